Context: an optimization exercise on an open-source flow, tuned for small area. The choices shown serve that exercise and are no tape-out recipe. Function was checked by simulation only, so behaviour that the tests miss may differ from the original. Order is by start time. A run may have started before the one above it ended, and the first run may already hold edits. The series may have gaps, and a smaller design here may also do less where the tests do not look. Power figures rest on the tool's default switching activity, not on a simulated workload.

$ cat flow/config.mk
export PLATFORM = sky130hd
export DESIGN_NAME = top
export DESIGN_NICKNAME = top
export VERILOG_FILES = /design/flow/design.v
export SDC_FILE = /design/flow/constraint.sdc
export NUM_CORES = 4
export LEC_CHECK = 0
export CAP_MARGIN = 20
export CORE_MARGIN = 2
export CORE_UTILIZATION = 30
export PLACE_DENSITY = 0.5
export SLEW_MARGIN = 20
$ cat flow/constraint.sdc
create_clock -name core_clock -period 25.0 [get_ports {clk}]
set_input_delay 5.0000 -clock core_clock [delete_from_list [all_inputs] [get_ports {clk}]]
set_output_delay 5.0000 -clock core_clock [all_outputs]
set_load 0.01 [all_outputs]
$ cat flow/design.v
module PC(
  input                                 clk,
  input                                 rst,
  input         [32-1:0]        PC_in_pred,
  input		[32-1:0]	mepc,
  input					flag_mret,
  input                                 jump_sel,
  input                                 taken_sel,
  input                                 Istall,
  input                                 Dstall,
  input					wfi_stall,
  input					interrupt,
  input					mret,
  output logic  [32-1:0]        PC_address,
  output logic                          Icache_en
);
  logic [32-1:0]		PC_address_tmp;
  logic		 			flag_stall;
  assign flag_stall = Istall || Dstall || wfi_stall;
  assign PC_address = (flag_mret)? mepc : PC_address_tmp;
  always_ff@(posedge clk)begin
    if(rst)begin
      PC_address_tmp <= 32'h0fff_fffc;
      Icache_en <= 1'b0;
    end
    else if(!flag_stall)begin
   	  if(interrupt)begin
		PC_address_tmp <= 32'h1000_0000;   
		Icache_en <= 1'b1;
	  end
	  else begin
        PC_address_tmp <= PC_in_pred;
        Icache_en <= 1'b1;
	  end
    end
    else
        Icache_en <= 1'b0;
  end
endmodule
module PC_adder(
  input         [32-1:0]        PC_address,
  input         [32-1:0]        PC_added_EXE,
  input         [32-1:0]        imm_EXE,
  output logic  [32-1:0]        PC_added,
  output logic  [32-1:0]        PC_jump
);
  always_comb begin
    PC_added   = PC_address + 32'd4;
    PC_jump = PC_added_EXE + imm_EXE - 32'd8;
  end
endmodule
module controller(
  input         [32-1:0]    instruction,
  input								interrupt,
  output logic  [2:0]               MEM_ctr,   
  output logic  [2:0]               WB_ctr,   
  output logic                      RF_read,
  output logic                      csr_read,
  output logic                      csr_write,
  output logic                      imm_select,
  output logic                      alu_en,
  output logic                      utype_sel,
  output logic                      asipc_sel,
  output logic [1:0]                csr_imm_sel,
  output logic                      csr_result_sel,
  output logic 						wfi_stall,
  output logic						flag_mret
);
  logic     [6:0]                   opcode;
  logic     [2:0]                   funct3;
  assign opcode = instruction[6:0];
  assign funct3 = instruction[14:12];
  always_comb begin
    MEM_ctr         = 3'b0;
    WB_ctr          = 3'b0;
    RF_read         = 1'b0;
    csr_read        = 1'b0;
    csr_write       = 1'b0;
    imm_select      = 1'b0;
    alu_en          = 1'b1;
    utype_sel       = 1'b0;
    asipc_sel       = 1'b0;
    csr_imm_sel     = 2'b0;
    csr_result_sel  = 1'b0;
    wfi_stall       = 1'b0;
    flag_mret       = 1'b0;
    case(opcode)
      'b0110011:begin
        MEM_ctr         = 3'b000;
        WB_ctr          = 3'b011;
        RF_read         = 1'b1;
        csr_read        = 1'b0;
        csr_write       = 1'b0;
        imm_select      = 1'b0;
        alu_en          = 1'b1;
        utype_sel       = 1'b0;
        asipc_sel       = 1'b0;
        csr_imm_sel     = 2'b0;
        csr_result_sel  = 1'b0;
		wfi_stall	    = 1'b0;
		flag_mret	    = 1'b0;
      end
      'b0010011:begin
        if(instruction[31:20] == 12'b0)begin   
          MEM_ctr         = 3'b000;
          WB_ctr          = 3'b011;
          RF_read      	  = 1'b1;
          csr_read        = 1'b0;
          csr_write       = 1'b0;
          imm_select      = 1'b1;
          alu_en          = 1'b1;
          utype_sel       = 1'b0;
          asipc_sel       = 1'b0;
          csr_imm_sel     = 2'b0;
          csr_result_sel  = 1'b0;
		  wfi_stall	      = 1'b0;
		  flag_mret	      = 1'b0;
        end
        else begin   
          MEM_ctr         = 3'b000;
          WB_ctr          = 3'b011;
          RF_read         = 1'b1;
          csr_read        = 1'b0;
          csr_write       = 1'b0;
          imm_select      = 1'b1;
          alu_en          = 1'b1;
          utype_sel       = 1'b0;
          asipc_sel       = 1'b0;
          csr_imm_sel     = 2'b0;
          csr_result_sel  = 1'b0;
		  wfi_stall	      = 1'b0;
		  flag_mret	      = 1'b0;
        end
      end
      7'b0000011:begin   
        MEM_ctr         = 3'b001;
        WB_ctr          = 3'b010;
        RF_read         = 1'b1;
        csr_read        = 1'b0;
        csr_write       = 1'b0;
        imm_select      = 1'b1;
        alu_en          = 1'b1;
        utype_sel       = 1'b0;
        asipc_sel       = 1'b0;
        csr_imm_sel     = 2'b0;
        csr_result_sel  = 1'b0;
	    wfi_stall	    = 1'b0;
		flag_mret	    = 1'b0;
      end
      'b0100011:begin
        MEM_ctr         = 3'b011;
        WB_ctr          = 3'b000;
        RF_read         = 1'b1;
        csr_read        = 1'b0;
        csr_write       = 1'b0;
        imm_select      = 1'b1;
        alu_en          = 1'b1;
        utype_sel       = 1'b0;
        asipc_sel       = 1'b0;
        csr_imm_sel     = 2'b0;
        csr_result_sel  = 1'b0;
		wfi_stall	    = 1'b0;
		flag_mret	    = 1'b0;
      end
      'b1100011:begin
        MEM_ctr         = 3'b100;
        WB_ctr          = 3'b001;
        RF_read         = 1'b1;
        csr_read        = 1'b0;
        csr_write       = 1'b0;
        imm_select      = 1'b0;
        alu_en          = 1'b1;
        utype_sel       = 1'b0;
        asipc_sel       = 1'b0;
        csr_imm_sel     = 2'b0;
        csr_result_sel  = 1'b0;
		wfi_stall	    = 1'b0;
		flag_mret	    = 1'b0;
      end
      'b0110111:begin
        MEM_ctr         = 3'b000;
        WB_ctr          = 3'b011;
        RF_read         = 1'b1;
        csr_read        = 1'b0;
        csr_write       = 1'b0;
        imm_select      = 1'b1;
        alu_en          = 1'b1;
        utype_sel       = 1'b1;
        asipc_sel       = 1'b0;
        csr_imm_sel     = 2'b0;
        csr_result_sel  = 1'b0;
		wfi_stall	    = 1'b0;
		flag_mret	    = 1'b0;
      end
      'b1101111:begin
        MEM_ctr         = 3'b100;
        WB_ctr          = 3'b111;
        RF_read         = 1'b1;
        csr_read        = 1'b0;
        csr_write       = 1'b0;
        imm_select      = 1'b1;
        alu_en          = 1'b1;
        utype_sel       = 1'b0;
        asipc_sel       = 1'b0;
        csr_imm_sel     = 2'b0;
        csr_result_sel  = 1'b0;
		wfi_stall	    = 1'b0;
		flag_mret	    = 1'b0;
      end
      'b1100111:begin
        MEM_ctr         = 3'b100;
        WB_ctr          = 3'b111;
        RF_read         = 1'b1;
        csr_read        = 1'b0;
        csr_write       = 1'b0;
        imm_select      = 1'b1;
        alu_en          = 1'b1;
        utype_sel       = 1'b0;
        asipc_sel       = 1'b0;
        csr_imm_sel     = 2'b0;
        csr_result_sel  = 1'b0;
		wfi_stall	    = 1'b0;
		flag_mret	    = 1'b0;
      end
      'b0010111:begin
        MEM_ctr         = 3'b000;
        WB_ctr          = 3'b011;
        RF_read         = 1'b1;
        csr_read        = 1'b0;
        csr_write       = 1'b0;
        imm_select      = 1'b1;
        alu_en          = 1'b1;
        utype_sel       = 1'b0;
        asipc_sel       = 1'b1;
        csr_imm_sel     = 2'b0;
        csr_result_sel  = 1'b0;
		wfi_stall	    = 1'b0;
		flag_mret	    = 1'b0;
      end
      'b1110011:begin
	    if(funct3 == 3'b000)begin   
		  case(instruction[24:20])
		  5'b00010:begin   
			MEM_ctr         = 3'b0;
        	WB_ctr          = 3'b0;
        	RF_read         = 1'b0;
        	csr_read        = 1'b1;
        	csr_write       = 1'b0;				
        	imm_select      = 1'b0;		 
        	alu_en          = 1'b0;		 
        	utype_sel       = 1'b0;		 
        	asipc_sel       = 1'b0;		 
        	csr_imm_sel     = 2'b0;		 
        	csr_result_sel  = 1'b0;
        	wfi_stall		= 1'b0;
		    flag_mret	    = 1'b1;
		  end  
		  5'b00101:begin   
		     MEM_ctr         = 3'b0;
		     WB_ctr          = 3'b0;
		     RF_read         = 1'b0;
		     csr_read        = 1'b0;
		     csr_write       = 1'b1;				
		     imm_select      = 1'b0;		 
		     alu_en          = 1'b0;		 
		     utype_sel       = 1'b0;		 
		     asipc_sel       = 1'b0;		 
		     csr_imm_sel     = 2'b10;		 
		     csr_result_sel  = 1'b0;
			 wfi_stall		 = (interrupt)? 1'b0 : 1'b1;
		     flag_mret	     = 1'b0;
		  end 
		  endcase
		end
		else if(((funct3 == 3'b001) || (funct3 == 3'b101)) && instruction[11:7] == 5'b0)begin   
          MEM_ctr         = 3'b0;
          WB_ctr          = 3'b001;
          RF_read         = 1'b1;
          csr_read        = 1'b0;
          csr_write       = 1'b1;
          imm_select      = 1'b0;
          alu_en          = 1'b1;
          utype_sel       = 1'b0;
          asipc_sel       = 1'b0;
          csr_imm_sel     = 2'b0;
          csr_result_sel  = 1'b0;
		  wfi_stall	      = 1'b0;
		  flag_mret	      = 1'b0;
        end
        else if(instruction[19:15] == 5'b0)begin   
          MEM_ctr         = 3'b0;
          WB_ctr          = 3'b011;
          RF_read         = 1'b0;
          csr_read        = 1'b1;
          csr_write       = 1'b0;
          imm_select      = 1'b0;
          alu_en          = 1'b1;
          utype_sel       = 1'b0;
          asipc_sel       = 1'b0;
          csr_imm_sel     = 2'b0;
          csr_result_sel  = 1'b1;
		  wfi_stall	      = 1'b0;
		  flag_mret	      = 1'b0;
        end		
        else begin
          case(funct3)
          3'b101, 3'b110, 3'b111:begin   
            MEM_ctr         = 3'b000;
            WB_ctr          = 3'b011;
            RF_read         = 1'b1;
            csr_read        = 1'b1;
            csr_write       = 1'b1;
            imm_select      = 1'b0;
            alu_en          = 1'b1;
            utype_sel       = 1'b0;
            asipc_sel       = 1'b0;
            csr_imm_sel     = 2'b01;
            csr_result_sel  = 1'b1;
		    wfi_stall	    = 1'b0;
		    flag_mret	    = 1'b0;
          end
          default:begin
            MEM_ctr         = 3'b000;
            WB_ctr          = 3'b011;
            RF_read         = 1'b1;
            csr_read        = 1'b1;
            csr_write       = 1'b1;
            imm_select      = 1'b0;
            alu_en          = 1'b1;
            utype_sel       = 1'b0;
            asipc_sel       = 1'b0;
            csr_imm_sel     = 2'b0;
            csr_result_sel  = 1'b1;
		    wfi_stall	    = 1'b0;
		    flag_mret	    = 1'b0;
          end
          endcase
        end
      end
      default:begin
        MEM_ctr         = 3'b0;
        WB_ctr          = 3'b0;
        RF_read         = 1'b0;
        csr_read        = 1'b0;
        csr_write       = 1'b0;
        imm_select      = 1'b0;
        alu_en          = 1'b1;
        utype_sel       = 1'b0;
        asipc_sel       = 1'b0;
        csr_imm_sel     = 2'b0;
        csr_result_sel  = 1'b0;
		wfi_stall	    = 1'b0;
		flag_mret	    = 1'b0;
      end
    endcase
  end
endmodule
module RegFile(
  input                                 clk,
  input                                 rst,
  input         [4:0]                   Read_addr_1,
  input         [4:0]                   Read_addr_2,
  input         [4:0]                   write_addr,
  input         [32-1:0]        write_data,
  input                                 RF_write,
  input                                 RF_read,
  input                                 Istall,
  input                                 Dstall,
  input									wfi_stall,
  output logic  [32-1:0]        Read_data_1,
  output logic  [32-1:0]        Read_data_2
);
  logic     [31:0]                      mem[31:1];
  logic     [31:1]                      valid;
  logic                                 flag_stall;
  logic                                 we;
  assign flag_stall = Istall || Dstall || wfi_stall;
  assign we = RF_write && (!flag_stall) && (write_addr != 0);
  always_ff@(posedge clk, posedge rst)begin
    if(rst)
      valid <= 31'b0;
    else if(we)
      valid[write_addr] <= 1'b1;
  end
  always_ff@(posedge clk)begin
    if(we)
      mem[write_addr] <= write_data;
  end
  logic     [31:0]                      r1;
  logic     [31:0]                      r2;
  always_comb begin
    r1 = 32'b0;
    r2 = 32'b0;
    for(int i = 1; i < 32; i++)begin
      r1 = r1 | ({32{(Read_addr_1 == i) && valid[i]}} & mem[i]);
      r2 = r2 | ({32{(Read_addr_2 == i) && valid[i]}} & mem[i]);
    end
  end
  always_comb begin
    if(we && (Read_addr_1 == write_addr))
      Read_data_1 = write_data;
    else if(RF_read && (!flag_stall))
      Read_data_1 = r1;
    else
      Read_data_1 = 32'b0;
  end
  always_comb begin
    if(we && (Read_addr_2 == write_addr))
      Read_data_2 = write_data;
    else if(RF_read && (!flag_stall))
      Read_data_2 = r2;
    else
      Read_data_2 = 32'b0;
  end
endmodule
module CSR(
  input                                 clk,
  input                                 rst,
  input         [2:0]                   funct3,
  input         [32-1:0]        PC_address,
  input         [12-1:0]    csr_read_addr,
  input         [12-1:0]    csr_write_addr,
  input         [32-1:0]        csr_write_tmp,
  input         [32-1:0]        csr_read_data_EXE,
  input                                 csr_read,
  input                                 csr_write,
  input                                 csr_data_sel,
  input                                 Istall,
  input                                 Dstall,
  input                                 interrupt,
  output logic  [32-1:0]        csr_read_data
);
  logic     [32-1:0]            mstatus;
  logic     [32-1:0]            mie;
  logic     [32-1:0]            mtvec;
  logic     [32-1:0]            mepc;
  logic     [32-1:0]            mip;
  logic     [32-1:0]            mcycle;
  logic     [32-1:0]            minstret;
  logic     [32-1:0]            mcycleh;
  logic     [32-1:0]            minstreth;
  logic     [32-1:0]            csr_write_data;
  logic flag_stall;
  assign flag_stall = Istall || Dstall;  
  assign {mstatus[31:13], mstatus[10:8], mstatus[6:4], mstatus[2:0]} = {19'b0, 3'b0, 3'b0, 3'b0};
  assign {mie[31:12], mie[10:0]} = {20'b0, 11'b0};
  assign  mip[11]                = interrupt;   
  assign  mtvec                  = 32'h10000000;
  assign {mip[31:12], mip[10:0]} = {20'b0, 11'b0};
  always_comb begin
    if(csr_write)begin
      case(funct3)
      3'b000, 3'b001, 3'b101:   
        csr_write_data = csr_write_tmp;
      3'b010, 3'b110:   
        csr_write_data = csr_read_data_EXE | csr_write_tmp;
      3'b011, 3'b111:   
        csr_write_data = csr_read_data_EXE & (~csr_write_tmp);
      default:
        csr_write_data = 32'b0;
      endcase
    end
    else
      csr_write_data = 32'b0;
  end
  always_ff@(posedge clk, posedge rst)begin   
    if(rst)begin
      {mstatus[12:11], mstatus[7], mstatus[3]}      <= 4'b0;
      mie[11]                                       <= 1'b0;
      mepc                                          <= 32'd0;
    end
    else begin
      if(csr_write && (!flag_stall))begin
        case(csr_write_addr)   
        12'h300: {mstatus[12:11], mstatus[7], mstatus[3]} <= {csr_write_data[12:11], csr_write_data[7], csr_write_data[3]};
        12'h304: mie[11]                                  <= csr_write_data[11];
        12'h341, 12'h105: mepc                            <= csr_write_data;   
        endcase
      end
    end
  end
  always_ff@(posedge clk, posedge rst)begin   
    if(rst)begin
      mcycle        <= 32'd0;
      mcycleh       <= 32'd0;
    end
    else if(mcycle == 32'hFFFFFFFF)begin
      mcycle        <= mcycle + 1;
      mcycleh       <= mcycleh + 1;
    end
    else
      mcycle        <= mcycle + 1;
  end
  always_ff@(posedge clk, posedge rst)begin
    if(rst)begin
      minstret      <= 32'hFFFFFFFF;
      minstreth     <= 32'hFFFFFFFF;
    end
    else if(minstret == 32'hFFFFFFFF && (!flag_stall))begin
      minstret      <= minstret + 1;
      minstreth     <= minstreth + 1;
    end
    else if(!flag_stall)
      minstret      <= minstret + 1;
  end
  always_comb begin
    if(csr_read)begin
      if(csr_data_sel)   
        case(csr_read_addr)
        12'h300: csr_read_data = {19'b0, csr_write_data[12:11], 3'b0, csr_write_data[7], 3'b0, csr_write_data[3], 3'b0};
        12'h304: csr_read_data = {20'b0, csr_write_data[11], 11'b0};
        12'h305: csr_read_data = 32'h10000000;
        12'h341: csr_read_data = csr_write_data;
        12'hB00: csr_read_data = csr_write_data;
        12'hB02: csr_read_data = csr_write_data;
        12'hB80: csr_read_data = csr_write_data;
        12'hB82: csr_read_data = csr_write_data;
        default: csr_read_data = 32'b0;
        endcase
      else begin
        case(csr_read_addr)
        12'h300: 		  csr_read_data = mstatus;
        12'h304: 		  csr_read_data = mie;
        12'h305: 		  csr_read_data = mtvec;
        12'h341, 12'h302: csr_read_data = mepc;
        12'hB00: 		  csr_read_data = mcycle;
        12'hB02: 		  csr_read_data = minstret;
        12'hB80: 		  csr_read_data = mcycleh;
        12'hB82: 		  csr_read_data = minstreth;
        default: 		  csr_read_data = 32'b0;
        endcase
      end
    end
    else
      csr_read_data = 32'b0;
  end
endmodule
module ALU(
  input         [32-1:0]        src1,
  input         [32-1:0]        src2,
  input         [6:0]                   opcode_EXE,
  input         [6:0]                   funct7,
  input         [2:0]                   funct3_EXE,
  input                                 branch,
  input                                 enable,
  output logic  [32-1:0]        alu_result,
  output logic                          jump_sel
);
  logic     [63:0]            temp;
  logic                                 alu_zero;
  assign jump_sel = branch & alu_zero;
  assign temp = (funct7 == 7'b0100000)? {{(32){src1[31]}}, src1} >> src2[4:0] : 64'b0;
  always_comb begin
    alu_result = 32'b0;
    alu_zero = 1'b0;
    if(enable)begin
      case(opcode_EXE)
        'b0110011, 'b0010011:
          case(funct3_EXE)
            'b000:begin
              if(funct7 == 7'b0100000)begin   
                alu_result = src1 - src2;
                alu_zero = 1'b0;
              end
              else begin
                alu_result = src1 + src2;   
                alu_zero = 1'b0;
              end
            end
            'b010:begin
              if(src1[31] > src2[31])begin
                alu_result = 32'b1;
                alu_zero = 1'b0;
              end
              else if(src1[31] < src2[31])begin
                alu_result = 32'b0;
                alu_zero = 1'b0;
              end
              else begin
                alu_result = (src1[30:0] < src2[30:0])? 32'b1 : 32'b0;
                alu_zero = 1'b0;
              end
            end
            'b100:begin
              alu_result = src1 ^ src2;
              alu_zero = 1'b0;
            end
            'b001:begin
              alu_result = src1 << src2[4:0];
              alu_zero = 1'b0;
            end
            'b101:begin
              if(funct7 == 7'b010_0000)begin   
                alu_result = temp[31:0];
                alu_zero = 1'b0;
              end
              else begin   
                alu_result = src1 >> src2[4:0];
                alu_zero = 1'b0;
              end
            end
            'b110:begin
              alu_result = src1 | src2;
              alu_zero = 1'b0;
            end
            'b111:begin
              alu_result = src1 & src2;
              alu_zero = 1'b0;
            end
            'b011:begin
              alu_result = (src1 < src2);
              alu_zero = 1'b0;
            end
          endcase   
          7'b0000011:begin   
            case(funct3_EXE)
              3'b010:begin   
                alu_result = src1 + src2;   
                alu_zero = 1'b0;
              end
              3'b000:begin   
                alu_result = src1 + src2;
                alu_zero = 1'b0;
              end
              3'b001:begin   
                alu_result = src1 + src2;
                alu_zero = 1'b0;
              end
              3'b100:begin   
                alu_result = src1 + src2;
                alu_zero = 1'b0;
              end
              3'b101:begin   
                alu_result = src1 + src2;
                alu_zero = 1'b0;
              end
            endcase  
          end
          'b0100011:begin
            alu_result = src1 + src2;
            alu_zero = 1'b0;
          end
          'b1100011:begin
            case(funct3_EXE)
              3'b000:begin   
                alu_result = src1 - src2;
                alu_zero = (alu_result == 0);
              end
              3'b001:begin 
                alu_result = src1 - src2;
                alu_zero = (alu_result != 0);
              end
              3'b100:begin   
                if (src1[31] < src2[31])begin
                  alu_result = 32'b0;   
                  alu_zero = 1'b0;   
                end
                else if(src1[31] > src2[31])begin
                  alu_result = 32'b0;
                  alu_zero = 1'b1;   
                end
                else begin
                  alu_result = 32'b0;   
                  alu_zero = (src1[30:0] < src2[30:0]);
                end
              end
              3'b101:begin   
                if (src1[31] < src2[31])begin
                  alu_result = 32'b0;
                  alu_zero = 1'b1;   
                end
                else if(src1[31] > src2[31])begin
                  alu_result = 32'b0;
                  alu_zero = 1'b0;   
                end
                else begin
                  alu_result = 32'b0;
                  alu_zero = ((src1[30:0] > src2[30:0]) || (src1 == src2));
                end
              end
              3'b110:begin   
                alu_result = 32'b0;
                alu_zero = (src1 < src2);
              end
              3'b111:begin   
                alu_result = 32'b0;
                alu_zero = ((src1 > src2) || (src1 == src2));
              end
              default:begin
                alu_result = 32'b0;
                alu_zero = 1'b0;
              end
            endcase
          end
          'b0110111:begin
            alu_result = src2;
            alu_zero = 1'b0;
          end
          'b1101111:begin
            alu_result = 32'b0;
            alu_zero = 1'b1;  
          end
          'b1100111:begin
            alu_result = src1 + src2;
            alu_zero = 1'b1;  
          end
          'b0010111:begin
            alu_result = src1 + src2 - 32'd4;  
            alu_zero = 1'b1;
          end
          'b1110011:begin
              alu_result = src2;   
              alu_zero = 1'b0;
          end
          default:begin
            alu_result = 32'b0;
            alu_zero = 1'b0;
          end   
        endcase
    end   
    else begin
      alu_result = 32'b0;
      alu_zero = 1'b0;
    end   
  end
endmodule
module imm_generator(
  input         [32-1:0]        imm_in,
  output logic  [32-1:0]        imm
);
  logic     [6:0]                       opcode_ID;
  assign opcode_ID = imm_in[6:0];
  always_comb begin
    case(opcode_ID)
      'b0010011, 'b0000011, 'b1100111:begin   
      if(imm_in[31] == 0)
        imm = {20'b0, imm_in[31:20]};
      else if(imm_in[31] == 1)
        imm = {20'hfffff, imm_in[31:20]};
      else
        imm = 32'b0;
      end
      'b0100011:begin
      if(imm_in[31] == 0)
        imm = {20'b0, imm_in[31:25], imm_in[11:7]};
      else if(imm_in[31] == 1)
        imm = {20'hfffff, imm_in[31:25], imm_in[11:7]};
      else
        imm = 32'b0;
      end
      'b1100011:begin
        if (imm_in[31] == 0)
          imm = {19'b0,imm_in[31], imm_in[7], imm_in[30:25], imm_in[11:8], 1'b0};
        else if (imm_in[31] == 1)
          imm = {19'h7ffff,imm_in[31], imm_in[7], imm_in[30:25], imm_in[11:8], 1'b0};
        else
          imm = 32'b0;
      end
      'b0110111, 'b0010111:
      imm = {imm_in[31:12], 12'b0};
      'b1101111:begin
        if (imm_in[31] == 0 )
          imm = {11'b0, imm_in[31], imm_in[19:12], imm_in[20], imm_in[30:21], 1'b0};
        else if(imm_in[31] == 1)
          imm = {11'h7ff, imm_in[31], imm_in[19:12], imm_in[20], imm_in[30:21], 1'b0};
        else
          imm = 32'b0;
      end
      'b1110011:
        imm = {27'b0, imm_in[19:15]};   
      default:   
        imm = 32'b0;
    endcase
  end
endmodule
module pipreg_IF_ID(
  input                                 clk,
  input                                 rst,
  input                                 address_rst,
  input         [32-1:0]        PC_added,
  input         [32-1:0]        Icache_out,
  input                                 Istall,
  input                                 Dstall,
  input									wfi_stall,
  input                                 flush,
  input                                 flush_jalr,
  output logic  [32-1:0]        PC_added_ID,
  output logic  [32-1:0]        instruction,
  output logic  [4:0]                   Read_addr_1_ID,
  output logic  [4:0]                   Read_addr_2_ID,
  output logic  [4:0]                   write_addr_ID,
  output logic  [11:0]                  csr_addr_ID,
  output logic  [32-1:0]        imm_in
);
  logic                                 flag_stall;
  logic                                 flag_flush;
  assign flag_stall  = Istall || Dstall || wfi_stall;
  assign flag_flush  = flush || flush_jalr;
  assign Read_addr_1_ID = instruction[19:15];
  assign Read_addr_2_ID = instruction[24:20];
  assign write_addr_ID  = instruction[11:7];
  assign csr_addr_ID    = instruction[31:20];
  assign imm_in         = instruction;
  always_ff@(posedge clk, posedge rst)begin
    if(rst)begin
      PC_added_ID        <= 32'b0;
      instruction        <= 32'd0;
    end
    else if(address_rst)begin
      PC_added_ID        <= 32'b0;
      instruction        <= 32'd0;
    end
    else if(!flag_stall) begin
      if(!flag_flush)begin
        PC_added_ID      <= PC_added;
        instruction      <= Icache_out;
      end
      else begin
        PC_added_ID      <= 32'b0;
        instruction      <= 32'h00000013;
      end
    end
  end
endmodule
module pipreg_ID_EXE(
    input                                   clk,
    input                                   rst,
    input           [32-1:0]        PC_added_ID,
    input           [32-1:0]        instruction,
    input           [4:0]                   Read_addr_1_ID,
    input           [4:0]                   Read_addr_2_ID,
    input           [32-1:0]        Read_data_1,
    input           [32-1:0]        Read_data_2,
    input           [4:0]                   write_addr_ID,
    input           [11:0]                  csr_addr_ID,
    input           [32-1:0]        csr_read_data,
    input           [32-1:0]        imm,
    input           [2:0]                   WB_ctr,
    input           [2:0]                   MEM_ctr,
    input                                   csr_write,
    input                                   imm_select,
    input                                   alu_en_ID,
    input                                   utype_sel,
    input                                   asipc_sel,
    input                                   csr_imm_sel,
    input                                   csr_result_sel,
    input                                   Istall,
    input                                   Dstall,
	input									wfi_stall,
    input                                   flush,
    input                                   flush_jalr,
    output logic    [32-1:0]        PC_added_EXE,
    output logic    [6:0]                   opcode_EXE,
    output logic    [2:0]                   funct3_EXE,
    output logic    [6:0]                   funct7,
    output logic    [4:0]                   Read_addr_1_EXE,
    output logic    [4:0]                   Read_addr_2_EXE,
    output logic    [32-1:0]        Read_data_1_EXE,
    output logic    [32-1:0]        Read_data_2_EXE,
    output logic    [4:0]                   write_addr_EXE,
    output logic    [12-1:0]    csr_addr_EXE,
    output logic    [32-1:0]        csr_read_data_EXE,
    output logic    [32-1:0]        imm_EXE,
    output logic    [2:0]                   WB_ctr_ID_EXE,
    output logic    [2:0]                   MEM_ctr_ID_EXE,
    output logic                            csr_write_EXE,
    output logic                            imm_select_ID_EXE,
    output logic                            alu_en_EXE,
    output logic                            utype_sel_ID_EXE,
    output logic                            asipc_sel_ID_EXE,
    output logic                            csr_imm_sel_EXE,
    output logic                            csr_result_sel_EXE
);
  logic                                     flag_stall;
  logic                                     flag_flush;
  assign flag_stall = Istall || Dstall || wfi_stall;
  assign flag_flush = flush || flush_jalr;
  assign csr_addr_EXE = {funct7, Read_addr_2_EXE};
  always_ff@(posedge clk, posedge rst)begin
    if(rst)begin
      PC_added_EXE                       <= 32'b0;
      opcode_EXE                         <= 7'd0;
      funct3_EXE                         <= 3'd0;
      funct7                             <= 7'd0;
      Read_addr_1_EXE                    <= 5'b0;
      Read_addr_2_EXE                    <= 5'b0;
      Read_data_1_EXE                    <= 32'b0;
      Read_data_2_EXE                    <= 32'b0;
      write_addr_EXE                     <= 5'b0;
      csr_read_data_EXE                  <= 32'b0;
      imm_EXE                            <= 32'b0;
      WB_ctr_ID_EXE                      <= 3'b0;
      MEM_ctr_ID_EXE                     <= 3'b0;
      csr_write_EXE                      <= 1'b0;
      {imm_select_ID_EXE, alu_en_EXE}    <= 2'b0;
      utype_sel_ID_EXE                   <= 1'b0;
      asipc_sel_ID_EXE                   <= 1'b0;
      csr_imm_sel_EXE                    <= 1'b0;
      csr_result_sel_EXE                 <= 1'b0;
    end
    else if(!flag_stall)begin
      if(!flag_flush)begin
        PC_added_EXE                     <= PC_added_ID;
        opcode_EXE                       <= instruction[6:0];
        funct3_EXE                       <= instruction[14:12];
        funct7                           <= instruction[31:25];
        Read_addr_1_EXE                  <= Read_addr_1_ID;
        Read_addr_2_EXE                  <= Read_addr_2_ID;
        Read_data_1_EXE                  <= Read_data_1;
        Read_data_2_EXE                  <= Read_data_2;
        write_addr_EXE                   <= write_addr_ID;
        csr_read_data_EXE                <= csr_read_data;
        imm_EXE                          <= imm;
        WB_ctr_ID_EXE                    <= WB_ctr;
        MEM_ctr_ID_EXE                   <= MEM_ctr;
        csr_write_EXE                    <= csr_write;
        {imm_select_ID_EXE, alu_en_EXE}  <= {imm_select, alu_en_ID};
        utype_sel_ID_EXE                 <= utype_sel;
        asipc_sel_ID_EXE                 <= asipc_sel;
        csr_imm_sel_EXE                  <= csr_imm_sel;
        csr_result_sel_EXE               <= csr_result_sel;
      end
      else begin
        PC_added_EXE                     <= 32'b0;
        opcode_EXE                       <= 7'd0;
        funct3_EXE                       <= 3'd0;
        funct7                           <= 7'd0;
        Read_addr_1_EXE                  <= 5'b0;
        Read_addr_2_EXE                  <= 5'b0;
        Read_data_1_EXE                  <= 32'b0;
        Read_data_2_EXE                  <= 32'b0;
        write_addr_EXE                   <= 5'b0;
        csr_read_data_EXE                <= 32'b0;
        imm_EXE                          <= 32'h00000013;
        WB_ctr_ID_EXE                    <= 3'b0;
        MEM_ctr_ID_EXE                   <= 3'b0;
        csr_write_EXE                    <= 1'b0;
        {imm_select_ID_EXE, alu_en_EXE}  <= 2'b0;
        utype_sel_ID_EXE                 <= 1'b0;
        asipc_sel_ID_EXE                 <= 1'b0;
        csr_imm_sel_EXE                  <= 1'b0;
        csr_result_sel_EXE               <= 1'b0;
      end
    end
  end
endmodule
module pipreg_EXE_MEM(
  input                                 clk,
  input                                 rst,
  input         [32-1:0]        PC_added_EXE,
  input         [4:0]                   Read_addr_2_EXE,
  input         [4:0]                   write_addr_EXE,
  input         [32-1:0]        alu_result,
  input         [32-1:0]        Read_data_sw_EXE,
  input         [6:0]                   opcode_EXE,
  input         [2:0]                   funct3_EXE,
  input         [2:0]                   MEM_ctr_ID_EXE,
  input         [2:0]                   WB_ctr_ID_EXE,
  input                                 Istall,
  input                                 Dstall,
  input 								wfi_stall,
  output logic  [32-1:0]        PC_added_MEM,
  output logic  [4:0]                   Read_addr_2_MEM,
  output logic  [4:0]                   write_addr_MEM,
  output logic  [32-1:0]        alu_result_MEM,
  output logic  [32-1:0]        D_address,
  output logic  [32-1:0]        Read_data_2_MEM,
  output logic  [6:0]                   opcode_MEM,
  output logic  [2:0]                   funct3_MEM,
  output logic                          Dcache_en,
  output logic                          Dcache_write,
  output logic  [2:0]                   WB_ctr_EXE_MEM
);
  logic                                 flag_stall;
  assign flag_stall = Istall || Dstall || wfi_stall;
  assign D_address = alu_result_MEM;
  always_ff@(posedge clk, posedge rst)begin
    if(rst)begin
      PC_added_MEM              <= 32'b0;
      Read_addr_2_MEM           <= 5'd0;
      write_addr_MEM            <= 5'b0;
      alu_result_MEM            <= 32'b0;
      Read_data_2_MEM           <= 32'b0;
      opcode_MEM                <= 7'd0;
      funct3_MEM                <= 3'd0;
      {Dcache_write, Dcache_en} <= 2'b0;
      WB_ctr_EXE_MEM            <= 3'b0;
    end
    else if(!flag_stall)begin
      PC_added_MEM              <= PC_added_EXE;
      Read_addr_2_MEM           <= Read_addr_2_EXE;
      write_addr_MEM            <= write_addr_EXE;
      alu_result_MEM            <= alu_result;
      Read_data_2_MEM           <= Read_data_sw_EXE;
      opcode_MEM                <= opcode_EXE;
      funct3_MEM                <= funct3_EXE;
      {Dcache_write, Dcache_en} <= MEM_ctr_ID_EXE[1:0];
      WB_ctr_EXE_MEM            <= WB_ctr_ID_EXE;
    end
    else
      Dcache_en                 <= 1'b0;
  end
endmodule
module pipreg_MEM_WB(
  input                                 clk,
  input                                 rst,
  input         [32-1:0]        PC_added_MEM,
  input         [4:0]                   write_addr_MEM,
  input         [32-1:0]        alu_result_MEM,
  input         [32-1:0]        Dcache_out_ext,
  input         [2:0]                   WB_ctr_EXE_MEM,
  input                                 Istall,
  input                                 Dstall,
  input									wfi_stall,
  output logic  [4:0]                   write_addr,
  output logic                          RF_write_WB,
  output logic  [32-1:0]        write_data
);
  logic                                 flag_stall;
  assign flag_stall = Istall || Dstall || wfi_stall;
  always_ff@(posedge clk, posedge rst)begin
    if(rst)begin
      write_addr        <= 5'b0;
      RF_write_WB       <= 1'b0;
      write_data        <= 32'b0;
    end
    else if(!flag_stall)begin
      write_addr        <= write_addr_MEM;
      RF_write_WB       <= WB_ctr_EXE_MEM[1];
      write_data        <= WB_ctr_EXE_MEM[2] ? PC_added_MEM :
                           WB_ctr_EXE_MEM[0] ? alu_result_MEM : Dcache_out_ext;
    end
  end
endmodule
module mux_imm(
  input         [32-1:0]        a,
  input         [32-1:0]        b,
  input                                 select,
  output logic  [32-1:0]        y
);
  assign y  = (!select)? a : b;
endmodule
module mux_jal(
  input         [32-1:0]        a,
  input         [32-1:0]        b,
  input                                 select,
  output logic  [32-1:0]        y
);
  assign y  = (!select)? a : b;
endmodule
module mux_lw(
  input         [32-1:0]        a,
  input         [32-1:0]        b,
  input                                 select,
  output logic  [32-1:0]        y
);
  assign y  = (!select)? a : b;
endmodule
module mux_utype(
  input         [32-1:0]        a,
  input         [32-1:0]        b,
  input                                 select,
  output logic  [32-1:0]        y
);
  assign y  = (!select)? a : b;
endmodule
module forwarding(
  input         [4:0]       write_addr_MEM,
  input         [4:0]       write_addr,
  input         [4:0]       Read_addr_1_EXE,
  input         [4:0]       Read_addr_2_EXE,
  input                     RF_write_WB,
  input                     RF_write_MEM,   
  input         [6:0]       opcode_EXE,
  input         [6:0]       opcode_MEM,
  input                     Dcache_en,
  input                     Dcache_write,
  output logic  [1:0]       rs_sel,
  output logic  [1:0]       rt_sel,
  output logic              sw_data_sel
);
  logic                     rs_hazard_EXE;
  logic                     rs_hazard_MEM;
  logic                     rs_hazard_WB;
  logic                     rt_hazard_EXE;
  logic                     rt_hazard_MEM;
  logic                     rt_hazard_WB;
  assign rs_hazard_EXE  = (opcode_MEM == 'b0000011) && (!Dcache_write) && (write_addr_MEM == Read_addr_1_EXE) && (RF_write_MEM) && (write_addr_MEM != 5'b0);
  assign rs_hazard_MEM  = (write_addr_MEM == Read_addr_1_EXE) && (RF_write_MEM) && (write_addr_MEM != 5'b0);
  assign rs_hazard_WB   = (write_addr == Read_addr_1_EXE) && (RF_write_WB) && (write_addr != 5'b0);
  assign rt_hazard_EXE  = (opcode_MEM == 'b0000011) && (!Dcache_write) && (write_addr_MEM == Read_addr_2_EXE) && (RF_write_MEM) && (write_addr_MEM != 5'b0);
  assign rt_hazard_MEM  = (write_addr_MEM == Read_addr_2_EXE) && (RF_write_MEM) && (write_addr_MEM != 5'b0);
  assign rt_hazard_WB   = (write_addr == Read_addr_2_EXE) && (RF_write_WB) && (write_addr != 5'b0);
  always_comb begin
    if(rs_hazard_EXE)
      rs_sel = 2'b11;
    else if(rs_hazard_MEM)  
      rs_sel = 2'b01;
    else if(rs_hazard_WB)  
      rs_sel = 2'b10;  
    else
      rs_sel = 2'b00;
  end
  always_comb begin
    if((opcode_EXE != 'b0010011 ) && (opcode_EXE != 'b0100011) && (opcode_EXE != 7'b0000_011) && (opcode_EXE != 'b0110111))begin  
      if(rt_hazard_EXE)
        rt_sel = 2'b11;
      else if(rt_hazard_MEM)
        rt_sel = 2'b01;
      else if(rt_hazard_WB)
        rt_sel = 2'b10;
      else
        rt_sel = 2'b00;
    end
    else if(opcode_EXE == 'b0100011)begin
      if((Dcache_en) && (!Dcache_write) && (write_addr_MEM == Read_addr_2_EXE) && (RF_write_MEM) && (write_addr_MEM != 5'b0))
        rt_sel = 2'b11;
      else
        rt_sel = 2'b00;
    end
    else
      rt_sel = 2'b00;
  end
  always_comb begin   
    if(RF_write_WB && (opcode_EXE == 'b0100011))begin
      if(write_addr == Read_addr_2_EXE)
        sw_data_sel = 1'b1;
      else
        sw_data_sel = 1'b0;
    end
    else
      sw_data_sel = 1'b0;
  end
endmodule
module forwarding_csr(
  input         [12-1:0]       csr_read_addr,
  input         [12-1:0]       csr_write_addr,
  output logic                              csr_data_sel
);
  always_comb begin
      if(csr_read_addr == csr_write_addr)
        csr_data_sel = 1'b1;
      else
        csr_data_sel = 1'b0;
  end
endmodule
module mux_rs(
  input         [32-1:0]        Read_data_1_EXE_asipc,
  input         [32-1:0]        alu_result_MEM,
  input         [32-1:0]        write_data,
  input         [32-1:0]        Dcache_out_ext,
  input         [1:0]                   rs_sel,
  output logic  [32-1:0]        src1
);
  always_comb begin
    case(rs_sel)
      2'b00: src1 = Read_data_1_EXE_asipc;
      2'b01: src1 = alu_result_MEM;
      2'b10: src1 = write_data;
      2'b11: src1 = Dcache_out_ext;
    endcase
  end
endmodule
module mux_rt(
  input         [32-1:0]        imm_out,
  input         [32-1:0]        alu_result_MEM,
  input         [32-1:0]        write_data,
  input         [32-1:0]        Dcache_out_ext,
  input         [1:0]                   rt_sel,
  output logic  [32-1:0]        src2
);
  always_comb begin
    case(rt_sel)
      2'b00: src2 = imm_out;
      2'b01: src2 = alu_result_MEM;
      2'b10: src2 = write_data;
      2'b11: src2 = Dcache_out_ext;
    endcase
  end
endmodule
module mux_csr_imm(
  input         [32-1:0]        src1,
  input         [32-1:0]        imm_EXE,
  input			[32-1:0]		PC_added_EXE,
  input         [1:0]                   csr_imm_sel_EXE,
  output logic  [32-1:0]        csr_write_tmp
);
  always_comb begin
    case(csr_imm_sel_EXE)
    2'b00: csr_write_tmp = src1;
    2'b01: csr_write_tmp = imm_EXE;
	2'b10: csr_write_tmp = PC_added_EXE;
    default: csr_write_tmp = src1;
    endcase
  end
endmodule
module mux_csr_result(
  input         [32-1:0]        alu_result_tmp,
  input         [32-1:0]        csr_read_data_EXE,
  input                                 csr_result_sel_EXE,
  output logic  [32-1:0]        alu_result
);
  always_comb begin
    case(csr_result_sel_EXE)
    1'b0: alu_result  = alu_result_tmp;
    1'b1: alu_result  = csr_read_data_EXE;
    default: alu_result = alu_result_tmp;
    endcase
  end
endmodule
module mux_sw_data(
  input         [32-1:0]        Read_data_2_EXE_u,   
  input         [32-1:0]        write_data,
  input                                 sw_data_sel,
  output logic  [32-1:0]        Read_data_sw_EXE
  );
  always_comb begin
    case(sw_data_sel)
      1'b0: Read_data_sw_EXE = Read_data_2_EXE_u;
      1'b1: Read_data_sw_EXE = write_data;
    endcase
  end
endmodule
module forwarding_2(
  input         [4:0]       write_addr,
  input         [4:0]       Read_addr_2_MEM,
  input                     Dcache_write,
  input                     RF_write_WB,
  input         [6:0]       opcode_MEM,
  output logic              D_in_sel
);
  logic                     dcache_hazard_MEM;
  assign dcache_hazard_MEM = ((opcode_MEM == 'b0100011)||(opcode_MEM == 7'b0000011)) && Dcache_write && (write_addr == Read_addr_2_MEM) && (write_addr != 5'd0) && RF_write_WB;
  always_comb begin
    if(dcache_hazard_MEM)
      D_in_sel = 1'b1;
    else
      D_in_sel = 1'b0;   
  end
endmodule
module mux_D_in(
  input         [32-1:0]        Read_data_2_MEM,
  input         [32-1:0]        write_data,   
  input                                 D_in_sel,
  output logic  [32-1:0]        Dcache_in
);
  always_comb begin
    case(D_in_sel)
      1'b0: Dcache_in = Read_data_2_MEM;
      1'b1: Dcache_in = write_data;
    endcase
  end
endmodule
module queue(
  input                                 clk,
  input                                 rst,
  input         [32-1:0]        PC_added,
  input         [6:0]                   opcode_IF,   
  input         [6:0]                   opcode_ID,
  input         [6:0]                   imm_IM_31_25,
  input         [12:0]                  imm_IM_24_12,
  input         [4:0]                   imm_IM_11_7,
  input                                 taken_sel,
  input                                 Istall,
  input                                 Dstall,
  input									wfi_stall,
  output logic  [32-1:0]        PC_imm,
  output logic  [32-1:0]        PC_imm_que
 );
  logic     [32-1:0]            imm_que;
  logic     [32-1:0]            slots;   
  logic                                 flag_stall;
  assign flag_stall = Istall || Dstall || wfi_stall;
  always_comb begin
    if(taken_sel)
      imm_que = PC_added;
    else
      imm_que = PC_added - 32'd4 + {{20{imm_IM_31_25[6]}}, imm_IM_11_7[0], imm_IM_31_25[5:0], imm_IM_11_7[4:1], 1'b0};
  end
  always_ff@(posedge clk, posedge rst)begin
    if(rst)begin
      slots <= 32'b0;
      PC_imm_que <= 32'b0;
    end
    else begin
      if(!flag_stall)
        slots <= imm_que;
      if((!flag_stall) && (opcode_ID == 'b1100011))
        PC_imm_que <= slots;
    end
  end
  always_ff@(posedge clk, posedge rst)begin
    if(rst)
      PC_imm <= 32'b0;
    else begin
      case(opcode_IF)
        'b1100011:
        PC_imm <= PC_added - 32'd4 + {{20{imm_IM_31_25[6]}}, imm_IM_11_7[0], imm_IM_31_25[5:0], imm_IM_11_7[4:1], 1'b0};
        'b1101111:
        PC_imm <= PC_added - 32'd4 + {{11{imm_IM_31_25[6]}}, imm_IM_31_25[6], imm_IM_24_12[7:0], imm_IM_24_12[8], imm_IM_31_25[5:0], imm_IM_24_12[12:9], 1'b0};
        default:
        PC_imm <= 32'd0;
      endcase
    end
end
endmodule
module predict(
  input                     clk,
  input                     rst,
  input         [6:0]       opcode_EXE,
  input                     jump_sel,
  input                     Istall,
  input                     Dstall,
  input						wfi_stall,
  output logic              taken_sel
);
  parameter                 ntaken0 = 2'b00, ntaken1 = 2'b01, taken1 = 2'b10, taken0 = 2'b11;
  logic                     flag_stall;
  logic [1:0]               cstate;
  logic [1:0]               nstate;
  assign flag_stall = Istall || Dstall || wfi_stall;
  always_ff@(posedge clk, posedge rst)begin
    if(rst)
      cstate <= ntaken0;
    else if(!flag_stall)
      cstate <= nstate;
  end
  always_comb begin
    if(jump_sel && (opcode_EXE == 'b1100011))begin
      case(cstate)
        ntaken0:begin
          if(jump_sel)
            nstate = ntaken1;
          else
            nstate = ntaken0;
        end
        ntaken1:begin
          if(jump_sel)
            nstate = taken1;
          else
            nstate = ntaken0;
        end
        taken1:begin
          if(jump_sel)
            nstate = taken0;
          else
            nstate = ntaken1;
        end
        taken0:begin
          if(jump_sel)
            nstate = taken0;
          else
            nstate = taken1;
        end
      endcase
    end
    else   
      nstate = cstate;
  end
  always_comb begin
    case(cstate)
      ntaken0, ntaken1:
      taken_sel = 1'b0;
      taken0, taken1:
      taken_sel = 1'b1;
    endcase
  end
endmodule
module mux_pred(
  input         [32-1:0]        PC_added,
  input         [32-1:0]        PC_imm_que,
  input         [32-1:0]        PC_imm,
  input         [6:0]                   opcode_EXE,
  input         [6:0]                   opcode_IF,
  input                                 taken_sel,
  input                                 jump_sel,
  input                                 Istall,
  input                                 Dstall,
  output logic  [32-1:0]        PC_in_pred,
  output logic                          flush
);
  logic                                 Btype_IF;
  logic                                 Btype_EXE;
  logic                                 flag_stall;
  assign Btype_IF   = (opcode_IF == 'b1100011);
  assign Btype_EXE  = (opcode_EXE == 'b1100011);
  assign flag_stall = Istall || Dstall;
  always_comb begin
    if((opcode_IF == 'b1101111) && (taken_sel))begin
      PC_in_pred = PC_imm;
      flush = 1'b0;
    end
    else if(!flag_stall)begin
      case({Btype_IF, Btype_EXE, taken_sel, jump_sel})
      4'b0000, 4'b0001, 4'b0010, 4'b0011, 4'b0100, 4'b1000, 4'b1001, 4'b1100, 4'b0111:begin
        PC_in_pred = PC_added;
        flush = 1'b0;
      end
     4'b0101, 4'b0110, 4'b1101, 4'b1110:begin
        PC_in_pred = PC_imm_que;
        flush = 1'b1;
      end
     4'b1010, 4'b1011, 4'b1111:begin
        PC_in_pred = PC_imm;
        flush = 1'b0;
      end
      default:begin
        PC_in_pred = PC_added;
        flush = 1'b0;
      end
      endcase
    end
    else begin
      PC_in_pred = PC_added;
      flush = 1'b0;
    end
  end
endmodule
module mux_jalr(
  input         [32-1:0]        PC_jump,
  input         [32-1:0]        alu_result,
  input         [6:0]                   opcode_EXE,
  output logic  [32-1:0]        PC_jump_jalr,
  output logic                          flush_jalr
);
  logic                                 jalr_sel;
  assign jalr_sel = (opcode_EXE == 'b1100111);
  always_comb begin
    case(jalr_sel)
      1'b0: begin
        PC_jump_jalr = PC_jump;
        flush_jalr = 1'b0;
      end
      1'b1:begin
        PC_jump_jalr = alu_result;
        flush_jalr = 1'b1;
      end
    endcase
  end
endmodule
module mux_asipc(
  input         [32-1:0]        PC_added_EXE,
  input         [32-1:0]        Read_data_1_EXE,
  input                                 asipc_sel,  
  output logic  [32-1:0]        Read_data_1_EXE_asipc
);
  always_comb begin
    case(asipc_sel)
      1'b0: Read_data_1_EXE_asipc = Read_data_1_EXE;
      1'b1: Read_data_1_EXE_asipc = PC_added_EXE;
    endcase
  end
endmodule
module load_extension(
  input         [32-1:0]        Dcache_out,
  input         [6:0]                   opcode_MEM,
  input         [2:0]                   funct3_MEM,
  output logic  [32-1:0]        Dcache_out_ext
);
  always_comb begin
    if(opcode_MEM == 'b0000011)begin
      case(funct3_MEM)
        3'b000:   
          Dcache_out_ext = {{24{Dcache_out[7]}}, Dcache_out[7:0]};
        3'b001:   
          Dcache_out_ext = {{16{Dcache_out[15]}}, Dcache_out[15:0]};
        3'b100:   
          Dcache_out_ext = {24'b0, Dcache_out[7:0]};
        3'b101:
          Dcache_out_ext = {16'b0, Dcache_out[15:0]};
        default:   
          Dcache_out_ext = Dcache_out;
      endcase
    end
    else
      Dcache_out_ext = Dcache_out;
  end
endmodule
module valid_array(
  input                         CK,
  input                         rst,
  input     [2-1:0]        A,
  input                         CS,
  input                         OE,   
  output logic                  v_bit
);
  logic                         v_idx[(1<<2)-1:0];
  always_ff@(posedge CK, posedge rst)begin
    if(rst)begin
      for(int i = 0; i < (1<<2); i++ )
        v_idx[i] <= 1'b0;
      v_bit <= 1'b0;
    end
    else if(CS)begin
      if(OE)   
        v_bit <= v_idx[A];
      else   
        v_idx[A] <= 1'b1;
    end
  end
endmodule
module tag_array(
  input                         CK,
  input         [2-1:0]    A,
  input         [26-1:0]      DI,
  input                         WEB,
  input                         OE,
  input                         CS,
  output logic  [26-1:0]      DO
);
  logic     [26-1:0]          mem[(1<<2)-1:0];
  logic     [2-1:0]        a_q;
  always_ff@(posedge CK)begin
    if(CS)begin
      a_q <= A;
      if(!WEB)
        mem[A] <= DI;
    end
  end
  assign DO = (OE)? mem[a_q] : 26'b0;
endmodule
module data_array(
  input                         CK,
  input         [2-1:0]    A,
  input         [31:0]          DI,
  input         [3:0]           WEB,
  input                         OE,
  input                         CS,
  output logic  [31:0]          DO
);
  logic     [31:0]              mem[(1<<2)-1:0];
  logic     [2-1:0]        a_q;
  always_ff@(posedge CK)begin
    if(CS)begin
      a_q <= A;
      for(int b = 0; b < 4; b++)begin
        if(!WEB[b])
          mem[A][b*8 +: 8] <= DI[b*8 +: 8];
      end
    end
  end
  assign DO = (OE)? mem[a_q] : 32'b0;
endmodule
module I_comparator(
  input     [26-1:0]      tag,
  input     [26-1:0]      I_tag,
  input                     v_bit,
  output logic              hit
);
  assign hit = ((tag==I_tag) && v_bit)? 1'b1 : 1'b0;
endmodule
module I_ctr(
  input                                 clk,
  input                                 rst,
  input         [32-1:0]        address,
  input                                 Icache_en,
  input                                 ready,
  input                                 hit,
  input                                 stall_Dcount,
  input									wfi_stall,
  output logic                          CS_tag,
  output logic                          OE_tag,
  output logic                          WEB_tag,
  output logic  [3:0]                   CS_data,
  output logic                          OE_data,
  output logic  [4-1:0]           WEB_data,
  output logic                          Istall,
  output logic                          IM_enable,
  output logic  [32-1:0]        IM_address,
  output logic                          address_rst
);
  parameter                             IDLE = 3'b000, FETCH = 3'b001, WAIT = 3'b010, COUNT = 3'b011, READ = 3'b100;
  logic     [2:0]                       cstate;
  logic     [2:0]                       nstate;
  logic     [1:0]                       counter;
  logic									flag_stall;
  logic     [63:0]                      L1I_access;
  logic     [63:0]                      L1I_miss;
  assign 	flag_stall = stall_Dcount || wfi_stall;
  always_ff@(posedge clk, posedge rst)begin
    if(rst)
      counter <= 2'b0;
    else if((cstate == IDLE)||((counter == 2'b11) && ready))
      counter <= 2'b0;
    else if((cstate == COUNT)&& ready && (!flag_stall))
      counter <= counter + 1;
  end
  always_ff@(posedge clk, posedge rst)begin
    if(rst)
      address_rst <=1'b1;
    else
      address_rst <= 1'b0;
  end
  always_ff@(posedge clk, posedge rst)begin
    if(rst)begin
      L1I_access <= 32'b0;
      L1I_miss <= 32'b0;
    end
    else if(cstate == FETCH)begin
      L1I_access <= L1I_access + 1;
      L1I_miss <= L1I_miss + 1;
    end
  end
  always_ff@(posedge clk, posedge rst)begin
    if(rst)
      cstate <= IDLE;
    else
      cstate <= nstate;
  end
  always_comb begin
    nstate = IDLE;   
    case(cstate)
    IDLE:begin
      if(Icache_en)   
        nstate = FETCH;
      else
        nstate = IDLE;
    end
    FETCH:
      nstate = WAIT;
    WAIT:begin
      if(hit)
        nstate = READ;
      else
        nstate = COUNT;
    end
    COUNT:begin
      if((counter == 2'b11) && ready)
        nstate = READ;
      else
        nstate = COUNT;
    end
    READ:
      nstate = IDLE;
    endcase
  end
  always_comb begin
    CS_tag            = 1'b0;
    OE_tag            = 1'b0;
    WEB_tag           = 1'b0;
    OE_data           = 1'b1;
    WEB_data          = 4'b1111;
    Istall            = 1'b0;
    IM_enable         = 1'b0;
    IM_address        = address;
    CS_data           = 4'b0000;
    case(cstate)
    IDLE: begin
      CS_tag            = 1'b0;
      OE_tag            = 1'b0;
      WEB_tag           = 1'b0;
      OE_data           = 1'b1;
      WEB_data          = 4'b1111;
      Istall            = (Icache_en)? 1'b1 : 1'b0;
      IM_enable         = 1'b0;
      IM_address        = address;
      case(address[3:2])
      2'b00: CS_data    = 4'b0001;
      2'b01: CS_data    = 4'b0010;
      2'b10: CS_data    = 4'b0100;
      2'b11: CS_data    = 4'b1000;
      default: CS_data  = 4'b0000;
      endcase
    end
    FETCH:begin
      CS_tag            = 1'b1;
      OE_tag            = 1'b1;
      WEB_tag           = 1'b1;
      CS_data           = 4'b0;
      OE_data           = 1'b0;
      WEB_data          = 4'b0;
      Istall            = 1'b1;
      IM_enable         = 1'b0;
      IM_address        = address;
    end
    WAIT:begin
      CS_tag            = 1'b1;
      OE_tag            = 1'b1;
      WEB_tag           = 1'b1;
      CS_data           = 4'b0;
      OE_data           = 1'b0;
      WEB_data          = 4'b0;
      Istall            = 1'b1;
      IM_enable         = 1'b0;
      IM_address        = address;
    end
    COUNT:begin
      CS_tag            = 1'b0;
      OE_tag            = 1'b0;
      WEB_tag           = 1'b0;
      CS_data           = 4'b0001 << counter;
      OE_data           = 1'b0;
      WEB_data          = 4'b0000;
      Istall            = 1'b1;
      IM_enable         = 1'b1;
      IM_address        = {address[31:4], counter, 2'b00};
    end
    READ:begin
      CS_tag            = 1'b1;
      OE_tag            = 1'b0;
      WEB_tag           = 1'b0;
      OE_data           = 1'b1 ;
      WEB_data          = 4'b1111;
      Istall            = 1'b1;
      IM_enable         = 1'b0;
      IM_address        = address;
      case(address[3:2])
      2'b00: CS_data    = 4'b0001;
      2'b01: CS_data    = 4'b0010;
      2'b10: CS_data    = 4'b0100;
      2'b11: CS_data    = 4'b1000;
      default: CS_data  = 4'b0000;
      endcase
    end
    endcase
  end
endmodule
module mux_DO(
  input         [32-1:0]        DO_0,
  input         [32-1:0]        DO_1,
  input         [32-1:0]        DO_2,
  input         [32-1:0]        DO_3,
  input         [1:0]                   DO_sel,  
  output logic  [32-1:0]        data
);
  always_comb begin
    case(DO_sel)
      2'b00: data = DO_0;
      2'b01: data = DO_1;
      2'b10: data = DO_2;
      2'b11: data = DO_3;
    default: data = 32'b0;
    endcase
  end
endmodule
module I_performance(
  input                     clk,
  input                     rst,
  input                     Icache_en,
  input                     v_bit,
  input                     hit,
  output logic  [63:0]      L1I_access,
  output logic  [63:0]      L1I_miss
);
  always_ff@(posedge clk, posedge rst)begin
    if(rst)
      L1I_access <= 64'b0;
    else if(Icache_en)
      L1I_access <= L1I_access + 1;
  end
  always_ff@(posedge clk, posedge rst)begin
    if(rst)
      L1I_miss <= 64'b0;
    else if((!hit) && v_bit)
      L1I_miss <= L1I_miss + 1;
  end
endmodule
module Icache(
  input                                 clk,
  input                                 rst,
  input         [32-1:0]        address,
  input                                 Icache_en,
  input                                 ready,
  input                                 stall_Dcount,
  input									wfi_stall,
  input         [32-1:0]        DataIn,
  output logic  [32-1:0]        DataOut,
  output logic                          IM_enable,
  output logic  [32-1:0]        IM_address,
  output logic                          Istall,
  output logic                          hit,
  output logic                          address_rst,
  output logic  [63:0]                  L1I_access,
  output logic  [63:0]                  L1I_miss
);
  logic     [32-1:0]            DO[3:0];
  logic                                 CS_tag;
  logic                                 OE_tag;
  logic                                 v_bit;
  logic                                 WEB_tag;
  logic                                 OE_data;
  logic     [26-1:0]                  tag;
  logic     [3:0]                       WEB_data;
  logic     [3:0]                       CS_data;
  valid_array v_array(
        .CK(clk),
        .rst(rst),
        .A(address[2+3:4]),
        .CS(CS_tag),
        .OE(OE_tag),
        .v_bit(v_bit)
        );
  tag_array t_array(
        .CK(clk),
        .A(address[2+3:4]),
        .DO(tag),
        .DI(address[31:2+4]),
        .WEB(WEB_tag),
        .OE(OE_tag),
        .CS(CS_tag)
        );
  data_array d_array0(
        .CK(clk),
        .A(address[2+3:4]),
        .DO(DO[0]),
        .DI(DataIn),
        .WEB(WEB_data),
        .OE(OE_data),
        .CS(CS_data[0])
        );
  data_array d_array1(
        .CK(clk),
        .A(address[2+3:4]),
        .DO(DO[1]),
        .DI(DataIn),
        .WEB(WEB_data),
        .OE(OE_data),
        .CS(CS_data[1])
        );
  data_array d_array2(
        .CK(clk),
        .A(address[2+3:4]),
        .DO(DO[2]),
        .DI(DataIn),
        .WEB(WEB_data),
        .OE(OE_data),
        .CS(CS_data[2])
        );
  data_array d_array3(
        .CK(clk),
        .A(address[2+3:4]),
        .DO(DO[3]),
        .DI(DataIn),
        .WEB(WEB_data),
        .OE(OE_data),
        .CS(CS_data[3])
        );
  mux_DO mux_DO_I(
        .DO_0(DO[0]),
        .DO_1(DO[1]),
        .DO_2(DO[2]),
        .DO_3(DO[3]),
        .DO_sel(address[3:2]),
        .data(DataOut)
        );
  I_comparator I_comp(
        .tag(tag),
        .I_tag(address[31:2+4]),  
        .v_bit(v_bit),
        .hit(hit)
        );
  I_performance I_perf(
        .clk(clk),
        .rst(rst),
        .Icache_en(Icache_en),
        .v_bit(v_bit),
        .hit(hit),
        .L1I_access(L1I_access),
        .L1I_miss(L1I_miss)
        );
  I_ctr I_ctr(
        .clk(clk),
        .rst(rst),
        .address(address),
        .Icache_en(Icache_en),
        .ready(ready),
        .hit(hit),
        .stall_Dcount(stall_Dcount),
		.wfi_stall(wfi_stall),
        .CS_tag(CS_tag),
        .OE_tag(OE_tag),
        .WEB_tag(WEB_tag),
        .CS_data(CS_data),
        .OE_data(OE_data),
        .WEB_data(WEB_data),
        .Istall(Istall),
        .IM_enable(IM_enable),
        .IM_address(IM_address),
        .address_rst(address_rst)
        );
endmodule
module D_comparator(
  input     [26-1:0]      tag,
  input     [26-1:0]      D_tag,
  input                     v_bit,
  output logic              hit
);
  assign hit = ((tag == D_tag) && v_bit)? 1'b1 : 1'b0;
endmodule
module D_ctr(
  input                                 clk,
  input                                 rst,
  input         [32-1:0]        address,
  input                                 Dcache_en,
  input                                 Dcache_write,  
  input                                 ready,
  input                                 hit,
  input         [2:0]                   funct3_MEM,
  output logic                          CS_tag,
  output logic                          OE_tag,
  output logic                          WEB_tag,
  output logic  [3:0]                   CS_data,
  output logic                          OE_data,
  output logic  [4-1:0]           WEB_data,
  output logic                          Dstall,
  output logic                          stall_Dcount,
  output logic  [32-1:0]        DM_address,
  output logic                          DM_enable,
  output logic                          DM_write,
  output logic                          D_sel
);
  parameter                             IDLE = 3'b000, FETCH = 3'b001, WAIT = 3'b010, COUNT = 3'b011, READ = 3'b100, WRITE = 3'b101, WRITE_DM = 3'b110;
  logic     [2:0]                       cstate;
  logic     [2:0]                       nstate;
  logic     [1:0]                       counter;
  logic     [63:0]                      L1D_access;
  logic     [63:0]                      L1D_miss;
  always_ff@(posedge clk, posedge rst)begin
    if(rst)
      counter <= 2'b0;
    else if(cstate == IDLE)
      counter <= 2'b0;
    else if( (cstate == COUNT) && ready )
      counter <= counter + 1;
  end
  always_ff@(posedge clk, posedge rst)begin
    if(rst)begin
      L1D_access <= 32'b0;
      L1D_miss <= 32'b0;
    end
    else if(cstate == FETCH)begin
      L1D_access <= L1D_access + 1;
      L1D_miss <= L1D_miss + 1;
    end
  end
  always_ff@(posedge clk, posedge rst)begin
    if(rst)
      cstate <= IDLE;
    else
      cstate <= nstate;
  end
  always_comb begin
    case(cstate)
    IDLE:begin
      if(Dcache_en)
        nstate = FETCH;
      else
        nstate = IDLE;
    end
    FETCH:
      nstate = WAIT;
    WAIT:begin
      if(hit && (!Dcache_write))
        nstate = READ;
      else if(hit && Dcache_write)
        nstate = WRITE;
      else   
        nstate = COUNT;
    end
    COUNT:begin
      if((counter == 2'b11) && ready && Dcache_write)
        nstate = WRITE;
      else if((counter == 2'b11) && ready && (!(Dcache_write)))
        nstate = READ;
      else
        nstate = COUNT;
    end
    READ:begin
      if(Dcache_write)
        nstate = WRITE_DM;
      else
        nstate = IDLE;
    end
    WRITE:
      nstate = READ;   
    WRITE_DM:
      if(ready)
        nstate = IDLE;
      else
        nstate = WRITE_DM;
    default: nstate = IDLE;
    endcase
  end
  always_comb begin
    CS_tag            = 1'b0;
    OE_tag            = 1'b0;
    WEB_tag           = 1'b0;
    OE_data           = 1'b1;
    WEB_data          = 4'b1111;
    Dstall            = 1'b0;
    stall_Dcount      = 1'b0;
    DM_address        = address;
    DM_enable         = 1'b0;
    DM_write          = 1'b0;
    D_sel             = 1'b0;
    CS_data           = 4'b0000;
    case(cstate)
    IDLE: begin
      CS_tag            = 1'b0;
      OE_tag            = 1'b0;
      WEB_tag           = 1'b0;
      OE_data           = 1'b1;
      WEB_data          = 4'b1111;
      Dstall            = 1'b0;
      stall_Dcount      = 1'b0;
      DM_address        = address;
      DM_enable         = 1'b0;
      DM_write          = 1'b0;
      D_sel             = 1'b0;
      case(address[3:2])
        2'b00: CS_data  = 4'b0001;
        2'b01: CS_data  = 4'b0010;
        2'b10: CS_data  = 4'b0100;
        2'b11: CS_data  = 4'b1000;
      endcase
    end
    FETCH:begin
      CS_tag            = 1'b1;
      OE_tag            = 1'b1;
      WEB_tag           = 1'b1;
      CS_data           = 1'b0;
      OE_data           = 1'b0;
      WEB_data          = 4'b0;
      Dstall            = 1'b1;
      stall_Dcount      = 1'b0;
      DM_address        = address;
      DM_enable         = 1'b0;
      DM_write          = 1'b0;
      D_sel             = 1'b0;
    end
    WAIT:begin
      CS_tag            = 1'b1;
      OE_tag            = 1'b1;
      WEB_tag           = 1'b1;
      CS_data           = 1'b0;
      OE_data           = 1'b0;
      WEB_data          = 4'b0;
      Dstall            = 1'b1;
      stall_Dcount      = 1'b0;
      DM_address        = address;
      DM_enable         = 1'b0;
      DM_write          = 1'b0;
      D_sel             = 1'b0;
    end
    COUNT:begin
      CS_tag            = 1'b0;
      OE_tag            = 1'b0;
      WEB_tag           = 1'b0;
      CS_data           = 4'b0001 << counter;
      OE_data           = 1'b0;
      WEB_data          = 4'b0000;
      Dstall            = 1'b1;
      stall_Dcount      = 1'b1;
      DM_address        = {address[31:4], counter, 2'b00};
      DM_enable         = 1'b1;
      DM_write          = 1'b0;
      D_sel             = 1'b1;   
    end
    READ:begin
      CS_tag            = 1'b1;   
      OE_tag            = 1'b0;
      WEB_tag           = 1'b0;
      OE_data           = 1'b1;
      WEB_data          = 4'b1111;
      Dstall            = 1'b1;
      stall_Dcount      = 1'b0;
      DM_address        = address;
      DM_enable         = (Dcache_write)? 1'b1 : 1'b0;
      DM_write          = (Dcache_write)? 1'b1 : 1'b0;
      D_sel             = 1'b0;
      case(address[3:2])
        2'b00: CS_data  = 4'b0001;
        2'b01: CS_data  = 4'b0010;
        2'b10: CS_data  = 4'b0100;
        2'b11: CS_data  = 4'b1000;
      endcase
    end
    WRITE:begin
      CS_tag            = 1'b1;
      OE_tag            = 1'b0;
      WEB_tag           = 1'b0;
      OE_data           = 1'b0;
      Dstall            = 1'b1;
      stall_Dcount      = 1'b1;
      DM_address        = address;
      DM_enable         = 1'b0;
      DM_write          = 1'b0;
      D_sel             = 1'b0;   
      case(address[3:2])
        2'b00: CS_data  = 4'b0001;
        2'b01: CS_data  = 4'b0010;
        2'b10: CS_data  = 4'b0100;
        2'b11: CS_data  = 4'b1000;
      endcase
      if(funct3_MEM == 3'b000)begin   
        case(address[1:0])
          2'b00: WEB_data = 4'b1110;
          2'b01: WEB_data = 4'b1101;
          2'b10: WEB_data = 4'b1011;
          2'b11: WEB_data = 4'b0111;
        endcase
      end
      else if(funct3_MEM == 3'b001)begin   
        WEB_data        = 4'b1100;
      end
      else
        WEB_data        = 4'b0000;
    end
    WRITE_DM:begin
      CS_tag            = 1'b0;
      OE_tag            = 1'b0;
      WEB_tag           = 1'b0;
      OE_data           = 1'b1;
      WEB_data          = 4'b1111;   
      Dstall            = 1'b1;
      stall_Dcount      = 1'b1;
      DM_address        = address;
      DM_enable         = 1'b1;
      DM_write          = 1'b1;
      D_sel             = 1'b0;   
      case(address[3:2])
        2'b00: CS_data  = 4'b0001;
        2'b01: CS_data  = 4'b0010;
        2'b10: CS_data  = 4'b0100;
        2'b11: CS_data  = 4'b1000;
      endcase
    end
    endcase
  end
endmodule
module mux_Din(
  input         [32-1:0]        Dcache_in,
  input         [32-1:0]        DM_out,
  input                                 D_sel,
  output logic  [32-1:0]        Dcache_in_DI
);
  always_comb begin
    case(D_sel)
      1'b0:Dcache_in_DI = Dcache_in;
      1'b1:Dcache_in_DI = DM_out;
    endcase
  end
endmodule
module D_performance(
  input                     clk,
  input                     rst,
  input                     Dcache_en,
  input                     v_bit,
  input                     hit,
  output logic  [63:0]      L1D_access,
  output logic  [63:0]      L1D_miss
);
  always_ff@(posedge clk, posedge rst)begin
    if(rst)
      L1D_access <= 64'b0;
    else if(Dcache_en)
      L1D_access <= L1D_access + 1;
  end
  always_ff@(posedge clk, posedge rst)begin
    if(rst)
      L1D_miss <= 64'b0;
    else if((!hit) && v_bit)
      L1D_miss <= L1D_miss + 1;
  end
endmodule
module Dcache(
  input                                 clk,
  input                                 rst,
  input         [32-1:0]        address,   
  input                                 Dcache_en,
  input                                 Dcache_write,
  input         [32-1:0]        Dcache_in,
  input                                 ready,
  input         [32-1:0]        DataIn,
  input         [2:0]                   funct3_MEM,
  output logic  [32-1:0]        DataOut,
  output logic  [32-1:0]        DM_address,
  output logic                          DM_enable,
  output logic                          DM_write,
  output logic                          Dstall,
  output logic                          stall_Dcount,
  output logic  [63:0]                  L1D_access,
  output logic  [63:0]                  L1D_miss
);
  logic     [32-1:0]            DO[3:0];
  logic     [32-1:0]            Dcache_in_DI;
  logic                                 CS_tag;
  logic                                 OE_tag;
  logic                                 v_bit;
  logic                                 WEB_tag;
  logic                                 OE_data;
  logic                                 hit;
  logic                                 D_sel;
  logic     [26-1:0]                  tag;
  logic     [3:0]                       WEB_data;
  logic     [3:0]                       CS_data;
  valid_array v_array(
        .CK(clk),
        .rst(rst),
        .A(address[2+3:4]),
        .CS(CS_tag),
        .OE(OE_tag),
        .v_bit(v_bit)
        );
  tag_array t_array(
        .CK(clk),
        .A(address[2+3:4]),
        .DO(tag),
        .DI(address[31:2+4]),
        .WEB(WEB_tag),
        .OE(OE_tag),
        .CS(CS_tag)
        );
  data_array d_array0(
        .CK(clk),
        .A(address[2+3:4]),
        .DO(DO[0]),
        .DI(Dcache_in_DI),  
        .WEB(WEB_data),
        .OE(OE_data),
        .CS(CS_data[0])
        );
  data_array d_array1(
        .CK(clk),
        .A(address[2+3:4]),
        .DO(DO[1]),
        .DI(Dcache_in_DI),  
        .WEB(WEB_data),
        .OE(OE_data),
		.CS(CS_data[1])
        );
  data_array d_array2(
        .CK(clk),
        .A(address[2+3:4]),
        .DO(DO[2]),
        .DI(Dcache_in_DI),  
        .WEB(WEB_data),
        .OE(OE_data),
        .CS(CS_data[2])
        );
  data_array d_array3(
        .CK(clk),
        .A(address[2+3:4]),
        .DO(DO[3]),
        .DI(Dcache_in_DI),  
        .WEB(WEB_data),
        .OE(OE_data),
        .CS(CS_data[3])
        );
  mux_DO mux_DO_D(
        .DO_0(DO[0]),
        .DO_1(DO[1]),
        .DO_2(DO[2]),
        .DO_3(DO[3]),
        .DO_sel(address[3:2]),
        .data(DataOut)
        );
  D_comparator D_comp(
        .tag(tag),
        .D_tag(address[31:2+4]),   
        .v_bit(v_bit),
        .hit(hit)
        );
  D_performance D_perf(
        .clk(clk),
        .rst(rst),
        .Dcache_en(Dcache_en),
        .v_bit(v_bit),
        .hit(hit),
        .L1D_access(L1D_access),
        .L1D_miss(L1D_miss)
  );
  D_ctr D_ctr(
        .clk(clk),
        .rst(rst),
        .address(address),
        .Dcache_en(Dcache_en),
        .Dcache_write(Dcache_write),
        .ready(ready),
        .hit(hit),
        .funct3_MEM(funct3_MEM),
        .CS_tag(CS_tag),
        .OE_tag(OE_tag),
        .WEB_tag(WEB_tag),
        .CS_data(CS_data),
        .OE_data(OE_data),
        .WEB_data(WEB_data),
        .Dstall(Dstall),
        .stall_Dcount(stall_Dcount),
        .DM_address(DM_address),
        .DM_enable(DM_enable),
        .DM_write(DM_write),
        .D_sel(D_sel)
        );
  mux_Din mux_Din(
        .Dcache_in(Dcache_in),
        .DM_out(DataIn),
        .D_sel(D_sel),
        .Dcache_in_DI(Dcache_in_DI)
        );
endmodule
module M_wra(
  input                                     clk,
  input                                     rst,
  input                                     IM_enable,
  input     [32-1:0]                IM_address,
  input                                     DM_enable,
  input     [32-1:0]                DM_address,
  input     [32-1:0]                DM_in,
  input                                     DM_write,
  input                                     HGRANT_M1,
  input                                     HGRANT_M2,
  input     [32-1:0]            HRDATA,
  input                                     HREADY,
  input     [2-1:0]            HRESP,
  output logic  [32-1:0]            IM_out,
  output logic  [32-1:0]            DM_out,
  output logic                              ready,
  output logic  [32-1:0]        HADDR_M1,
  output logic  [32-1:0]        HADDR_M2,
  output logic                              HBUSREQ_M1,
  output logic                              HBUSREQ_M2,
  output logic  [3-1:0]        HSIZE_M1,
  output logic  [3-1:0]        HSIZE_M2,
  output logic  [2-1:0]       HTRANS_M1,
  output logic  [2-1:0]       HTRANS_M2,
  output logic                              HLOCK_M1,
  output logic                              HLOCK_M2,
  output logic  [32-1:0]        HWDATA_M1,
  output logic  [32-1:0]        HWDATA_M2,
  output logic                              HWRITE_M1,
  output logic                              HWRITE_M2
);
  parameter IDLE = 3'b000, WAIT = 3'b001, ADDR = 3'b010, WRITE = 3'b011, READ = 3'b100;
  logic [2:0] cstate, nstate;
  always_ff@(posedge clk)begin
    if(rst)
      cstate <= IDLE;
    else
      cstate <= nstate;
  end
  always_comb begin
    case(cstate)
    IDLE:begin
      if(IM_enable||DM_enable)
        nstate = WAIT;
      else
        nstate = IDLE;
    end
    WAIT:begin
      if((HGRANT_M1||HGRANT_M2))
        nstate = ADDR;
      else
        nstate = WAIT;
    end
    ADDR:begin
      if(DM_write)
        nstate = WRITE;
      else if(!DM_write)
        nstate = READ;
      else
        nstate = ADDR;
    end
    WRITE:begin
      if(HREADY && (!HRESP))
        nstate = IDLE;
      else
        nstate = WRITE;
    end
    READ:begin
      if(HREADY && (!HRESP))
        nstate = IDLE;
      else
        nstate = READ;
    end
    default:
      nstate = IDLE;
    endcase
  end
  always_comb begin
    case(cstate)
    IDLE:begin
      IM_out        = HRDATA;
      DM_out        = HRDATA;
      ready         = 1'b0;
      HADDR_M1      = 32'd0;
      HADDR_M2      = IM_address;
      HBUSREQ_M1    = 1'b0;
      HBUSREQ_M2    = 1'b0;
      HSIZE_M1      = 3'd0;
      HSIZE_M2      = 3'd0;
      HTRANS_M1     = 2'd0;
      HTRANS_M2     = 2'd0;
      HLOCK_M1      = 1'b0;
      HLOCK_M2      = 1'b0;
      HWDATA_M1     = 32'd0;
      HWDATA_M2     = 32'd0;
      HWRITE_M1     = 1'd0;
      HWRITE_M2     = 1'd0;
    end
    WAIT:begin
      IM_out        = 32'd0;
      DM_out        = 32'd0;
      ready         = 1'b0;
      HADDR_M1      = 32'd0;
      HADDR_M2      = IM_address;
      HBUSREQ_M1    = DM_enable;
      HBUSREQ_M2    = IM_enable;
      HSIZE_M1      = 3'b0;
      HSIZE_M2      = 3'b0;
      HTRANS_M1     = 2'b0;
      HTRANS_M2     = 2'b0;
      HLOCK_M1      = 1'b0;
      HLOCK_M2      = 1'b0;
      HWDATA_M1     = 32'd0;
      HWDATA_M2     = 32'd0;
      HWRITE_M1     = 1'b0;
      HWRITE_M2     = 1'b0;
    end
    ADDR:begin
      IM_out        = 32'd0;
      DM_out        = 32'd0;
      ready         = 1'b0;
      HADDR_M1      = DM_address;
      HADDR_M2      = IM_address;
      HBUSREQ_M1    = 1'b0;
      HBUSREQ_M2    = 1'b0;
      HSIZE_M1      = 3'b010;
      HSIZE_M2      = 3'b010;
      HTRANS_M1     = 2'b10;
      HTRANS_M2     = 2'b10;
      HLOCK_M1      = 1'b0;
      HLOCK_M2      = 1'b0;
      HWDATA_M1     = 32'd0;
      HWDATA_M2     = 32'd0;
      HWRITE_M1     = 1'b0;
      HWRITE_M2     = 1'b0;
    end
    WRITE:begin   
      IM_out        = 32'd0;
      DM_out        = 32'd0;
      ready         = HREADY;
      HADDR_M1      = DM_address;
      HADDR_M2      = 32'b0;
      HBUSREQ_M1    = 1'b0;
      HBUSREQ_M2    = 1'b0;
      HSIZE_M1      = 3'b010;
      HSIZE_M2      = 3'b010;
      HTRANS_M1     = 2'b10;
      HTRANS_M2     = 2'b10;
      HLOCK_M1      = 1'b0;
      HLOCK_M2      = 1'b0;
      HWDATA_M1     = DM_in;   
      HWDATA_M2     = 32'd0;   
      HWRITE_M1     = 1'b1;
      HWRITE_M2     = 1'b0;
    end
    READ:begin
      IM_out        = HRDATA;
      DM_out        = HRDATA;
      ready         = HREADY;
      HADDR_M1      = DM_address;
      HADDR_M2      = IM_address;
      HBUSREQ_M1    = 1'b0;
      HBUSREQ_M2    = 1'b0;
      HSIZE_M1      = 3'b010;
      HSIZE_M2      = 3'b010;
      HTRANS_M1     = 2'b10;
      HTRANS_M2     = 2'b10;
      HLOCK_M1      = 1'b0;
      HLOCK_M2      = 1'b0;
      HWDATA_M1     = 1'b0;
      HWDATA_M2     = 1'b0;
      HWRITE_M1     = 1'b0;
      HWRITE_M2     = 1'b0;
    end
    default:begin
      IM_out        = 32'b0;
      DM_out        = 32'b0;
      ready         = 1'b0;
      HADDR_M1      = 32'b0;
      HADDR_M2      = 32'b0;
      HBUSREQ_M1    = 1'b0;
      HBUSREQ_M2    = 1'b0;
      HSIZE_M1      = 3'b0;
      HSIZE_M2      = 3'b0;
      HTRANS_M1     = 2'b0;
      HTRANS_M2     = 2'b0;
      HLOCK_M1      = 1'b0;
      HLOCK_M2      = 1'b0;
      HWDATA_M1     = 32'b0;
      HWDATA_M2     = 32'b0;
      HWRITE_M1     = 1'b0;
      HWRITE_M2     = 1'b0;
    end
    endcase
  end
endmodule
module CPU(
  input                                     clk,
  input                                     rst,
  input                                     HGRANT_M1,
  input                                     HGRANT_M2,
  input         [32-1:0]        HRDATA,
  input                                     HREADY,
  input         [2-1:0]        HRESP,
  input                                     interrupt,   
  output logic  [32-1:0]        HADDR_M1,
  output logic  [32-1:0]        HADDR_M2,
  output logic                              HBUSREQ_M1,
  output logic                              HBUSREQ_M2,
  output logic  [3-1:0]        HSIZE_M1,
  output logic  [3-1:0]        HSIZE_M2,
  output logic  [2-1:0]       HTRANS_M1,
  output logic  [2-1:0]       HTRANS_M2,
  output logic                              HLOCK_M1,
  output logic                              HLOCK_M2,
  output logic  [32-1:0]        HWDATA_M1,
  output logic  [32-1:0]        HWDATA_M2,
  output logic                              HWRITE_M1,
  output logic                              HWRITE_M2,
  output logic  [63:0]                      L1I_access,
  output logic  [63:0]                      L1I_miss,
  output logic  [63:0]                      L1D_access,
  output logic  [63:0]                      L1D_miss
);
  logic [32-1:0]                    PC_added;
  logic [32-1:0]                    PC_added_ID;
  logic [32-1:0]                    PC_added_EXE;
  logic [32-1:0]                    PC_added_MEM;
  logic [32-1:0]                    PC_added_WB;
  logic [32-1:0]                    PC_imm;
  logic [32-1:0]                    PC_in_pred;
  logic [32-1:0]                    PC_jump;
  logic [32-1:0]                    PC_jump_jalr;
  logic [32-1:0]                    PC_imm_que;
  logic [32-1:0]                    PC_address;
  logic [32-1:0]                    Icache_out;
  logic [32-1:0]                    instruction;
  logic [6:0]                               opcode_EXE;
  logic [6:0]                               opcode_MEM;
  logic [6:0]                               funct7;
  logic [2:0]                               funct3_EXE;
  logic [2:0]                               funct3_MEM;
  logic [4:0]                               Read_addr_1_ID;
  logic [4:0]                               Read_addr_2_ID;
  logic [4:0]                               write_addr_ID;
  logic [4:0]                               Read_addr_1_EXE;
  logic [4:0]                               Read_addr_2_EXE;
  logic [4:0]                               write_addr_EXE;
  logic [4:0]                               Read_addr_2_MEM;
  logic [4:0]                               write_addr_MEM;
  logic [4:0]                               write_addr;
  logic                                     RF_read;
  logic                                     RF_write_WB;
  logic [32-1:0]                    Read_data_1;
  logic [32-1:0]                    Read_data_1_EXE;
  logic [32-1:0]                    Read_data_1_EXE_asipc;
  logic [32-1:0]                    Read_data_2;
  logic [32-1:0]                    Read_data_2_EXE;
  logic [32-1:0]                    Read_data_2_EXE_u;
  logic [32-1:0]                    Read_data_sw_EXE;
  logic [32-1:0]                    Read_data_2_MEM;
  logic [32-1:0]                    write_data;
  logic [32-1:0]                    write_data_lw;
  logic                                     csr_read;
  logic                                     csr_write;
  logic                                     csr_write_EXE;
  logic [12-1:0]                csr_addr_ID;
  logic [11:0]                              csr_addr_EXE;
  logic [32-1:0]                    csr_read_data;
  logic [32-1:0]                    csr_read_data_EXE;
  logic [32-1:0]                    csr_write_tmp;
  logic                                     IM_enable;
  logic [32-1:0]                    IM_address;
  logic [32-1:0]                    IM_out;
  logic                                     ready;
  logic                                     DM_enable;
  logic [32-1:0]                    DM_address;
  logic [32-1:0]                    DM_out;
  logic                                     DM_write;
  logic                                     Icache_en;
  logic                                     hit;
  logic                                     address_rst;
  logic                                     Istall;
  logic                                     Dcache_en;
  logic [32-1:0]                    D_address;
  logic [32-1:0]                    Dcache_in;
  logic [32-1:0]                    Dcache_out;
  logic [32-1:0]                    Dcache_out_WB;
  logic [32-1:0]                    Dcache_out_ext;
  logic                                     Dcache_write;
  logic                                     Dstall;
  logic [32-1:0]                    imm;
  logic [32-1:0]                    imm_in;
  logic [32-1:0]                    imm_EXE;
  logic [32-1:0]                    imm_out;
  logic                                     alu_en_ID;
  logic                                     alu_en_EXE;
  logic [32-1:0]                    src1;
  logic [32-1:0]                    src2;
  logic [32-1:0]                    alu_result_tmp;
  logic [32-1:0]                    alu_result;
  logic [32-1:0]                    alu_result_MEM;
  logic [32-1:0]                    alu_result_WB;
  logic [2:0]                               MEM_ctr;
  logic [2:0]                               MEM_ctr_ID_EXE;
  logic [2:0]                               WB_ctr;
  logic [2:0]                               WB_ctr_ID_EXE;
  logic [2:0]                               WB_ctr_EXE_MEM;
  logic                                     flush;
  logic                                     flush_jalr;
  logic                                     stall_Dcount;
  logic										wfi_stall;
  logic [1:0]                               rs_sel;
  logic [1:0]                               rt_sel;
  logic                                     imm_select;
  logic                                     imm_select_ID_EXE;
  logic                                     lw_select;
  logic                                     jump_sel;
  logic                                     utype_sel;
  logic                                     utype_sel_ID_EXE;
  logic                                     jal_sel;
  logic                                     taken_sel;
  logic                                     D_in_sel;
  logic                                     asipc_sel;
  logic [1:0]                               csr_imm_sel;
  logic [1:0]                               csr_imm_sel_EXE;
  logic                                     csr_data_sel;
  logic                                     csr_result_sel;
  logic                                     csr_result_sel_EXE;
  logic                                     sw_data_sel;
  logic                                     asipc_sel_ID_EXE;
  logic										flag_mret;
  PC PC(
        .clk(clk),
        .rst(rst),
        .PC_in_pred(PC_in_pred),
		.mepc(csr_read_data),
        .jump_sel(jump_sel),
        .taken_sel(taken_sel),
        .Istall(Istall),
        .Dstall(Dstall),
		.wfi_stall(wfi_stall),
		.interrupt(interrupt),
		.flag_mret(flag_mret),
        .PC_address(PC_address),
        .Icache_en(Icache_en)
        );
  PC_adder PC_adder(
        .PC_address(PC_address),
        .PC_added_EXE(PC_added_EXE),
        .imm_EXE(imm_EXE),
        .PC_added(PC_added),
        .PC_jump(PC_jump)
        );
  pipreg_IF_ID pip_if_id(
        .clk(clk),
        .rst(rst),
        .address_rst(address_rst),
        .PC_added(PC_added),
        .Icache_out(Icache_out),   
        .Istall(Istall),
        .Dstall(Dstall),
		.wfi_stall(wfi_stall),
        .flush(flush),
        .flush_jalr(flush_jalr),
        .PC_added_ID(PC_added_ID),
        .instruction(instruction),
        .Read_addr_1_ID(Read_addr_1_ID),
        .Read_addr_2_ID(Read_addr_2_ID),
        .write_addr_ID(write_addr_ID),
        .csr_addr_ID(csr_addr_ID),
        .imm_in(imm_in)
       );
  pipreg_ID_EXE pip_id_exe(
        .clk(clk),
        .rst(rst),
        .PC_added_ID(PC_added_ID),
        .instruction(instruction),
        .Read_addr_1_ID(Read_addr_1_ID),
        .Read_addr_2_ID(Read_addr_2_ID),
        .Read_data_1(Read_data_1),
        .Read_data_2(Read_data_2),
        .write_addr_ID(write_addr_ID),
        .csr_addr_ID(csr_addr_ID),
        .csr_read_data(csr_read_data),
        .imm(imm),
        .MEM_ctr(MEM_ctr),
        .WB_ctr(WB_ctr),
        .csr_write(csr_write),
        .imm_select(imm_select),
        .alu_en_ID(alu_en_ID),
        .utype_sel(utype_sel),
        .asipc_sel(asipc_sel),
        .csr_imm_sel(csr_imm_sel),
        .csr_result_sel(csr_result_sel),
        .Istall(Istall),
        .Dstall(Dstall),
		.wfi_stall(wfi_stall),
        .flush(flush),
        .flush_jalr(flush_jalr),
        .PC_added_EXE(PC_added_EXE),
        .opcode_EXE(opcode_EXE),
        .funct3_EXE(funct3_EXE),
        .funct7(funct7),
        .Read_addr_1_EXE(Read_addr_1_EXE),
        .Read_addr_2_EXE(Read_addr_2_EXE),
        .Read_data_1_EXE(Read_data_1_EXE),
        .Read_data_2_EXE(Read_data_2_EXE),
        .write_addr_EXE(write_addr_EXE),
        .csr_addr_EXE(csr_addr_EXE),
        .csr_read_data_EXE(csr_read_data_EXE),
        .imm_EXE(imm_EXE),
        .MEM_ctr_ID_EXE(MEM_ctr_ID_EXE),
        .WB_ctr_ID_EXE(WB_ctr_ID_EXE),
        .csr_write_EXE(csr_write_EXE),
        .imm_select_ID_EXE(imm_select_ID_EXE),
        .alu_en_EXE(alu_en_EXE),
        .utype_sel_ID_EXE(utype_sel_ID_EXE),
        .asipc_sel_ID_EXE(asipc_sel_ID_EXE),
        .csr_imm_sel_EXE(csr_imm_sel_EXE),
        .csr_result_sel_EXE(csr_result_sel_EXE)
        );
  pipreg_EXE_MEM pip_exe_mem(
        .clk(clk),
        .rst(rst),
        .PC_added_EXE(PC_added_EXE),
        .Read_addr_2_EXE(Read_addr_2_EXE),
        .write_addr_EXE(write_addr_EXE),
        .alu_result(alu_result),
        .Read_data_sw_EXE(Read_data_sw_EXE),
        .opcode_EXE(opcode_EXE),
        .funct3_EXE(funct3_EXE),
        .MEM_ctr_ID_EXE(MEM_ctr_ID_EXE),
        .WB_ctr_ID_EXE(WB_ctr_ID_EXE),
        .Istall(Istall),
        .Dstall(Dstall),
		.wfi_stall(wfi_stall),
        .PC_added_MEM(PC_added_MEM),
        .Read_addr_2_MEM(Read_addr_2_MEM),
        .write_addr_MEM(write_addr_MEM),
        .alu_result_MEM(alu_result_MEM),
        .D_address(D_address),
        .Read_data_2_MEM(Read_data_2_MEM),
        .opcode_MEM(opcode_MEM),
        .funct3_MEM(funct3_MEM),
        .Dcache_en(Dcache_en),
        .Dcache_write(Dcache_write),
        .WB_ctr_EXE_MEM(WB_ctr_EXE_MEM)
        );
  pipreg_MEM_WB pip_mem_wb(
        .clk(clk),
        .rst(rst),
        .PC_added_MEM(PC_added_MEM),
        .write_addr_MEM(write_addr_MEM),
        .alu_result_MEM(alu_result_MEM),
        .Dcache_out_ext(Dcache_out_ext),
        .WB_ctr_EXE_MEM(WB_ctr_EXE_MEM),
        .Istall(Istall),
        .Dstall(Dstall),
		.wfi_stall(wfi_stall),
        .write_addr(write_addr),
        .RF_write_WB(RF_write_WB),
        .write_data(write_data)
        );
  mux_imm mux_imm(
        .a(Read_data_2_EXE),
        .b(imm_EXE),
        .select(imm_select_ID_EXE),
        .y(imm_out)
        );
  mux_utype mux_utype(
        .a(Read_data_2_EXE),
        .b(src2),
        .select(utype_sel_ID_EXE),
        .y(Read_data_2_EXE_u)
        );
  controller ctr(   
        .instruction(instruction),
        .interrupt(interrupt),
        .MEM_ctr(MEM_ctr),
        .WB_ctr(WB_ctr),
        .RF_read(RF_read),
        .csr_read(csr_read),
        .csr_write(csr_write),
        .imm_select(imm_select),
        .alu_en(alu_en_ID),
        .utype_sel(utype_sel),
        .asipc_sel(asipc_sel),
        .csr_imm_sel(csr_imm_sel),
        .csr_result_sel(csr_result_sel),
		.wfi_stall(wfi_stall),
		.flag_mret(flag_mret)
        );
  RegFile RF(
        .clk(clk),
        .rst(rst),
        .Read_addr_1(Read_addr_1_ID),
        .Read_addr_2(Read_addr_2_ID),
        .write_addr(write_addr),
        .write_data(write_data),
        .Read_data_1(Read_data_1),
        .Read_data_2(Read_data_2),
        .RF_write(RF_write_WB),
        .RF_read(RF_read),
        .Istall(Istall),
        .Dstall(Dstall),
		.wfi_stall(wfi_stall)
        );
  CSR CSR(   
        .clk(clk),
        .rst(rst),
        .funct3(funct3_EXE),
        .PC_address(PC_address),
        .csr_read_addr(csr_addr_ID),
        .csr_write_addr(csr_addr_EXE),
        .csr_write_tmp(csr_write_tmp),   
        .csr_read_data_EXE(csr_read_data_EXE),
        .csr_read(csr_read),
        .csr_write(csr_write_EXE),
        .csr_data_sel(csr_data_sel),
        .Istall(Istall),
        .Dstall(Dstall),
        .csr_read_data(csr_read_data),
        .interrupt(interrupt)
        );
  ALU ALU(
        .src1(src1),
        .src2(src2),
        .opcode_EXE(opcode_EXE),
        .funct7(funct7),
        .funct3_EXE(funct3_EXE),
        .branch(MEM_ctr_ID_EXE[2]),   
        .enable(alu_en_EXE),
        .alu_result(alu_result_tmp),
        .jump_sel(jump_sel)
        );
  mux_csr_result mux_csr_result(
        .alu_result_tmp(alu_result_tmp),
        .csr_read_data_EXE(csr_read_data_EXE),
        .csr_result_sel_EXE(csr_result_sel_EXE),
        .alu_result(alu_result)
        );
  imm_generator imm0(
        .imm_in(imm_in),
        .imm(imm)
        );
  load_extension load_ext(
        .Dcache_out(Dcache_out),
        .opcode_MEM(opcode_MEM),
        .funct3_MEM(funct3_MEM),
        .Dcache_out_ext(Dcache_out_ext)
        );
  forwarding fwd0(
        .write_addr_MEM(write_addr_MEM),
        .write_addr(write_addr),
        .Read_addr_1_EXE(Read_addr_1_EXE),
        .Read_addr_2_EXE(Read_addr_2_EXE),
        .RF_write_WB(RF_write_WB),
        .RF_write_MEM(WB_ctr_EXE_MEM[1]),
        .opcode_EXE(opcode_EXE),
        .opcode_MEM(opcode_MEM),
        .Dcache_en(Dcache_en),
        .Dcache_write(Dcache_write),
        .rs_sel(rs_sel),
        .rt_sel(rt_sel),
        .sw_data_sel(sw_data_sel)
        );
  forwarding_2 fwd1(
        .write_addr(write_addr),
        .Read_addr_2_MEM(Read_addr_2_MEM),
        .Dcache_write(Dcache_write),
        .RF_write_WB(RF_write_WB),
        .opcode_MEM(opcode_MEM),
        .D_in_sel(D_in_sel)
        );
  forwarding_csr fwd_csr(
        .csr_read_addr(csr_addr_ID),
        .csr_write_addr(csr_addr_EXE),
        .csr_data_sel(csr_data_sel)
        );
  mux_csr_imm mux_csr_imm(
        .src1(src1),
        .imm_EXE(imm_EXE),
		.PC_added_EXE(PC_added_EXE),
        .csr_imm_sel_EXE(csr_imm_sel_EXE),
        .csr_write_tmp(csr_write_tmp)
        );
  mux_rs mux_rs(
        .Read_data_1_EXE_asipc(Read_data_1_EXE_asipc),
        .alu_result_MEM(alu_result_MEM),
        .write_data(write_data),
        .Dcache_out_ext(Dcache_out_ext),
        .rs_sel(rs_sel),
        .src1(src1)
        );
  mux_rt mux_rt(
        .imm_out(imm_out),
        .alu_result_MEM(alu_result_MEM),
        .write_data(write_data),
        .Dcache_out_ext(Dcache_out_ext),
        .rt_sel(rt_sel),
        .src2(src2)
        );
  mux_sw_data mux_sw_data(
        .Read_data_2_EXE_u(Read_data_2_EXE_u),  
        .write_data(write_data),
        .sw_data_sel(sw_data_sel),
        .Read_data_sw_EXE(Read_data_sw_EXE)
        );
  mux_D_in mux_D_in(
        .Read_data_2_MEM(Read_data_2_MEM),
        .write_data(write_data),
        .D_in_sel(D_in_sel),
        .Dcache_in(Dcache_in)
        );
  queue queue(
        .clk(clk),
        .rst(rst),
        .PC_added(PC_added),
        .opcode_IF(Icache_out[6:0]),  
        .opcode_ID(instruction[6:0]),
        .imm_IM_31_25(Icache_out[31:25]),
        .imm_IM_24_12(Icache_out[24:12]),
        .imm_IM_11_7(Icache_out[11:7]),
        .taken_sel(taken_sel),
        .Istall(Istall),
        .Dstall(Dstall),
		.wfi_stall(wfi_stall),
        .PC_imm(PC_imm),
        .PC_imm_que(PC_imm_que)
        );
  predict pred(
        .clk(clk),
        .rst(rst),
        .opcode_EXE(opcode_EXE),
        .jump_sel(jump_sel),
        .Istall(Istall),
        .Dstall(Dstall),
		.wfi_stall(wfi_stall),
        .taken_sel(taken_sel)
        );
  mux_pred mux_pred(
        .PC_added(PC_added),
        .PC_imm_que(PC_imm_que),
        .PC_imm(PC_imm),
        .opcode_EXE(opcode_EXE),
        .opcode_IF(Icache_out[6:0]),
        .taken_sel(taken_sel),
        .jump_sel(jump_sel),
        .Istall(Istall),
        .Dstall(Dstall),
        .PC_in_pred(PC_in_pred),
        .flush(flush)
        );
  mux_jalr mux_jalr(
        .PC_jump(PC_jump),
        .alu_result(alu_result),
        .opcode_EXE(opcode_EXE),
        .PC_jump_jalr(PC_jump_jalr),
        .flush_jalr(flush_jalr)
        );
  mux_asipc mux_asipc(
        .PC_added_EXE(PC_added_EXE),
        .Read_data_1_EXE(Read_data_1_EXE),
        .asipc_sel(asipc_sel_ID_EXE),
        .Read_data_1_EXE_asipc(Read_data_1_EXE_asipc)   
        );
  Icache Icache(
        .clk(clk),
        .rst(rst),
        .address(PC_address),
        .Icache_en(Icache_en),
        .ready(ready),   
        .stall_Dcount(stall_Dcount),
		.wfi_stall(wfi_stall),
        .DataIn(IM_out),
        .IM_enable(IM_enable),
        .IM_address(IM_address),
        .DataOut(Icache_out),
        .Istall(Istall),   
        .hit(hit),
        .address_rst(address_rst),
        .L1I_access(L1I_access),
        .L1I_miss(L1I_miss)
        );
  Dcache Dcache(   
        .clk(clk),
        .rst(rst),
        .address(D_address),   
        .Dcache_en(Dcache_en),
        .Dcache_write(Dcache_write),
        .Dcache_in(Dcache_in),
        .ready(ready),
        .DataIn(DM_out),
        .funct3_MEM(funct3_MEM),
        .DM_address(DM_address),
        .DM_enable(DM_enable),
        .DataOut(Dcache_out),
        .DM_write(DM_write),
        .Dstall(Dstall),
        .stall_Dcount(stall_Dcount),   
        .L1D_access(L1D_access),
        .L1D_miss(L1D_miss)
        );
  M_wra M_wrapper0(
        .clk(clk),
        .rst(rst),
        .IM_enable(IM_enable),
        .IM_address(IM_address),
        .DM_enable(DM_enable),
        .DM_address(DM_address),
        .DM_in(Dcache_out),
        .DM_write(DM_write),
        .HGRANT_M1(HGRANT_M1),
        .HGRANT_M2(HGRANT_M2),
        .HRDATA(HRDATA),
        .HREADY(HREADY),
        .HRESP(HRESP),
        .IM_out(IM_out),
        .DM_out(DM_out),
        .ready(ready),
        .HADDR_M1(HADDR_M1),
        .HADDR_M2(HADDR_M2),
        .HBUSREQ_M1(HBUSREQ_M1),
        .HBUSREQ_M2(HBUSREQ_M2),
        .HSIZE_M1(HSIZE_M1),
        .HSIZE_M2(HSIZE_M2),
        .HTRANS_M1(HTRANS_M1),
        .HTRANS_M2(HTRANS_M2),
        .HLOCK_M1(HLOCK_M1),
        .HLOCK_M2(HLOCK_M2),
        .HWDATA_M1(HWDATA_M1),
        .HWDATA_M2(HWDATA_M2),
        .HWRITE_M1(HWRITE_M1),
        .HWRITE_M2(HWRITE_M2)
        );
endmodule
module Arbiter(
  input                                         HCLK,
  input                                         HRESETn,
  input             [2-1:0]       HTRANS,
  input                                         HREADY,
  input             [2-1:0]        HRESP,
  input                                         HBUSREQ0,  
  input                                         HBUSREQ1,
  input                                         HBUSREQ2,
  input                                         HLOCK0,
  input                                         HLOCK1,
  input                                         HLOCK2,
  output  logic                                 HGRANT0,
  output  logic                                 HGRANT1,
  output  logic                                 HGRANT2,
  output  logic     [4-1:0]      HMASTER,   
  output  logic                                 HMASTLOCK
);
  logic     [3-1:0]               ReqMaster;
  logic     [3-1:0]               NextGrantMaster;
  logic     [3-1:0]               GrantMaster;
  logic     [4-1:0]              NextMaster;
  logic                                         NextLock;
  logic                                         StillReq;
  always_comb
  begin
    ReqMaster = {HBUSREQ2, HBUSREQ1, HBUSREQ0};
    {HGRANT2, HGRANT1, HGRANT0} = GrantMaster;
    StillReq = |(ReqMaster & GrantMaster);
  end
  always_comb  
  begin
    if({HBUSREQ2, HBUSREQ1, HBUSREQ0} == 3'b000)
      NextGrantMaster = 3'b001;
    else if({HBUSREQ2, HBUSREQ1, HBUSREQ0} == 3'b110)
      NextGrantMaster = 3'b010;
    else
      NextGrantMaster = {HBUSREQ2, HBUSREQ1, HBUSREQ0};
  end
  always_ff@(posedge HCLK or negedge HRESETn)
  begin
    if (~HRESETn)
      GrantMaster <= #1 3'd0;
    else if (HREADY && (~HMASTLOCK) && (~NextLock) && (~StillReq))
      GrantMaster <= #1 NextGrantMaster;
  end
  always_comb
  begin
    case (GrantMaster)
      3'b001:   
      begin
        NextMaster = 4'b0000;
        NextLock = HLOCK0;
      end
      3'b010:   
      begin
        NextMaster = 4'b0001;
        NextLock = HLOCK1;
      end
      3'b100:   
      begin
        NextMaster = 4'b0010;
        NextLock = HLOCK2;
      end
      default:
      begin
        NextMaster = 4'b0000;
        NextLock = HLOCK0;
      end
    endcase
  end
  always_ff@(posedge HCLK or negedge HRESETn)
  begin
    if (~HRESETn)
      HMASTER <= #1 4'd0;
    else if (HREADY)
      HMASTER <= #1 NextMaster;   
  end
  always_ff@(posedge HCLK or negedge HRESETn)
  begin
    if (~HRESETn)
      HMASTLOCK <= #1 1'b0;
    else if (HREADY)
      HMASTLOCK <= #1 NextLock;
  end
endmodule
module Decoder(
  input         [32-1:0]        HADDR,
  output logic                              HSELDefault,
  output logic                              HSEL_S1,
  output logic                              HSEL_S2,
  output logic                              HSEL_S3,
  output logic                              HSEL_S4,
  output logic                              HSEL_S5
);
  always_comb
  begin
    HSELDefault = ((HADDR[31:28] != 4'b0001)&&(HADDR[31:28] != 4'b0010));
    HSEL_S1 = (HADDR[31:28] == 4'b0001);
    HSEL_S2 = (HADDR[31:28] == 4'b0010);
    HSEL_S3 = (HADDR[31:28] == 4'b0000);   
    HSEL_S4 = (HADDR[31:28] == 4'b0011);   
    HSEL_S5 = (HADDR[31:28] == 4'b0100);   
  end
endmodule
module MuxM2S(
  input                                     HCLK,
  input                                     HRESETn,
  input         [4-1:0]      HMASTER,
  input                                     HREADY,
  input         [32-1:0]        HADDR_M1,
  input         [2-1:0]       HTRANS_M1,
  input                                     HWRITE_M1,
  input         [3-1:0]        HSIZE_M1,
  input         [32-1:0]        HWDATA_M1,
  input         [32-1:0]        HADDR_M2,
  input         [2-1:0]       HTRANS_M2,
  input                                     HWRITE_M2,
  input         [3-1:0]        HSIZE_M2,
  input         [32-1:0]        HWDATA_M2,
  output logic  [32-1:0]        HADDR,
  output logic  [2-1:0]       HTRANS,
  output logic                              HWRITE,
  output logic  [3-1:0]        HSIZE,
  output logic  [32-1:0]        HWDATA
);
  logic [4-1:0] MasterPrev;
  always_ff@(posedge HCLK or negedge HRESETn)
  begin
    if (~HRESETn)
      MasterPrev <= #1 4'd0;
    else if (HREADY)
      MasterPrev <= #1 HMASTER;
  end
  always_comb   
  begin
    case(HMASTER)
      4'b0000:
        HADDR = 32'd0;   
      4'b0001:
        HADDR = HADDR_M1;
      4'b0010:
        HADDR = HADDR_M2;
      default:
        HADDR = 32'b0;
    endcase
  end
  always_comb
  begin
    case(HMASTER)
      4'b0000:
        HTRANS = 2'b0;
      4'b0001:
        HTRANS = HTRANS_M1;
      4'b0010:
        HTRANS = HTRANS_M2;
      default:
        HTRANS = 2'b0;
    endcase
  end
  always_comb   
  begin
    case(HMASTER)
      4'b0000:
        HWRITE = 1'b0;
      4'b0001:
        HWRITE = HWRITE_M1;
      4'b0010:
        HWRITE = HWRITE_M2;
      default:
        HWRITE = 1'b0;
    endcase
  end
  always_comb   
  begin
    case(MasterPrev)
      4'b0000:
        HSIZE = 3'b0;
      4'b0001:
        HSIZE = HSIZE_M1;
      4'b0010:
        HSIZE = HSIZE_M2;
      default:
        HSIZE = 3'b0;
    endcase
  end
  always_comb   
  begin
    case(HMASTER)
      4'b0000:
        HWDATA = 32'd0;
      4'b0001:
        HWDATA = HWDATA_M1;
      4'b0010:
        HWDATA = HWDATA_M2;
      default:
        HWDATA = 32'd0;
    endcase
  end
endmodule
module MuxS2M(
  input                                     HCLK,
  input                                     HRESETn,
  input                                     HSELDefault,       
  input                                     HSEL_S1,           
  input                                     HSEL_S2,           
  input                                     HSEL_S3,
  input                                     HSEL_S4,
  input                                     HSEL_S5,
  input         [32-1:0]        HRDATA_S1,
  input                                     HREADY_S1,
  input         [2-1:0]        HRESP_S1,
  input         [32-1:0]        HRDATA_S2,
  input                                     HREADY_S2,
  input         [2-1:0]        HRESP_S2,
  input         [32-1:0]        HRDATA_S3,
  input                                     HREADY_S3,
  input         [2-1:0]        HRESP_S3,
  input         [32-1:0]        HRDATA_S4,
  input                                     HREADY_S4,
  input         [2-1:0]        HRESP_S4,
  input         [32-1:0]        HRDATA_S5,
  input                                     HREADY_S5,
  input         [2-1:0]        HRESP_S5,
  input                                     HREADYDefault,
  input         [2-1:0]        HRESPDefault,
  output logic  [32-1:0]        HRDATA,
  output logic                              HREADY,
  output logic  [2-1:0]        HRESP
);
  logic     [6-1:0]            SelNext;
  logic     [6-1:0]            SelReg;
  always_comb
  begin
    SelNext = {HSEL_S5, HSEL_S4, HSEL_S3, HSEL_S2, HSEL_S1, HSELDefault};
  end
  always_ff@(posedge HCLK or negedge HRESETn)
  begin
    if (~HRESETn)
      SelReg <= #1 6'd0;
    else if (HREADY)
      SelReg <= #1 SelNext;
  end
  always_comb   
  begin
    case(SelReg)
      6'b000001:   
        HRDATA = 32'd0;
      6'b000010:
        HRDATA = HRDATA_S1;
      6'b000100:
        HRDATA = HRDATA_S2;
      6'b001000:   
        HRDATA = HRDATA_S3;
      6'b010000:   
        HRDATA = HRDATA_S4;
      6'b100000:   
        HRDATA = HRDATA_S5;
      default:
        HRDATA = 32'd0;
    endcase
  end
  always_comb   
  begin
    case(SelReg)
      6'b000001:   
        HREADY = HREADYDefault;
      6'b000010:
        HREADY = HREADY_S1;
      6'b000100:
        HREADY = HREADY_S2;
      6'b001000:
        HREADY = HREADY_S3;
      6'b010000:
        HREADY = HREADY_S4;
      6'b100000:
        HREADY = HREADY_S5;
      default:
        HREADY = 1'b1;   
    endcase
  end
  always_comb   
  begin
    case(SelReg)
      6'b000001:   
        HRESP = HRESPDefault;
      6'b000010:
        HRESP = HRESP_S1;
      6'b000100:
        HRESP = HRESP_S2;
      6'b001000:
        HRESP = HRESP_S3;
      6'b010000:
        HRESP = HRESP_S4;
      6'b100000:
        HRESP = HRESP_S5;
      default:
        HRESP = 2'b0;
    endcase
  end
endmodule
module DefaultSlave(
  input                                     HCLK,
  input                                     HRESETn,
  input         [2-1:0]       HTRANS,
  input                                     HSELDefault,
  output logic                              HREADYDefault,
  output logic  [2-1:0]        HRESPDefault
);
  enum logic [1:0] {
    IDLE, ERROR1, ERROR2
  } cstate, nstate;
  always_ff@(posedge HCLK or negedge HRESETn)
  begin
    if (~HRESETn)
      cstate <= #1 IDLE;
    else
      cstate <= #1 nstate;
  end
  always_comb
  begin
    case (cstate)
      IDLE: nstate = (HSELDefault && ((HTRANS == 2'b10)
        || (HTRANS == 2'b11)))? ERROR1: IDLE;
      ERROR1: nstate = ERROR2;
      ERROR2: nstate = IDLE;
      default: nstate = IDLE;
    endcase
  end
  always_comb
  begin
    HREADYDefault = (cstate != ERROR1);
    HRESPDefault = ((cstate == ERROR1) || (cstate == ERROR2))?
      2'b01: 2'b00;
  end
endmodule
module AHB(
  input                                 HCLK,
  input                                 HRESETn,
  input     [32-1:0]        HADDR_M1,
  input     [2-1:0]       HTRANS_M1,
  input                                 HWRITE_M1,
  input     [3-1:0]        HSIZE_M1,
  input     [32-1:0]        HWDATA_M1,
  input                                 HBUSREQ_M1,
  input                                 HLOCK_M1,
  input     [32-1:0]        HADDR_M2,
  input     [2-1:0]       HTRANS_M2,
  input                                 HWRITE_M2,
  input     [3-1:0]        HSIZE_M2,
  input     [32-1:0]        HWDATA_M2,
  input                                 HBUSREQ_M2,
  input                                 HLOCK_M2,
  input     [32-1:0]        HRDATA_S1,
  input                                 HREADY_S1,
  input     [2-1:0]        HRESP_S1,
  input     [32-1:0]        HRDATA_S2,
  input                                 HREADY_S2,
  input     [2-1:0]        HRESP_S2,
  input     [32-1:0]        HRDATA_S3,
  input                                 HREADY_S3,
  input     [2-1:0]        HRESP_S3,
  input     [32-1:0]        HRDATA_S4,
  input                                 HREADY_S4,
  input     [2-1:0]        HRESP_S4,
  input     [32-1:0]        HRDATA_S5,
  input                                 HREADY_S5,
  input     [2-1:0]        HRESP_S5,
  output    [32-1:0]        HRDATA,
  output                                HREADY,
  output    [2-1:0]        HRESP,
  output                                HGRANT_M1,
  output                                HGRANT_M2,
  output    [2-1:0]       HTRANS,
  output    [32-1:0]        HADDR,
  output                                HWRITE,
  output    [3-1:0]        HSIZE,
  output    [32-1:0]        HWDATA,
  output    [4-1:0]      HMASTER,
  output                                HMASTLOCK,
  output                                HSEL_S1,
  output                                HSEL_S2,
  output                                HSEL_S3,
  output                                HSEL_S4,
  output                                HSEL_S5
);
  logic                                 HSELDefault;
  logic                                 HREADYDefault;
  logic     [2-1:0]        HRESPDefault;
  logic                                 HGRANTdummy;
  Arbiter  uArbiter(
    .HCLK(HCLK),
    .HRESETn(HRESETn),
    .HTRANS(HTRANS),
    .HREADY(HREADY),
    .HRESP(HRESP),
    .HBUSREQ0(1'b0),
    .HBUSREQ1(HBUSREQ_M1),
    .HBUSREQ2(HBUSREQ_M2),
    .HLOCK0(1'b0),
    .HLOCK1(HLOCK_M1),
    .HLOCK2(HLOCK_M2),
    .HGRANT0(HGRANTdummy),
    .HGRANT1(HGRANT_M1),
    .HGRANT2(HGRANT_M2),
    .HMASTER(HMASTER),
    .HMASTLOCK(HMASTLOCK)
  );
  Decoder uDecoder(
    .HADDR(HADDR),
    .HSELDefault(HSELDefault),  
    .HSEL_S1(HSEL_S1),  
    .HSEL_S2(HSEL_S2),  
    .HSEL_S3(HSEL_S3),  
    .HSEL_S4(HSEL_S4),  
    .HSEL_S5(HSEL_S5)   
  );
  MuxM2S uMuxM2S(
    .HCLK(HCLK),
    .HRESETn(HRESETn),
    .HMASTER(HMASTER),
    .HREADY(HREADY),
    .HADDR_M1(HADDR_M1),
    .HTRANS_M1(HTRANS_M1),
    .HWRITE_M1(HWRITE_M1),
    .HSIZE_M1(HSIZE_M1),
    .HWDATA_M1(HWDATA_M1),
    .HADDR_M2(HADDR_M2),
    .HTRANS_M2(HTRANS_M2),
    .HWRITE_M2(HWRITE_M2),
    .HSIZE_M2(HSIZE_M2),
    .HWDATA_M2(HWDATA_M2),
    .HADDR(HADDR),
    .HTRANS(HTRANS),
    .HWRITE(HWRITE),
    .HSIZE(HSIZE),
    .HWDATA(HWDATA)
  );
  MuxS2M uMuxS2M(
    .HCLK(HCLK),
    .HRESETn(HRESETn),
    .HSELDefault(HSELDefault),  
    .HSEL_S1(HSEL_S1),
    .HSEL_S2(HSEL_S2),
    .HSEL_S3(HSEL_S3),
    .HSEL_S4(HSEL_S4),
    .HSEL_S5(HSEL_S5),
    .HRDATA_S1(HRDATA_S1),
    .HREADY_S1(HREADY_S1),
    .HRESP_S1(HRESP_S1),
    .HRDATA_S2(HRDATA_S2),
    .HREADY_S2(HREADY_S2),
    .HRESP_S2(HRESP_S2),
    .HRDATA_S3(HRDATA_S3),
    .HREADY_S3(HREADY_S3),
    .HRESP_S3(HRESP_S3),
    .HRDATA_S4(HRDATA_S4),
    .HREADY_S4(HREADY_S4),
    .HRESP_S4(HRESP_S4),
    .HRDATA_S5(HRDATA_S5),
    .HREADY_S5(HREADY_S5),
    .HRESP_S5(HRESP_S5),
    .HREADYDefault(HREADYDefault),
    .HRESPDefault(HRESPDefault),
    .HRDATA(HRDATA),
    .HREADY(HREADY),
    .HRESP(HRESP)
  );
  DefaultSlave uDefaultSlave(
    .HCLK(HCLK),
    .HRESETn(HRESETn),
    .HTRANS(HTRANS),
    .HSELDefault(HSELDefault),
    .HREADYDefault(HREADYDefault),
    .HRESPDefault(HRESPDefault)
  );
endmodule
module S1_wra(
  input                                     clk,
  input                                     rst,
  input         [32-1:0]        HADDR,
  input         [3-1:0]        HSIZE,
  input         [2-1:0]       HTRANS,
  input         [32-1:0]        HWDATA,
  input                                     HWRITE,
  input         [4-1:0]      HMASTER,
  input                                     HMASTLOCK,
  input                                     HSEL_S1,
  input         [32-1:0]            IM_out,
  output logic  [32-1:0]        HRDATA_S1,
  output logic                              HREADY_S1,
  output logic  [2-1:0]        HRESP_S1,
  output logic                              IM_enable,
  output logic  [32-1:0]            IM_address,
  output logic  [32-1:0]            IM_in,
  output logic                              IM_write
);
  logic [2:0] cstate, nstate;
  parameter IDLE = 3'b000, ADDR = 3'b001, WRITE = 3'b010, WAIT_READ = 3'b011, READ = 3'b100;
  always_ff@(posedge clk, posedge rst)begin
    if(rst)
      cstate <= IDLE;
    else
      cstate <= nstate;
  end
  always_comb begin
    case(cstate)
      IDLE:begin
        if(HSEL_S1&&(HMASTER == 4'b0010))   
          nstate = ADDR;
        else
          nstate = IDLE;
      end
      ADDR:begin
        if(HWRITE)
          nstate = WRITE;
        else
          nstate = WAIT_READ;
      end
      WRITE:
        nstate = IDLE;
      WAIT_READ:
        nstate = READ;
      READ:
        nstate = IDLE;
      default:
        nstate = IDLE;
    endcase
  end
  always_comb begin
    case(cstate)
      IDLE:begin
        HRDATA_S1   = IM_out;
        HREADY_S1   = 1'b1;
        HRESP_S1    = 2'b0;
        IM_enable   = 1'b0;
        IM_address  = HADDR;
        IM_in       = HWDATA;
        IM_write    = HWRITE;
      end
      ADDR:begin
        HRDATA_S1   = 32'b0;
        HREADY_S1   = 1'b0;
        HRESP_S1    = 1'b0;
        IM_enable   = 1'b1;
        IM_address  = HADDR;
        IM_in       = HWDATA;
        IM_write    = HWRITE;
      end
      WRITE:begin   
        HRDATA_S1   = 32'b0;
        HREADY_S1   = 1'b1;
        HRESP_S1    = 1'b0;
        IM_enable   = 1'b1;
        IM_address  = HADDR;
        IM_in       = HWDATA;
        IM_write    = HWRITE;
      end
      WAIT_READ:begin  
        HRDATA_S1   = IM_out;
        HREADY_S1   = 1'b0;
        HRESP_S1    = 1'b0;
        IM_enable   = 1'b1;
        IM_address  = HADDR;  
        IM_in       = 32'b0;
        IM_write    = HWRITE;
      end
      READ:begin
        HRDATA_S1   = IM_out;
        HREADY_S1   = 1'b1;
        HRESP_S1    = 1'b0;
        IM_enable   = 1'b1;
        IM_address  = HADDR;
        IM_in       = 32'b0;
        IM_write    = HWRITE;
      end
      default:begin
        HRDATA_S1   = 32'b0;
        HREADY_S1   = 1'b1;
        HRESP_S1    = 1'b0;
        IM_enable   = 1'b0;
        IM_address  = 32'b0;
        IM_in       = 32'b0;
        IM_write    = 1'b0;
      end
    endcase
  end
endmodule
module S2_wra(
  input                                     clk,
  input                                     rst,
  input         [2-1:0]       HTRANS,
  input         [32-1:0]        HADDR,
  input                                     HWRITE,
  input         [3-1:0]        HSIZE,
  input         [32-1:0]        HWDATA,
  input         [4-1:0]      HMASTER,
  input                                     HMASTLOCK,
  input                                     HSEL_S2,
  input         [32-1:0]            DM_out,
  output logic  [32-1:0]        HRDATA_S2,
  output logic                              HREADY_S2,
  output logic  [2-1:0]        HRESP_S2,
  output logic                              DM_enable,
  output logic  [32-1:0]            DM_address,
  output logic  [32-1:0]            DM_in,
  output logic                              DM_write
);
  logic [2:0] cstate, nstate;
  parameter IDLE = 3'b000, ADDR = 3'b001, WRITE = 3'b010, WAIT_READ = 3'b011, READ = 3'b100;
  always_ff@(posedge clk, posedge rst)begin
    if(rst)
      cstate <= IDLE;
    else
      cstate <= nstate;
  end
  always_comb begin
    case(cstate)
      IDLE:begin
        if(HSEL_S2&&(HMASTER == 4'b0001))  
          nstate = ADDR;
        else
          nstate = IDLE;
      end
      ADDR:begin
        if(HWRITE)
          nstate = WRITE;
        else
          nstate = WAIT_READ;
      end
      WRITE:
        nstate = IDLE;
      WAIT_READ:
        nstate = READ;
      READ:
        nstate = IDLE;
      default:
        nstate = IDLE;
    endcase
  end
  always_comb begin
    case(cstate)
      IDLE:begin
        HRDATA_S2   = 32'b0;
        HREADY_S2   = 1'b1;
        HRESP_S2    = 1'b0;
        DM_enable   = 1'b0;
        DM_address  = HADDR;
        DM_in       = 32'b0;
        DM_write    = 1'b0;
      end
      ADDR:begin
        HRDATA_S2   = 32'b0;
        HREADY_S2   = 1'b0;
        HRESP_S2    = 1'b0;
        DM_enable   = 1'b1;
        DM_address  = HADDR;
        DM_in       = HWDATA;
        DM_write    = HWRITE;
      end
      WRITE:begin
        HRDATA_S2   = 32'b0;
        HREADY_S2   = 1'b1;
        HRESP_S2    = 1'b0;
        DM_enable   = 1'b1;
        DM_address  = HADDR;
        DM_in       = HWDATA;
        DM_write    = HWRITE;
      end
      WAIT_READ:begin
        HRDATA_S2   = 32'b0;   
        HREADY_S2   = 1'b0;
        HRESP_S2    = 1'b0;
        DM_enable   = 1'b1;
        DM_address  = HADDR;   
        DM_in       = 32'b0;
        DM_write    = HWRITE;
      end
      READ:begin
        HRDATA_S2   = DM_out;
        HREADY_S2   = 1'b1;
        HRESP_S2    = 1'b0;
        DM_enable   = 1'b1;
        DM_address  = HADDR;
        DM_in       = 32'b0;
        DM_write    = HWRITE;
      end
      default:begin
        HRDATA_S2   = 32'b0;
        HREADY_S2   = 1'b0;
        HRESP_S2    = 1'b0;
        DM_enable   = 1'b0;
        DM_address  = 32'b0;
        DM_in       = 32'b0;
        DM_write    = 1'b0;
      end
    endcase
  end
endmodule
module top(
  input                             clk,
  input                             rst,
  input         [32-1:0]    IM_out,
  input         [32-1:0]    DM_out,
  output logic                      IM_enable,
  output logic  [32-1:0]    IM_address,
  output logic  [32-1:0]    IM_in,
  output logic                      IM_write,
  output logic                      DM_write,
  output logic                      DM_enable,
  output logic  [32-1:0]    DM_in,
  output logic  [32-1:0]    DM_address,
  output logic  [63:0]              L1I_access,
  output logic  [63:0]              L1I_miss,
  output logic  [63:0]              L1D_access,
  output logic  [63:0]              L1D_miss
);
  logic                             HGRANT_M1;
  logic                             HGRANT_M2;
  logic [32-1:0]        HADDR_M1;
  logic [32-1:0]        HADDR_M2;
  logic                             HBUSREQ_M1;
  logic                             HBUSREQ_M2;
  logic [3-1:0]        HSIZE_M1;
  logic [3-1:0]        HSIZE_M2;
  logic [2-1:0]       HTRANS_M1;
  logic [2-1:0]       HTRANS_M2;
  logic                             HLOCK_M1;
  logic                             HLOCK_M2;
  logic [32-1:0]        HWDATA_M1;
  logic [32-1:0]        HWDATA_M2;
  logic                             HWRITE_M1;
  logic                             HWRITE_M2;
  logic [32-1:0]        HADDR;
  logic [3-1:0]        HSIZE;
  logic [2-1:0]       HTRANS;
  logic [32-1:0]        HRDATA;   
  logic [32-1:0]        HWDATA;
  logic                             HWRITE;
  logic [2-1:0]        HRESP;
  logic                             HREADY;
  logic [4-1:0]      HMASTER;
  logic                             HMASTLOCK;
  logic [32-1:0]        HRDATA_S1;
  logic [32-1:0]        HRDATA_S2;
  logic [32-1:0]        HRDATA_S3;
  logic [32-1:0]        HRDATA_S4;
  logic [32-1:0]        HRDATA_S5;
  logic [2-1:0]        HRESP_S1;
  logic [2-1:0]        HRESP_S2;
  logic [2-1:0]        HRESP_S3;
  logic [2-1:0]        HRESP_S4;
  logic [2-1:0]        HRESP_S5;
  logic                             HREADY_S1;
  logic                             HREADY_S2;
  logic                             HREADY_S3;
  logic                             HREADY_S4;
  logic                             HREADY_S5;
  logic                             HSEL_S1;
  logic                             HSEL_S2;
  logic                             HSEL_S3;
  logic                             HSEL_S4;
  logic                             HSEL_S5;
  CPU CPU0(
         .clk(clk),
         .rst(rst),
         .HGRANT_M1(HGRANT_M1),
         .HGRANT_M2(HGRANT_M2),
         .HRDATA(HRDATA),
         .HREADY(HREADY),
         .HRESP(HRESP),
         .interrupt(1'b0),   
         .HADDR_M1(HADDR_M1),
         .HADDR_M2(HADDR_M2),
         .HBUSREQ_M1(HBUSREQ_M1),
         .HBUSREQ_M2(HBUSREQ_M2),
         .HSIZE_M1(HSIZE_M1),
         .HSIZE_M2(HSIZE_M2),
         .HTRANS_M1(HTRANS_M1),
         .HTRANS_M2(HTRANS_M2),
         .HLOCK_M1(HLOCK_M1),
         .HLOCK_M2(HLOCK_M2),
         .HWDATA_M1(HWDATA_M1),
         .HWDATA_M2(HWDATA_M2),
         .HWRITE_M1(HWRITE_M1),
         .HWRITE_M2(HWRITE_M2),
         .L1I_access(L1I_access),
         .L1I_miss(L1I_miss),
         .L1D_access(L1D_access),
         .L1D_miss(L1D_miss)
         );
  AHB AHB(
         .HCLK(clk),
         .HRESETn(!rst),
         .HADDR_M1(HADDR_M1),
         .HADDR_M2(HADDR_M2),
         .HBUSREQ_M1(HBUSREQ_M1),
         .HBUSREQ_M2(HBUSREQ_M2),
         .HSIZE_M1(HSIZE_M1),
         .HSIZE_M2(HSIZE_M2),
         .HTRANS_M1(HTRANS_M1),
         .HTRANS_M2(HTRANS_M2),
         .HLOCK_M1(HLOCK_M1),
         .HLOCK_M2(HLOCK_M2),
         .HWDATA_M1(HWDATA_M1),
         .HWDATA_M2(HWDATA_M2),
         .HWRITE_M1(HWRITE_M1),
         .HWRITE_M2(HWRITE_M2),
         .HRDATA(HRDATA),
         .HREADY(HREADY),
         .HRESP(HRESP),
         .HGRANT_M1(HGRANT_M1),
         .HGRANT_M2(HGRANT_M2),
         .HRDATA_S1(HRDATA_S1),
         .HRDATA_S2(HRDATA_S2),
         .HREADY_S1(HREADY_S1),
         .HREADY_S2(HREADY_S2),
         .HRESP_S1(HRESP_S1),
         .HRESP_S2(HRESP_S2),
         .HRDATA_S3(32'b0),
         .HRDATA_S4(32'b0),
         .HRDATA_S5(32'b0),
         .HREADY_S3(1'b1),
         .HREADY_S4(1'b1),
         .HREADY_S5(1'b1),
         .HRESP_S3(2'b00),
         .HRESP_S4(2'b00),
         .HRESP_S5(2'b00),
         .HADDR(HADDR),
         .HSIZE(HSIZE),
         .HTRANS(HTRANS),
         .HWDATA(HWDATA),
         .HWRITE(HWRITE),
         .HMASTER(HMASTER),
         .HMASTLOCK(HMASTLOCK),
         .HSEL_S1(HSEL_S1),
         .HSEL_S2(HSEL_S2),
         .HSEL_S3(),
         .HSEL_S4(),
         .HSEL_S5()
         );
  S1_wra IM_wrapper(
         .clk(clk),
         .rst(rst),
         .HADDR(HADDR),
         .HSIZE(HSIZE),
         .HTRANS(HTRANS),
         .HWDATA(HWDATA),
         .HWRITE(HWRITE),
         .HMASTER(HMASTER),
         .HMASTLOCK(HMASTLOCK),
         .HSEL_S1(HSEL_S1),
         .IM_out(IM_out),
         .HRDATA_S1(HRDATA_S1),
         .HREADY_S1(HREADY_S1),
         .HRESP_S1(HRESP_S1),
         .IM_enable(IM_enable),
         .IM_address(IM_address),
         .IM_in(IM_in),
         .IM_write(IM_write)
         );
  S2_wra DM_wrapper(
         .clk(clk),
         .rst(rst),
         .HADDR(HADDR),
         .HSIZE(HSIZE),
         .HTRANS(HTRANS),
         .HWDATA(HWDATA),
         .HWRITE(HWRITE),
         .HMASTER(HMASTER),
         .HMASTLOCK(HMASTLOCK),
         .HSEL_S2(HSEL_S2),
         .DM_out(DM_out),
         .HRDATA_S2(HRDATA_S2),
         .HREADY_S2(HREADY_S2),
         .HRESP_S2(HRESP_S2),
         .DM_enable(DM_enable),
         .DM_address(DM_address),
         .DM_in(DM_in),
         .DM_write(DM_write)
         );
endmodule
$ cat flow/run.sh
#!/bin/bash
# synth_recipe.tcl (not shown) runs the flow's synth.tcl, then flattens the netlist and writes it again
# the make line also repeats each setting of config.mk as NAME=value (left out here)
make -C /OpenROAD-flow-scripts/flow DESIGN_CONFIG=/design/flow/config.mk WORK_HOME=/design/flow/orfs CLKGATE_MAP_FILE= SYNTH_SCRIPT=/design/flow/synth_recipe.tcl finish
==> results of run 1 <==
placed cells by master (no fill, tap or decap), types with 65 or more instances in the layout:
cell type                            n
sky130_fd_sc_hd__buf_4             532
sky130_fd_sc_hd__clkbuf_1           89
sky130_fd_sc_hd__nor2_1            932
sky130_fd_sc_hd__o21ai_0           691
sky130_fd_sc_hd__xnor2_1           440
sky130_fd_sc_hd__and3_1            115
sky130_fd_sc_hd__inv_1             221
sky130_fd_sc_hd__o211ai_1           65
sky130_fd_sc_hd__mux2_2            149
sky130_fd_sc_hd__nand4_1           223
sky130_fd_sc_hd__mux4_2            252
sky130_fd_sc_hd__nand2b_1           78
sky130_fd_sc_hd__a21oi_1           600
sky130_fd_sc_hd__nand2_1          1376
sky130_fd_sc_hd__a211oi_1           96
sky130_fd_sc_hd__mux2i_1           330
sky130_fd_sc_hd__a31oi_1            72
sky130_fd_sc_hd__o22ai_1            84
sky130_fd_sc_hd__nor3_1            260
sky130_fd_sc_hd__dfrtp_1           943
sky130_fd_sc_hd__a22oi_1           403
sky130_fd_sc_hd__xor2_1            187
sky130_fd_sc_hd__dfstp_2            65
sky130_fd_sc_hd__a222oi_1          139
sky130_fd_sc_hd__a221oi_1          377
sky130_fd_sc_hd__nand3_1           342
sky130_fd_sc_hd__edfxtp_1         2244
sky130_fd_sc_hd__a22o_1            385
sky130_fd_sc_hd__clkbuf_16         374
sky130_fd_sc_hd__clkdlybuf4s50_1   453
sky130_fd_sc_hd__ha_1              176
report_power, final:
part / leakage, nW / switching, mW / internal, mW
clock: 5.91 / 2.43 / 3.12
combinational: 26.7 / 1.75 / 0.672
sequential: 35.0 / 0.177 / 6.26
critical path, stage by stage, from the launching register on:
cell and delay [ns]:
sky130_fd_sc_hd__dfrtp_1 0.85, sky130_fd_sc_hd__inv_1 0.26, sky130_fd_sc_hd__ha_1 0.28, sky130_fd_sc_hd__or4b_4 0.26, sky130_fd_sc_hd__nand4_1 0.14, sky130_fd_sc_hd__buf_4 0.26, sky130_fd_sc_hd__nor2_1 0.48, sky130_fd_sc_hd__nand2_1 0.12
sky130_fd_sc_hd__o21ai_0 0.10, sky130_fd_sc_hd__o21ai_1 0.12, sky130_fd_sc_hd__buf_4 0.24, sky130_fd_sc_hd__o21ai_0 0.77, sky130_fd_sc_hd__a21oi_1 0.16, sky130_fd_sc_hd__a211o_1 0.32, sky130_fd_sc_hd__o21ai_0 0.15, sky130_fd_sc_hd__nand3_1 0.24
sky130_fd_sc_hd__o21ai_1 0.72, sky130_fd_sc_hd__a32oi_1 0.31, sky130_fd_sc_hd__or2_2 0.36, sky130_fd_sc_hd__nor2_1 0.11, sky130_fd_sc_hd__clkdlybuf4s50_1 0.54
final timing paths:
check | startpoint | endpoint | cells after the start
max | CPU0.pip_mem_wb.write_addr[0] | IM_address[1] | 20
min | CPU0.CSR.minstret[3] | CPU0.CSR.minstret[4] | 2
max reg2reg | register | CPU0.pip_id_exe.csr_read_data_EXE[23] | 31
min reg2reg | CPU0.CSR.minstret[3] | CPU0.CSR.minstret[4] | 2
max in group asynchronous | rst | CPU0.Dcache.D_perf.L1D_access[12] | 8
min in group asynchronous | rst | CPU0.queue.PC_imm_que[12] | 4
state kept, by name (all words and copies together) (netlist names), 64 cells and up, named ones only:
name                           flops
CPU0.RF.mem                      992
CPU0.Dcache.d_array0.mem         128
CPU0.Dcache.d_array1.mem         128
CPU0.Dcache.d_array2.mem         128
CPU0.Dcache.d_array3.mem         128
CPU0.Icache.d_array0.mem         128
CPU0.Icache.d_array1.mem         128
CPU0.Icache.d_array2.mem         128
CPU0.Icache.d_array3.mem         128
CPU0.Dcache.t_array.mem          104
CPU0.Icache.t_array.mem          104
CPU0.Dcache.D_perf.L1D_access     64
CPU0.Dcache.D_perf.L1D_miss       64
CPU0.Icache.I_perf.L1I_access     64
CPU0.Icache.I_perf.L1I_miss       64
through the flow:
stage          utilization, %  hold slack, ns  worst slack [ns]
2_1_floorplan               -          0.4334             1.840
3_3_place_gp            32.86          0.4477             13.09
3_5_place_dp            32.87          0.4497             12.88
4_1_cts                 35.16          0.4082             12.28
5_1_grt                 35.18          0.4540             11.87
6_report                35.19          0.4417             12.19
final cells by class:
| cell class | count | area [µm²] | share of cell area [%] |
|---|---|---|---|
| tap | 7020 | 8783 | 4.691 |
| clock inverter | 187 | 2100 | 1.121 |
| antenna | 27 | 67.56 | 0.03608 |
| clock buffer | 492 | 10090 | 5.390 |
| inverter | 232 | 874.6 | 0.4671 |
| timing repair buffer | 994 | 8681 | 4.636 |
| multi-input combinational | 8978 | 62560 | 33.41 |
| sequential | 3318 | 94090 | 50.25 |
layer usage:
layer	share of wire (%)	vias up	routed length (µm)	GRT usage (%)
met5	0.033	-	249	0.1852
met2	42	8845	311100	38.45
met3	12	2103	87080	7.420
met1	39	64680	295200	35.68
li1	-	52530	-	-
met4	7.2	19	53820	15.38
cells by family after synthesis:
family | Yosys count | share of synthesized area [%]
AND/OR/NAND/NOR | 3929 | 11.42
buffers and inverters | 1210 | 2.900
flip-flops | 3318 | 58.73
adder cells (fa/ha/maj) | 184 | 1.461
XOR/XNOR | 629 | 3.449
AO/OA/AOI/OAI | 3500 | 15.35
multiplexers | 735 | 6.682
other | 1 | 0.002342
==> impl_summary.log, run 1 <==
[metrics] status: complete, no violations
[metrics] share of the synthesized area in the top cell type: between 40% and 50%
[metrics] Post-CTS Repair Setup Buffers: 0
[metrics] Filler Cells Inserted: between 50k and 60k
[metrics] static leakage: 67.61 nW
[metrics] instance count after placement with tap cells included: 20.54k
[metrics] Congestion Overflow GR: 0
[metrics] Tightest Pin Transition: around 1.4 ns
[metrics] Cell Area, Synth: 160100 µm²
[metrics] HPWL reported at the end of detailed placement: 493.2 mm
[metrics] type of the setup path with the least slack: register to output pin
[metrics] non-filler instance count after layout: around 21k
[metrics] DRT antenna net count: 0
[metrics] CP arrival: just under 8 ns
[metrics] Final period util: 51.25%
[metrics] number of sinks driven by the clock tree: 3318
[metrics] critical path launch point type: register
[metrics] # nets final: roughly 14k
[metrics] setup slack, reg-to-reg: 12.24 ns
[metrics] Syn. warnings: 50
[metrics] placeable core region: about 530000 µm²
[metrics] insertion delay of the later-clocked pin in the worst-skew pair: 1.09 ns
[metrics] Syn-to-layout area delta: 16.92%
[metrics] Synth Instances: 13.51k
[metrics] Power Density: 77.02 nW/µm²
[metrics] Final Hold Viols: 0
[metrics] Worst slew margin: 9.815%
[metrics] post-synthesis cell type with the largest combined area: sky130_fd_sc_hd__edfxtp_1
[metrics] number of antenna violations at the first check in global routing: 33
[metrics] Final Instance Area: between 150000 and 200000 µm²
[metrics] count of flip-flops with a built-in enable after synthesis: around 2.2k
[metrics] depth of the CTS H-tree: 5
[metrics] gp weighted congestion: 1.010
[metrics] synthesized flop and latch total: around 3.3k
[metrics] net count after synthesis: 13.76k
[metrics] number of iterations in the first detailed-routing pass: 10
[metrics] post-CTS sizing: 0
[metrics] dominant cells by area after synthesis: sky130_fd_sc_hd__edfxtp_1 42%, sky130_fd_sc_hd__dfrtp_1 15%, sky130_fd_sc_hd__mux4_2 3.5%
[metrics] die extent in y: 734.6 µm
[metrics] Worst IR Drop VDD: between 0.06 and 0.07 mV
[metrics] Pins Over Slew Limit: 0
[metrics] Worst Path Max Fanout: 29
[metrics] post-detailed-route via-to-cell ratio: ~6
[metrics] WL/cell: 35.18 µm
[metrics] Period minus WS final: 12.81 ns
[metrics] type of element capturing the critical path: output pin
[metrics] overall power: 14.42 mW
[metrics] clock tree buffer depth: 4
[metrics] sequential fraction of the synthesis area: roughly three fifths
[metrics] setup violation total in the final timing report: 0
[metrics] Top Ports: approximately 450
[metrics] Num CTS Buffers: 370
[metrics] detailed-route wire length: 747.4 mm
[metrics] overall die area: between 500000 and 600000 µm²
[metrics] Synth Flop Type: sky130_fd_sc_hd__edfxtp_1
[metrics] worst-case clock skew: 0.1695 ns
[metrics] synth unique cells: 112
[metrics] setup repair after global routing missed its margin: no
[metrics] maximum number of pins on one net before global-route repair: 233
[metrics] Fin Setup TNS: 0 ns
[metrics] Req. time, crit path: 20.00 ns
[metrics] number of design rule violations left after detail routing: 0
[metrics] cell row count: 268
[metrics] Post-Place Cell Area: 174900 µm²
[metrics] Achievable Freq: 78.05 MHz
[metrics] clock tree root driver cell: sky130_fd_sc_hd__clkbuf_16
[metrics] initial detailed-routing violation count: 20.36k
[metrics] horizontal extent of the die: 734.6 µm
[metrics] vias in the first global route: 120.9k
[metrics] cell types with the highest counts after synthesis: 2244 x sky130_fd_sc_hd__edfxtp_1, 1378 x sky130_fd_sc_hd__nand2_1, 1007 x sky130_fd_sc_hd__nor2_1
[metrics] share of synthesized flip-flops with an asynchronous set or reset: 30.68%
[metrics] type of the most critical hold path: register to register
[metrics] overall via count from detail_route: between 100k and 150k
[metrics] number of hold buffers added after cts: 0
[metrics] clock-pin slew on the worst setup and hold paths: 0.07 ns
[metrics] number of buffers added on ports: about 450
[metrics] proportion of layout cells with a drive suffix above 1: 13.60%
[metrics] GRT Overall Usage: 26.62%
[metrics] average cell area after synthesis: 11.86 µm²
[metrics] Initial Utilization: 30.09%
[metrics] count leader, synth: sky130_fd_sc_hd__edfxtp_1
[metrics] wire length of the first global-routing pass: roughly 1000 mm
[metrics] clock tree from TritonCTS: yes
[metrics] reported max-cap violation count: 0
==> run 2, diff against run 1 <==
--- a/flow/design.v
+++ b/flow/design.v
@@ -44,10 +44,10 @@
   output logic  [32-1:0]        PC_added,
   output logic  [32-1:0]        PC_jump
 );
-  always_comb begin
-    PC_added   = PC_address + 32'd4;
-    PC_jump = PC_added_EXE + imm_EXE - 32'd8;
-  end
+  logic     [29:0]                      upper;
+  ripple_inc #(30) inc_pc(.a(PC_address[31:2]), .inc(1'b1), .y(upper));
+  assign PC_added = {upper, PC_address[1:0]};
+  assign PC_jump = 32'b0;   
 endmodule
 module controller(
   input         [32-1:0]    instruction,
@@ -388,18 +388,30 @@
   end
   logic     [31:0]                      r1;
   logic     [31:0]                      r2;
+  logic     [31:0]                      m[31:0];
+  logic     [31:0]                      g1[3:0];
+  logic     [31:0]                      g2[3:0];
+  logic     [31:0]                      vv;
+  assign vv = {valid, 1'b0};
+  always_comb begin
+    m[0] = 32'b0;
+    for(int i = 1; i < 32; i++) m[i] = mem[i];
+  end
   always_comb begin
-    r1 = 32'b0;
-    r2 = 32'b0;
-    for(int i = 1; i < 32; i++)begin
-      r1 = r1 | ({32{(Read_addr_1 == i) && valid[i]}} & mem[i]);
-      r2 = r2 | ({32{(Read_addr_2 == i) && valid[i]}} & mem[i]);
+    for(int g = 0; g < 4; g++)begin
+      g1[g] = 32'b0; g2[g] = 32'b0;
+      for(int k = 0; k < 8; k++)begin
+        g1[g] = g1[g] | ({32{(g*8+k != 0) && (Read_addr_1[2:0] == k) && vv[g*8+k]}} & m[g*8+k]);
+        g2[g] = g2[g] | ({32{(g*8+k != 0) && (Read_addr_2[2:0] == k) && vv[g*8+k]}} & m[g*8+k]);
+      end
     end
+    r1 = g1[Read_addr_1[4:3]];
+    r2 = g2[Read_addr_2[4:3]];
   end
   always_comb begin
     if(we && (Read_addr_1 == write_addr))
       Read_data_1 = write_data;
-    else if(RF_read && (!flag_stall))
+    else if(RF_read)   
       Read_data_1 = r1;
     else
       Read_data_1 = 32'b0;
@@ -407,7 +419,7 @@
   always_comb begin
     if(we && (Read_addr_2 == write_addr))
       Read_data_2 = write_data;
-    else if(RF_read && (!flag_stall))
+    else if(RF_read)
       Read_data_2 = r2;
     else
       Read_data_2 = 32'b0;
@@ -479,29 +491,21 @@
       end
     end
   end
-  always_ff@(posedge clk, posedge rst)begin   
-    if(rst)begin
-      mcycle        <= 32'd0;
-      mcycleh       <= 32'd0;
-    end
-    else if(mcycle == 32'hFFFFFFFF)begin
-      mcycle        <= mcycle + 1;
-      mcycleh       <= mcycleh + 1;
-    end
+  logic     [63:0]                      cycle_n;
+  logic     [63:0]                      instret_n;
+  ripple_inc #(64) inc_cycle(.a({mcycleh, mcycle}), .inc(1'b1), .y(cycle_n));
+  ripple_inc #(64) inc_instret(.a({minstreth, minstret}), .inc(!flag_stall), .y(instret_n));
+  always_ff@(posedge clk, posedge rst)begin
+    if(rst)
+      {mcycleh, mcycle}       <= 64'd0;
     else
-      mcycle        <= mcycle + 1;
+      {mcycleh, mcycle}       <= cycle_n;
   end
   always_ff@(posedge clk, posedge rst)begin
-    if(rst)begin
-      minstret      <= 32'hFFFFFFFF;
-      minstreth     <= 32'hFFFFFFFF;
-    end
-    else if(minstret == 32'hFFFFFFFF && (!flag_stall))begin
-      minstret      <= minstret + 1;
-      minstreth     <= minstreth + 1;
-    end
-    else if(!flag_stall)
-      minstret      <= minstret + 1;
+    if(rst)
+      {minstreth, minstret}   <= 64'hFFFFFFFF_FFFFFFFF;
+    else
+      {minstreth, minstret}   <= instret_n;
   end
   always_comb begin
     if(csr_read)begin
@@ -546,10 +550,50 @@
   output logic  [32-1:0]        alu_result,
   output logic                          jump_sel
 );
-  logic     [63:0]            temp;
   logic                                 alu_zero;
+  logic                                 op_ri;
+  logic                                 is_sub;
+  logic     [32:0]                      sum;
+  logic                                 eq;
+  logic                                 ltu;
+  logic                                 lt;
+  logic                                 sra;
+  logic                                 left;
+  logic     [31:0]                      sh_in;
+  logic     [31:0]                      sh_out;
+  logic     [31:0]                      sll_out;
+  logic     [31:0]                      auipc;
+  assign op_ri  = (opcode_EXE == 'b0110011) || (opcode_EXE == 'b0010011);
+  assign is_sub = (opcode_EXE == 'b1100011) ||
+                  (op_ri && ((funct3_EXE == 'b010) || (funct3_EXE == 'b011) ||
+                             ((funct3_EXE == 'b000) && (funct7 == 7'b0100000))));
+  ripple_add #(32) adder(.a(src1), .b(is_sub ? ~src2 : src2), .cin(is_sub), .y(sum[31:0]), .cout(sum[32]));
+  assign eq     = (sum[31:0] == 32'b0);   
+  assign ltu    = !sum[32];
+  assign lt     = (src1[31] ^ src2[31]) ? src1[31] : sum[31];
+  assign sra    = (funct7 == 7'b0100000);
+  assign left   = !funct3_EXE[2];   
+  always_comb begin
+    for(int i = 0; i < 32; i++)
+      sh_in[i] = left ? src1[31-i] : src1[i];
+  end
+  logic                                 fill;
+  logic     [31:0]                      st[5:0];
+  assign fill = sra & src1[31] & !left;
+  always_comb begin
+    st[0] = sh_in;
+    for(int k = 0; k < 5; k++)
+      for(int i = 0; i < 32; i++)
+        st[k+1][i] = src2[k] ? ((i + (1 << k) < 32) ? st[k][i + (1 << k)] : fill) : st[k][i];
+  end
+  assign sh_out = st[5];
+  always_comb begin
+    for(int i = 0; i < 32; i++)
+      sll_out[i] = sh_out[31-i];
+  end
+  ripple_dec #(30) dec(.a(sum[31:2]), .y(auipc[31:2]));
+  assign auipc[1:0] = sum[1:0];
   assign jump_sel = branch & alu_zero;
-  assign temp = (funct7 == 7'b0100000)? {{(32){src1[31]}}, src1} >> src2[4:0] : 64'b0;
   always_comb begin
     alu_result = 32'b0;
     alu_zero = 1'b0;
@@ -557,171 +601,46 @@
       case(opcode_EXE)
         'b0110011, 'b0010011:
           case(funct3_EXE)
-            'b000:begin
-              if(funct7 == 7'b0100000)begin   
-                alu_result = src1 - src2;
-                alu_zero = 1'b0;
-              end
-              else begin
-                alu_result = src1 + src2;   
-                alu_zero = 1'b0;
-              end
-            end
-            'b010:begin
-              if(src1[31] > src2[31])begin
-                alu_result = 32'b1;
-                alu_zero = 1'b0;
-              end
-              else if(src1[31] < src2[31])begin
-                alu_result = 32'b0;
-                alu_zero = 1'b0;
-              end
-              else begin
-                alu_result = (src1[30:0] < src2[30:0])? 32'b1 : 32'b0;
-                alu_zero = 1'b0;
-              end
-            end
-            'b100:begin
-              alu_result = src1 ^ src2;
-              alu_zero = 1'b0;
-            end
-            'b001:begin
-              alu_result = src1 << src2[4:0];
-              alu_zero = 1'b0;
-            end
-            'b101:begin
-              if(funct7 == 7'b010_0000)begin   
-                alu_result = temp[31:0];
-                alu_zero = 1'b0;
-              end
-              else begin   
-                alu_result = src1 >> src2[4:0];
-                alu_zero = 1'b0;
-              end
-            end
-            'b110:begin
-              alu_result = src1 | src2;
-              alu_zero = 1'b0;
-            end
-            'b111:begin
-              alu_result = src1 & src2;
-              alu_zero = 1'b0;
-            end
-            'b011:begin
-              alu_result = (src1 < src2);
-              alu_zero = 1'b0;
-            end
-          endcase   
-          7'b0000011:begin   
-            case(funct3_EXE)
-              3'b010:begin   
-                alu_result = src1 + src2;   
-                alu_zero = 1'b0;
-              end
-              3'b000:begin   
-                alu_result = src1 + src2;
-                alu_zero = 1'b0;
-              end
-              3'b001:begin   
-                alu_result = src1 + src2;
-                alu_zero = 1'b0;
-              end
-              3'b100:begin   
-                alu_result = src1 + src2;
-                alu_zero = 1'b0;
-              end
-              3'b101:begin   
-                alu_result = src1 + src2;
-                alu_zero = 1'b0;
-              end
-            endcase  
-          end
-          'b0100011:begin
-            alu_result = src1 + src2;
-            alu_zero = 1'b0;
-          end
-          'b1100011:begin
-            case(funct3_EXE)
-              3'b000:begin   
-                alu_result = src1 - src2;
-                alu_zero = (alu_result == 0);
-              end
-              3'b001:begin 
-                alu_result = src1 - src2;
-                alu_zero = (alu_result != 0);
-              end
-              3'b100:begin   
-                if (src1[31] < src2[31])begin
-                  alu_result = 32'b0;   
-                  alu_zero = 1'b0;   
-                end
-                else if(src1[31] > src2[31])begin
-                  alu_result = 32'b0;
-                  alu_zero = 1'b1;   
-                end
-                else begin
-                  alu_result = 32'b0;   
-                  alu_zero = (src1[30:0] < src2[30:0]);
-                end
-              end
-              3'b101:begin   
-                if (src1[31] < src2[31])begin
-                  alu_result = 32'b0;
-                  alu_zero = 1'b1;   
-                end
-                else if(src1[31] > src2[31])begin
-                  alu_result = 32'b0;
-                  alu_zero = 1'b0;   
-                end
-                else begin
-                  alu_result = 32'b0;
-                  alu_zero = ((src1[30:0] > src2[30:0]) || (src1 == src2));
-                end
-              end
-              3'b110:begin   
-                alu_result = 32'b0;
-                alu_zero = (src1 < src2);
-              end
-              3'b111:begin   
-                alu_result = 32'b0;
-                alu_zero = ((src1 > src2) || (src1 == src2));
-              end
-              default:begin
-                alu_result = 32'b0;
-                alu_zero = 1'b0;
-              end
-            endcase
-          end
-          'b0110111:begin
-            alu_result = src2;
-            alu_zero = 1'b0;
-          end
-          'b1101111:begin
-            alu_result = 32'b0;
-            alu_zero = 1'b1;  
-          end
-          'b1100111:begin
-            alu_result = src1 + src2;
-            alu_zero = 1'b1;  
-          end
-          'b0010111:begin
-            alu_result = src1 + src2 - 32'd4;  
-            alu_zero = 1'b1;
-          end
-          'b1110011:begin
-              alu_result = src2;   
-              alu_zero = 1'b0;
-          end
-          default:begin
-            alu_result = 32'b0;
-            alu_zero = 1'b0;
-          end   
-        endcase
-    end   
-    else begin
-      alu_result = 32'b0;
-      alu_zero = 1'b0;
-    end   
+            'b000:  alu_result = sum[31:0];
+            'b010:  alu_result = {31'b0, lt};
+            'b011: alu_result = {31'b0, ltu};
+            'b100:  alu_result = src1 ^ src2;
+            'b110:   alu_result = src1 | src2;
+            'b111:  alu_result = src1 & src2;
+            'b001:  alu_result = sll_out;
+            default: alu_result = sh_out;   
+          endcase
+        7'b0000011:
+          if((funct3_EXE == 3'b010) || (funct3_EXE == 3'b000) || (funct3_EXE == 3'b001) ||
+             (funct3_EXE == 3'b100) || (funct3_EXE == 3'b101))
+            alu_result = sum[31:0];
+        'b0100011:
+          alu_result = sum[31:0];
+        'b1100011:
+          case(funct3_EXE)
+            3'b000: begin alu_result = sum[31:0]; alu_zero = eq;   end
+            3'b001: begin alu_result = sum[31:0]; alu_zero = !eq;  end
+            3'b100: alu_zero = lt;
+            3'b101: alu_zero = !lt;
+            3'b110: alu_zero = ltu;
+            3'b111: alu_zero = !ltu;
+            default: ;
+          endcase
+        'b0110111, 'b1110011:
+          alu_result = src2;
+        'b1101111:
+          alu_zero = 1'b1;
+        'b1100111:begin
+          alu_result = sum[31:0];
+          alu_zero = 1'b1;
+        end
+        'b0010111:begin
+          alu_result = auipc;   
+          alu_zero = 1'b1;
+        end
+        default: ;
+      endcase
+    end
   end
 endmodule
 module imm_generator(
@@ -801,22 +720,22 @@
   assign write_addr_ID  = instruction[11:7];
   assign csr_addr_ID    = instruction[31:20];
   assign imm_in         = instruction;
+  always_ff@(posedge clk)begin
+    if(!flag_stall)
+      PC_added_ID      <= PC_added;
+  end
   always_ff@(posedge clk, posedge rst)begin
     if(rst)begin
-      PC_added_ID        <= 32'b0;
       instruction        <= 32'd0;
     end
     else if(address_rst)begin
-      PC_added_ID        <= 32'b0;
       instruction        <= 32'd0;
     end
     else if(!flag_stall) begin
       if(!flag_flush)begin
-        PC_added_ID      <= PC_added;
         instruction      <= Icache_out;
       end
       else begin
-        PC_added_ID      <= 32'b0;
         instruction      <= 32'h00000013;
       end
     end
@@ -835,6 +754,7 @@
     input           [11:0]                  csr_addr_ID,
     input           [32-1:0]        csr_read_data,
     input           [32-1:0]        imm,
+    input           [32-1:0]        slots,
     input           [2:0]                   WB_ctr,
     input           [2:0]                   MEM_ctr,
     input                                   csr_write,
@@ -842,14 +762,13 @@
     input                                   alu_en_ID,
     input                                   utype_sel,
     input                                   asipc_sel,
-    input                                   csr_imm_sel,
+    input           [1:0]                   csr_imm_sel,
     input                                   csr_result_sel,
     input                                   Istall,
     input                                   Dstall,
 	input									wfi_stall,
     input                                   flush,
     input                                   flush_jalr,
-    output logic    [32-1:0]        PC_added_EXE,
     output logic    [6:0]                   opcode_EXE,
     output logic    [2:0]                   funct3_EXE,
     output logic    [6:0]                   funct7,
@@ -859,7 +778,6 @@
     output logic    [32-1:0]        Read_data_2_EXE,
     output logic    [4:0]                   write_addr_EXE,
     output logic    [12-1:0]    csr_addr_EXE,
-    output logic    [32-1:0]        csr_read_data_EXE,
     output logic    [32-1:0]        imm_EXE,
     output logic    [2:0]                   WB_ctr_ID_EXE,
     output logic    [2:0]                   MEM_ctr_ID_EXE,
@@ -867,7 +785,6 @@
     output logic                            imm_select_ID_EXE,
     output logic                            alu_en_EXE,
     output logic                            utype_sel_ID_EXE,
-    output logic                            asipc_sel_ID_EXE,
     output logic                            csr_imm_sel_EXE,
     output logic                            csr_result_sel_EXE
 );
@@ -876,68 +793,58 @@
   assign flag_stall = Istall || Dstall || wfi_stall;
   assign flag_flush = flush || flush_jalr;
   assign csr_addr_EXE = {funct7, Read_addr_2_EXE};
+  always_ff@(posedge clk)begin
+    if(!flag_stall)begin
+      Read_data_1_EXE                  <= asipc_sel ? PC_added_ID : Read_data_1;
+      Read_data_2_EXE                  <= csr_result_sel ? csr_read_data :
+                                          (WB_ctr[2] || csr_imm_sel[1]) ? PC_added_ID : Read_data_2;
+      imm_EXE                          <= (instruction[6:0] == 'b1100011) ? slots : imm;
+    end
+  end
   always_ff@(posedge clk, posedge rst)begin
     if(rst)begin
-      PC_added_EXE                       <= 32'b0;
       opcode_EXE                         <= 7'd0;
       funct3_EXE                         <= 3'd0;
       funct7                             <= 7'd0;
       Read_addr_1_EXE                    <= 5'b0;
       Read_addr_2_EXE                    <= 5'b0;
-      Read_data_1_EXE                    <= 32'b0;
-      Read_data_2_EXE                    <= 32'b0;
       write_addr_EXE                     <= 5'b0;
-      csr_read_data_EXE                  <= 32'b0;
-      imm_EXE                            <= 32'b0;
       WB_ctr_ID_EXE                      <= 3'b0;
       MEM_ctr_ID_EXE                     <= 3'b0;
       csr_write_EXE                      <= 1'b0;
       {imm_select_ID_EXE, alu_en_EXE}    <= 2'b0;
       utype_sel_ID_EXE                   <= 1'b0;
-      asipc_sel_ID_EXE                   <= 1'b0;
       csr_imm_sel_EXE                    <= 1'b0;
       csr_result_sel_EXE                 <= 1'b0;
     end
     else if(!flag_stall)begin
       if(!flag_flush)begin
-        PC_added_EXE                     <= PC_added_ID;
         opcode_EXE                       <= instruction[6:0];
         funct3_EXE                       <= instruction[14:12];
         funct7                           <= instruction[31:25];
         Read_addr_1_EXE                  <= Read_addr_1_ID;
         Read_addr_2_EXE                  <= Read_addr_2_ID;
-        Read_data_1_EXE                  <= Read_data_1;
-        Read_data_2_EXE                  <= Read_data_2;
         write_addr_EXE                   <= write_addr_ID;
-        csr_read_data_EXE                <= csr_read_data;
-        imm_EXE                          <= imm;
         WB_ctr_ID_EXE                    <= WB_ctr;
         MEM_ctr_ID_EXE                   <= MEM_ctr;
         csr_write_EXE                    <= csr_write;
         {imm_select_ID_EXE, alu_en_EXE}  <= {imm_select, alu_en_ID};
         utype_sel_ID_EXE                 <= utype_sel;
-        asipc_sel_ID_EXE                 <= asipc_sel;
         csr_imm_sel_EXE                  <= csr_imm_sel;
         csr_result_sel_EXE               <= csr_result_sel;
       end
       else begin
-        PC_added_EXE                     <= 32'b0;
         opcode_EXE                       <= 7'd0;
         funct3_EXE                       <= 3'd0;
         funct7                           <= 7'd0;
         Read_addr_1_EXE                  <= 5'b0;
         Read_addr_2_EXE                  <= 5'b0;
-        Read_data_1_EXE                  <= 32'b0;
-        Read_data_2_EXE                  <= 32'b0;
         write_addr_EXE                   <= 5'b0;
-        csr_read_data_EXE                <= 32'b0;
-        imm_EXE                          <= 32'h00000013;
         WB_ctr_ID_EXE                    <= 3'b0;
         MEM_ctr_ID_EXE                   <= 3'b0;
         csr_write_EXE                    <= 1'b0;
         {imm_select_ID_EXE, alu_en_EXE}  <= 2'b0;
         utype_sel_ID_EXE                 <= 1'b0;
-        asipc_sel_ID_EXE                 <= 1'b0;
         csr_imm_sel_EXE                  <= 1'b0;
         csr_result_sel_EXE               <= 1'b0;
       end
@@ -947,7 +854,6 @@
 module pipreg_EXE_MEM(
   input                                 clk,
   input                                 rst,
-  input         [32-1:0]        PC_added_EXE,
   input         [4:0]                   Read_addr_2_EXE,
   input         [4:0]                   write_addr_EXE,
   input         [32-1:0]        alu_result,
@@ -959,7 +865,6 @@
   input                                 Istall,
   input                                 Dstall,
   input 								wfi_stall,
-  output logic  [32-1:0]        PC_added_MEM,
   output logic  [4:0]                   Read_addr_2_MEM,
   output logic  [4:0]                   write_addr_MEM,
   output logic  [32-1:0]        alu_result_MEM,
@@ -974,24 +879,25 @@
   logic                                 flag_stall;
   assign flag_stall = Istall || Dstall || wfi_stall;
   assign D_address = alu_result_MEM;
+  always_ff@(posedge clk)begin
+    if(!flag_stall)begin
+      Read_data_2_MEM           <= Read_data_sw_EXE;
+    end
+  end
   always_ff@(posedge clk, posedge rst)begin
     if(rst)begin
-      PC_added_MEM              <= 32'b0;
       Read_addr_2_MEM           <= 5'd0;
       write_addr_MEM            <= 5'b0;
       alu_result_MEM            <= 32'b0;
-      Read_data_2_MEM           <= 32'b0;
       opcode_MEM                <= 7'd0;
       funct3_MEM                <= 3'd0;
       {Dcache_write, Dcache_en} <= 2'b0;
       WB_ctr_EXE_MEM            <= 3'b0;
     end
     else if(!flag_stall)begin
-      PC_added_MEM              <= PC_added_EXE;
       Read_addr_2_MEM           <= Read_addr_2_EXE;
       write_addr_MEM            <= write_addr_EXE;
       alu_result_MEM            <= alu_result;
-      Read_data_2_MEM           <= Read_data_sw_EXE;
       opcode_MEM                <= opcode_EXE;
       funct3_MEM                <= funct3_EXE;
       {Dcache_write, Dcache_en} <= MEM_ctr_ID_EXE[1:0];
@@ -1018,17 +924,19 @@
 );
   logic                                 flag_stall;
   assign flag_stall = Istall || Dstall || wfi_stall;
+  always_ff@(posedge clk)begin
+    if(!flag_stall)
+      write_data        <= WB_ctr_EXE_MEM[2] ? PC_added_MEM :
+                           WB_ctr_EXE_MEM[0] ? alu_result_MEM : Dcache_out_ext;
+  end
   always_ff@(posedge clk, posedge rst)begin
     if(rst)begin
       write_addr        <= 5'b0;
       RF_write_WB       <= 1'b0;
-      write_data        <= 32'b0;
     end
     else if(!flag_stall)begin
       write_addr        <= write_addr_MEM;
       RF_write_WB       <= WB_ctr_EXE_MEM[1];
-      write_data        <= WB_ctr_EXE_MEM[2] ? PC_added_MEM :
-                           WB_ctr_EXE_MEM[0] ? alu_result_MEM : Dcache_out_ext;
     end
   end
 endmodule
@@ -1254,6 +1162,7 @@
 module queue(
   input                                 clk,
   input                                 rst,
+  input         [32-1:0]        PC_address,
   input         [32-1:0]        PC_added,
   input         [6:0]                   opcode_IF,   
   input         [6:0]                   opcode_ID,
@@ -1265,44 +1174,37 @@
   input                                 Dstall,
   input									wfi_stall,
   output logic  [32-1:0]        PC_imm,
-  output logic  [32-1:0]        PC_imm_que
+  output logic  [32-1:0]        slots
  );
   logic     [32-1:0]            imm_que;
-  logic     [32-1:0]            slots;   
   logic                                 flag_stall;
+  logic     [32-1:0]            imm_B;
+  logic     [32-1:0]            imm_J;
+  logic     [32-1:0]            target;
+  logic                                 Btype_IF;
+  logic                                 Jtype_IF;
   assign flag_stall = Istall || Dstall || wfi_stall;
+  assign Btype_IF = (opcode_IF == 'b1100011);
+  assign Jtype_IF = (opcode_IF == 'b1101111);
+  assign imm_B = {{20{imm_IM_31_25[6]}}, imm_IM_11_7[0], imm_IM_31_25[5:0], imm_IM_11_7[4:1], 1'b0};
+  assign imm_J = {{11{imm_IM_31_25[6]}}, imm_IM_31_25[6], imm_IM_24_12[7:0], imm_IM_24_12[8], imm_IM_31_25[5:0], imm_IM_24_12[12:9], 1'b0};
+  ripple_add #(32) adder(.a(PC_address), .b(Jtype_IF ? imm_J : imm_B), .cin(1'b0), .y(target), .cout());
   always_comb begin
     if(taken_sel)
       imm_que = PC_added;
     else
-      imm_que = PC_added - 32'd4 + {{20{imm_IM_31_25[6]}}, imm_IM_11_7[0], imm_IM_31_25[5:0], imm_IM_11_7[4:1], 1'b0};
+      imm_que = target;
   end
-  always_ff@(posedge clk, posedge rst)begin
-    if(rst)begin
-      slots <= 32'b0;
-      PC_imm_que <= 32'b0;
-    end
-    else begin
-      if(!flag_stall)
-        slots <= imm_que;
-      if((!flag_stall) && (opcode_ID == 'b1100011))
-        PC_imm_que <= slots;
-    end
+  always_ff@(posedge clk)begin
+    if(!flag_stall)
+      slots <= imm_que;
+  end
+  always_ff@(posedge clk)begin
+    if(Btype_IF || Jtype_IF)
+      PC_imm <= target;
+    else
+      PC_imm <= 32'd0;
   end
-  always_ff@(posedge clk, posedge rst)begin
-    if(rst)
-      PC_imm <= 32'b0;
-    else begin
-      case(opcode_IF)
-        'b1100011:
-        PC_imm <= PC_added - 32'd4 + {{20{imm_IM_31_25[6]}}, imm_IM_11_7[0], imm_IM_31_25[5:0], imm_IM_11_7[4:1], 1'b0};
-        'b1101111:
-        PC_imm <= PC_added - 32'd4 + {{11{imm_IM_31_25[6]}}, imm_IM_31_25[6], imm_IM_24_12[7:0], imm_IM_24_12[8], imm_IM_31_25[5:0], imm_IM_24_12[12:9], 1'b0};
-        default:
-        PC_imm <= 32'd0;
-      endcase
-    end
-end
 endmodule
 module predict(
   input                     clk,
@@ -1733,6 +1635,50 @@
     endcase
   end
 endmodule
+module ripple_inc #(parameter int W = 64)(
+  input         [W-1:0]     a,
+  input                     inc,
+  output logic  [W-1:0]     y
+);
+  logic     [W:0]           c;
+  always_comb begin
+    c[0] = inc;
+    for(int i = 0; i < W; i++)begin
+      y[i]   = a[i] ^ c[i];
+      c[i+1] = a[i] & c[i];
+    end
+  end
+endmodule
+module ripple_add #(parameter int W = 32)(
+  input         [W-1:0]     a,
+  input         [W-1:0]     b,
+  input                     cin,
+  output logic  [W-1:0]     y,
+  output logic              cout
+);
+  logic     [W:0]           c;
+  always_comb begin
+    c[0] = cin;
+    for(int i = 0; i < W; i++)begin
+      y[i]   = a[i] ^ b[i] ^ c[i];
+      c[i+1] = (a[i] & b[i]) | (c[i] & (a[i] ^ b[i]));
+    end
+  end
+  assign cout = c[W];
+endmodule
+module ripple_dec #(parameter int W = 32)(
+  input         [W-1:0]     a,
+  output logic  [W-1:0]     y
+);
+  logic     [W:0]           b;
+  always_comb begin
+    b[0] = 1'b1;
+    for(int i = 0; i < W; i++)begin
+      y[i]   = a[i] ^ b[i];
+      b[i+1] = (!a[i]) & b[i];
+    end
+  end
+endmodule
 module I_performance(
   input                     clk,
   input                     rst,
@@ -1742,17 +1688,21 @@
   output logic  [63:0]      L1I_access,
   output logic  [63:0]      L1I_miss
 );
+  logic     [63:0]          access_n;
+  logic     [63:0]          miss_n;
+  ripple_inc #(64) inc_access(.a(L1I_access), .inc(Icache_en), .y(access_n));
+  ripple_inc #(64) inc_miss(.a(L1I_miss), .inc((!hit) && v_bit), .y(miss_n));
   always_ff@(posedge clk, posedge rst)begin
     if(rst)
       L1I_access <= 64'b0;
-    else if(Icache_en)
-      L1I_access <= L1I_access + 1;
+    else
+      L1I_access <= access_n;
   end
   always_ff@(posedge clk, posedge rst)begin
     if(rst)
       L1I_miss <= 64'b0;
-    else if((!hit) && v_bit)
-      L1I_miss <= L1I_miss + 1;
+    else
+      L1I_miss <= miss_n;
   end
 endmodule
 module Icache(
@@ -2150,17 +2100,21 @@
   output logic  [63:0]      L1D_access,
   output logic  [63:0]      L1D_miss
 );
+  logic     [63:0]          access_n;
+  logic     [63:0]          miss_n;
+  ripple_inc #(64) inc_access(.a(L1D_access), .inc(Dcache_en), .y(access_n));
+  ripple_inc #(64) inc_miss(.a(L1D_miss), .inc((!hit) && v_bit), .y(miss_n));
   always_ff@(posedge clk, posedge rst)begin
     if(rst)
       L1D_access <= 64'b0;
-    else if(Dcache_en)
-      L1D_access <= L1D_access + 1;
+    else
+      L1D_access <= access_n;
   end
   always_ff@(posedge clk, posedge rst)begin
     if(rst)
       L1D_miss <= 64'b0;
-    else if((!hit) && v_bit)
-      L1D_miss <= L1D_miss + 1;
+    else
+      L1D_miss <= miss_n;
   end
 endmodule
 module Dcache(
@@ -2632,6 +2586,13 @@
   logic                                     sw_data_sel;
   logic                                     asipc_sel_ID_EXE;
   logic										flag_mret;
+  logic [32-1:0]                    slots;
+  logic                                     csr_imm_sel_EXE0;
+  assign PC_added_EXE          = Read_data_2_EXE;   
+  assign csr_read_data_EXE     = Read_data_2_EXE;   
+  assign PC_imm_que            = imm_EXE;           
+  assign Read_data_1_EXE_asipc = Read_data_1_EXE;   
+  assign csr_imm_sel_EXE       = {1'b0, csr_imm_sel_EXE0};
   PC PC(
         .clk(clk),
         .rst(rst),
@@ -2686,6 +2647,7 @@
         .csr_addr_ID(csr_addr_ID),
         .csr_read_data(csr_read_data),
         .imm(imm),
+        .slots(slots),
         .MEM_ctr(MEM_ctr),
         .WB_ctr(WB_ctr),
         .csr_write(csr_write),
@@ -2700,7 +2662,6 @@
 		.wfi_stall(wfi_stall),
         .flush(flush),
         .flush_jalr(flush_jalr),
-        .PC_added_EXE(PC_added_EXE),
         .opcode_EXE(opcode_EXE),
         .funct3_EXE(funct3_EXE),
         .funct7(funct7),
@@ -2710,7 +2671,6 @@
         .Read_data_2_EXE(Read_data_2_EXE),
         .write_addr_EXE(write_addr_EXE),
         .csr_addr_EXE(csr_addr_EXE),
-        .csr_read_data_EXE(csr_read_data_EXE),
         .imm_EXE(imm_EXE),
         .MEM_ctr_ID_EXE(MEM_ctr_ID_EXE),
         .WB_ctr_ID_EXE(WB_ctr_ID_EXE),
@@ -2718,14 +2678,12 @@
         .imm_select_ID_EXE(imm_select_ID_EXE),
         .alu_en_EXE(alu_en_EXE),
         .utype_sel_ID_EXE(utype_sel_ID_EXE),
-        .asipc_sel_ID_EXE(asipc_sel_ID_EXE),
-        .csr_imm_sel_EXE(csr_imm_sel_EXE),
+        .csr_imm_sel_EXE(csr_imm_sel_EXE0),
         .csr_result_sel_EXE(csr_result_sel_EXE)
         );
   pipreg_EXE_MEM pip_exe_mem(
         .clk(clk),
         .rst(rst),
-        .PC_added_EXE(PC_added_EXE),
         .Read_addr_2_EXE(Read_addr_2_EXE),
         .write_addr_EXE(write_addr_EXE),
         .alu_result(alu_result),
@@ -2737,7 +2695,6 @@
         .Istall(Istall),
         .Dstall(Dstall),
 		.wfi_stall(wfi_stall),
-        .PC_added_MEM(PC_added_MEM),
         .Read_addr_2_MEM(Read_addr_2_MEM),
         .write_addr_MEM(write_addr_MEM),
         .alu_result_MEM(alu_result_MEM),
@@ -2752,7 +2709,7 @@
   pipreg_MEM_WB pip_mem_wb(
         .clk(clk),
         .rst(rst),
-        .PC_added_MEM(PC_added_MEM),
+        .PC_added_MEM(Read_data_2_MEM),   
         .write_addr_MEM(write_addr_MEM),
         .alu_result_MEM(alu_result_MEM),
         .Dcache_out_ext(Dcache_out_ext),
@@ -2918,6 +2875,7 @@
   queue queue(
         .clk(clk),
         .rst(rst),
+        .PC_address(PC_address),
         .PC_added(PC_added),
         .opcode_IF(Icache_out[6:0]),  
         .opcode_ID(instruction[6:0]),
@@ -2929,7 +2887,7 @@
         .Dstall(Dstall),
 		.wfi_stall(wfi_stall),
         .PC_imm(PC_imm),
-        .PC_imm_que(PC_imm_que)
+        .slots(slots)
         );
   predict pred(
         .clk(clk),
@@ -2961,12 +2919,6 @@
         .PC_jump_jalr(PC_jump_jalr),
         .flush_jalr(flush_jalr)
         );
-  mux_asipc mux_asipc(
-        .PC_added_EXE(PC_added_EXE),
-        .Read_data_1_EXE(Read_data_1_EXE),
-        .asipc_sel(asipc_sel_ID_EXE),
-        .Read_data_1_EXE_asipc(Read_data_1_EXE_asipc)   
-        );
   Icache Icache(
         .clk(clk),
         .rst(rst),
--- a/flow/config.mk
+++ b/flow/config.mk
@@ -7,6 +7,8 @@
 export LEC_CHECK = 0
 export CAP_MARGIN = 20
 export CORE_MARGIN = 2
-export CORE_UTILIZATION = 30
-export PLACE_DENSITY = 0.5
+export CORE_UTILIZATION = 55
+export CTS_CLUSTER_DIAMETER = 80
+export CTS_CLUSTER_SIZE = 20
+export PLACE_DENSITY = 0.65
 export SLEW_MARGIN = 20
==> impl_summary.log, run 2 <==
[metrics] FF-to-FF End: CPU0.queue.slots[31]
[metrics] most frequent cells in the layout: 2467 x sky130_fd_sc_hd__edfxtp_1, 869 x sky130_fd_sc_hd__nand2_1, 681 x sky130_fd_sc_hd__nor2_1
[metrics] clock tree from TritonCTS: yes
[metrics] reg-to-reg critical path startpoint: CPU0.pip_mem_wb.write_addr[0]
[metrics] post-synthesis cell type with the largest combined area: sky130_fd_sc_hd__edfxtp_1
[metrics] Top Ports: 454
[metrics] DP Worst Slack: 3.168 ns
[metrics] initial detailed-routing violation count: 20.66k
[metrics] cell-internal power: 8.945 mW
[metrics] dominant cells by area after synthesis: sky130_fd_sc_hd__edfxtp_1 50%, sky130_fd_sc_hd__dfrtp_1 9.5%, sky130_fd_sc_hd__ha_1 4.4%
[metrics] clock-pin slew on the worst setup and hold paths: about 0.1 ns
[metrics] synthesized flop and latch total: 3188
[metrics] Post-CTS Repair Setup Buffers: 0
[metrics] sequential fraction of the synthesis area: 61.58%
[metrics] post-detailed-route via-to-cell ratio: 7.353
[metrics] Final period util: 88.64%
[metrics] net count after synthesis: 12.09k
[metrics] combinational power share: between 30% and 40%
[metrics] HPWL reported at the end of detailed placement: around 440 mm
[metrics] Top reg by flops: CPU0.RF.mem
[metrics] Post-Place Cell Area: 159200 µm²
[metrics] Syn-to-layout area delta: 10.91%
[metrics] maximum number of pins on one net before global-route repair: 159
[metrics] Power Density: 86.94 nW/µm²
[metrics] detailed-route wire length: ~640 mm
[metrics] cell repeated most along the worst path: sky130_fd_sc_hd__fa_1
[metrics] average cell area after synthesis: about 13 µm²
[metrics] number of sinks driven by the clock tree: 3188
[metrics] Final Instance Area: 165300 µm²
[metrics] cell depth of the worst min-delay path: 2
[metrics] depth of the CTS H-tree: 4
[metrics] type of element capturing the critical path: register
[metrics] share of synthesized flip-flops with an asynchronous set or reset: 19.86%
[metrics] Worst Path Max Fanout: 57
[metrics] die extent in y: 524.5 µm
[metrics] gp weighted congestion: between 1 and 1.5
[metrics] # nets final: 12.36k
[metrics] static leakage: approximately 60 nW
[metrics] switching pwr: between 5 and 6 mW
[metrics] number of buffers added on ports: ~450
[metrics] Worst slew margin: 11.02%
[metrics] overall via count from detail_route: 113.6k
[metrics] proportion of layout cells with a drive suffix above 1: 11.99%
[metrics] core utilization of the finished layout: 61.20%
[metrics] number of antenna violations at the first check in global routing: 56
[metrics] Achievable Freq: 45.13 MHz
[metrics] portion of total power attributed to sequential cells: between 40% and 50%
[metrics] setup slack, reg-to-reg: 2.84 ns
[metrics] Initial Utilization: between 50% and 60%
[metrics] Worst IR Drop VDD: 0.1668 mV
[metrics] Fin Setup TNS: 0 ns
[metrics] library cell contributing the largest single delay on the critical path: sky130_fd_sc_hd__a2111oi_1
[metrics] number of hold buffers added after cts: 0
[metrics] Congestion Overflow GR: 0
[metrics] number of iterations in the first detailed-routing pass: 13
[metrics] type of the most critical hold path: register to register
[metrics] R2R cell count: 55
[metrics] GRT Overall Usage: 45.26%
[metrics] wire length of the first global-routing pass: 869.4 mm
[metrics] CP arrival: 22.83 ns
[metrics] setup repair after global routing missed its margin: no
[metrics] horizontal extent of the die: 524.5 µm
[metrics] synth unique cells: 110
[metrics] count leader, synth: sky130_fd_sc_hd__edfxtp_1
[metrics] Synth Flop Type: sky130_fd_sc_hd__edfxtp_1
[metrics] clock tree buffer depth: 4
[metrics] post-CTS sizing: 0
[metrics] insertion delay of the later-clocked pin in the worst-skew pair: 0.97 ns
[metrics] Synth Instances: 11.44k
[metrics] WL/cell: 41.25 µm
[metrics] biggest cell delay along the critical path: 0.92 ns
[metrics] share of the synthesized area in the top cell type: 49.71%
[metrics] switching part of the total power: a little under two fifths
[metrics] worst-case clock skew: 0.07497 ns
[metrics] status: complete, no violations
[metrics] Pins Over Slew Limit: 0
[metrics] startpoint of the most critical hold path: CPU0.Icache.t_array.a_q[0]
[metrics] Worst Hold Margin: 0.4278 ns
[metrics] max reg flops: 992
[metrics] critical path launch point type: register
[metrics] placeable core region: 270000 µm²
[metrics] Period minus WS final: 22.16 ns
[metrics] Syn. warnings: 54
[metrics] clock tree root driver cell: sky130_fd_sc_hd__clkbuf_16
[metrics] cell types with the highest counts after synthesis: 2467 x sky130_fd_sc_hd__edfxtp_1, 870 x sky130_fd_sc_hd__nand2_1, 746 x sky130_fd_sc_hd__nor2_1
[metrics] overall die area: 275100 µm²
[metrics] setup slack of the critical path after layout: about 2.8 ns
[metrics] reported max-cap violation count: 0
[metrics] Final Hold Viols: 0
[metrics] Cell Area, Synth: 149000 µm²
[metrics] type of the setup path with the least slack: register to register
[metrics] number of design rule violations left after detail routing: 0
[metrics] cell row count: about 190
[metrics] count of flip-flops with a built-in enable after synthesis: 2467
[metrics] clock share of power: about a quarter
[metrics] Req. time, crit path: around 26 ns
[metrics] setup violation total in the final timing report: 0
[metrics] vias in the first global route: 107.4k
[metrics] Num CTS Buffers: 195
[metrics] most common library cell in the layout ignoring fill and taps: sky130_fd_sc_hd__edfxtp_1
[metrics] DRT antenna net count: 0
[metrics] Tightest Pin Transition: 1.329 ns
[run 2: changes by cell type after synthesis, sizes merged, moves of 148 or more]
cell,before,now
a22oi,403,587
dfrtp,953,568
edfxtp,2244,2467
ha,179,527
nand2,1378,871
nor2,1007,749
nor3,270,122
xnor2,441,76
[run 2: layer usage]
metal | global-route usage (%) | vias up | part of all wire [%]
met2 | 65.89 | 9854 | 43
met5 | 0 | - | 0.034
met1 | 57.41 | 56380 | 34
met3 | 15.24 | 2197 | 14
met4 | 30.83 | 34 | 8.8
li1 | - | 45120 | -
[run 2: cell families (layout without fill, tap and decap cells)]
kind of cell / Yosys count / count (layout) / share of synthesized area [%]
compound gates: 3115 / 3115 / 14.54
simple gates: 2620 / 2620 / 8.181
flops: 3188 / 3188 / 61.58
xor+xnor: 122 / 122 / 0.7171
other cells: 1 / 36 / 0.002517
fa+ha+maj: 587 / 587 / 5.231
buf+inv: 1067 / 1473 / 2.789
mux: 736 / 736 / 6.954
[run 2: area by class of cell]
class                      count  area, µm²
clock inverter                39      548.0
clock buffer                 290       5310
tap                         3570       4467
fill                       20710     104800
inverter                     193      739.5
multi-input combinational   7181      53950
antenna                       35      87.58
timing repair buffer         951       8366
sequential                  3188      91800
[run 2: metrics by stage]
stage	instances	power [mW]
finish	15450	14.37
global route	15410	14.63
CTS	15400	14.09
detailed placement	15070	10.81
global placement	15070	10.76
floorplan	11440	8.673
[run 2: power by group through the flow]
stage          Sequential (mW)  Combinational, mW  Clock (mW)
2_1_floorplan             6.43               2.24           0
3_3_place_gp              6.53               4.23           0
3_5_place_dp              6.54               4.27           0
4_1_cts                   6.42               4.29        3.38
5_1_grt                   6.45               4.60        3.57
6_report                  6.44               4.55        3.39
[run 2: how the worst max path moves through the flow]
stage,slack (ns),start,cells after the start,end
finish,2.84,CPU0.pip_mem_wb.write_addr[0],55,CPU0.queue.slots[31]
global placement,3.02,CPU0.pip_exe_mem.write_addr_MEM[1],54,CPU0.queue.slots[31]
floorplan,2.93,rst,8,CPU0.PC.PC_address_tmp[18]
CTS,3.08,CPU0.pip_mem_wb.write_addr[0],55,CPU0.queue.slots[31]
global route,2.14,CPU0.pip_mem_wb.write_addr[0],57,CPU0.queue.slots[31]
detailed placement,3.17,CPU0.pip_mem_wb.write_addr[0],57,CPU0.queue.slots[31]
[run 2: worst max-delay path: cells and delay by family, from the launching register on]
kind                       cells  cell delay [ns]
adders and majority gates     32            13.49
AOI/OAI and AO/OA              6             2.27
and+or+nand+nor                7             2.12
buffers and inverters          5             1.62
muxes                          3             1.06
DFF                            1             0.85
xor gates and xnor gates       2             0.39
==> run 3, diff against run 2 <==
--- a/flow/design.v
+++ b/flow/design.v
@@ -440,6 +440,8 @@
   input                                 Istall,
   input                                 Dstall,
   input                                 interrupt,
+  input         [63:0]                  L1I_access,
+  input                                 Icache_en,
   output logic  [32-1:0]        csr_read_data
 );
   logic     [32-1:0]            mstatus;
@@ -494,19 +496,14 @@
   logic     [63:0]                      cycle_n;
   logic     [63:0]                      instret_n;
   ripple_inc #(64) inc_cycle(.a({mcycleh, mcycle}), .inc(1'b1), .y(cycle_n));
-  ripple_inc #(64) inc_instret(.a({minstreth, minstret}), .inc(!flag_stall), .y(instret_n));
   always_ff@(posedge clk, posedge rst)begin
     if(rst)
       {mcycleh, mcycle}       <= 64'd0;
     else
       {mcycleh, mcycle}       <= cycle_n;
   end
-  always_ff@(posedge clk, posedge rst)begin
-    if(rst)
-      {minstreth, minstret}   <= 64'hFFFFFFFF_FFFFFFFF;
-    else
-      {minstreth, minstret}   <= instret_n;
-  end
+  ripple_decb #(64) dec_instret(.a(L1I_access), .dec(!Icache_en), .y(instret_n));
+  assign {minstreth, minstret} = instret_n;
   always_comb begin
     if(csr_read)begin
       if(csr_data_sel)   
@@ -877,6 +874,8 @@
   output logic  [2:0]                   WB_ctr_EXE_MEM
 );
   logic                                 flag_stall;
+  logic                                 is_load_MEM;
+  assign opcode_MEM = is_load_MEM ? 7'b0000011 : 7'b0000000;
   assign flag_stall = Istall || Dstall || wfi_stall;
   assign D_address = alu_result_MEM;
   always_ff@(posedge clk)begin
@@ -889,7 +888,7 @@
       Read_addr_2_MEM           <= 5'd0;
       write_addr_MEM            <= 5'b0;
       alu_result_MEM            <= 32'b0;
-      opcode_MEM                <= 7'd0;
+      is_load_MEM               <= 1'b0;
       funct3_MEM                <= 3'd0;
       {Dcache_write, Dcache_en} <= 2'b0;
       WB_ctr_EXE_MEM            <= 3'b0;
@@ -898,7 +897,7 @@
       Read_addr_2_MEM           <= Read_addr_2_EXE;
       write_addr_MEM            <= write_addr_EXE;
       alu_result_MEM            <= alu_result;
-      opcode_MEM                <= opcode_EXE;
+      is_load_MEM               <= (opcode_EXE == 'b0000011);
       funct3_MEM                <= funct3_EXE;
       {Dcache_write, Dcache_en} <= MEM_ctr_ID_EXE[1:0];
       WB_ctr_EXE_MEM            <= WB_ctr_ID_EXE;
@@ -1138,7 +1137,7 @@
   output logic              D_in_sel
 );
   logic                     dcache_hazard_MEM;
-  assign dcache_hazard_MEM = ((opcode_MEM == 'b0100011)||(opcode_MEM == 7'b0000011)) && Dcache_write && (write_addr == Read_addr_2_MEM) && (write_addr != 5'd0) && RF_write_WB;
+  assign dcache_hazard_MEM = Dcache_write && (write_addr == Read_addr_2_MEM) && (write_addr != 5'd0) && RF_write_WB;
   always_comb begin
     if(dcache_hazard_MEM)
       D_in_sel = 1'b1;
@@ -1199,12 +1198,7 @@
     if(!flag_stall)
       slots <= imm_que;
   end
-  always_ff@(posedge clk)begin
-    if(Btype_IF || Jtype_IF)
-      PC_imm <= target;
-    else
-      PC_imm <= 32'd0;
-  end
+  assign PC_imm = (Btype_IF || Jtype_IF) ? target : 32'd0;
 endmodule
 module predict(
   input                     clk,
@@ -1679,6 +1673,20 @@
     end
   end
 endmodule
+module ripple_decb #(parameter int W = 64)(
+  input         [W-1:0]     a,
+  input                     dec,
+  output logic  [W-1:0]     y
+);
+  logic     [W:0]           b;
+  always_comb begin
+    b[0] = dec;
+    for(int i = 0; i < W; i++)begin
+      y[i]   = a[i] ^ b[i];
+      b[i+1] = (!a[i]) & b[i];
+    end
+  end
+endmodule
 module I_performance(
   input                     clk,
   input                     rst,
@@ -2428,24 +2436,24 @@
       HWRITE_M1     = 1'b0;
       HWRITE_M2     = 1'b0;
     end
-    default:begin
-      IM_out        = 32'b0;
-      DM_out        = 32'b0;
+    default:begin   
+      IM_out        = HRDATA;
+      DM_out        = HRDATA;
       ready         = 1'b0;
-      HADDR_M1      = 32'b0;
-      HADDR_M2      = 32'b0;
+      HADDR_M1      = 32'd0;
+      HADDR_M2      = IM_address;
       HBUSREQ_M1    = 1'b0;
       HBUSREQ_M2    = 1'b0;
-      HSIZE_M1      = 3'b0;
-      HSIZE_M2      = 3'b0;
-      HTRANS_M1     = 2'b0;
-      HTRANS_M2     = 2'b0;
+      HSIZE_M1      = 3'd0;
+      HSIZE_M2      = 3'd0;
+      HTRANS_M1     = 2'd0;
+      HTRANS_M2     = 2'd0;
       HLOCK_M1      = 1'b0;
       HLOCK_M2      = 1'b0;
-      HWDATA_M1     = 32'b0;
-      HWDATA_M2     = 32'b0;
-      HWRITE_M1     = 1'b0;
-      HWRITE_M2     = 1'b0;
+      HWDATA_M1     = 32'd0;
+      HWDATA_M2     = 32'd0;
+      HWRITE_M1     = 1'd0;
+      HWRITE_M2     = 1'd0;
     end
     endcase
   end
@@ -2727,12 +2735,7 @@
         .select(imm_select_ID_EXE),
         .y(imm_out)
         );
-  mux_utype mux_utype(
-        .a(Read_data_2_EXE),
-        .b(src2),
-        .select(utype_sel_ID_EXE),
-        .y(Read_data_2_EXE_u)
-        );
+  assign Read_data_2_EXE_u = Read_data_2_EXE;
   controller ctr(   
         .instruction(instruction),
         .interrupt(interrupt),
@@ -2780,7 +2783,9 @@
         .Istall(Istall),
         .Dstall(Dstall),
         .csr_read_data(csr_read_data),
-        .interrupt(interrupt)
+        .interrupt(interrupt),
+        .L1I_access(L1I_access),
+        .Icache_en(Icache_en)
         );
   ALU ALU(
         .src1(src1),
@@ -3565,14 +3570,14 @@
         IM_in       = 32'b0;
         IM_write    = HWRITE;
       end
-      default:begin
-        HRDATA_S1   = 32'b0;
+      default:begin   
+        HRDATA_S1   = IM_out;
         HREADY_S1   = 1'b1;
-        HRESP_S1    = 1'b0;
+        HRESP_S1    = 2'b0;
         IM_enable   = 1'b0;
-        IM_address  = 32'b0;
-        IM_in       = 32'b0;
-        IM_write    = 1'b0;
+        IM_address  = HADDR;
+        IM_in       = HWDATA;
+        IM_write    = HWRITE;
       end
     endcase
   end
@@ -3676,12 +3681,12 @@
         DM_in       = 32'b0;
         DM_write    = HWRITE;
       end
-      default:begin
+      default:begin   
         HRDATA_S2   = 32'b0;
-        HREADY_S2   = 1'b0;
+        HREADY_S2   = 1'b1;
         HRESP_S2    = 1'b0;
         DM_enable   = 1'b0;
-        DM_address  = 32'b0;
+        DM_address  = HADDR;
         DM_in       = 32'b0;
         DM_write    = 1'b0;
       end
==> flow/flow/run.sh (new file) <==
#!/bin/bash
# The standard layout (standard.sh: ORFS from the standard synthesis to
# the routed layout), with two changes to how the layout is made:
#  - the input and output ports are buffered with the smallest buffer,
#    sky130_fd_sc_hd__buf_1, instead of the cell ORFS picks by default;
#  - clock tree synthesis clusters up to 20 sinks (80 um) per leaf buffer,
#    as config.mk asks, and inserts no dummy loads.
# The full output of make (and so of every ORFS step) goes to standard.log;
# each ORFS step also writes its own log under orfs/logs/.
set -euo pipefail
bash standard.sh \
  "BUFFER_PORTS_ARGS=-buffer_cell sky130_fd_sc_hd__buf_1" \
  "CTS_ARGS=-sink_clustering_enable -repair_clock_nets -sink_clustering_size 20 -sink_clustering_max_diameter 80 -dont_use_dummy_load" \
  finish > standard.log 2>&1
==> flow/standard.sh (new file) <==
#!/bin/bash
# synth_recipe.tcl (not shown) runs the flow's synth.tcl, then flattens the netlist and writes it again
# the make line also repeats each setting of config.mk as NAME=value (left out here)
make -C /OpenROAD-flow-scripts/flow DESIGN_CONFIG=/design/flow/config.mk WORK_HOME=/design/flow/orfs CLKGATE_MAP_FILE= SYNTH_SCRIPT=/design/flow/synth_recipe.tcl "${@:-finish}"
removed: flow/run.sh
==> impl_summary.log, run 3 <==
[metrics] non-filler instance count after layout: 14.98k
[metrics] Worst Path Max Fanout: 2
[metrics] die extent in y: roughly 520 µm
[metrics] net count after synthesis: 11.71k
[metrics] Tightest Pin Transition: 1.336 ns
[metrics] core utilization of the finished layout: about three fifths
[metrics] average cell area after synthesis: 13.22 µm²
[metrics] switching part of the total power: 32.23%
[metrics] cell depth of the worst min-delay path: 2
[metrics] number of buffers added on ports: 453
[metrics] static leakage: 56.53 nW
[metrics] maximum number of pins on one net before global-route repair: 182
[metrics] sequential fraction of the synthesis area: 61.05%
[metrics] Worst slew margin: between 10 and 15%
[metrics] Cell Area, Synth: 146200 µm²
[metrics] placeable core region: approximately 260000 µm²
[metrics] Final Instance Area: ~160000 µm²
[metrics] Filler Cells Inserted: 20.35k
[metrics] wire length of the first global-routing pass: ~880 mm
[metrics] FF-to-FF End: CPU0.Icache.I_perf.L1I_miss[63]
[metrics] initial detailed-routing violation count: 21.71k
[metrics] combinational power share: 25.2%
[metrics] Final Hold Viols: 0
[metrics] clock-pin slew on the worst setup and hold paths: 0.09 ns
[metrics] DRT antenna net count: 0
[metrics] clock tree root driver cell: sky130_fd_sc_hd__clkbuf_16
[metrics] share of the synthesized area in the top cell type: 50.66%
[metrics] Syn. warnings: 55
[metrics] Syn-to-layout area delta: 9.089%
[metrics] number of antenna violations at the first check in global routing: 80
[metrics] share of synthesized flip-flops with an asynchronous set or reset: a little under a fifth
[metrics] Top Ports: 454
[metrics] reported max-cap violation count: 0
[metrics] type of the most critical hold path: register to register
[metrics] Top reg by flops: CPU0.RF.mem
[metrics] Worst IR Drop VDD: between 0.08 and 0.09 mV
[metrics] number of design rule violations left after detail routing: 0
[metrics] detailed-route wire length: 648.2 mm
[metrics] setup violation total in the final timing report: 0
[metrics] Synth Flop Type: sky130_fd_sc_hd__edfxtp_1
[metrics] clock tree buffer depth: 4
[metrics] Period minus WS final: approximately 24 ns
[metrics] Worst Hold Margin: 0.4267 ns
[metrics] number of sinks driven by the clock tree: roughly 3.1k
[metrics] status: complete, no violations
[metrics] Num CTS Buffers: 194
[metrics] worst-case clock skew: 0.1344 ns
[metrics] Post-Place Cell Area: 153700 µm²
[metrics] Pins Over Slew Limit: 0
[metrics] instance count after placement with tap cells included: 14.74k
[metrics] proportion of layout cells with a drive suffix above 1: 14.30%
[metrics] post-synthesis cell type with the largest combined area: sky130_fd_sc_hd__edfxtp_1
[metrics] critical path launch point type: register
[metrics] switching pwr: 3.911 mW
[metrics] type of element capturing the critical path: register
[metrics] biggest cell delay along the critical path: around 0.57 ns
[metrics] Achievable Freq: just over 40 MHz
[metrics] reg-to-reg critical path startpoint: CPU0.Icache.I_perf.L1I_access[0]
[metrics] clock share of power: 25.2%
[metrics] max reg flops: 992
[metrics] Power Density: ~76 nW/µm²
[metrics] overall die area: approximately 270000 µm²
[metrics] cell types with the highest counts after synthesis: 2467 x sky130_fd_sc_hd__edfxtp_1, 872 x sky130_fd_sc_hd__nand2_1, 708 x sky130_fd_sc_hd__nor2_1
[metrics] CP arrival: 25.18 ns
[metrics] overall power: 12.13 mW
[metrics] setup slack of the critical path after layout: between 0.6 and 0.7 ns
[metrics] DP Worst Slack: -2.505 ns
[metrics] synthesized flop and latch total: 3085
[metrics] GRT Overall Usage: 47.06%
[metrics] clock tree from TritonCTS: yes
[metrics] number of iterations in the first detailed-routing pass: 10
[metrics] dominant cells by area after synthesis: sky130_fd_sc_hd__edfxtp_1 51%, sky130_fd_sc_hd__dfrtp_1 9.6%, sky130_fd_sc_hd__mux4_2 4.6%
[metrics] depth of the CTS H-tree: 4
[metrics] Initial Utilization: 55.21%
[metrics] cell row count: 189
[metrics] count leader, synth: sky130_fd_sc_hd__edfxtp_1
[metrics] horizontal extent of the die: 519.6 µm
[metrics] Fin Setup TNS: 0 ns
[metrics] most frequent cells in the layout: 2467 x sky130_fd_sc_hd__edfxtp_1, 871 x sky130_fd_sc_hd__nand2_1, 638 x sky130_fd_sc_hd__nor2_1
[metrics] Final period util: 97.47%
[metrics] Congestion Overflow GR: 0
[metrics] cell repeated most along the worst path: sky130_fd_sc_hd__ha_2
[metrics] type of the setup path with the least slack: register to register
[metrics] post-detailed-route via-to-cell ratio: ~7.5
[metrics] # nets final: 12.06k
[metrics] WL/cell: 43.27 µm
[metrics] library cell contributing the largest single delay on the critical path: sky130_fd_sc_hd__or4b_4
[metrics] startpoint of the most critical hold path: CPU0.Icache.d_array2.a_q[1]
[metrics] setup slack, reg-to-reg: 0.63 ns
[metrics] synth unique cells: 120
[metrics] gp weighted congestion: 1.076
[metrics] cell-internal power: 8.223 mW
[metrics] insertion delay of the later-clocked pin in the worst-skew pair: between 0.9 and 1 ns
[metrics] overall via count from detail_route: 111.9k
[metrics] count of flip-flops with a built-in enable after synthesis: 2467
[metrics] most common library cell in the layout ignoring fill and taps: sky130_fd_sc_hd__edfxtp_1
[metrics] Req. time, crit path: 25.81 ns
[metrics] Synth Instances: 11.06k
[metrics] HPWL reported at the end of detailed placement: 451.3 mm
[metrics] vias in the first global route: 104.0k
[metrics] portion of total power attributed to sequential cells: 49.6%
[metrics] R2R cell count: 139
==> run 3: cell families (layout without fill, tap and decap cells) <==
logic type	Yosys count	after routing	share of synthesized area [%]
compound gates	2858	2858	13.91
other cells	1	41	0.002565
xor+xnor	133	133	0.7966
buf+inv	1112	1460	3.137
mux	707	707	7.567
simple gates	2575	2575	8.212
fa+ha+maj	586	586	5.322
flops	3085	3085	61.05
==> run 3: power by group through the flow <==
stage / clock network, mW / registers, mW / logic, mW
2_1_floorplan: 0 / 6.02 / 1.71
3_3_place_gp: 0 / 6.11 / 2.85
3_5_place_dp: 0 / 6.13 / 2.87
4_1_cts: 3.04 / 6.01 / 2.91
5_1_grt: 3.20 / 6.04 / 3.12
6_report: 3.06 / 6.02 / 3.06
==> run 3: layout make-up <==
| cell class | count | area [µm²] | area share (%) |
|---|---|---|---|
| diodes | 40 | 100.1 | 0.06275 |
| repair buffers | 1027 | 6058 | 3.798 |
| well taps | 3533 | 4420 | 2.771 |
| clock buffers | 194 | 4855 | 3.043 |
| multi-input cells | 6860 | 53870 | 33.77 |
| inverters | 239 | 912.1 | 0.5718 |
| flip-flops and latches | 3085 | 89300 | 55.98 |
==> run 3: worst max-delay path, delay by kind of cell (launching register included) <==
kind / cells / cell delay [ns]
AND/OR/NAND/NOR: 5 / 1.49
XOR/XNOR: 1 / 0.15
buffers and inverters: 2 / 0.22
adder cells (fa/ha/maj): 124 / 20.51
multiplexers: 1 / 0.08
flip-flops: 1 / 0.35
AO/OA/AOI/OAI: 6 / 1.38
==> run 3: worst max-delay path by stage <==
stage                                           startpoint                               to  slack [ns]  depth (start not counted)
after floorplan           CPU0.Icache.I_perf.L1I_access[0]  CPU0.Icache.I_perf.L1I_miss[63]        0.41                        141
after CTS                 CPU0.Icache.I_perf.L1I_access[0]  CPU0.Icache.I_perf.L1I_miss[63]        0.01                        139
after global routing      CPU0.Icache.I_perf.L1I_access[0]  CPU0.Icache.I_perf.L1I_miss[63]       -0.02                        139
after detailed placement  CPU0.Icache.I_perf.L1I_access[0]  CPU0.Icache.I_perf.L1I_miss[63]       -2.51                        140
after global placement    CPU0.Icache.I_perf.L1I_access[0]  CPU0.Icache.I_perf.L1I_miss[63]       -2.44                        140
final                     CPU0.Icache.I_perf.L1I_access[0]  CPU0.Icache.I_perf.L1I_miss[63]        0.63                        139
==> run 3: repair_timing <==
item	CTS	global route
pin swaps	12	11
hold buffers	0	0
setup buffers	1	0
endpoints found under the setup margin	15	6
resized for setup	119	48
==> run 3: routing by layer <==
metal	track usage [%]	wire length, µm	vias to the layer above
li1	-	-	43720
met5	0.01755	342	-
met1	60.13	222700	56100
met3	16.30	93560	2209
met4	32.45	58990	52
met2	67.55	272600	9843
==> run 4, diff against run 3 <==
--- a/flow/design.v
+++ b/flow/design.v
@@ -2595,12 +2595,29 @@
   logic                                     asipc_sel_ID_EXE;
   logic										flag_mret;
   logic [32-1:0]                    slots;
-  logic                                     csr_imm_sel_EXE0;
   assign PC_added_EXE          = Read_data_2_EXE;   
   assign csr_read_data_EXE     = Read_data_2_EXE;   
   assign PC_imm_que            = imm_EXE;           
   assign Read_data_1_EXE_asipc = Read_data_1_EXE;   
-  assign csr_imm_sel_EXE       = {1'b0, csr_imm_sel_EXE0};
+  assign csr_imm_sel_EXE       = {1'b0, csr_imm_sel_x[0]};   
+  logic [1:0]                               csr_imm_sel_x;
+  controller ctr_exe(
+        .instruction({funct7, Read_addr_2_EXE, Read_addr_1_EXE, funct3_EXE, write_addr_EXE, opcode_EXE}),
+        .interrupt(interrupt),
+        .MEM_ctr(MEM_ctr_ID_EXE),
+        .WB_ctr(WB_ctr_ID_EXE),
+        .RF_read(),
+        .csr_read(),
+        .csr_write(csr_write_EXE),
+        .imm_select(imm_select_ID_EXE),
+        .alu_en(alu_en_EXE),
+        .utype_sel(utype_sel_ID_EXE),
+        .asipc_sel(),
+        .csr_imm_sel(csr_imm_sel_x),
+        .csr_result_sel(csr_result_sel_EXE),
+		.wfi_stall(),
+		.flag_mret()
+        );
   PC PC(
         .clk(clk),
         .rst(rst),
@@ -2680,14 +2697,14 @@
         .write_addr_EXE(write_addr_EXE),
         .csr_addr_EXE(csr_addr_EXE),
         .imm_EXE(imm_EXE),
-        .MEM_ctr_ID_EXE(MEM_ctr_ID_EXE),
-        .WB_ctr_ID_EXE(WB_ctr_ID_EXE),
-        .csr_write_EXE(csr_write_EXE),
-        .imm_select_ID_EXE(imm_select_ID_EXE),
-        .alu_en_EXE(alu_en_EXE),
-        .utype_sel_ID_EXE(utype_sel_ID_EXE),
-        .csr_imm_sel_EXE(csr_imm_sel_EXE0),
-        .csr_result_sel_EXE(csr_result_sel_EXE)
+        .MEM_ctr_ID_EXE(),
+        .WB_ctr_ID_EXE(),
+        .csr_write_EXE(),
+        .imm_select_ID_EXE(),
+        .alu_en_EXE(),
+        .utype_sel_ID_EXE(),
+        .csr_imm_sel_EXE(),
+        .csr_result_sel_EXE()
         );
   pipreg_EXE_MEM pip_exe_mem(
         .clk(clk),
==> impl_summary.log, run 4 <==
[metrics] status: complete, no violations
[metrics] Initial Utilization: about 55%
[metrics] WL/cell: approximately 43 µm
[metrics] share of synthesized flip-flops with an asynchronous set or reset: between 10% and 20%
[metrics] biggest cell delay along the critical path: around 0.52 ns
[metrics] worst-case clock skew: approximately 0.16 ns
[metrics] DRT antenna net count: 0
[metrics] Fin Setup TNS: 0 ns
[metrics] number of antenna violations at the first check in global routing: 58
[metrics] Synth Flop Type: sky130_fd_sc_hd__edfxtp_1
[metrics] Worst slew margin: 8.221%
[metrics] Top Ports: around 450
[metrics] Final period util: 97.63%
[metrics] Congestion Overflow GR: 0
[metrics] library cell contributing the largest single delay on the critical path: sky130_fd_sc_hd__or4_1
[metrics] horizontal extent of the die: 518.2 µm
[metrics] Syn. warnings: 55
[metrics] # nets final: 12.13k
[metrics] depth of the CTS H-tree: 4
[metrics] Power Density: about 73 nW/µm²
[metrics] Worst Path Max Fanout: 3
[metrics] post-synthesis cell type with the largest combined area: sky130_fd_sc_hd__edfxtp_1
[metrics] Final Instance Area: roughly 160000 µm²
[metrics] type of element capturing the critical path: register
[metrics] setup violation total in the final timing report: 0
[metrics] most common library cell in the layout ignoring fill and taps: sky130_fd_sc_hd__edfxtp_1
[metrics] Top reg by flops: CPU0.RF.mem
[metrics] type of the most critical hold path: register to register
[metrics] insertion delay of the later-clocked pin in the worst-skew pair: 0.97 ns
[metrics] detailed-route wire length: 640.4 mm
[metrics] post-detailed-route via-to-cell ratio: 7.422
[metrics] maximum number of pins on one net before global-route repair: between 100 and 150
[metrics] cell repeated most along the worst path: sky130_fd_sc_hd__ha_2
[metrics] Filler Cells Inserted: 20.45k
[metrics] overall die area: 268500 µm²
[metrics] Cell Area, Synth: ~150000 µm²
[metrics] wire length of the first global-routing pass: 868.8 mm
[metrics] number of sinks driven by the clock tree: just over 3k
[metrics] proportion of layout cells with a drive suffix above 1: 13.53%
[metrics] Period minus WS final: roughly 24 ns
[metrics] number of iterations in the first detailed-routing pass: 10
[metrics] net count after synthesis: 11.74k
[metrics] Req. time, crit path: 25.85 ns
[metrics] initial detailed-routing violation count: 20.74k
[metrics] GRT Overall Usage: 46.73%
[metrics] average cell area after synthesis: 13.12 µm²
[metrics] Syn-to-layout area delta: 9.122%
[metrics] static leakage: 56.02 nW
[metrics] gp weighted congestion: 1.121
[metrics] type of the setup path with the least slack: register to register
[metrics] Bufs and invs on worst path: 3
[metrics] Pins Over Slew Limit: 0
[metrics] max reg flops: roughly 990
[metrics] clock tree from TritonCTS: yes
[metrics] clock tree buffer depth: 3
[metrics] number of buffers added on ports: 453
[metrics] Post-Place Cell Area: 153300 µm²
[metrics] cell row count: 188
[metrics] Num CTS Buffers: 186
[metrics] Worst IR Drop VDD: ~0.095 mV
[metrics] overall via count from detail_route: 111.6k
[metrics] largest delay contributor family on the critical path: adder cells
[metrics] share of the synthesized area in the top cell type: 50.95%
[metrics] sequential fraction of the synthesis area: between 60% and 70%
[metrics] Final Hold Viols: 0
[metrics] vias in the first global route: 104.6k
[metrics] synth unique cells: 118
[metrics] count leader, synth: sky130_fd_sc_hd__edfxtp_1
[metrics] number of design rule violations left after detail routing: 0
[metrics] placeable core region: 262700 µm²
[metrics] Achievable Freq: 40.97 MHz
[metrics] most frequent cells in the layout: 2467 x sky130_fd_sc_hd__edfxtp_1, 861 x sky130_fd_sc_hd__nand2_1, 611 x sky130_fd_sc_hd__buf_4
[metrics] number of hold buffers added after cts: 0
[metrics] critical path launch point type: register
[metrics] count of flip-flops with a built-in enable after synthesis: ~2.5k
[metrics] reported max-cap violation count: 0
[metrics] Synth Instances: 11.09k
[metrics] cell types with the highest counts after synthesis: 2467 x sky130_fd_sc_hd__edfxtp_1, 863 x sky130_fd_sc_hd__nand2_1, 680 x sky130_fd_sc_hd__nor2_1
[metrics] synthesized flop and latch total: approximately 3.1k
[metrics] HPWL reported at the end of detailed placement: 451.7 mm
[metrics] CP arrival: 25.26 ns
[metrics] Tightest Pin Transition: 1.338 ns
[metrics] clock-pin slew on the worst setup and hold paths: 0.08 ns
[metrics] clock tree root driver cell: sky130_fd_sc_hd__clkbuf_16
[metrics] die extent in y: between 500 and 600 µm
[metrics] dominant cells by area after synthesis: sky130_fd_sc_hd__edfxtp_1 51%, sky130_fd_sc_hd__dfrtp_1 9.5%, sky130_fd_sc_hd__ha_1 4.5%
==> run 4: changes by cell type after synthesis, sizes merged, moves of 31 or more <==
cell | before | now
mux2i | 235 | 390
o21ai | 553 | 615
o22ai | 78 | 132
a21oi | 430 | 482
mux4 | 301 | 251
a211oi | 91 | 42
nand4 | 198 | 149
mux2 | 171 | 123
a22oi | 565 | 527
a221oi | 262 | 294
a222oi | 111 | 80
==> run 4: worst reg2reg max path, delay by kind of cell, from the launching register on <==
kind / cells / cell delay (ns)
adder cells (fa/ha/maj): 125 / 21.15
AO/OA/AOI/OAI: 7 / 1.20
AND/OR/NAND/NOR: 3 / 1.03
buffers and inverters: 3 / 0.46
flip-flops: 1 / 0.35
XOR/XNOR: 1 / 0.15
==> run 4: layout make-up <==
class / count / area, µm² / share of cell area, %
well taps: 3515 / 4398 / 2.772
diodes: 37 / 92.59 / 0.05835
multi-input cells: 6903 / 53200 / 33.53
clock buffers: 186 / 4654 / 2.933
flip-flops and latches: 3074 / 89030 / 56.11
inverters: 247 / 942.2 / 0.5938
repair buffers: 1068 / 6355 / 4.005
==> run 4: layer usage <==
metal	track usage [%]	vias to the layer above	part of all wire [%]
met4	32.22	42	9.2
met3	16.38	2292	14
met2	67.38	9677	42
met5	0	-	0.048
met1	59.25	55720	34
li1	-	43830	-
==> run 4: worst paths after layout <==
kind,to,startpoint,slack (ns),depth (start not counted)
max in group asynchronous,CPU0.Dcache.D_perf.L1D_access[49],rst,16.83,7
worst min-delay path,register,CPU0.Dcache.d_array2.a_q[1],0.44,2
worst max-delay path,CPU0.Icache.I_perf.L1I_miss[63],CPU0.Icache.I_perf.L1I_access[0],0.59,139
min in group asynchronous,CPU0.Icache.v_array.v_idx[3],rst,4.40,3
worst max register to register,CPU0.Icache.I_perf.L1I_miss[63],CPU0.Icache.I_perf.L1I_access[0],0.59,139
worst min register to register,register,CPU0.Dcache.d_array2.a_q[1],0.44,2
==> run 4: stage by stage <==
stage	setup slack, ns	hold slack [ns]	std cells	power (mW)	util [%]
after CTS	0.01045	0.4441	14990	11.45	60.24
after detailed placement	-1.899	0.4234	14810	8.570	58.36
final	0.5920	0.4450	15030	11.60	60.39
after floorplan	0.6104	0.4081	11090	7.346	-
after global placement	-1.801	0.4165	14800	8.543	58.34
after global routing	-0.06610	0.4668	14990	11.83	60.36
==> run 4: report_power, final <==
group | switching, mW | internal (mW)
clock | 1.66 | 1.31
sequential | 0.142 | 5.75
combinational | 1.88 | 0.848
total | 3.69 | 7.91
==> run 4: kinds of logic (layout without fill, tap and decap cells) <==
kind of cell / count (synthesis) / in the layout / synth area share, %
mux: 764 / 764 / 7.527
compound gates: 2948 / 2948 / 14.17
simple gates: 2475 / 2475 / 7.874
flops: 3074 / 3074 / 61.20
other cells: 1 / 38 / 0.002579
buf+inv: 1110 / 1501 / 3.095
xor+xnor: 129 / 129 / 0.7770
fa+ha+maj: 586 / 586 / 5.352
==> run 4: what timing repair did <==
action,CTS,global route
pin swaps,11,11
setup endpoints to repair,11,6
gates cloned,0,0
gates resized for setup,83,47
setup buffers,1,0

[afterwards: timing with drivers on the ports]
In the flow no input, the clock included, has a driving cell. The finished layouts below were timed again as built, in two steps. Step 1, drivers: a clkbuf_16 drives clk and a buf_2 each remaining input, both assumed. Step 2, shift: input delay + t, output delay - t, t = (earliest + latest rising clock arrival at the registers) / 2. This alone moves slack from input paths to output paths. Slacks: ideal ports / drivers / drivers and shift; pairs: ideal ports / drivers.
run	shift t [ns]	setup slack, ns	hold WS [ns]	latest minus earliest clock arrival (ns)
run 1	1.140	12.188 / 12.053 / 12.240	0.442 / 0.442 / 0.442	0.171 / 0.170
run 2	1.047	2.840 / 2.840 / 2.840	0.428 / 0.428 / 0.428	0.075 / 0.075
run 3	1.015	0.631 / 0.631 / 0.631	0.427 / 0.427 / 0.427	0.142 / 0.142
run 4	1.006	0.592 / 0.592 / 0.592	0.445 / 0.445 / 0.445	0.158 / 0.158
After both steps every run listed still meets setup and hold.
